Background: an optimization exercise with open tools, aiming at small area. Do not read the settings as production practice.
RTL that was checked went through simulation tests only; none was proved equivalent to the original.
Runs are listed by start time; runs that overlapped did not see each other's results, and the first one shown may already differ from the original design.
Not every run is shown, and edits may drop behaviour that the tests do not exercise.
Function not checked in runs 10 and 13: the RTL went through the layout flow alone.
No activity file was given, so power comes from the tool's default toggle rates.

==> flow/design.v <==
`timescale 1ns / 1ps
module D_FF(Clk  , reset, D    , Q);
    input D, Clk, reset;
    output reg Q;
    always @(posedge Clk or negedge reset)
        if (~reset)
            begin
                Q <= 1'b0;
            end 
        else
            begin
                Q <= D;
            end
endmodule 
`timescale 1ns / 1ps
module Register16b(Clk  ,     reset,      In,Out);
    input [15:0] In;
    input Clk, reset;
    output [15:0] Out;
    D_FF    DFF [15:0] (Clk  , reset, In    , Out);
endmodule
`timescale 1ns / 1ps
module Decoder_3to8(E     ,X        ,Z);
    input E;
    input [2:0] X;
    output [7:0] Z;
    and A0(Z[0],E,~X[2],~X[1],~X[0]);
    and A1(Z[1],E,~X[2],~X[1], X[0]);
    and A2(Z[2],E,~X[2], X[1],~X[0]);
    and A3(Z[3],E,~X[2], X[1], X[0]);
    and A4(Z[4],E, X[2],~X[1],~X[0]);
    and A5(Z[5],E, X[2],~X[1], X[0]);
    and A6(Z[6],E, X[2], X[1],~X[0]);
    and A7(Z[7],E, X[2], X[1], X[0]);
endmodule
`timescale 1ns / 1ps
module Decoder_4to16(E,X,Z);
    input E;
    input [3:0] X;
    output [15:0] Z;  
    not(X3not,X[3]);
    and(E1,X3not,E);
    and(E2,X[3],E);
    Decoder_3to8        DEC1        (E1     ,X[2:0]        ,Z[7:0]);
    Decoder_3to8        DEC2        (E2      ,X[2:0]        ,Z[15:8]);
endmodule
`timescale 1ns / 1ps
module Mux16bit_2to1(E     ,   S  , X1   , X0   , Z);
    input E, S;
    input [15:0] X1;
    input [15:0] X0;
    output [15:0] Z;
    wire Snot; 
    wire [15:0] A1;
    wire [15:0] A2; 
    not            n1(Snot,S);
    genvar i;
    generate
        for (i = 0; i < 16; i = i + 1) begin : bit_slice
            and a2  (A2[i],E,Snot,X0[i]);
            and a1  (A1[i],E,S,X1[i]);
            or  o1  (Z[i], A1[i], A2[i]);
        end
    endgenerate
endmodule
`timescale 1ns / 1ps
module Mux16bit_8to1(E     ,   S  , X0,X1,X2,X3,X4,X5,X6,X7, Z);
    input E;
    input [2:0] S;
    input [15:0] X0,X1,X2,X3,X4,X5,X6,X7;
    output [15:0] Z;
    wire [15:0] Z0,Z1, Z2, Z3, Z4,Z5;
    Mux16bit_2to1       MUX4        (E     ,   S[0]  , X1   , X0   , Z0); 
    Mux16bit_2to1       MUX3        (E     ,   S[0]  , X3   , X2   , Z1);
    Mux16bit_2to1       MUX2        (E     ,   S[0]  , X5   , X4   , Z2);     
    Mux16bit_2to1       MUX1        (E     ,   S[0]  , X7   , X6   , Z3);
    Mux16bit_2to1       MUX6        (E     ,   S[1]  , Z1   , Z0   , Z4);
    Mux16bit_2to1       MUX5        (E     ,   S[1]  , Z3   , Z2   , Z5);
    Mux16bit_2to1       MUX7        (E     ,   S[2]  , Z5   , Z4   , Z);        
endmodule
`timescale 1ns / 1ps
module Mux16bit_16to1(E,S,X0,X1,X2,X3,X4,X5,X6,X7,X8,X9,X10,X11,X12,X13,X14,X15,Z);
    input E;
    input [3:0] S;
    input [15:0] X0,X1,X2,X3,X4,X5,X6,X7,X8,X9,X10,X11,X12,X13,X14,X15;
    output [15:0] Z;
    wire [15:0] Z1, Z2;
    Mux16bit_8to1       MUX1        (E,S[2:0],X0,X1,X2,X3,X4,X5,X6,X7,Z1);
    Mux16bit_8to1       MUX2        (E,S[2:0],X8,X9,X10,X11,X12,X13,X14,X15,Z2);
    Mux16bit_2to1       MUX3        (E     ,   S[3]  ,  Z2  , Z1   , Z);    
endmodule
`timescale 1ns / 1ps
module Reg_File16b(A,B,C,Aaddr,Baddr,Caddr,Load,Clear,Clk);
    output [15:0] A,B;
    input [15:0] C;
    input [3:0] Aaddr,Baddr,Caddr;
    input Load,Clear,Clk;
    wire [255:0] In, Out;  
    wire [15:0] Zdec;     
    Register16b         REG0            (Clk  ,Clear      ,In[15:0]     ,Out[15:0]);
    Register16b         REG1            (Clk  ,Clear      ,In[31:16]    ,Out[31:16]);
    Register16b         REG2            (Clk  ,Clear      ,In[47:32]    ,Out[47:32]);
    Register16b         REG3            (Clk  ,Clear      ,In[63:48]    ,Out[63:48]);
    Register16b         REG4            (Clk  ,Clear      ,In[79:64]    ,Out[79:64]);
    Register16b         REG5            (Clk  ,Clear      ,In[95:80]    ,Out[95:80]);
    Register16b         REG6            (Clk  ,Clear      ,In[111:96]   ,Out[111:96]);
    Register16b         REG7            (Clk  ,Clear      ,In[127:112]  ,Out[127:112] );
    Register16b         REG8            (Clk  ,Clear      ,In[143:128]  ,Out[143:128]);
    Register16b         REG9            (Clk  ,Clear      ,In[159:144]  ,Out[159:144]);
    Register16b         REG10           (Clk  ,Clear      ,In[175:160]  ,Out[175:160]);
    Register16b         REG11           (Clk  ,Clear      ,In[191:176]  ,Out[191:176]);
    Register16b         REG12           (Clk  ,Clear      ,In[207:192]  ,Out[207:192]);
    Register16b         REG13           (Clk  ,Clear      ,In[223:208]  ,Out[223:208]);
    Register16b         REG14           (Clk  ,Clear      ,In[239:224]  ,Out[239:224]);
    Register16b         REG15           (Clk  ,Clear      ,In[255:240]  ,Out[255:240]);
    Mux16bit_16to1       MUX1        (1,Aaddr,Out[15:0],Out[31:16],Out[47:32],Out[63:48],Out[79:64],Out[95:80],Out[111:96],Out[127:112],Out[143:128],Out[159:144],Out[175:160],Out[191:176],Out[207:192],Out[223:208],Out[239:224],Out[255:240],A);
    Mux16bit_16to1       MUX2        (1,Baddr,Out[15:0],Out[31:16],Out[47:32],Out[63:48],Out[79:64],Out[95:80],Out[111:96],Out[127:112],Out[143:128],Out[159:144],Out[175:160],Out[191:176],Out[207:192],Out[223:208],Out[239:224],Out[255:240],B);
    Decoder_4to16         DECODER1            (Load     ,Caddr        ,Zdec);
    Mux16bit_2to1          MUX_0                (1'b1      ,Zdec[0]  ,C      , Out[15:0]    , In[15:0]);
    Mux16bit_2to1          MUX_1                (1'b1      ,Zdec[1]  ,C      , Out[31:16]   , In[31:16]);
    Mux16bit_2to1          MUX_2                (1'b1      ,Zdec[2]  ,C      , Out[47:32]   , In[47:32]);
    Mux16bit_2to1          MUX_3                (1'b1      ,Zdec[3]  ,C      , Out[63:48]   , In[63:48]);
    Mux16bit_2to1          MUX_4                (1'b1      ,Zdec[4]  ,C      , Out[79:64]   , In[79:64]);
    Mux16bit_2to1          MUX_5                (1'b1      ,Zdec[5]  ,C      , Out[95:80]   , In[95:80]);
    Mux16bit_2to1          MUX_6                (1'b1      ,Zdec[6]  ,C      , Out[111:96]  , In[111:96]);
    Mux16bit_2to1          MUX_7                (1'b1      ,Zdec[7]  ,C      , Out[127:112] , In[127:112]);
    Mux16bit_2to1          MUX_8                (1'b1      ,Zdec[8]  ,C      , Out[143:128] , In[143:128]);
    Mux16bit_2to1          MUX_9                (1'b1      ,Zdec[9]  ,C      , Out[159:144] , In[159:144]);
    Mux16bit_2to1          MUX_10               (1'b1     ,Zdec[10]  ,C      , Out[175:160] , In[175:160]);
    Mux16bit_2to1          MUX_11               (1'b1     ,Zdec[11]  ,C      , Out[191:176] , In[191:176]);
    Mux16bit_2to1          MUX_12               (1'b1     ,Zdec[12]  ,C      , Out[207:192] , In[207:192]);
    Mux16bit_2to1          MUX_13               (1'b1     ,Zdec[13]  ,C      , Out[223:208] , In[223:208]);
    Mux16bit_2to1          MUX_14               (1'b1     ,Zdec[14]  ,C      , Out[239:224] , In[239:224]);
    Mux16bit_2to1          MUX_15               (1'b1     ,Zdec[15]  ,C      , Out[255:240] , In[255:240]);
endmodule
==> flow/run.sh <==
#!/bin/bash
# synth_recipe.tcl (not shown) runs the flow's synth.tcl, then flattens the netlist and writes it again
# the make line also repeats each setting of config.mk as NAME=value (left out here)
make -C /OpenROAD-flow-scripts/flow DESIGN_CONFIG=/design/flow/config.mk WORK_HOME=/design/flow/orfs CLKGATE_MAP_FILE= SYNTH_SCRIPT=/design/flow/synth_recipe.tcl finish
==> flow/config.mk <==
export PLATFORM = sky130hd
export DESIGN_NAME = Reg_File16b
export DESIGN_NICKNAME = Reg_File16b
export VERILOG_FILES = /design/flow/design.v
export SDC_FILE = /design/flow/constraint.sdc
export NUM_CORES = 4
export LEC_CHECK = 0
export CAP_MARGIN = 20
export CORE_MARGIN = 2
export CORE_UTILIZATION = 40
export SLEW_MARGIN = 20
==> flow/constraint.sdc <==
create_clock -name core_clock -period 5.0 [get_ports {Clk}]
set_input_delay 1.0000 -clock core_clock [delete_from_list [all_inputs] [get_ports {Clk}]]
set_output_delay 1.0000 -clock core_clock [all_outputs]
set_load 0.01 [all_outputs]
==> results of run 1 <==
## worst max-delay path, cell delays in order
cell and delay (ns):
clkdlybuf4s50_1 0.56, and2_1 0.62, buf_4 0.34, a22oi_1 0.10, nand2_1 0.11, clkdlybuf4s50_1 0.55
## placed cells by master, fill, tap and decap left out, drive strengths merged, types with 7 or more instances in the layout
master / instances
mux2: 256
clkinv: 7
clkbuf: 40
a22oi: 64
nand2: 34
dfrtp: 256
mux4: 128
nor2: 12
buf: 44
clkdlybuf4s50: 57
## routing by layer
layer	wire [um]	vias to the layer above	global-route usage
met3	2159	51	0.03216
met2	16880	235	0.3263
met1	15620	4345	0.3034
li1	-	3417	-
met5	0	-	0
met4	766	0	0.04976
## kinds of logic after synthesis
family / count (synthesis) / share of synthesized area
flops: 256 / 0.4797
simple gates: 64 / 0.02361
compound gates: 64 / 0.03598
buf+inv: 80 / 0.02895
mux: 384 / 0.4317
## final cells by class
type                       count  area (um^2)
fill                        2890        17200
multi-input combinational    512         6594
clock inverter                11        121.4
clock buffer                  40        845.8
tap                          442        553.0
timing repair buffer         101        983.4
sequential                   256         6406
## worst paths after layout
check | startpoint | end | slack (ns)
worst min register to register | register | register | 0.52
worst max register to register | register | register | 4.21
worst max-delay path | Baddr[3] | B[12] | 0.69
max in group asynchronous | Clear | asynchronous set/reset pin | 3.45
min in group core_clock | register | register | 0.52
worst min-delay path | Clear | asynchronous set/reset pin | 0.49
## power by group
part / internal [mW] / switching, mW
Sequential: 2.56 / 0.327
Clock: 1.28 / 0.864
Combinational: 0.981 / 0.540
==> reports/results.txt, run 1 <==
Post-Route Utilization - 0.4741
Final HPWL DP - 21,620 um
final hold vios - 0
vias in the first global route - 8,585
Slew @ Worst Pin - 1.094 ns
DP Worst Slack - 0.6920 ns
die width - 186.7 um
CP arrival - 3.31 ns
TritonCTS clock tree - yes
largest net degree at the start of global routing - 107
Remaining DRCs - 0
per-cell routed wire length - 26.01 um
layout cells sized above 1 - 0.5326
ranking of synthesized cells by area - dfrtp_1 48%, mux4_2 22%, mux2_2 21%, a22oi_1 3.6%, buf_2 1.1%
via count - 8,048
Leak - 6.329 nW
row count - 66
Final WS setup - 0.6949 ns
setup TNS - 0 ns
PortBufs - 62
final cell count without fillers - 1,362
Global Route Usage Sum - 0.2073
vias per inst - 5.909
hold_ws - 0.4869 ns
hold_buf cts - 0
Area growth syn-to-layout - 16.10%
Die Footprint - 34,860 um^2
# diodes - 0
top-count cell post-synth - dfrtp_1
initial antenna violation count - 0
Tightest Hold Check Type - in -> async
grt ovf - 0
post-synthesis cell count - 848
Initial Util - 0.4084
crit path launch type - input pin
Die H - 186.7 um
flops & latches, synth - 256
Longest Clk Path Bufs - 3
status - no timing/DRC/antenna violations
Cells after DPL - 1,311
Post-CTS Setup Bufs - 0
Post-synth EDFFs - 0
final setup fails - 0
period utilization - 0.8610
total power - 6.544 mW
slew margin rel. - 0.2708
Finished Cell Area - 15,500 um^2
post-placement cell area - 14,540 um^2
Final min period - 4.305 ns
Ports - 63
clock latency on the worst-skew pair - 0.53 ns
area of the core - 32,700 um^2
sequential area share after synthesis - 0.4797
H-tree levels - 1
RSZ-0062 raised after global routing - false
RD Place Congestion - 0.7471
Syn Std Cell Area - 13,350 um^2
top cells by count, synth - 256 x dfrtp_1, 253 x mux2_2, 128 x mux4_2, 64 x a22oi_1, 38 x clkbuf_1
max-slew violation count - 0
Synth area leader - dfrtp_1
Synth cell types - 22
max cap viols - 0
Max Clock Skew - 0 ns
DRT iter0 DRCs - 656
Post-Syn Nets - 879
# resized after CTS - 0
worst-path maximum fanout - 9
Worst EP required - 4.00 ns
Worst-path clk slew - 0.06 ns
Routed Antenna Nets - 0
Yosys top cell area share - 0.4797
Avg Cell Area, Syn - 15.75 um^2
IR drop worst, VDD - 0.2622 mV
ys flop type - dfrtp_1
final WL - 35,420 um
reg2reg path depth - 1
fraction of registers with async set or reset after synthesis - 1.000
clock sink count - 256
Max Fclk - 232.3 MHz
drt pass-1 iters - 4
Setup Crit Path Kind - in -> out
pwr dens - 422.1 nW/um^2
yosys warns - 6
crit end category - output pin
Num CTS Buffers - 28
first-pass GRT wire length - 54,960 um
nets@finish - 930
root buf cell - clkbuf_16
==> run 2: changes to the inputs <==
==> flow/design.v (replaced) <==
`timescale 1ns / 1ps
module D_FF(Clk  , reset, D    , Q);
    input D, Clk, reset;
    output reg Q;
    always @(posedge Clk or negedge reset)
        if (~reset)
            begin
                Q <= 1'b0;
            end 
        else
            begin
                Q <= D;
            end
endmodule 
`timescale 1ns / 1ps
module Register16b(Clk  ,     reset,      In,Out);
    input [15:0] In;
    input Clk, reset;
    output [15:0] Out;
    D_FF    DFF [15:0] (Clk  , reset, In    , Out);
endmodule
`timescale 1ns / 1ps
module Decoder_3to8(E     ,X        ,Z);
    input E;
    input [2:0] X;
    output [7:0] Z;
    and A0(Z[0],E,~X[2],~X[1],~X[0]);
    and A1(Z[1],E,~X[2],~X[1], X[0]);
    and A2(Z[2],E,~X[2], X[1],~X[0]);
    and A3(Z[3],E,~X[2], X[1], X[0]);
    and A4(Z[4],E, X[2],~X[1],~X[0]);
    and A5(Z[5],E, X[2],~X[1], X[0]);
    and A6(Z[6],E, X[2], X[1],~X[0]);
    and A7(Z[7],E, X[2], X[1], X[0]);
endmodule
`timescale 1ns / 1ps
module Decoder_4to16(E,X,Z);
    input E;
    input [3:0] X;
    output [15:0] Z;  
    not(X3not,X[3]);
    and(E1,X3not,E);
    and(E2,X[3],E);
    Decoder_3to8        DEC1        (E1     ,X[2:0]        ,Z[7:0]);
    Decoder_3to8        DEC2        (E2      ,X[2:0]        ,Z[15:8]);
endmodule
`timescale 1ns / 1ps
module Mux16bit_2to1(E     ,   S  , X1   , X0   , Z);
    input E, S;
    input [15:0] X1;
    input [15:0] X0;
    output [15:0] Z;
    wire Snot; 
    wire [15:0] A1;
    wire [15:0] A2; 
    not            n1(Snot,S);
    genvar i;
    generate
        for (i = 0; i < 16; i = i + 1) begin : bit_slice
            and a2  (A2[i],E,Snot,X0[i]);
            and a1  (A1[i],E,S,X1[i]);
            or  o1  (Z[i], A1[i], A2[i]);
        end
    endgenerate
endmodule
`timescale 1ns / 1ps
module Mux16bit_8to1(E     ,   S  , X0,X1,X2,X3,X4,X5,X6,X7, Z);
    input E;
    input [2:0] S;
    input [15:0] X0,X1,X2,X3,X4,X5,X6,X7;
    output [15:0] Z;
    wire [15:0] Z0,Z1, Z2, Z3, Z4,Z5;
    Mux16bit_2to1       MUX4        (E     ,   S[0]  , X1   , X0   , Z0); 
    Mux16bit_2to1       MUX3        (E     ,   S[0]  , X3   , X2   , Z1);
    Mux16bit_2to1       MUX2        (E     ,   S[0]  , X5   , X4   , Z2);     
    Mux16bit_2to1       MUX1        (E     ,   S[0]  , X7   , X6   , Z3);
    Mux16bit_2to1       MUX6        (E     ,   S[1]  , Z1   , Z0   , Z4);
    Mux16bit_2to1       MUX5        (E     ,   S[1]  , Z3   , Z2   , Z5);
    Mux16bit_2to1       MUX7        (E     ,   S[2]  , Z5   , Z4   , Z);        
endmodule
`timescale 1ns / 1ps
module Mux16bit_16to1(E,S,X0,X1,X2,X3,X4,X5,X6,X7,X8,X9,X10,X11,X12,X13,X14,X15,Z);
    input E;
    input [3:0] S;
    input [15:0] X0,X1,X2,X3,X4,X5,X6,X7,X8,X9,X10,X11,X12,X13,X14,X15;
    output [15:0] Z;
    wire [15:0] Z1, Z2;
    Mux16bit_8to1       MUX1        (E,S[2:0],X0,X1,X2,X3,X4,X5,X6,X7,Z1);
    Mux16bit_8to1       MUX2        (E,S[2:0],X8,X9,X10,X11,X12,X13,X14,X15,Z2);
    Mux16bit_2to1       MUX3        (E     ,   S[3]  ,  Z2  , Z1   , Z);    
endmodule
`timescale 1ns / 1ps
module Reg_File16b(A,B,C,Aaddr,Baddr,Caddr,Load,Clear,Clk);
    output [15:0] A,B;
    input [15:0] C;
    input [3:0] Aaddr,Baddr,Caddr;
    input Load,Clear,Clk;
    reg  [15:0] valid;
    wire [15:0] we = Load ? (16'h0001 << Caddr) : 16'h0000;
    always @(posedge Clk or negedge Clear)
        if (~Clear) valid <= 16'h0000;
        else        valid <= valid | we;
    wire [15:0] asel = valid & (16'h0001 << Aaddr);
    wire [15:0] bsel = valid & (16'h0001 << Baddr);
    wire [255:0] q;
    genvar i;
    generate
        for (i = 0; i < 16; i = i + 1) begin : r
            reg [15:0] d;
            always @(posedge Clk)
                d <= we[i] ? C : (d & {16{valid[i]}});
            assign q[16*i +: 16] = d;
        end
    endgenerate
    integer k;
    reg [15:0] a_r, b_r;
    always @* begin
        a_r = 16'h0000;
        b_r = 16'h0000;
        for (k = 0; k < 16; k = k + 1) begin
            a_r = a_r | ({16{asel[k]}} & q[16*k +: 16]);
            b_r = b_r | ({16{bsel[k]}} & q[16*k +: 16]);
        end
    end
    assign A = a_r;
    assign B = b_r;
endmodule
--- a/flow/config.mk
+++ b/flow/config.mk
@@ -8,4 +8,4 @@
 export CAP_MARGIN = 20
 export CORE_MARGIN = 2
-export CORE_UTILIZATION = 40
+export CORE_UTILIZATION = 70
 export SLEW_MARGIN = 20
==> reports/results.txt, run 2 <==
status - no timing/DRC/antenna violations
grt ovf - 0 (unchanged)
vias in the first global route - 13,060 (+52%)
Post-CTS Setup Bufs - 0 (unchanged)
ranking of synthesized cells by area - dfxtp_1 41%, nand2_1 16%, o22ai_1 12%, o21ai_0 10%, clkbuf_1 3.6%
final hold vios - 0 (unchanged)
ys flop type - dfxtp_1
H-tree levels - 1 (unchanged)
worst-path maximum fanout - 16 (+7)
IR drop worst, VDD - 0.3341 mV (+27%)
Final HPWL DP - 30,760 um (+42%)
Leak - 4.615 nW (-27%)
Longest Clk Path Bufs - 3 (unchanged)
Slew @ Worst Pin - 1.250 ns (+0.1564 ns)
root buf cell - clkbuf_16
final cell count without fillers - 1,923 (+41%)
pwr dens - 383.9 nW/um^2 (-9.0%)
total power - 5.384 mW (-18%)
Num CTS Buffers - 27 (-3.6%)
Setup Crit Path Kind - in -> out
# resized after CTS - 0 (unchanged)
Final min period - 4.827 ns (+0.5219 ns)
slew margin rel. - 0.1666 (-0.1042)
Avg Cell Area, Syn - 7.303 um^2 (-54%)
Max Fclk - 207.2 MHz (-11%)
top-count cell post-synth - nand2_1
Initial Util - 0.7182 (+0.3098)
Worst EP required - 4.00 ns (about the same)
area of the core - 17,300 um^2 (-47%)
drt pass-1 iters - 14 (+10)
crit path launch type - input pin
first-pass GRT wire length - 74,180 um (+35%)
most common cell after layout, fill and taps aside - nand2_1
commonest non-fill, non-tap cells in the layout - 516 x nand2_1, 260 x o21ai_0, 256 x dfxtp_1
post-placement cell area - 13,050 um^2 (-10%)
biggest regs - r.d (256), valid (16)
Synth cell types - 33 (+50%)
Cells after DPL - 1,873 (+43%)
Post-Syn Nets - 1,732 (+97%)
Ports - 63 (unchanged)
Filler cells - 1,222 (-58%)
Post-Route Utilization - 0.8108 (+0.3367)
Area growth syn-to-layout - 12.89%
Die H - 137.2 um (-27%)
post-synthesis cell count - 1,701 (+100%)
Global Route Usage Sum - 0.5350 (+0.3277)
max-slew violation count - 0 (unchanged)
Hold Crit Depth - 2
largest net degree at the start of global routing - 34 (-68%)
via count - 13,840 (+72%)
RSZ-0062 raised after global routing - false
nets@finish - 1,708 (+84%)
Reg-to-Reg Start - valid[10]
Routed Antenna Nets - 0 (unchanged)
fraction of registers with async set or reset after synthesis - 0.05882 (-0.9412)
RD Place Congestion - 1.048 (+40%)
DP Worst Slack - 0.3693 ns (-0.3228 ns)
top cells by count, synth - 516 x nand2_1, 260 x o21ai_0, 256 x dfxtp_1, 243 x o22ai_1, 119 x clkbuf_1
final setup fails - 0 (unchanged)
worst reg2reg setup slack - 3.17 ns (-1.04 ns)
hold_buf cts - 0 (unchanged)
Post-synth EDFFs - 0 (unchanged)
Die Footprint - 18,830 um^2 (-46%)
Tightest Hold Check Type - reg -> reg
TritonCTS clock tree - yes
Final WS setup - 0.1730 ns (-0.5219 ns)
clock sink count - 272 (+6.3%)
Yosys top cell area share - 0.4126 (-0.06714)
Syn Std Cell Area - 12,420 um^2 (-7.0%)
yosys warns - 1 (-5)
sequential area share after synthesis - 0.4448 (-0.03491)
RR Endpoint - r[10].d[4]
hold path endpoint - r[7].d[15]
max cap viols - 0 (unchanged)
period utilization - 0.9654 (+0.1044)
Synth area leader - dfxtp_1
reg2reg path depth - 2 (+1)
CP arrival - 3.83 ns (+0.52 ns)
Remaining DRCs - 0 (unchanged)
max FFs per register - 256
flops & latches, synth - 272 (+6.3%)
crit end category - output pin
clock latency on the worst-skew pair - 0.55 ns (+0.02 ns)
hold path start - r[7].d[15]
hold_ws - 0.4967 ns (+0.009820 ns)
Max Clock Skew - 0.01180 ns (+0.01180 ns)
DRT iter0 DRCs - 2,844 (+330%)
Top reg by flops - r.d
final WL - 50,710 um (+43%)
initial antenna violation count - 2 (+2)
PortBufs - 62 (unchanged)
setup TNS - 0 ns (unchanged)
Worst-path clk slew - 0.06 ns (about the same)
per-cell routed wire length - 26.37 um (+1.4%)
vias per inst - 7.199 (+22%)
Finished Cell Area - 14,020 um^2 (-9.5%)
row count - 48 (-27%)
layout cells sized above 1 - 0.08132 (-0.4513)
die width - 137.2 um (-27%)
[run 2: cell types whose count changed after synthesis, moves of 81 or more]
cell | before | now
o22ai_1 | 0 | 243
dfrtp_1 | 256 | 16
mux2_2 | 253 | 0
mux4_2 | 128 | 1
nand2_1 | 34 | 516
o21ai_0 | 0 | 260
clkbuf_1 | 38 | 119
dfxtp_1 | 0 | 256
nor2_1 | 4 | 94
[run 2: cell type report]
class,instances,area [um^2],area share
clock inverters,13,193.9,0.01383
well taps,225,281.5,0.02008
diodes,1,2.502,0.0001784
flip-flops and latches,272,5525,0.3940
inverters,2,7.507,0.0005353
multi-input cells,1253,6167,0.4398
clock buffers,36,769.5,0.05487
repair buffers,121,1076,0.07673
[run 2: logic make-up (layout without fill, tap and decap cells)]
group | count (synthesis) | after routing | synth area share
flip-flops | 272 | 272 | 0.4448
buffers and inverters | 176 | 172 | 0.06376
AO/OA/AOI/OAI | 517 | 517 | 0.2348
AND/OR/NAND/NOR | 735 | 735 | 0.2548
other | 0 | 1 | 0
multiplexers | 1 | 1 | 0.001813
[run 2: worst max-delay path by stage]
| stage | from | to | slack [ns] |
|---|---|---|---|
| global placement | Baddr[0] | B[15] | 0.47 |
| global route | Aaddr[0] | A[15] | 0.12 |
| detailed placement | Baddr[0] | B[15] | 0.37 |
| floorplan | Baddr[1] | B[10] | 1.77 |
| finish | Aaddr[0] | A[15] | 0.17 |
| CTS | Baddr[0] | B[15] | 0.37 |
[run 2: critical path, stage by stage]
cell,delay (ns)
clkdlybuf4s50_1,0.66
buf_4,0.26
nand4bb_1,0.42
buf_12,0.33
o22ai_1,0.13
a21oi_1,0.06
o2111ai_1,0.09
clkdlybuf4s50_1,0.86
[run 2: routing by layer]
layer	up-vias	part of all wire	global-route usage
li1	5907	-	-
met1	6029	0.33	0.6607
met2	1446	0.38	0.7355
met5	-	0	0.008333
met3	461	0.19	0.2425
met4	0	0.092	0.3786
[run 2: power breakdown]
| group | total (mW) | switching [mW] | leakage (nW) | internal, mW |
|---|---|---|---|---|
| sequential | 2.60 | 0.269 | 2.24 | 2.33 |
| clock | 2.21 | 0.874 | 0.482 | 1.33 |
| combinational | 0.573 | 0.374 | 1.89 | 0.199 |
| total | 5.38 | 1.52 | 4.61 | 3.87 |
==> run 3: changes to the inputs <==
--- a/flow/config.mk
+++ b/flow/config.mk
@@ -8,4 +8,4 @@
 export CAP_MARGIN = 20
 export CORE_MARGIN = 2
-export CORE_UTILIZATION = 70
+export CORE_UTILIZATION = 40
 export SLEW_MARGIN = 20
==> reports/results.txt, run 3 <==
crit path launch - Aaddr[1]
hold_buf cts - 0 (unchanged)
Final min period - 4.739 ns (-0.08840 ns)
Max Fclk - 211.0 MHz (+1.9%)
vias in the first global route - 12,040 (-7.8%)
Final WS setup - 0.2614 ns (+0.08841 ns)
DRT iter0 DRCs - 1,810 (-36%)
Synth cell types - 33 (unchanged)
crit end category - output pin
Num CTS Buffers - 29 (+7.4%)
slowest cell delay on critical path - 0.73 ns (-0.13 ns)
die width - 180.2 um (+31%)
root buf cell - clkbuf_16
Die Footprint - 32,480 um^2 (+73%)
Avg Cell Area, Syn - 7.303 um^2 (unchanged)
total power - 5.323 mW (-1.1%)
Post-CTS Setup Bufs - 0 (unchanged)
ys flop type - dfxtp_1
switching fraction of total power - 0.2860 (+0.004360)
Die H - 180.2 um (+31%)
CP dominant cell by count - clkdlybuf4s50_1
fraction of registers with async set or reset after synthesis - 0.05882 (unchanged)
net load switching power - 1.523 mW (+0.39%)
ranking of synthesized cells by area - dfxtp_1 41%, nand2_1 16%, o22ai_1 12%, o21ai_0 10%, clkbuf_1 3.6%
commonest non-fill, non-tap cells in the layout - 516 x nand2_1, 260 x o21ai_0, 256 x dfxtp_1
hold path start - r[7].d[15]
worst-path cell chain - clkdlybuf4s50_1, nand4b_1, buf_4, o22ai_1, nor2_1, nand4_1, clkdlybuf4s50_1
Gate power share - 0.114 (+0.008)
biggest regs - r.d (256), valid (16)
Slew @ Worst Pin - 1.168 ns (-0.08240 ns)
RD Place Congestion - 0.9859 (-5.9%)
CP arrival - 3.74 ns (-0.09 ns)
Post-synth EDFFs - 0 (unchanged)
final cell count without fillers - 2,103 (+9.4%)
Synth area leader - dfxtp_1
Cells after DPL - 2,051 (+9.5%)
# resized after CTS - 0 (unchanged)
max cap viols - 0 (unchanged)
yosys warns - 1 (unchanged)
Reg-to-Reg Start - valid[14]
nets@finish - 1,717 (+0.53%)
Sequential Power Share - 0.479 (-0.004)
Crit-path slowest cell - clkdlybuf4s50_1
DP Worst Slack - 0.4236 ns (+0.05437 ns)
Max Clock Skew - 0.007028 ns (-0.004772 ns)
Longest Clk Path Bufs - 3 (unchanged)
# diodes - 0 (-1)
Setup Crit Path Kind - in -> out
H-tree levels - 1 (unchanged)
post-placement cell area - 13,300 um^2 (+1.9%)
via count - 13,010 (-6.0%)
PortBufs - 62 (unchanged)
setup TNS - 0 ns (unchanged)
IR drop worst, VDD - 0.2699 mV (-19%)
initial antenna violation count - 0 (-2)
Routed Antenna Nets - 0 (unchanged)
Remaining DRCs - 0 (unchanged)
Worst-path clk slew - 0.06 ns (about the same)
worst-path maximum fanout - 13 (-3)
Yosys top cell area share - 0.4126 (unchanged)
most common cell after layout, fill and taps aside - nand2_1
post-synthesis cell count - 1,701 (unchanged)
Syn Std Cell Area - 12,420 um^2 (unchanged)
sequential area share after synthesis - 0.4448 (unchanged)
Tightest Hold Check Type - reg -> reg
TritonCTS clock tree - yes
crit path launch type - input pin
area of the core - 30,590 um^2 (+77%)
flops & latches, synth - 272 (unchanged)
Final HPWL DP - 32,830 um (+6.7%)
final hold vios - 0 (unchanged)
Top reg by flops - r.d
drt pass-1 iters - 7 (-7)
Ports - 63 (unchanged)
layout cells sized above 1 - 0.08436 (+0.003039)
largest net degree at the start of global routing - 34 (unchanged)
vias per inst - 6.188 (-14%)
Initial Util - 0.4061 (-0.3121)
Area growth syn-to-layout - 14.75%
RSZ-0062 raised after global routing - false
slew margin rel. - 0.2215 (+0.05494)
status - no timing/DRC/antenna violations
clock latency on the worst-skew pair - 0.57 ns (+0.02 ns)
Finished Cell Area - 14,250 um^2 (+1.6%)
hold_ws - 0.5022 ns (+0.005484 ns)
Post-Route Utilization - 0.4660 (-0.3448)
final WL - 51,900 um (+2.4%)
per-cell routed wire length - 24.68 um (-6.4%)
Leak - 4.629 nW (+0.31%)
clock sink count - 272 (unchanged)
Post-Syn Nets - 1,732 (unchanged)
Worst EP required - 4.00 ns (about the same)
top cells by count, synth - 516 x nand2_1, 260 x o21ai_0, 256 x dfxtp_1, 243 x o22ai_1, 119 x clkbuf_1
final setup fails - 0 (unchanged)
Clk pwr share - 0.406 (-0.004)
max FFs per register - 256 (unchanged)
grt ovf - 0 (unchanged)
period utilization - 0.9477 (-0.01768)
max-slew violation count - 0 (unchanged)
first-pass GRT wire length - 75,730 um (+2.1%)
pwr dens - 373.4 nW/um^2 (-2.7%)
Pint - 3.800 mW (-1.7%)
row count - 64 (+33%)
Global Route Usage Sum - 0.3080 (-0.2270)
top-count cell post-synth - nand2_1
-- run 3: cell counts after synthesis --
Identical to the previous run, type by type.
-- run 3: path summary, 6_finish.rpt --
kind | end | slack [ns] | cells past startpoint
worst max-delay path | A[13] | 0.26 | 7
max in group asynchronous | valid[0] | 3.60 | 1
min in group asynchronous | valid[7] | 0.90 | 1
worst min register to register | r[7].d[15] | 0.50 | 2
worst min-delay path | r[7].d[15] | 0.50 | 2
worst max register to register | r[14].d[2] | 3.24 | 2
-- run 3: final cells by class --
| cell class | count | area (um^2) |
|---|---|---|
| fill | 3084 | 16340 |
| multi-input combinational | 1253 | 6156 |
| sequential | 272 | 5525 |
| timing repair buffer | 128 | 1116 |
| clock buffer | 42 | 834.6 |
| tap | 396 | 495.5 |
| clock inverter | 10 | 118.9 |
| inverter | 2 | 7.507 |
-- run 3: layer usage --
layer	global-route usage	vias to the layer above	wire length [um]
met5	0	-	0
met4	0.1442	0	2915
met3	0.07761	197	6857
met2	0.4605	989	21570
met1	0.4165	5906	20560
li1	-	5922	-
-- run 3: power groups by stage --
stage / clock network [mW] / logic [mW] / registers [mW]
global route: 2.28 / 0.648 / 2.56
global placement: 0 / 0.579 / 2.58
CTS: 2.18 / 0.591 / 2.54
finish: 2.16 / 0.609 / 2.55
detailed placement: 0 / 0.588 / 2.58
floorplan: 0 / 0.429 / 2.42
-- run 3: kinds of logic after synthesis --
| logic type | count (synthesis) | synth area share |
|---|---|---|
| compound gates | 517 | 0.2348 |
| mux | 1 | 0.001813 |
| flops | 272 | 0.4448 |
| buf+inv | 176 | 0.06376 |
| simple gates | 735 | 0.2548 |
-- run 3: critical path, delay by kind of cell --
family,cells,cell delay [ns]
AND/OR/NAND/NOR,3,0.87
buffers and inverters,3,1.73
AO/OA/AOI/OAI,1,0.13
==> run 4: changes to the inputs <==
--- a/flow/design.v
+++ b/flow/design.v
@@ -107,21 +107,56 @@
     generate
         for (i = 0; i < 16; i = i + 1) begin : r
-            reg [15:0] d;
+            wire keep = ~we[i] & valid[i];
+            wire [15:0] nd;
+            reg  [15:0] d;
+            genvar k;
+            for (k = 0; k < 16; k = k + 1) begin : b
+                Rf_Ao22 m (we[i], C[k], keep, d[k], nd[k]);
+            end
             always @(posedge Clk)
-                d <= we[i] ? C : (d & {16{valid[i]}});
+                d <= nd;
             assign q[16*i +: 16] = d;
         end
+        for (i = 0; i < 16; i = i + 1) begin : rd
+            wire [15:0] col;
+            genvar k;
+            for (k = 0; k < 16; k = k + 1) begin : c
+                assign col[k] = q[16*k + i];
+            end
+            Rf_Read16 ra (.s(asel), .d(col), .y(A[i]));
+            Rf_Read16 rb (.s(bsel), .d(col), .y(B[i]));
+        end
     endgenerate
-    integer k;
-    reg [15:0] a_r, b_r;
-    always @* begin
-        a_r = 16'h0000;
-        b_r = 16'h0000;
-        for (k = 0; k < 16; k = k + 1) begin
-            a_r = a_r | ({16{asel[k]}} & q[16*k +: 16]);
-            b_r = b_r | ({16{bsel[k]}} & q[16*k +: 16]);
-        end
-    end
-    assign A = a_r;
-    assign B = b_r;
 endmodule
+module Rf_Read16(s, d, y);
+    input [15:0] s, d;
+    output y;
+    wire [5:0] t;
+    Rf_Aoi222 g0 (s[0],  d[0],  s[1],  d[1],  s[2],  d[2],  t[0]);
+    Rf_Aoi222 g1 (s[3],  d[3],  s[4],  d[4],  s[5],  d[5],  t[1]);
+    Rf_Aoi222 g2 (s[6],  d[6],  s[7],  d[7],  s[8],  d[8],  t[2]);
+    Rf_Aoi222 g3 (s[9],  d[9],  s[10], d[10], s[11], d[11], t[3]);
+    Rf_Aoi222 g4 (s[12], d[12], s[13], d[13], s[14], d[14], t[4]);
+    Rf_Nand2  g5 (s[15], d[15], t[5]);
+    Rf_Nand6  g6 (t, y);
+endmodule
+module Rf_Aoi222(a1, a2, b1, b2, c1, c2, y);
+    input a1, a2, b1, b2, c1, c2;
+    output y;
+    assign y = ~((a1 & a2) | (b1 & b2) | (c1 & c2));
+endmodule
+module Rf_Ao22(a1, a2, b1, b2, y);
+    input a1, a2, b1, b2;
+    output y;
+    assign y = (a1 & a2) | (b1 & b2);
+endmodule
+module Rf_Nand2(a, b, y);
+    input a, b;
+    output y;
+    assign y = ~(a & b);
+endmodule
+module Rf_Nand6(t, y);
+    input [5:0] t;
+    output y;
+    assign y = ~(&t);
+endmodule
--- a/flow/config.mk
+++ b/flow/config.mk
@@ -10,2 +10,3 @@
 export CORE_UTILIZATION = 40
 export SLEW_MARGIN = 20
+export SYNTH_HIERARCHICAL = 1
==> reports/results.txt, run 4 <==
Area growth syn-to-layout - 20.53%
Synth cell types - 33 (unchanged)
area of the core - 26,210 um^2 (-14%)
reg2reg path depth - 2 (unchanged)
grt ovf - 0 (unchanged)
final WL - 38,050 um (-27%)
root buf cell - clkbuf_16
Remaining DRCs - 0 (unchanged)
crit path to - A[9]
Num CTS Buffers - 28 (-3.4%)
Setup Crit Path Kind - in -> out
Max Clock Skew - 0.01730 ns (+0.01028 ns)
Die H - 167.7 um (-7.0%)
row count - 59 (-7.8%)
Die Footprint - 28,110 um^2 (-13%)
Post-synth EDFFs - 0 (unchanged)
setup TNS - 0 ns (unchanged)
Final min period - 4.741 ns (+0.002061 ns)
vias per inst - 7.149 (+16%)
Final WS setup - 0.2593 ns (-0.002061 ns)
Initial Util - 0.4088 (+0.002746)
Ports - 63 (unchanged)
Leak - 4.751 nW (+2.6%)
Post-Syn Nets - 937 (-46%)
fraction of registers with async set or reset after synthesis - 0.05882 (unchanged)
Top reg by flops - r.d
hold_ws - 0.4982 ns (-0.004055 ns)
crit path launch - Aaddr[3]
crit path launch type - input pin
DRT iter0 DRCs - 1,916 (+5.9%)
via count - 9,858 (-24%)
final setup fails - 0 (unchanged)
Worst EP required - 4.00 ns (about the same)
Global Route Usage Sum - 0.2609 (-0.04704)
Slew @ Worst Pin - 0.9805 ns (-0.1872 ns)
Tightest Hold Check Type - reg -> reg
pwr dens - 412.3 nW/um^2 (+10%)
largest net degree at the start of global routing - 17 (-50%)
# diodes - 0 (unchanged)
total power - 5.324 mW (about the same)
Longest Clk Path Bufs - 3 (unchanged)
Worst-path clk slew - 0.07 ns (about the same)
final hold vios - 0 (unchanged)
CP arrival - 3.74 ns (about the same)
IR drop worst, VDD - 0.2389 mV (-11%)
hold_buf cts - 0 (unchanged)
RR Endpoint - r[3].d[7]
Yosys top cell area share - 0.4783 (+0.06577)
post-placement cell area - 11,970 um^2 (-10%)
max FFs per register - 256 (unchanged)
TritonCTS clock tree - yes
ranking of synthesized cells by area - dfxtp_1 48%, a22o_1 21%, a222oi_1 15%, dfrtp_1 3.7%, and4_1 2.8%
vias in the first global route - 9,208 (-24%)
crit end category - output pin
layout cells sized above 1 - 0.08429 (about the same)
RD Place Congestion - 0.9082 (-7.9%)
Syn Std Cell Area - 10,710 um^2 (-14%)
top cells by count, synth - 256 x a22o_1, 256 x dfxtp_1, 160 x a222oi_1, 34 x and4_1, 34 x nand2_1
post-synthesis cell count - 906 (-47%)
first-pass GRT wire length - 58,040 um (-23%)
DP Worst Slack - 0.3127 ns (-0.1109 ns)
# resized after CTS - 0 (unchanged)
biggest regs - r.d (256), valid (16)
worst-path maximum fanout - 16 (+3)
Synth area leader - dfxtp_1
yosys warns - 7 (+6)
Reg-to-Reg Start - valid[3]
Max Fclk - 210.9 MHz (about the same)
RSZ-0062 raised after global routing - false
clock sink count - 272 (unchanged)
per-cell routed wire length - 27.59 um (+12%)
Avg Cell Area, Syn - 11.83 um^2 (+62%)
ys flop type - dfxtp_1
Routed Antenna Nets - 0 (unchanged)
nets@finish - 1,053 (-39%)
status - no timing/DRC/antenna violations
Final HPWL DP - 25,760 um (-22%)
initial antenna violation count - 0 (unchanged)
H-tree levels - 1 (unchanged)
Finished Cell Area - 12,910 um^2 (-9.4%)
die width - 167.7 um (-7.0%)
sequential area share after synthesis - 0.5157 (+0.07090)
PortBufs - 62 (unchanged)
flops & latches, synth - 272 (unchanged)
period utilization - 0.9481 (about the same)
drt pass-1 iters - 9 (+2)
max-slew violation count - 0 (unchanged)
Post-CTS Setup Bufs - 0 (unchanged)
clock latency on the worst-skew pair - 0.56 ns (about the same)
slew margin rel. - 0.3463 (+0.1248)
max cap viols - 0 (unchanged)
worst reg2reg setup slack - 3.42 ns (+0.18 ns)
commonest non-fill, non-tap cells in the layout - 256 x a22o_1, 256 x dfxtp_1, 160 x a222oi_1
run 4: final cells by class:
type / count / area (um^2)
repair buffers: 94 / 860.8
multi-input cells: 624 / 5160
clock buffers: 39 / 772.0
fillers: 2309 / 13290
inverters: 2 / 7.507
well taps: 335 / 419.2
clock inverters: 13 / 168.9
flip-flops and latches: 272 / 5525
run 4: cell families (layout without fill, tap and decap cells):
logic type             after synthesis  after routing  synth area share
DFF                                272            272            0.5157
buffers and inverters               10            148          0.005605
and+or+nand+nor                    176            176           0.09705
AOI/OAI and AO/OA                  448            448            0.3816
run 4: how the worst min path moves through the flow:
stage | startpoint | endpoint | slack (ns) | cells after the start
after floorplan | valid[0] | valid[0] | 0.45 | 1
after global placement | r[9].d[9] | r[9].d[9] | 0.47 | 1
after detailed placement | r[1].d[4] | r[1].d[4] | 0.48 | 1
after CTS | r[1].d[11] | r[1].d[11] | 0.50 | 1
after global routing | r[9].d[11] | r[9].d[11] | 0.51 | 1
final | r[1].d[4] | r[1].d[4] | 0.50 | 1
run 4: power breakdown:
group	switching, mW	total (mW)	leakage, nW	internal [mW]
Sequential	0.186	2.56	2.25	2.38
Clock	0.902	2.14	0.446	1.24
Combinational	0.357	0.619	2.06	0.262
run 4: worst max-delay path, cell delays in order:
cell             delay, ns
clkdlybuf4s50_1       0.56
and3b_1               0.28
and3b_1               0.39
a222oi_1              0.56
and4_1                0.34
nand3_1               0.10
clkdlybuf4s50_1       0.49
run 4: stage by stage:
stage                     std cells    util
after floorplan                 906       -
after global placement         1327  0.4567
after detailed placement       1327  0.4568
after CTS                      1379  0.4927
after global routing           1379  0.4928
final                          1379  0.4928
run 4: Yosys stat by module (local to each module, per instance), a selection:
module	area (um^2)	flops+latches	times used	cells inside
Rf_Nand6	13.76	0	32	2
Rf_Nand2	3.754	0	32	1
Rf_Aoi222	10.01	0	160	1
Reg_File16b	6310	272	1	394
Rf_Ao22	8.758	0	256	1
run 4: metal layers:
metal,routed length (um),track usage,vias up
met5,0,0,-
met4,466,0.05860,0
met3,3791,0.05602,41
met2,16470,0.3973,553
met1,17320,0.3794,4935
li1,-,-,4329
==> run 5: changes to the inputs <==
==> flow/flow/run.sh (new file) <==
#!/bin/bash
# Standard layout, logged.
bash standard.sh > standard.log 2>&1
==> flow/standard.sh (new file) <==
#!/bin/bash
# synth_recipe.tcl (not shown) runs the flow's synth.tcl, then flattens the netlist and writes it again
# the make line also repeats each setting of config.mk as NAME=value (left out here)
make -C /OpenROAD-flow-scripts/flow DESIGN_CONFIG=/design/flow/config.mk WORK_HOME=/design/flow/orfs CLKGATE_MAP_FILE= SYNTH_SCRIPT=/design/flow/synth_recipe.tcl "${@:-finish}"
removed: flow/run.sh
==> reports/results.txt, run 5 <==
Max Fclk - 210.9 MHz (unchanged)
max cap viols - 0 (unchanged)
nets@finish - 1,053 (unchanged)
layout cells sized above 1 - 0.08429 (unchanged)
ranking of synthesized cells by area - dfxtp_1 48%, a22o_1 21%, a222oi_1 15%, dfrtp_1 3.7%, and4_1 2.8%
vias in the first global route - 9,208 (unchanged)
hold_buf cts - 0 (unchanged)
Tightest Hold Check Type - reg -> reg
Global Route Usage Sum - 0.2609 (unchanged)
crit end category - output pin
Reg area - 5525 um^2 (unchanged)
pwr dens - 412.3 nW/um^2 (unchanged)
CP arrival - 3.74 ns (about the same)
Yosys top cell area share - 0.4783 (unchanged)
post-synthesis cell count - 906 (unchanged)
TritonCTS clock tree - yes
final setup fails - 0 (unchanged)
Filler cells - 2,309 (unchanged)
Post-synth EDFFs - 0 (unchanged)
RSZ-0062 raised after global routing - false
area of the core - 26,210 um^2 (unchanged)
clock latency on the worst-skew pair - 0.56 ns (about the same)
crit path launch type - input pin
# diodes - 0 (unchanged)
drt pass-1 iters - 9 (unchanged)
Final HPWL DP - 25,760 um (unchanged)
Initial Util - 0.4088 (unchanged)
setup TNS - 0 ns (unchanged)
Max Clock Skew - 0.01730 ns (unchanged)
grt met3 use - 0.05602 (unchanged)
Synth cell types - 33 (unchanged)
initial antenna violation count - 0 (unchanged)
Ports - 63 (unchanged)
worst-path maximum fanout - 16 (unchanged)
status - no timing/DRC/antenna violations
Finished Cell Area - 12,910 um^2 (unchanged)
Multi-input gate area - 5160 um^2 (unchanged)
via count - 9,858 (unchanged)
die width - 167.7 um (unchanged)
grt ovf - 0 (unchanged)
H-tree levels - 1 (unchanged)
Cells after DPL - 1,327 (unchanged)
Synth area leader - dfxtp_1
Final min period - 4.741 ns (unchanged)
root buf cell - clkbuf_16
RD Place Congestion - 0.9082 (unchanged)
Setup Crit Path Kind - in -> out
Die H - 167.7 um (unchanged)
biggest regs - r.d (256), valid (16)
fraction of registers with async set or reset after synthesis - 0.05882 (unchanged)
commonest non-fill, non-tap cells in the layout - 256 x a22o_1, 256 x dfxtp_1, 160 x a222oi_1
Slew @ Worst Pin - 0.9805 ns (unchanged)
top cells by count, synth - 256 x a22o_1, 256 x dfxtp_1, 160 x a222oi_1, 34 x and4_1, 34 x nand2_1
Post-CTS Setup Bufs - 0 (unchanged)
Die Footprint - 28,110 um^2 (unchanged)
Worst-path clk slew - 0.07 ns (about the same)
Top reg by flops - r.d
clock sink count - 272 (unchanged)
Leak - 4.751 nW (unchanged)
sequential area share after synthesis - 0.5157 (unchanged)
vias per inst - 7.149 (unchanged)
Remaining DRCs - 0 (unchanged)
largest net degree at the start of global routing - 17 (unchanged)
ys flop type - dfxtp_1
Area growth syn-to-layout - 20.53% (unchanged)
row count - 59 (unchanged)
Longest Clk Path Bufs - 3 (unchanged)
max FFs per register - 256 (unchanged)
Syn Std Cell Area - 10,710 um^2 (unchanged)
GR Layer Usage met1 - 0.3794 (unchanged)
final WL - 38,050 um (unchanged)
period utilization - 0.9481 (unchanged)
yosys warns - 7 (unchanged)
Post-Syn Nets - 937 (unchanged)
DRT iter0 DRCs - 1,916 (unchanged)
post-placement cell area - 11,970 um^2 (unchanged)
flops & latches, synth - 272 (unchanged)
Worst EP required - 4.00 ns (about the same)
final cell count without fillers - 1,379 (unchanged)
Routed Antenna Nets - 0 (unchanged)
final hold vios - 0 (unchanged)
met2 Use GR - 0.3973 (unchanged)
busiest grt layer - met2
per-cell routed wire length - 27.59 um (unchanged)
IR drop worst, VDD - 0.2389 mV (unchanged)
slew margin rel. - 0.3463 (unchanged)
# resized after CTS - 0 (unchanged)
Avg Cell Area, Syn - 11.83 um^2 (unchanged)
PortBufs - 62 (unchanged)
first-pass GRT wire length - 58,040 um (unchanged)
Num CTS Buffers - 28 (unchanged)
max-slew violation count - 0 (unchanged)
## run 5: cell counts in the layout (fill, tap and decap cells not counted)
Identical to the previous run, type by type.
## run 5: modules after synthesis (local to each module, per instance), excerpt
module	flops+latches	cells inside	times used	area [um^2]
Rf_Nand2	0	1	32	3.754
Rf_Aoi222	0	1	160	10.01
Rf_Nand6	0	2	32	13.76
Reg_File16b	272	394	1	6310
Rf_Ao22	0	1	256	8.758
## run 5: layout make-up
cell class              count  share of cell area
flip-flops and latches    272              0.4279
multi-input cells         624              0.3996
repair buffers             94             0.06666
clock buffers              39             0.05978
well taps                 335             0.03246
clock inverters            13             0.01308
inverters                   2           0.0005813
## run 5: final timing paths
kind / cells past startpoint / startpoint / slack (ns) / end
worst max-delay path: 7 / Aaddr[3] / 0.26 / A[9]
worst min-delay path: 1 / r[1].d[4] / 0.50 / r[1].d[4]
worst max register to register: 2 / valid[3] / 3.42 / r[3].d[7]
worst min register to register: 1 / r[1].d[4] / 0.50 / r[1].d[4]
max in group asynchronous: 1 / Clear / 3.57 / valid[3]
min in group asynchronous: 1 / Clear / 0.93 / valid[13]
## run 5: per-layer routing
layer	part of all wire	wire length [um]
met5	0	0
met4	0.012	466
met3	0.10	3791
met2	0.43	16470
met1	0.46	17320
## run 5: power breakdown
group | internal (mW) | leakage (nW) | switching [mW]
clock | 1.24 | 0.446 | 0.902
combinational | 0.262 | 2.06 | 0.357
sequential | 2.38 | 2.25 | 0.186
## run 5: kinds of logic after synthesis
family          Yosys count  share of synthesized area
compound gates          448                     0.3816
simple gates            176                    0.09705
buf+inv                  10                   0.005605
flops                   272                     0.5157
## run 5: stage by stage
stage | util | power, mW | hold WS [ns] | setup slack [ns]
after floorplan | - | 2.889 | 0.4482 | 1.316
after global placement | 0.4567 | 3.196 | 0.4727 | 0.3259
after detailed placement | 0.4568 | 3.202 | 0.4768 | 0.3127
after CTS | 0.4927 | 5.319 | 0.4976 | 0.3009
after global routing | 0.4928 | 5.493 | 0.5095 | 0.06147
final | 0.4928 | 5.324 | 0.4982 | 0.2593
## run 5: critical path, stage by stage
cell	delay, ns
clkdlybuf4s50_1	0.56
and3b_1	0.28
and3b_1	0.39
a222oi_1	0.56
and4_1	0.34
nand3_1	0.10
clkdlybuf4s50_1	0.49
==> run 6: changes to the inputs <==
==> flow/run.sh (new file) <==
#!/bin/bash
# synth_recipe.tcl (not shown) runs the flow's synth.tcl, then flattens the netlist and writes it again
# the make line also repeats each setting of config.mk as NAME=value (left out here)
make -C /OpenROAD-flow-scripts/flow DESIGN_CONFIG=/design/flow/config.mk WORK_HOME=/design/flow/orfs CLKGATE_MAP_FILE= SYNTH_SCRIPT=/design/flow/synth_recipe.tcl finish
--- a/flow/config.mk
+++ b/flow/config.mk
@@ -9,4 +9,6 @@
 export CORE_MARGIN = 2
 export CORE_UTILIZATION = 40
+export CTS_BUF_LIST = sky130_fd_sc_hd__clkbuf_4
+export CTS_CLUSTER_SIZE = 20
 export SLEW_MARGIN = 20
 export SYNTH_HIERARCHICAL = 1
removed: flow/flow/run.sh
removed: flow/standard.sh
==> reports/results.txt, run 6 <==
largest net degree at the start of global routing - 17 (unchanged)
Num CTS Buffers - 72 (+160%)
switching fraction of total power - 0.2815 (+0.01012)
grt ovf - 0 (unchanged)
Max Clock Skew - 0.04261 ns (+0.02531 ns)
nets@finish - 1,097 (+4.2%)
biggest regs - r.d (256), valid (16)
slew margin rel. - 0.3588 (+0.01250)
Crit-path slowest cell - clkdlybuf4s50_1
crit end category - output pin
Top reg by flops - r.d
Sequential Power Share - 0.487 (+0.006)
slowest cell delay on critical path - 0.65 ns (+0.09 ns)
status - no timing/DRC/antenna violations
cell family with most CP delay - simple AND/OR/NAND/NOR gates
CP dominant cell by count - clkdlybuf4s50_1
pwr dens - 406.4 nW/um^2 (-1.4%)
Global Route Usage Sum - 0.2662 (+0.005298)
Worst-path clk slew - 0.07 ns (about the same)
Ports - 63 (unchanged)
Die H - 167.7 um (unchanged)
# resized after CTS - 0 (unchanged)
Post-Route Utilization - 0.4938 (+0.001050)
CP arrival - 3.78 ns (+0.04 ns)
per-cell routed wire length - 26.46 um (-4.1%)
Final HPWL DP - 25,760 um (unchanged)
Routed Antenna Nets - 0 (unchanged)
commonest non-fill, non-tap cells in the layout - 256 x a22o_1, 256 x dfxtp_1, 160 x a222oi_1
fraction of registers with async set or reset after synthesis - 0.05882 (unchanged)
Reg area - 5525 um^2 (unchanged)
via count - 10,120 (+2.6%)
post-synthesis cell count - 906 (unchanged)
Die Footprint - 28,110 um^2 (unchanged)
max FFs per register - 256 (unchanged)
die width - 167.7 um (unchanged)
drt pass-1 iters - 15 (+6)
root buf cell - clkbuf_4
max-slew violation count - 0 (unchanged)
PortBufs - 62 (unchanged)
final cell count without fillers - 1,455 (+5.5%)
period utilization - 0.9568 (+0.008691)
Leak - 4.869 nW (+2.5%)
Slew @ Worst Pin - 0.9617 ns (-0.01875 ns)
Cells after DPL - 1,327 (unchanged)
vias per inst - 6.954 (-2.7%)
net load switching power - 1.480 mW (+2.5%)
Worst EP required - 4.00 ns (about the same)
top cells by count, synth - 256 x a22o_1, 256 x dfxtp_1, 160 x a222oi_1, 34 x and4_1, 34 x nand2_1
H-tree levels - 3 (+2)
setup TNS - 0 ns (unchanged)
final hold vios - 0 (unchanged)
Pint - 3.779 mW (-2.6%)
ranking of synthesized cells by area - dfxtp_1 48%, a22o_1 21%, a222oi_1 15%, dfrtp_1 3.7%, and4_1 2.8%
Clk pwr share - 0.395 (-0.008)
clock sink count - 272 (unchanged)
Multi-input gate area - 5160 um^2 (unchanged)
sequential area share after synthesis - 0.5157 (unchanged)
final WL - 38,500 um (+1.2%)
first-pass GRT wire length - 58,710 um (+1.2%)
Synth area leader - dfxtp_1
total power - 5.259 mW (-1.2%)
Setup Crit Path Kind - in -> out
Longest Clk Path Bufs - 3 (unchanged)
Post-synth EDFFs - 0 (unchanged)
crit path launch type - input pin
hold_ws - 0.4999 ns (+0.001693 ns)
Tightest Hold Check Type - reg -> reg
TritonCTS clock tree - yes
max cap viols - 0 (unchanged)
worst path buffer plus inverter count - 2 (unchanged)
RSZ-0062 raised after global routing - false
Area growth syn-to-layout - 20.79%
Synth cell types - 33 (unchanged)
Remaining DRCs - 0 (unchanged)
Post-CTS Setup Bufs - 0 (unchanged)
Final min period - 4.784 ns (+0.04345 ns)
initial antenna violation count - 1 (+1)
Initial Util - 0.4088 (unchanged)
row count - 59 (unchanged)
Post-Syn Nets - 937 (unchanged)
area of the core - 26,210 um^2 (unchanged)
clock latency on the worst-skew pair - 0.69 ns (+0.13 ns)
Yosys top cell area share - 0.4783 (unchanged)
Max Fclk - 209.0 MHz (-0.91%)
worst-path cell chain - clkdlybuf4s50_1, nor2b_1, and3_1, a222oi_1, and4_1, nand3_1, clkdlybuf4s50_1
Gate power share - 0.118 (+0.002)
hold_buf cts - 0 (unchanged)
flops & latches, synth - 272 (unchanged)
layout cells sized above 1 - 0.1398 (+0.05549)
worst-path maximum fanout - 16 (unchanged)
IR drop worst, VDD - 0.1254 mV (-48%)
DRT iter0 DRCs - 1,828 (-4.6%)
vias in the first global route - 9,662 (+4.9%)
ys flop type - dfxtp_1
RD Place Congestion - 0.9082 (unchanged)
Syn Std Cell Area - 10,710 um^2 (unchanged)
yosys warns - 7 (unchanged)
Avg Cell Area, Syn - 11.83 um^2 (unchanged)
Filler cells - 2,352 (+1.9%)
final setup fails - 0 (unchanged)
-- run 6: cell counts after synthesis --
No cell type changed its count.
-- run 6: per-stage QoR --
stage               instance area [um^2]  worst slack, ns
floorplan                          10710            1.316
global placement                   11970           0.3259
detailed placement                 11970           0.3127
CTS                                12930           0.3042
global route                       12940          0.07068
finish                             12940           0.2159
-- run 6: path summary, 6_finish.rpt --
| kind | slack (ns) | end | from | depth (start not counted) |
|---|---|---|---|---|
| min in group asynchronous | 0.80 | valid[1] | Clear | 1 |
| worst min register to register | 0.50 | r[1].d[4] | r[1].d[4] | 1 |
| worst max register to register | 3.46 | r[3].d[14] | valid[3] | 2 |
| max in group asynchronous | 3.67 | valid[13] | Clear | 1 |
| worst max-delay path | 0.22 | A[14] | Aaddr[3] | 7 |
| worst min-delay path | 0.50 | r[1].d[4] | r[1].d[4] | 1 |
-- run 6: layout make-up --
| type | instances | area share |
|---|---|---|
| diodes | 4 | 0.0007735 |
| clock inverters | 23 | 0.01547 |
| flip-flops and latches | 272 | 0.4270 |
| well taps | 335 | 0.03239 |
| clock buffers | 101 | 0.05859 |
| inverters | 2 | 0.0005801 |
| repair buffers | 94 | 0.06652 |
| multi-input cells | 624 | 0.3987 |
-- run 6: routing by layer --
layer	wire, um	GRT usage	vias to the layer above
met4	667	0.08809	0
met3	3986	0.06854	64
li1	-	-	4458
met1	17370	0.3748	4986
met2	16480	0.3980	610
met5	0	0	-
-- run 6: logic make-up (layout without fill, tap and decap cells) --
family / count (synthesis) / in the layout / synth area share
AND/OR/NAND/NOR: 176 / 176 / 0.09705
AO/OA/AOI/OAI: 448 / 448 / 0.3816
other: 0 / 4 / 0
flip-flops: 272 / 272 / 0.5157
buffers and inverters: 10 / 220 / 0.005605
-- run 6: Yosys stat by module (local to each module, per instance), excerpt --
module       cells  copies in the design
Rf_Nand6         2                    32
Rf_Ao22          1                   256
Rf_Nand2         1                    32
Reg_File16b    394                     1
Rf_Aoi222        1                   160
-- run 6: power by group through the flow --
stage / Clock [mW] / Combinational (mW) / Sequential, mW
2_1_floorplan: 0 / 0.354 / 2.53
3_3_place_gp: 0 / 0.599 / 2.60
3_5_place_dp: 0 / 0.608 / 2.59
4_1_cts: 2.12 / 0.611 / 2.55
5_1_grt: 2.24 / 0.661 / 2.58
6_report: 2.08 / 0.619 / 2.56
==> run 7: changes to the inputs <==
==> flow/flow/run.sh (new file) <==
#!/bin/bash
# The standard layout (standard.sh, unchanged synthesis), with two
# changes: port buffers use the smallest buffer, and the clock tree uses
# clkbuf_4 without dummy balancing loads. ORFS writes each step's full log
# under orfs/logs/; make's own output goes to standard.log.
set -uo pipefail
bash standard.sh \
  'BUFFER_PORTS_ARGS=-buffer_cell sky130_fd_sc_hd__buf_1' \
  'CTS_ARGS=-sink_clustering_enable -repair_clock_nets -buf_list sky130_fd_sc_hd__clkbuf_4 -dont_use_dummy_load' \
  finish > standard.log 2>&1
==> flow/standard.sh (new file) <==
#!/bin/bash
# synth_recipe.tcl (not shown) runs the flow's synth.tcl, then flattens the netlist and writes it again
# the make line also repeats each setting of config.mk as NAME=value (left out here)
make -C /OpenROAD-flow-scripts/flow DESIGN_CONFIG=/design/flow/config.mk WORK_HOME=/design/flow/orfs CLKGATE_MAP_FILE= SYNTH_SCRIPT=/design/flow/synth_recipe.tcl "${@:-finish}"
--- a/flow/config.mk
+++ b/flow/config.mk
@@ -9,6 +9,4 @@
 export CORE_MARGIN = 2
 export CORE_UTILIZATION = 40
-export CTS_BUF_LIST = sky130_fd_sc_hd__clkbuf_4
-export CTS_CLUSTER_SIZE = 20
 export SLEW_MARGIN = 20
 export SYNTH_HIERARCHICAL = 1
removed: flow/run.sh
==> reports/results.txt, run 7 <==
DP Worst Slack - 1.010 ns (+0.6970 ns)
per-cell routed wire length - 27.83 um (+5.2%)
Post-Syn Nets - 937 (unchanged)
Longest Clk Path Bufs - 3 (unchanged)
final cell count without fillers - 1,381 (-5.1%)
first-pass GRT wire length - 57,970 um (-1.3%)
slowest cell delay on critical path - 0.71 ns (+0.06 ns)
RD Place Congestion - 0.8846 (-2.6%)
Post-CTS Setup Bufs - 0 (unchanged)
largest net degree at the start of global routing - 17 (unchanged)
top cells by count, synth - 256 x a22o_1, 256 x dfxtp_1, 160 x a222oi_1, 34 x and4_1, 34 x nand2_1
switching fraction of total power - 0.2929 (+0.01147)
Multi-input gate area - 5172 um^2 (+0.24%)
Clk pwr share - 0.318 (-0.077)
Gate power share - 0.123 (+0.005)
initial antenna violation count - 1 (unchanged)
sequential area share after synthesis - 0.5157 (unchanged)
Die H - 167.7 um (unchanged)
# resized after CTS - 0 (unchanged)
clock latency on the worst-skew pair - 0.67 ns (-0.02 ns)
root buf cell - clkbuf_4
Cells after DPL - 1,307 (-1.5%)
Synth area leader - dfxtp_1
Avg Cell Area, Syn - 11.83 um^2 (unchanged)
commonest non-fill, non-tap cells in the layout - 256 x a22o_1, 256 x dfxtp_1, 160 x a222oi_1
net load switching power - 1.343 mW (-9.3%)
Area growth syn-to-layout - 11.94%
Yosys top cell area share - 0.4783 (unchanged)
Synth cell types - 33 (unchanged)
Remaining DRCs - 0 (unchanged)
grt ovf - 0 (unchanged)
final WL - 38,440 um (-0.17%)
hold_buf cts - 0 (unchanged)
vias per inst - 7.343 (+5.6%)
Final min period - 4.084 ns (-0.7002 ns)
Worst EP required - 4.00 ns (about the same)
via count - 10,140 (+0.22%)
Leak - 4.373 nW (-10%)
Max Clock Skew - 0.03862 ns (-0.003991 ns)
Worst-path clk slew - 0.06 ns (about the same)
Syn Std Cell Area - 10,710 um^2 (unchanged)
Top reg by flops - r.d
max-slew violation count - 0 (unchanged)
Post-Route Utilization - 0.4576 (-0.03619)
drt pass-1 iters - 10 (-5)
Filler cells - 2,437 (+3.6%)
Final HPWL DP - 25,680 um (-0.33%)
area of the core - 26,210 um^2 (unchanged)
row count - 59 (unchanged)
crit path launch type - input pin
Final WS setup - 0.9160 ns (+0.7002 ns)
period utilization - 0.8168 (-0.1400)
Routed Antenna Nets - 0 (unchanged)
Tightest Hold Check Type - in -> async
Die Footprint - 28,110 um^2 (unchanged)
post-synthesis cell count - 906 (unchanged)
H-tree levels - 3 (unchanged)
Reg area - 5525 um^2 (unchanged)
Ports - 63 (unchanged)
PortBufs - 62 (unchanged)
RSZ-0062 raised after global routing - false
Num CTS Buffers - 72 (unchanged)
DRT iter0 DRCs - 2,333 (+28%)
setup TNS - 0 ns (unchanged)
Sequential Power Share - 0.559 (+0.072)
final hold vios - 0 (unchanged)
slew margin rel. - 0.3140 (-0.04482)
flops & latches, synth - 272 (unchanged)
Crit-path slowest cell - and3_1
reg2reg path depth - 2 (unchanged)
nets@finish - 1,077 (-1.8%)
IR drop worst, VDD - 0.1272 mV (+1.5%)
die width - 167.7 um (unchanged)
worst-path cell chain - buf_1, nor2b_1, and3_1, a222oi_1, and4_1, nand3_1, buf_1
fraction of registers with async set or reset after synthesis - 0.05882 (unchanged)
yosys warns - 7 (unchanged)
max cap viols - 0 (unchanged)
Setup Crit Path Kind - in -> out
CP dominant cell by count - buf_1
final setup fails - 0 (unchanged)
Initial Util - 0.4088 (unchanged)
worst-path maximum fanout - 16 (unchanged)
Pint - 3.241 mW (-14%)
Slew @ Worst Pin - 1.029 ns (+0.06724 ns)
crit end category - output pin
max FFs per register - 256 (unchanged)
ranking of synthesized cells by area - dfxtp_1 48%, a22o_1 21%, a222oi_1 15%, dfrtp_1 3.7%, and4_1 2.8%
Global Route Usage Sum - 0.2637 (-0.002528)
Post-synth EDFFs - 0 (unchanged)
pwr dens - 382.2 nW/um^2 (-5.9%)
vias in the first global route - 9,329 (-3.4%)
status - no timing/DRC/antenna violations
clock sink count - 272 (unchanged)
biggest regs - r.d (256), valid (16)
Max Fclk - 244.9 MHz (+17%)
ys flop type - dfxtp_1
CP arrival - 3.08 ns (-0.70 ns)
TritonCTS clock tree - yes
layout cells sized above 1 - 0.09674 (-0.04304)
-- run 7: cell types whose count changed in the layout (fill, tap and decap cells not counted), sizes merged --
cell           delta
clkinvlp          -1
clkinv           -16
clkdlybuf4s50    -62
diode             -2
inv               -2
clkbuf           -29
buf              +42
bufinv            -4
-- run 7: logic make-up (layout without fill, tap and decap cells) --
kind of cell,Yosys count,after routing,share of synthesized area
AOI/OAI and AO/OA,448,448,0.3816
and+or+nand+nor,176,176,0.09705
DFF,272,272,0.5157
buffers and inverters,10,148,0.005605
other,0,2,0
-- run 7: critical path, delay by kind of cell --
family / cells / cell delay, ns
AOI/OAI and AO/OA: 1 / 0.23
buffers and inverters: 2 / 0.47
and+or+nand+nor: 4 / 1.38
-- run 7: layout make-up --
type                    count  area share
multi-input cells         624      0.4313
clock buffers              72     0.04507
well taps                 335     0.03495
repair buffers             74     0.02692
diodes                      2   0.0004173
flip-flops and latches    272      0.4607
inverters                   2   0.0006260
-- run 7: final timing paths --
kind | startpoint | slack (ns) | to
worst max-delay path | Aaddr[3] | 0.92 | A[10]
worst min-delay path | Clear | 0.49 | valid[10]
worst max register to register | valid[2] | 3.47 | r[2].d[3]
worst min register to register | r[7].d[15] | 0.50 | r[7].d[15]
max in group asynchronous | Clear | 3.91 | valid[9]
min in group core_clock | r[7].d[15] | 0.50 | r[7].d[15]
-- run 7: power by group through the flow --
stage / combinational (mW) / clock [mW] / sequential [mW]
after CTS: 0.554 / 1.49 / 2.55
after global routing: 0.602 / 1.61 / 2.58
final: 0.565 / 1.46 / 2.56
after detailed placement: 0.555 / 0 / 2.59
after floorplan: 0.354 / 0 / 2.53
after global placement: 0.544 / 0 / 2.59
-- run 7: stage by stage --
step | total power, mW | cell area [um^2] | hold WS (ns)
floorplan | 2.889 | 10710 | 0.4482
CTS | 4.597 | 11980 | 0.4931
finish | 4.584 | 11990 | 0.4947
global placement | 3.137 | 11430 | 0.4740
detailed placement | 3.147 | 11440 | 0.4775
global route | 4.798 | 11990 | 0.5086
-- run 7: per-module statistics from Yosys, one instance, submodules excluded, a selection --
module       cell area [um^2]  cells  flops+latches
Rf_Aoi222               10.01      1              0
Rf_Nand2                3.754      1              0
Rf_Ao22                 8.758      1              0
Reg_File16b              6310    394            272
Rf_Nand6                13.76      2              0
-- run 7: per-layer routing --
| layer | part of all wire | global-route usage |
|---|---|---|
| met5 | 0 | 0 |
| met4 | 0.022 | 0.08696 |
| met3 | 0.13 | 0.06287 |
| met2 | 0.43 | 0.3897 |
| met1 | 0.42 | 0.3781 |
==> run 8: changes to the inputs <==
==> flow/flow/run.sh (replaced) <==
#!/bin/bash
# The standard layout (standard.sh, unchanged synthesis), with two
# changes: port buffers use the smallest buffer, and the clock tree uses
# clkbuf_4 in clusters of at most 10 sinks within 40 um, without dummy
# balancing loads. ORFS writes each step's full log under orfs/logs/;
# make's own output goes to standard.log.
set -uo pipefail
bash standard.sh \
  'BUFFER_PORTS_ARGS=-buffer_cell sky130_fd_sc_hd__buf_1' \
  'CTS_ARGS=-sink_clustering_enable -repair_clock_nets -dont_use_dummy_load -buf_list sky130_fd_sc_hd__clkbuf_4 -sink_clustering_size 10 -sink_clustering_max_diameter 40' \
  finish > standard.log 2>&1
==> reports/results.txt, run 8 <==
Synth cell types - 33 (unchanged)
Ports - 63 (unchanged)
vias per inst - 7.373 (+0.41%)
area of the core - 26,210 um^2 (unchanged)
final hold vios - 0 (unchanged)
Filler cells - 2,441 (+0.16%)
cell family with most CP delay - simple AND/OR/NAND/NOR gates
DP Worst Slack - 1.010 ns (unchanged)
commonest non-fill, non-tap cells in the layout - 256 x a22o_1, 256 x dfxtp_1, 160 x a222oi_1
layout cells sized above 1 - 0.06818 (-0.02856)
vias in the first global route - 9,084 (-2.6%)
worst path buffer plus inverter count - 2 (unchanged)
crit path launch - Aaddr[3]
Reg-to-Reg Start - valid[3]
slew margin rel. - 0.3025 (-0.01152)
worst reg2reg setup slack - 3.49 ns (+0.02 ns)
CP dominant cell by count - buf_1
Remaining DRCs - 0 (unchanged)
fraction of registers with async set or reset after synthesis - 0.05882 (unchanged)
# resized after CTS - 0 (unchanged)
initial antenna violation count - 1 (unchanged)
Setup Crit Path Kind - in -> out
hold_ws - 0.4854 ns (-0.009274 ns)
H-tree levels - 2 (-1)
Post-CTS Setup Bufs - 0 (unchanged)
Avg Cell Area, Syn - 11.83 um^2 (unchanged)
flops & latches, synth - 272 (unchanged)
pwr dens - 358.5 nW/um^2 (-6.2%)
Global Route Usage Sum - 0.2615 (-0.002230)
RD Place Congestion - 0.8846 (unchanged)
drt pass-1 iters - 10 (unchanged)
setup TNS - 0 ns (unchanged)
max-slew violation count - 0 (unchanged)
Die H - 167.7 um (unchanged)
hold_buf cts - 0 (unchanged)
biggest regs - r.d (256), valid (16)
Area growth syn-to-layout - 9.693%
total power - 4.213 mW (-8.1%)
Leak - 4.225 nW (-3.4%)
largest net degree at the start of global routing - 17 (unchanged)
Num CTS Buffers - 40 (-44%)
Max Clock Skew - 0.06249 ns (+0.02387 ns)
Post-synth EDFFs - 0 (unchanged)
first-pass GRT wire length - 57,730 um (-0.42%)
row count - 59 (unchanged)
per-cell routed wire length - 28.32 um (+1.8%)
Final min period - 4.090 ns (+0.006143 ns)
max FFs per register - 256 (unchanged)
met2 routed WL - 16,370 um (about the same)
status - no timing/DRC/antenna violations
Max Fclk - 244.5 MHz (-0.15%)
Worst EP required - 4.00 ns (about the same)
clock sink count - 272 (unchanged)
die width - 167.7 um (unchanged)
post-synthesis cell count - 906 (unchanged)
DRT iter0 DRCs - 2,224 (-4.7%)
Routed Antenna Nets - 0 (unchanged)
highest routed layer - met4
period utilization - 0.8180 (+0.001229)
worst-path cell chain - buf_1, nor2b_1, and3_1, a222oi_1, and4_1, nand3_1, buf_1
Slew @ Worst Pin - 1.046 ns (+0.01727 ns)
Crit-path slowest cell - and3_1
Syn Std Cell Area - 10,710 um^2 (unchanged)
top cells by count, synth - 256 x a22o_1, 256 x dfxtp_1, 160 x a222oi_1, 34 x and4_1, 34 x nand2_1
worst-path maximum fanout - 16 (unchanged)
grt ovf - 0 (unchanged)
max cap viols - 0 (unchanged)
sequential area share after synthesis - 0.5157 (unchanged)
slowest cell delay on critical path - 0.67 ns (-0.04 ns)
ranking of synthesized cells by area - dfxtp_1 48%, a22o_1 21%, a222oi_1 15%, dfrtp_1 3.7%, and4_1 2.8%
Longest Clk Path Bufs - 3 (unchanged)
Final HPWL DP - 25,680 um (unchanged)
Initial Util - 0.4088 (unchanged)
root buf cell - clkbuf_4
yosys warns - 7 (unchanged)
TritonCTS clock tree - yes
wire length on met3 - 4529 um (-7.6%)
IR drop worst, VDD - 0.1164 mV (-8.5%)
crit end category - output pin
Synth area leader - dfxtp_1
ys flop type - dfxtp_1
Final WS setup - 0.9099 ns (-0.006143 ns)
PortBufs - 62 (unchanged)
Die Footprint - 28,110 um^2 (unchanged)
Tightest Hold Check Type - in -> async
Post-Syn Nets - 937 (unchanged)
crit path launch type - input pin
RSZ-0062 raised after global routing - false
Yosys top cell area share - 0.4783 (unchanged)
CP arrival - 3.09 ns (about the same)
met1 wire length - 16,520 um (+1.3%)
final WL - 38,210 um (-0.60%)
Worst-path clk slew - 0.10 ns (+0.04 ns)
Top reg by flops - r.d
nets@finish - 1,045 (-3.0%)
clock latency on the worst-skew pair - 0.66 ns (about the same)
final setup fails - 0 (unchanged)
via count - 9,946 (-1.9%)
==> run 8: per-stage QoR <==
step           instances  utilization  area (um^2)
6_report            1349       0.4485        11750
3_3_place_gp        1307       0.4363        11430
5_1_grt             1349       0.4485        11750
2_1_floorplan        906            -        10710
3_5_place_dp        1307       0.4365        11440
4_1_cts             1347       0.4480        11740
==> run 8: cells by family (layout without fill, tap and decap cells) <==
kind of cell | Yosys count | count (layout) | synth area share
and+or+nand+nor | 176 | 176 | 0.09705
DFF | 272 | 272 | 0.5157
buffers and inverters | 10 | 116 | 0.005605
other | 0 | 2 | 0
AOI/OAI and AO/OA | 448 | 448 | 0.3816
==> run 8: final timing paths <==
path | endpoint | cells after the start
worst max-delay path | A[10] | 7
min in group core_clock | r[7].d[15] | 1
worst min register to register | r[7].d[15] | 1
max in group asynchronous | valid[7] | 1
worst min-delay path | valid[14] | 1
worst max register to register | r[3].d[10] | 2
==> run 8: routing by layer <==
metal  vias up  GRT usage
met1      4850     0.3758
met4         0    0.08355
li1       4291          -
met5         -          0
met3        72    0.06121
met2       733     0.3875
==> run 8: modules after synthesis, one instance, submodules excluded, excerpt <==
module,flip-flops and latches,area (um^2)
Rf_Ao22,0,8.758
Rf_Aoi222,0,10.01
Reg_File16b,272,6310
Rf_Nand2,0,3.754
Rf_Nand6,0,13.76
==> run 8: power by group <==
| part | total (mW) | internal, mW | switching, mW |
|---|---|---|---|
| Combinational | 0.564 | 0.208 | 0.356 |
| Sequential | 2.56 | 2.37 | 0.186 |
| Clock | 1.09 | 0.369 | 0.721 |
==> run 8: cell type report <==
cell class | count | area, um^2 | area share
multi-input combinational | 624 | 5172 | 0.4401
clock buffer | 40 | 300.3 | 0.02555
timing repair buffer | 74 | 322.8 | 0.02747
antenna | 2 | 5.005 | 0.0004258
sequential | 272 | 5525 | 0.4701
inverter | 2 | 7.507 | 0.0006388
tap | 335 | 419.2 | 0.03566
==> run 9: changes to the inputs <==
--- a/flow/config.mk
+++ b/flow/config.mk
@@ -8,5 +8,5 @@
 export CAP_MARGIN = 20
 export CORE_MARGIN = 2
-export CORE_UTILIZATION = 40
+export CORE_UTILIZATION = 55
 export SLEW_MARGIN = 20
 export SYNTH_HIERARCHICAL = 1
==> reports/results.txt, run 9 <==
first-pass GRT wire length - 62,360 um (+8.0%)
worst path buffer plus inverter count - 2 (unchanged)
Max Fclk - 227.5 MHz (-7.0%)
yosys warns - 7 (unchanged)
worst reg2reg setup slack - 3.41 ns (-0.08 ns)
PortBufs - 62 (unchanged)
Worst-path clk slew - 0.11 ns (about the same)
Initial Util - 0.5560 (+0.1471)
Post-synth EDFFs - 0 (unchanged)
Remaining DRCs - 0 (unchanged)
root buf cell - clkbuf_4
max cap viols - 0 (unchanged)
RSZ-0062 raised after global routing - false
H-tree levels - 2 (unchanged)
Num CTS Buffers - 38 (-5.0%)
Synth area leader - dfxtp_1
final WL - 43,460 um (+14%)
IR drop worst, VDD - 0.1961 mV (+69%)
commonest non-fill, non-tap cells in the layout - 256 x a22o_1, 256 x dfxtp_1, 160 x a222oi_1
RD Place Congestion - 0.9735 (+10%)
fraction of registers with async set or reset after synthesis - 0.05882 (unchanged)
biggest regs - r.d (256), valid (16)
TritonCTS clock tree - yes
hold_buf cts - 0 (unchanged)
Global Route Usage Sum - 0.4072 (+0.1458)
period utilization - 0.8792 (+0.06122)
compound-gate portion of the synthesized area - 0.3816 (unchanged)
xor/xnor share of the synthesized area - 0 (unchanged)
crit end category - output pin
Tightest Hold Check Type - in -> async
Finished Cell Area - 11,690 um^2 (-0.55%)
max FFs per register - 256 (unchanged)
post-placement cell area - 11,390 um^2 (-0.39%)
Area growth syn-to-layout - 9.086%
top cells by count, synth - 256 x a22o_1, 256 x dfxtp_1, 160 x a222oi_1, 34 x and4_1, 34 x nand2_1
clock latency on the worst-skew pair - 0.69 ns (+0.03 ns)
Longest Clk Path Bufs - 3 (unchanged)
Crit-path slowest cell - and3_1
Syn Std Cell Area - 10,710 um^2 (unchanged)
Post-Syn Nets - 937 (unchanged)
per-cell routed wire length - 33.82 um (+19%)
cell family with most CP delay - simple AND/OR/NAND/NOR gates
final hold vios - 0 (unchanged)
ys flop type - dfxtp_1
slowest cell delay on critical path - 0.87 ns (+0.20 ns)
Ports - 63 (unchanged)
clock sink count - 272 (unchanged)
setup TNS - 0 ns (unchanged)
crit path launch type - input pin
vias in the first global route - 9,803 (+7.9%)
via count - 10,590 (+6.5%)
vias per inst - 8.244 (+12%)
post-synthesis mux area share - 0 (unchanged)
flops & latches, synth - 272 (unchanged)
CP dominant cell by count - buf_1
worst-path maximum fanout - 16 (unchanged)
Post-CTS Setup Bufs - 0 (unchanged)
Die Footprint - 20,610 um^2 (-27%)
final setup fails - 0 (unchanged)
total power - 4.256 mW (+1.0%)
pwr dens - 364.1 nW/um^2 (+1.6%)
hold_ws - 0.4025 ns (-0.08292 ns)
# resized after CTS - 0 (unchanged)
Max Clock Skew - 0.08553 ns (+0.02303 ns)
Slew @ Worst Pin - 1.069 ns (+0.02226 ns)
Synth cell types - 33 (unchanged)
Setup Crit Path Kind - in -> out
Die H - 143.6 um (-14%)
Final HPWL DP - 27,500 um (+7.1%)
Avg Cell Area, Syn - 11.83 um^2 (unchanged)
Leak - 4.255 nW (+0.71%)
Routed Antenna Nets - 0 (unchanged)
slew margin rel. - 0.2877 (-0.01484)
worst-path cell chain - buf_1, nor2b_1, and3_1, a222oi_1, and4_1, nand3_1, buf_1
CP arrival - 3.40 ns (+0.31 ns)
initial antenna violation count - 3 (+2)
DRT iter0 DRCs - 2,391 (+7.5%)
Top reg by flops - r.d
post-synthesis cell count - 906 (unchanged)
nets@finish - 1,050 (+0.48%)
drt pass-1 iters - 14 (+4)
status - no timing/DRC/antenna violations
Post-Synth Adder-Cell Area - 0 (unchanged)
area of the core - 19,270 um^2 (-26%)
layout cells sized above 1 - 0.06588 (-0.002302)
ranking of synthesized cells by area - dfxtp_1 48%, a22o_1 21%, a222oi_1 15%, dfrtp_1 3.7%, and4_1 2.8%
Final min period - 4.396 ns (+0.3061 ns)
grt ovf - 0 (unchanged)
die width - 143.6 um (-14%)
sequential area share after synthesis - 0.5157 (unchanged)
largest family of logic cells by synthesized area - compound AO/OA/AOI/OAI gates
Worst EP required - 4.00 ns (about the same)
largest net degree at the start of global routing - 17 (unchanged)
max-slew violation count - 0 (unchanged)
row count - 51 (-14%)
Yosys top cell area share - 0.4783 (unchanged)
simple-gate share of the synthesized area - 0.09705 (unchanged)
==> run 9: changes by cell type in the layout (fill, tap and decap cells not counted) <==
cell,delta
buf_4,+7
clkbuf_4,-2
diode_2,+1
nor2_1,+7
nor2_2,-7
==> run 9: routing by layer <==
metal	vias up	share of wire	wire, um	global-route usage
li1	4307	-	-	-
met1	5126	0.38	16610	0.5565
met2	1009	0.42	18460	0.6023
met3	151	0.16	6903	0.1393
met4	0	0.034	1482	0.1419
met5	-	0	0	0
==> run 9: stage by stage <==
| stage | util | setup WS (ns) | std cells |
|---|---|---|---|
| after floorplan | - | 1.316 | 906 |
| after global placement | 0.5913 | 0.9365 | 1244 |
| after detailed placement | 0.5913 | 0.8465 | 1244 |
| after CTS | 0.6061 | 0.8165 | 1282 |
| after global routing | 0.6064 | 0.6439 | 1284 |
| final | 0.6065 | 0.6038 | 1285 |
==> run 9: power by group <==
group | leakage (nW) | switching, mW | internal, mW
Sequential | 2.25 | 0.195 | 2.37
Clock | 0.175 | 0.716 | 0.351
Combinational | 1.83 | 0.410 | 0.210
Total | 4.26 | 1.32 | 2.93
==> run 9: worst paths after layout <==
check | start | end | cells past startpoint
worst min register to register | r[4].d[2] | r[4].d[2] | 1
worst min-delay path | Clear | valid[15] | 1
min in group core_clock | r[4].d[2] | r[4].d[2] | 1
max in group asynchronous | Clear | valid[0] | 1
worst max register to register | valid[15] | r[15].d[8] | 2
worst max-delay path | Baddr[1] | B[3] | 7
==> run 9: cell type report <==
| class | count | area [um^2] |
|---|---|---|
| inverter | 2 | 7.507 |
| timing repair buffer | 81 | 375.4 |
| multi-input combinational | 624 | 5155 |
| antenna | 3 | 7.507 |
| clock buffer | 38 | 285.3 |
| fill | 1619 | 7584 |
| sequential | 272 | 5525 |
| tap | 265 | 331.6 |
==> run 9: worst register-to-register path, delay by kind of cell, from the launching register on <==
| kind | cells | cell delay [ns] |
|---|---|---|
| flops | 1 | 0.44 |
| compound gates | 2 | 1.01 |
==> run 9: cell families after synthesis <==
group,after synthesis
buf+inv,10
simple gates,176
flops,272
compound gates,448
==> run 9: per-module statistics from Yosys (local to each module, per instance), a selection <==
module / times used / flip-flops and latches / cells
Rf_Nand2: 32 / 0 / 1
Reg_File16b: 1 / 272 / 394
Rf_Nand6: 32 / 0 / 2
Rf_Aoi222: 160 / 0 / 1
Rf_Ao22: 256 / 0 / 1
==> run 10: changes to the inputs <==
--- a/flow/design.v
+++ b/flow/design.v
@@ -97,20 +97,29 @@
     input Load,Clear,Clk;
     reg  [15:0] valid;
-    wire [15:0] we = Load ? (16'h0001 << Caddr) : 16'h0000;
+    wire [15:0] we, keep, vnext, asel, bsel;
+    wire [3:0] wlo, whi, alo, ahi, blo, bhi;
+    Rf_Pre2 pwl (Load, Caddr[1:0], wlo);
+    Rf_Dec2 pwh (Caddr[3:2], whi);
+    Rf_Dec2 pal (Aaddr[1:0], alo);
+    Rf_Dec2 pah (Aaddr[3:2], ahi);
+    Rf_Dec2 pbl (Baddr[1:0], blo);
+    Rf_Dec2 pbh (Baddr[3:2], bhi);
     always @(posedge Clk or negedge Clear)
         if (~Clear) valid <= 16'h0000;
-        else        valid <= valid | we;
-    wire [15:0] asel = valid & (16'h0001 << Aaddr);
-    wire [15:0] bsel = valid & (16'h0001 << Baddr);
+        else        valid <= vnext;
     wire [255:0] q;
     genvar i;
     generate
         for (i = 0; i < 16; i = i + 1) begin : r
-            wire keep = ~we[i] & valid[i];
+            Rf_And2   gw (wlo[i%4], whi[i/4], we[i]);
+            Rf_AndNot gk (we[i], valid[i], keep[i]);
+            Rf_Or2    gv (we[i], valid[i], vnext[i]);
+            Rf_And3   ga (alo[i%4], ahi[i/4], valid[i], asel[i]);
+            Rf_And3   gb (blo[i%4], bhi[i/4], valid[i], bsel[i]);
             wire [15:0] nd;
             reg  [15:0] d;
             genvar k;
             for (k = 0; k < 16; k = k + 1) begin : b
-                Rf_Ao22 m (we[i], C[k], keep, d[k], nd[k]);
+                Rf_Ao22 m (we[i], C[k], keep[i], d[k], nd[k]);
             end
             always @(posedge Clk)
@@ -146,4 +155,35 @@
     assign y = ~((a1 & a2) | (b1 & b2) | (c1 & c2));
 endmodule
+module Rf_Pre2(e, a, y);
+    input e;
+    input [1:0] a;
+    output [3:0] y;
+    assign y = e ? (4'b0001 << a) : 4'b0000;
+endmodule
+module Rf_Dec2(a, y);
+    input [1:0] a;
+    output [3:0] y;
+    assign y = 4'b0001 << a;
+endmodule
+module Rf_And2(a, b, y);
+    input a, b;
+    output y;
+    assign y = a & b;
+endmodule
+module Rf_And3(a, b, c, y);
+    input a, b, c;
+    output y;
+    assign y = a & b & c;
+endmodule
+module Rf_AndNot(a, b, y);
+    input a, b;
+    output y;
+    assign y = ~a & b;
+endmodule
+module Rf_Or2(a, b, y);
+    input a, b;
+    output y;
+    assign y = a | b;
+endmodule
 module Rf_Ao22(a1, a2, b1, b2, y);
     input a1, a2, b1, b2;
==> flow/flow/run.sh (replaced) <==
#!/bin/bash
# The standard layout (standard.sh) with these changes:
#  - synthesis is the standard flow's own script (synth_recipe.tcl, ORFS synth.tcl) except
#    that ABC's last buffering and gate-sizing commands are dropped, so small
#    gates keep their smallest size; the placer's repair resizes where needed.
#    Registers are mapped before ABC runs, so they are exactly the standard
#    synthesis's.
#  - port buffers use the smallest buffer;
#  - the clock tree uses clkbuf_4 in clusters of at most 10 sinks within
#    40 um, without dummy balancing loads.
# ORFS writes each step's full log under orfs/logs/; make's own output goes
# to standard.log.
set -uo pipefail
W=$PWD
sed -e '/^buffer -c$/d;/^topo$/d;/^stime -c$/d;/^upsize -c$/d;/^dnsize -c$/d' \
  "$FLOW_HOME/scripts/abc_speed.script" > "$W/abc_noup.script"
grep -q 'log_cmd abc {\*}$abc_args' "$FLOW_HOME/scripts/synth.tcl" || { echo "abc call not found" >&2; exit 1; }
sed -e "s#log_cmd abc {\*}\$abc_args#log_cmd abc {*}[lreplace \$abc_args 1 1 $W/abc_noup.script]#" \
  "$FLOW_HOME/scripts/synth.tcl" > "$W/synth_noup.tcl"
sed -e "s#source \$::env(SCRIPTS_DIR)/synth.tcl#source $W/synth_noup.tcl#" \
  "$W/synth_recipe.tcl" > "$W/my_synth.tcl"
grep -q synth_noup "$W/my_synth.tcl" || { echo "synth.tcl source line not found" >&2; exit 1; }
bash standard.sh \
  "SYNTH_SCRIPT=$W/my_synth.tcl" \
  'BUFFER_PORTS_ARGS=-buffer_cell sky130_fd_sc_hd__buf_1' \
  'CTS_ARGS=-sink_clustering_enable -repair_clock_nets -dont_use_dummy_load -buf_list sky130_fd_sc_hd__clkbuf_4 -sink_clustering_size 10 -sink_clustering_max_diameter 40' \
  finish > standard.log 2>&1
--- a/flow/config.mk
+++ b/flow/config.mk
@@ -8,5 +8,5 @@
 export CAP_MARGIN = 20
 export CORE_MARGIN = 2
-export CORE_UTILIZATION = 55
+export CORE_UTILIZATION = 40
 export SLEW_MARGIN = 20
 export SYNTH_HIERARCHICAL = 1
==> reports/results.txt, run 10 <==
status - no timing/DRC/antenna violations
TritonCTS clock tree - yes
clock sink count - 272 (unchanged)
sequential area share after synthesis - 0.5225 (+0.006835)
xor/xnor share of the synthesized area - 0 (unchanged)
DRT iter0 DRCs - 2,470 (+3.3%)
PortBufs - 62 (unchanged)
crit path launch type - input pin
via count - 10,250 (-3.3%)
layout cells sized above 1 - 0.08977 (+0.02389)
vias in the first global route - 9,622 (-1.8%)
highest routed layer - met4
Post-Route Utilization - 0.4576 (-0.1489)
# resized after CTS - 0 (unchanged)
Remaining DRCs - 0 (unchanged)
top cells by count, synth - 256 x a22o_1, 256 x dfxtp_1, 160 x a222oi_1, 33 x and3_1
H-tree levels - 2 (unchanged)
Routed Antenna Nets - 0 (unchanged)
pwr dens - 353.8 nW/um^2 (-2.8%)
Avg Cell Area, Syn - 11.91 um^2 (+0.69%)
Synth cell types - 14 (-58%)
Tightest Hold Check Type - in -> async
Num CTS Buffers - 40 (+5.3%)
Post-Synth Adder-Cell Area - 0 (unchanged)
CP arrival - 3.02 ns (-0.38 ns)
worst-path maximum fanout - 16 (unchanged)
grt ovf - 0 (unchanged)
Longest Clk Path Bufs - 3 (unchanged)
biggest regs - r.d (256), valid (16)
Yosys top cell area share - 0.4847 (+0.006339)
worst-path cell chain - buf_1, and2_0, and3_1, a222oi_1, and4_1, nand3_1, buf_1
crit end category - output pin
Setup Crit Path Kind - in -> out
clock latency on the worst-skew pair - 0.70 ns (about the same)
Post-CTS Setup Bufs - 0 (unchanged)
Post-Syn Nets - 919 (-1.9%)
post-synthesis cell count - 888 (-2.0%)
area of the core - 25,980 um^2 (+35%)
IR drop worst, VDD - 0.1917 mV (-2.3%)
drt pass-1 iters - 14 (unchanged)
final setup fails - 0 (unchanged)
first-pass GRT wire length - 62,600 um (+0.38%)
simple-gate share of the synthesized area - 0.1140 (+0.01691)
worst path buffer plus inverter count - 2 (unchanged)
compound-gate portion of the synthesized area - 0.3635 (-0.01813)
Reg area - 5525 um^2 (unchanged)
Worst-path clk slew - 0.09 ns (-0.02 ns)
Max Fclk - 248.7 MHz (+9.3%)
RD Place Congestion - 0.8943 (-8.1%)
Filler cells - 2,462 (+52%)
post-synthesis mux area share - 0 (unchanged)
Slew @ Worst Pin - 1.205 ns (+0.1362 ns)
vias per inst - 7.467 (-9.4%)
Multi-input gate area - 5064 um^2 (-1.8%)
hold_buf cts - 0 (unchanged)
largest net degree at the start of global routing - 19 (+2)
Max Clock Skew - 0.06944 ns (-0.01608 ns)
wire length on met3 - 5616 um (-19%)
Die H - 166.6 um (+16%)
Leak - 4.340 nW (+2.0%)
final hold vios - 0 (unchanged)
met1 wire length - 17,090 um (+2.9%)
Top reg by flops - r.d
nets@finish - 1,069 (+1.8%)
Initial Util - 0.4069 (-0.1490)
final WL - 42,710 um (-1.7%)
Syn Std Cell Area - 10,570 um^2 (-1.3%)
met2 routed WL - 17,990 um (-2.6%)
max cap viols - 0 (unchanged)
slew margin rel. - 0.1969 (-0.09079)
ranking of synthesized cells by area - dfxtp_1 48%, a22o_1 21%, a222oi_1 15%, dfrtp_1 3.8%, and4_1 2.7%
yosys warns - 7 (unchanged)
commonest non-fill, non-tap cells in the layout - 256 x a22o_1, 256 x dfxtp_1, 160 x a222oi_1
initial antenna violation count - 1 (-2)
ys flop type - dfxtp_1
root buf cell - clkbuf_4
Crit-path slowest cell - a222oi_1
max-slew violation count - 0 (unchanged)
RSZ-0062 raised after global routing - false
Synth area leader - dfxtp_1
Final min period - 4.021 ns (-0.3752 ns)
Ports - 63 (unchanged)
period utilization - 0.8042 (-0.07504)
fraction of registers with async set or reset after synthesis - 0.05882 (unchanged)
die width - 166.6 um (+16%)
CP dominant cell by count - buf_1
Post-synth EDFFs - 0 (unchanged)
Worst EP required - 4.00 ns (about the same)
max FFs per register - 256 (unchanged)
per-cell routed wire length - 31.13 um (-8.0%)
Global Route Usage Sum - 0.2947 (-0.1125)
setup TNS - 0 ns (unchanged)
cell family with most CP delay - simple AND/OR/NAND/NOR gates
Final HPWL DP - 26,660 um (-3.0%)
Area growth syn-to-layout - 12.45%
slowest cell delay on critical path - 0.73 ns (-0.14 ns)
row count - 59 (+16%)
Die Footprint - 27,750 um^2 (+35%)
flops & latches, synth - 272 (unchanged)
largest family of logic cells by synthesized area - compound AO/OA/AOI/OAI gates
run 10: cell types whose count changed after synthesis, sizes merged, moves of 6 or more:
cell	delta
and3	+6
nor2	-12
buf	-7
and2	+18
o21a	-12
or2	+15
nor2b	+18
o21bai	-12
run 10: routing by layer:
layer	vias to the layer above	track usage
met4	0	0.1548
met1	4920	0.4092
met2	886	0.4290
li1	4283	-
met3	156	0.06440
met5	-	0
run 10: final cells by class:
class / instances / area share
Antenna cell: 1 / 0.0002105
Clock buffer: 40 / 0.02526
Multi-Input combinational cell: 616 / 0.4259
Sequential cell: 272 / 0.4647
Tap cell: 335 / 0.03525
Timing Repair Buffer: 108 / 0.04872
run 10: logic make-up (layout without fill, tap and decap cells):
group,Yosys count,in the layout
buffers and inverters,0,148
other,0,1
flip-flops,272,272
AO/OA/AOI/OAI,416,416
AND/OR/NAND/NOR,200,200
run 10: per-stage QoR:
stage,instance area (um^2),std cells,hold slack (ns),setup WS [ns],power [mW]
2_1_floorplan,10570,888,0.4599,1.908,2.787
3_3_place_gp,11590,1331,0.4720,1.168,3.096
3_5_place_dp,11590,1331,0.4778,1.142,3.106
4_1_cts,11890,1371,0.4985,1.137,4.184
5_1_grt,11890,1372,0.2731,0.9142,4.346
6_report,11890,1372,0.2593,0.9790,4.207
run 10: worst paths after layout:
| path | from | end | slack, ns | cells past startpoint |
|---|---|---|---|---|
| max in group asynchronous | Clear | valid[13] | 4.36 | 1 |
| min in group core_clock | r[9].d[4] | r[9].d[4] | 0.50 | 1 |
| worst max-delay path | Baddr[2] | B[5] | 0.98 | 7 |
| worst min-delay path | Clear | valid[0] | 0.26 | 1 |
| worst max register to register | valid[11] | r[11].d[4] | 3.16 | 3 |
| worst min register to register | r[9].d[4] | r[9].d[4] | 0.50 | 1 |
run 10: where the power goes:
part,internal (mW),switching [mW],leakage (nW),total (mW)
Clock,0.368,0.750,0.184,1.12
Sequential,2.34,0.151,2.24,2.49
Combinational,0.197,0.401,1.91,0.598
run 10: modules after synthesis, one instance, submodules excluded, a selection:
module       flops+latches  area (um^2)  times used  cells inside
Reg_File16b            272         5525           1           272
Rf_And2                  0        6.256          16             1
Rf_And3                  0        6.256          32             1
Rf_AndNot                0        6.256          16             1
Rf_Ao22                  0        8.758         256             1
Rf_Aoi222                0        10.01         160             1
Rf_Nand2                 0        3.754          32             1
Rf_Nand6                 0        13.76          32             2
Rf_Pre2                  0        31.28           1             4
run 10: worst register-to-register path, delay by kind of cell, from the launching register on:
family	cells	cell delay, ns
buffers and inverters	1	0.35
flip-flops	1	0.38
AND/OR/NAND/NOR	1	0.91
AO/OA/AOI/OAI	1	0.15
==> run 11: changes to the inputs <==
--- a/flow/design.v
+++ b/flow/design.v
@@ -97,29 +97,20 @@
     input Load,Clear,Clk;
     reg  [15:0] valid;
-    wire [15:0] we, keep, vnext, asel, bsel;
-    wire [3:0] wlo, whi, alo, ahi, blo, bhi;
-    Rf_Pre2 pwl (Load, Caddr[1:0], wlo);
-    Rf_Dec2 pwh (Caddr[3:2], whi);
-    Rf_Dec2 pal (Aaddr[1:0], alo);
-    Rf_Dec2 pah (Aaddr[3:2], ahi);
-    Rf_Dec2 pbl (Baddr[1:0], blo);
-    Rf_Dec2 pbh (Baddr[3:2], bhi);
+    wire [15:0] we = Load ? (16'h0001 << Caddr) : 16'h0000;
     always @(posedge Clk or negedge Clear)
         if (~Clear) valid <= 16'h0000;
-        else        valid <= vnext;
+        else        valid <= valid | we;
+    wire [15:0] asel = valid & (16'h0001 << Aaddr);
+    wire [15:0] bsel = valid & (16'h0001 << Baddr);
     wire [255:0] q;
     genvar i;
     generate
         for (i = 0; i < 16; i = i + 1) begin : r
-            Rf_And2   gw (wlo[i%4], whi[i/4], we[i]);
-            Rf_AndNot gk (we[i], valid[i], keep[i]);
-            Rf_Or2    gv (we[i], valid[i], vnext[i]);
-            Rf_And3   ga (alo[i%4], ahi[i/4], valid[i], asel[i]);
-            Rf_And3   gb (blo[i%4], bhi[i/4], valid[i], bsel[i]);
+            wire keep = ~we[i] & valid[i];
             wire [15:0] nd;
             reg  [15:0] d;
             genvar k;
             for (k = 0; k < 16; k = k + 1) begin : b
-                Rf_Ao22 m (we[i], C[k], keep[i], d[k], nd[k]);
+                Rf_Ao22 m (we[i], C[k], keep, d[k], nd[k]);
             end
             always @(posedge Clk)
@@ -155,35 +146,4 @@
     assign y = ~((a1 & a2) | (b1 & b2) | (c1 & c2));
 endmodule
-module Rf_Pre2(e, a, y);
-    input e;
-    input [1:0] a;
-    output [3:0] y;
-    assign y = e ? (4'b0001 << a) : 4'b0000;
-endmodule
-module Rf_Dec2(a, y);
-    input [1:0] a;
-    output [3:0] y;
-    assign y = 4'b0001 << a;
-endmodule
-module Rf_And2(a, b, y);
-    input a, b;
-    output y;
-    assign y = a & b;
-endmodule
-module Rf_And3(a, b, c, y);
-    input a, b, c;
-    output y;
-    assign y = a & b & c;
-endmodule
-module Rf_AndNot(a, b, y);
-    input a, b;
-    output y;
-    assign y = ~a & b;
-endmodule
-module Rf_Or2(a, b, y);
-    input a, b;
-    output y;
-    assign y = a | b;
-endmodule
 module Rf_Ao22(a1, a2, b1, b2, y);
     input a1, a2, b1, b2;
==> flow/flow/run.sh (replaced) <==
#!/bin/bash
# The standard layout (standard.sh, unchanged synthesis), with two
# changes: port buffers use the smallest buffer, and the clock tree uses
# clkbuf_4 in clusters of at most 10 sinks within 50 um, without dummy
# balancing loads. ORFS writes each step's full log under orfs/logs/;
# make's own output goes to standard.log.
set -uo pipefail
bash standard.sh \
  'BUFFER_PORTS_ARGS=-buffer_cell sky130_fd_sc_hd__buf_1' \
  'CTS_ARGS=-sink_clustering_enable -repair_clock_nets -dont_use_dummy_load -buf_list sky130_fd_sc_hd__clkbuf_4 -sink_clustering_size 10 -sink_clustering_max_diameter 50' \
  finish > standard.log 2>&1
==> reports/results.txt, run 11 <==
CP dominant cell by count - buf_1
Die Footprint - 28,110 um^2 (+1.3%)
via count - 9,927 (-3.1%)
Syn Std Cell Area - 10,710 um^2 (+1.3%)
Global Route Usage Sum - 0.2611 (-0.03361)
final hold vios - 0 (unchanged)
clock sink count - 272 (unchanged)
ranking of synthesized cells by area - dfxtp_1 48%, a22o_1 21%, a222oi_1 15%, dfrtp_1 3.7%, and4_1 2.8%
Crit-path slowest cell - and3_1
slowest cell delay on critical path - 0.65 ns (-0.08 ns)
Initial Util - 0.4088 (+0.001909)
final setup fails - 0 (unchanged)
Cells after DPL - 1,307 (-1.8%)
post-synthesis cell count - 906 (+2.0%)
Post-Syn Nets - 937 (+2.0%)
Leak - 4.202 nW (-3.2%)
crit end category - output pin
PortBufs - 62 (unchanged)
Max Fclk - 246.3 MHz (-0.96%)
Worst-path clk slew - 0.11 ns (+0.02 ns)
max-slew violation count - 0 (unchanged)
Final min period - 4.060 ns (+0.03892 ns)
slew margin rel. - 0.3172 (+0.1204)
met2 Use GR - 0.3886 (-0.04044)
Routed Antenna Nets - 0 (unchanged)
DRT iter0 DRCs - 2,235 (-9.5%)
ys flop type - dfxtp_1
worst-path maximum fanout - 16 (unchanged)
Avg Cell Area, Syn - 11.83 um^2 (-0.69%)
Yosys top cell area share - 0.4783 (-0.006339)
die width - 167.7 um (+0.65%)
Gate power share - 0.135 (-0.007)
status - no timing/DRC/antenna violations
Tightest Hold Check Type - in -> async
max FFs per register - 256 (unchanged)
commonest non-fill, non-tap cells in the layout - 256 x a22o_1, 256 x dfxtp_1, 160 x a222oi_1
worst-path cell chain - buf_1, nor2b_1, and3_1, a222oi_1, and4_1, nand3_1, buf_1
grt ovf - 0 (unchanged)
crit path launch type - input pin
initial antenna violation count - 1 (unchanged)
Sequential Power Share - 0.615 (+0.023)
TritonCTS clock tree - yes
setup TNS - 0 ns (unchanged)
Clk pwr share - 0.250 (-0.016)
Pint - 2.907 mW (about the same)
Longest Clk Path Bufs - 3 (unchanged)
yosys warns - 7 (unchanged)
period utilization - 0.8120 (+0.007784)
area of the core - 26,210 um^2 (+0.85%)
top cells by count, synth - 256 x a22o_1, 256 x dfxtp_1, 160 x a222oi_1, 34 x and4_1, 34 x nand2_1
first-pass GRT wire length - 57,540 um (-8.1%)
flops & latches, synth - 272 (unchanged)
largest net degree at the start of global routing - 17 (-2)
Slew @ Worst Pin - 1.024 ns (-0.1805 ns)
drt pass-1 iters - 12 (-2)
H-tree levels - 2 (unchanged)
grt met3 use - 0.05247 (-0.01193)
post-placement cell area - 11,440 um^2 (-1.3%)
Area growth syn-to-layout - 9.319%
root buf cell - clkbuf_4
clock latency on the worst-skew pair - 0.65 ns (-0.05 ns)
Num CTS Buffers - 35 (-13%)
busiest grt layer - met2
fraction of registers with async set or reset after synthesis - 0.05882 (unchanged)
# resized after CTS - 0 (unchanged)
Worst EP required - 4.00 ns (about the same)
layout cells sized above 1 - 0.06356 (-0.02621)
max cap viols - 0 (unchanged)
nets@finish - 1,040 (-2.7%)
Post-Route Utilization - 0.4469 (-0.01065)
GR Layer Usage met1 - 0.3793 (-0.02990)
Die H - 167.7 um (+0.65%)
RD Place Congestion - 0.8846 (-1.1%)
pwr dens - 355.7 nW/um^2 (+0.52%)
final cell count without fillers - 1,343 (-2.1%)
Finished Cell Area - 11,710 um^2 (-1.5%)
Setup Crit Path Kind - in -> out
Ports - 63 (unchanged)
hold_buf cts - 0 (unchanged)
vias in the first global route - 8,966 (-6.8%)
Post-synth EDFFs - 0 (unchanged)
Synth area leader - dfxtp_1
RSZ-0062 raised after global routing - false
CP arrival - 3.06 ns (+0.04 ns)
final WL - 38,100 um (-11%)
Max Clock Skew - 0.04666 ns (-0.02278 ns)
row count - 59 (unchanged)
Post-CTS Setup Bufs - 0 (unchanged)
switching fraction of total power - 0.3022 (-0.007343)
vias per inst - 7.392 (-1.0%)
Final HPWL DP - 25,680 um (-3.7%)
Top reg by flops - r.d
biggest regs - r.d (256), valid (16)
net load switching power - 1.259 mW (-3.3%)
sequential area share after synthesis - 0.5157 (-0.006835)
Synth cell types - 33 (+19)
per-cell routed wire length - 28.37 um (-8.9%)
IR drop worst, VDD - 0.1139 mV (-41%)
Remaining DRCs - 0 (unchanged)
-- run 11: cell types whose count changed after synthesis, moves of 6 or more --
cell and delta:
and2_0 -21, or2_0 -16, o21bai_1 +12, nor2_1 +12, o21a_1 +12, nor2b_1 -18
and3_1 -6
-- run 11: per-module statistics from Yosys, one instance, submodules excluded, a selection --
module,flip-flops and latches,times used,area [um^2]
Rf_Nand2,0,32,3.754
Rf_Nand6,0,32,13.76
Rf_Ao22,0,256,8.758
Reg_File16b,272,1,6310
Rf_Aoi222,0,160,10.01
-- run 11: logic make-up (layout without fill, tap and decap cells) --
family | after synthesis | after routing | synth area share
flip-flops | 272 | 272 | 0.5157
buffers and inverters | 10 | 111 | 0.005605
other | 0 | 1 | 0
AND/OR/NAND/NOR | 176 | 176 | 0.09705
AO/OA/AOI/OAI | 448 | 448 | 0.3816
-- run 11: layer usage --
metal,wire [um],share of wire,vias up
met5,0,0,-
met3,4252,0.11,78
li1,-,-,4292
met4,886,0.023,0
met1,16750,0.44,4865
met2,16210,0.43,692
-- run 11: area by class of cell --
class                           instances  area, um^2
Multi-Input combinational cell        624        5172
Tap cell                              335       419.2
Inverter                                2       7.507
Antenna cell                            1       2.502
Clock buffer                           35       262.8
Timing Repair Buffer                   74       322.8
Sequential cell                       272        5525
Fill cell                            2423       14490
-- run 11: final timing paths --
path | endpoint | from | slack, ns | cells after the start
worst max-delay path | A[10] | Aaddr[3] | 0.94 | 7
worst min-delay path | valid[0] | Clear | 0.50 | 1
worst max register to register | r[2].d[0] | valid[2] | 3.44 | 2
worst min register to register | r[14].d[9] | r[14].d[9] | 0.51 | 1
max in group asynchronous | valid[4] | Clear | 3.85 | 1
min in group core_clock | r[14].d[9] | r[14].d[9] | 0.51 | 1
-- run 11: power groups by stage --
stage	clock network [mW]	logic [mW]	registers [mW]
after floorplan	0	0.354	2.53
after global placement	0	0.544	2.59
after detailed placement	0	0.555	2.59
after CTS	1.06	0.554	2.55
after global routing	1.16	0.603	2.58
final	1.04	0.564	2.56
-- run 11: stage by stage --
stage,power (mW),hold WS (ns),setup slack (ns)
finish,4.166,0.4952,0.9400
CTS,4.161,0.4748,1.019
global placement,3.137,0.4740,1.034
floorplan,2.889,0.4482,1.316
global route,4.348,0.5092,0.8310
detailed placement,3.147,0.4775,1.010
-- run 11: worst max-delay path, delay by kind of cell --
kind,cells,cell delay (ns)
buffers and inverters,2,0.47
AO/OA/AOI/OAI,1,0.26
AND/OR/NAND/NOR,4,1.32
==> run 12: changes to the inputs <==
--- a/flow/config.mk
+++ b/flow/config.mk
@@ -6,7 +6,7 @@
 export NUM_CORES = 4
 export LEC_CHECK = 0
-export CAP_MARGIN = 20
+export CAP_MARGIN = 0
 export CORE_MARGIN = 2
 export CORE_UTILIZATION = 40
-export SLEW_MARGIN = 20
+export SLEW_MARGIN = 0
 export SYNTH_HIERARCHICAL = 1
==> reports/results.txt, run 12 <==
status - no timing/DRC/antenna violations
max cap viols - 0 (unchanged)
clock sink count - 272 (unchanged)
post-synthesis cell count - 906 (unchanged)
PortBufs - 62 (unchanged)
Final HPWL DP - 25,420 um (-1.0%)
Avg Cell Area, Syn - 11.83 um^2 (unchanged)
Slew @ Worst Pin - 1.325 ns (+0.3004 ns)
Max Clock Skew - 0.08772 ns (+0.04106 ns)
Remaining DRCs - 0 (unchanged)
Area growth syn-to-layout - 9.296% (about the same)
sequential area share after synthesis - 0.5157 (unchanged)
H-tree levels - 2 (unchanged)
Tightest Hold Check Type - in -> async
final hold vios - 0 (unchanged)
row count - 59 (unchanged)
drt pass-1 iters - 11 (-1)
RSZ-0062 raised after global routing - false
commonest non-fill, non-tap cells in the layout - 256 x a22o_1, 256 x dfxtp_1, 160 x a222oi_1
Post-synth EDFFs - 0 (unchanged)
crit path to - A[10]
Reg-to-Reg Start - valid[2]
reg2reg path depth - 2 (unchanged)
pwr dens - 356.0 nW/um^2 (about the same)
Post-Syn Nets - 937 (unchanged)
final setup fails - 0 (unchanged)
per-cell routed wire length - 28.10 um (-0.95%)
slew margin rel. - 0.1137 (-0.2035)
RD Place Congestion - 0.8846 (unchanged)
Final min period - 4.089 ns (+0.02874 ns)
crit path launch - Aaddr[3]
worst reg2reg setup slack - 3.44 ns (about the same)
Setup Crit Path Kind - in -> out
Die H - 167.7 um (unchanged)
Initial Util - 0.4088 (unchanged)
final cell count without fillers - 1,345 (+0.15%)
worst-path maximum fanout - 16 (unchanged)
# resized after CTS - 0 (unchanged)
IR drop worst, VDD - 0.1201 mV (+5.5%)
die width - 167.7 um (unchanged)
Longest Clk Path Bufs - 3 (unchanged)
top cells by count, synth - 256 x a22o_1, 256 x dfxtp_1, 160 x a222oi_1, 34 x and4_1, 34 x nand2_1
RR Endpoint - r[2].d[6]
crit end category - output pin
nets@finish - 1,041 (+0.096%)
grt ovf - 0 (unchanged)
area of the core - 26,210 um^2 (unchanged)
layout cells sized above 1 - 0.05952 (-0.004031)
via count - 9,997 (+0.71%)
initial antenna violation count - 1 (unchanged)
Ports - 63 (unchanged)
Top reg by flops - r.d
setup TNS - 0 ns (unchanged)
Leak - 4.208 nW (+0.13%)
CP arrival - 3.09 ns (+0.03 ns)
period utilization - 0.8177 (+0.005749)
Num CTS Buffers - 36 (+2.9%)
final WL - 37,790 um (-0.81%)
TritonCTS clock tree - yes
vias per inst - 7.433 (+0.56%)
Max Fclk - 244.6 MHz (-0.70%)
fraction of registers with async set or reset after synthesis - 0.05882 (unchanged)
DRT iter0 DRCs - 2,298 (+2.8%)
Worst EP required - 4.00 ns (about the same)
clock latency on the worst-skew pair - 0.68 ns (+0.03 ns)
max FFs per register - 256 (unchanged)
root buf cell - clkbuf_4
ranking of synthesized cells by area - dfxtp_1 48%, a22o_1 21%, a222oi_1 15%, dfrtp_1 3.7%, and4_1 2.8%
Synth cell types - 33 (unchanged)
Synth area leader - dfxtp_1
hold_ws - 0.5000 ns (+0.004812 ns)
Syn Std Cell Area - 10,710 um^2 (unchanged)
hold_buf cts - 0 (unchanged)
biggest regs - r.d (256), valid (16)
Global Route Usage Sum - 0.2593 (-0.001774)
flops & latches, synth - 272 (unchanged)
ys flop type - dfxtp_1
Yosys top cell area share - 0.4783 (unchanged)
Cells after DPL - 1,307 (unchanged)
max-slew violation count - 0 (unchanged)
vias in the first global route - 9,198 (+2.6%)
first-pass GRT wire length - 57,700 um (+0.27%)
crit path launch type - input pin
largest net degree at the start of global routing - 17 (unchanged)
Worst-path clk slew - 0.10 ns (about the same)
Die Footprint - 28,110 um^2 (unchanged)
Routed Antenna Nets - 0 (unchanged)
Filler cells - 2,410 (-0.54%)
yosys warns - 7 (unchanged)
Post-CTS Setup Bufs - 0 (unchanged)
-- run 12: cell counts after synthesis --
No cell type changed its count.
-- run 12: final cells by class --
cell class | instances | area, um^2 | area share
Timing Repair Buffer | 74 | 322.8 | 0.02757
Clock buffer | 36 | 270.3 | 0.02308
Antenna cell | 2 | 5.005 | 0.0004274
Tap cell | 335 | 419.2 | 0.03579
Multi-Input combinational cell | 624 | 5160 | 0.4406
Inverter | 2 | 7.507 | 0.0006411
Sequential cell | 272 | 5525 | 0.4718
-- run 12: worst max-delay path, cell delays in order --
cell and delay, ns:
buf_1 0.30, nor2b_1 0.29, and3_1 0.66, a222oi_1 0.28, and4_1 0.26, nand3_1 0.13
buf_1 0.17
-- run 12: per-module statistics from Yosys, one instance, submodules excluded, a selection --
module / area [um^2] / flip-flops and latches / cells
Rf_Nand2: 3.754 / 0 / 1
Rf_Ao22: 8.758 / 0 / 1
Rf_Nand6: 13.76 / 0 / 2
Reg_File16b: 6310 / 272 / 394
Rf_Aoi222: 10.01 / 0 / 1
-- run 12: kinds of logic (layout without fill, tap and decap cells) --
logic type / count (synthesis) / count (layout) / synth area share
AOI/OAI and AO/OA: 448 / 448 / 0.3816
DFF: 272 / 272 / 0.5157
and+or+nand+nor: 176 / 176 / 0.09705
buffers and inverters: 10 / 112 / 0.005605
other: 0 / 2 / 0
-- run 12: how the worst min path moves through the flow --
| stage | slack (ns) | from | endpoint |
|---|---|---|---|
| 2_1_floorplan | 0.45 | valid[0] | valid[0] |
| 3_3_place_gp | 0.47 | r[12].d[10] | r[12].d[10] |
| 3_5_place_dp | 0.48 | r[7].d[6] | r[7].d[6] |
| 4_1_cts | 0.49 | Clear | valid[3] |
| 5_1_grt | 0.52 | r[7].d[13] | r[7].d[13] |
| 6_report | 0.50 | Clear | valid[3] |
-- run 12: layer usage --
metal	global-route usage	up-vias	wire length (um)
met5	0	-	0
met4	0.07637	0	748
met3	0.05720	79	4177
met2	0.3902	741	16200
met1	0.3726	4886	16670
li1	-	4291	-
-- run 12: power breakdown --
part | switching, mW | total [mW] | internal, mW
logic | 0.356 | 0.564 | 0.208
registers | 0.185 | 2.56 | 2.37
clock network | 0.712 | 1.05 | 0.333
-- run 12: through the flow --
step | total power [mW] | util | setup slack, ns | area [um^2]
after floorplan | 2.889 | - | 1.316 | 10710
after global placement | 3.137 | 0.4363 | 1.034 | 11430
after detailed placement | 3.145 | 0.4363 | 1.025 | 11430
after CTS | 4.167 | 0.4466 | 1.030 | 11710
after global routing | 4.348 | 0.4468 | 0.8124 | 11710
final | 4.168 | 0.4468 | 0.9113 | 11710
==> run 13: changes to the inputs <==
--- a/flow/design.v
+++ b/flow/design.v
@@ -107,5 +107,5 @@
     generate
         for (i = 0; i < 16; i = i + 1) begin : r
-            wire keep = ~we[i] & valid[i];
+            wire keep = ~we[i];
             wire [15:0] nd;
             reg  [15:0] d;
==> flow/flow/run.sh (replaced) <==
#!/bin/bash
# The standard layout (standard.sh, unchanged synthesis), with two
# changes: port buffers use the smallest buffer, and the clock tree uses
# clkbuf_4 in clusters of at most 10 sinks within 40 um, without dummy
# balancing loads. ORFS writes each step's full log under orfs/logs/;
# make's own output goes to standard.log.
set -uo pipefail
bash standard.sh \
  'BUFFER_PORTS_ARGS=-buffer_cell sky130_fd_sc_hd__buf_1' \
  'CTS_ARGS=-sink_clustering_enable -repair_clock_nets -dont_use_dummy_load -buf_list sky130_fd_sc_hd__clkbuf_4 -sink_clustering_size 10 -sink_clustering_max_diameter 40' \
  finish > standard.log 2>&1
--- a/flow/config.mk
+++ b/flow/config.mk
@@ -6,7 +6,7 @@
 export NUM_CORES = 4
 export LEC_CHECK = 0
-export CAP_MARGIN = 0
+export CAP_MARGIN = 20
 export CORE_MARGIN = 2
 export CORE_UTILIZATION = 40
-export SLEW_MARGIN = 0
+export SLEW_MARGIN = 20
 export SYNTH_HIERARCHICAL = 1
==> reports/results.txt, run 13 <==
first-pass GRT wire length - 63,290 um (+9.7%)
ys flop type - dfxtp_1
final WL - 43,380 um (+15%)
Synth cell types - 24 (-27%)
Yosys top cell area share - 0.4791 (+0.0007273)
nets@finish - 1,051 (+0.96%)
status - no timing/DRC/antenna violations
sequential area share after synthesis - 0.5165 (+0.0007841)
Sequential Power Share - 0.613 (about the same)
hold_buf cts - 0 (unchanged)
largest net degree at the start of global routing - 18 (+1)
max cap viols - 0 (unchanged)
Pint - 3.427 mW (+18%)
Initial Util - 0.4094 (+0.0005325)
worst-path maximum fanout - 16 (unchanged)
Slew @ Worst Pin - 1.278 ns (-0.04639 ns)
Tightest Hold Check Type - in -> async
net load switching power - 1.556 mW (+24%)
worst-path cell chain - buf_1, nor2b_1, and3_1, a222oi_1, and4_1, nand3_1, buf_1
yosys warns - 7 (unchanged)
commonest non-fill, non-tap cells in the layout - 256 x a22o_1, 256 x dfxtp_1, 160 x a222oi_1
biggest regs - r.d (256), valid (16)
post-placement cell area - 11,470 um^2 (+0.28%)
worst path buffer plus inverter count - 2 (unchanged)
# resized after CTS - 0 (unchanged)
Ports - 63 (unchanged)
crit path launch type - input pin
vias in the first global route - 9,617 (+4.6%)
Worst-path clk slew - 0.09 ns (about the same)
via count - 10,280 (+2.8%)
top cells by count, synth - 256 x a22o_1, 256 x dfxtp_1, 160 x a222oi_1, 44 x nand2_1, 39 x nand3_1
clock latency on the worst-skew pair - 0.63 ns (-0.05 ns)
Cells after DPL - 1,314 (+0.54%)
Worst EP required - 4.00 ns (about the same)
cell family with most CP delay - simple AND/OR/NAND/NOR gates
vias per inst - 7.592 (+2.1%)
Synth area leader - dfxtp_1
die width - 167.5 um (about the same)
Area growth syn-to-layout - 9.953%
Max Clock Skew - 0 ns (-0.08772 ns)
Finished Cell Area - 11,760 um^2 (+0.45%)
slowest cell delay on critical path - 0.85 ns (+0.19 ns)
Setup Crit Path Kind - in -> out
Avg Cell Area, Syn - 11.78 um^2 (-0.37%)
Reg area - 5525 um^2 (unchanged)
crit end category - output pin
Crit-path slowest cell - and3_1
Routed Antenna Nets - 0 (unchanged)
clock sink count - 272 (unchanged)
final setup fails - 0 (unchanged)
CP arrival - 3.20 ns (+0.11 ns)
drt pass-1 iters - 22 (+11)
fraction of registers with async set or reset after synthesis - 0.05882 (unchanged)
total power - 4.983 mW (+20%)
Top reg by flops - r.d
Multi-input gate area - 5147 um^2 (-0.24%)
PortBufs - 62 (unchanged)
Gate power share - 0.167 (+0.032)
Final min period - 4.198 ns (+0.1098 ns)
row count - 59 (unchanged)
DP Worst Slack - 0.9260 ns (-0.09913 ns)
IR drop worst, VDD - 0.1991 mV (+66%)
Post-synth EDFFs - 0 (unchanged)
Filler cells - 2,486 (+3.2%)
Post-Syn Nets - 939 (+0.21%)
post-synthesis cell count - 908 (+0.22%)
max-slew violation count - 0 (unchanged)
setup TNS - 0 ns (unchanged)
switching fraction of total power - 0.3122 (+0.01162)
Global Route Usage Sum - 0.2978 (+0.03848)
hold_ws - 0.4427 ns (-0.05736 ns)
period utilization - 0.8397 (+0.02195)
Final WS setup - 0.8016 ns (-0.1098 ns)
Num CTS Buffers - 39 (+8.3%)
grt ovf - 0 (unchanged)
TritonCTS clock tree - yes
Die Footprint - 28,070 um^2 (-0.15%)
Post-Route Utilization - 0.4501 (+0.003273)
CP dominant cell by count - buf_1
Clk pwr share - 0.220 (-0.031)
per-cell routed wire length - 32.04 um (+14%)
Remaining DRCs - 0 (unchanged)
root buf cell - clkbuf_4
pwr dens - 423.6 nW/um^2 (+19%)
final hold vios - 0 (unchanged)
initial antenna violation count - 2 (+1)
RD Place Congestion - 0.8675 (-1.9%)
Syn Std Cell Area - 10,700 um^2 (-0.15%)
flops & latches, synth - 272 (unchanged)
Leak - 4.656 nW (+11%)
H-tree levels - 2 (unchanged)
Final HPWL DP - 26,630 um (+4.7%)
Max Fclk - 238.2 MHz (-2.6%)
Longest Clk Path Bufs - 3 (unchanged)
max FFs per register - 256 (unchanged)
final cell count without fillers - 1,354 (+0.67%)
Die H - 167.5 um (about the same)
RSZ-0062 raised after global routing - false
Post-CTS Setup Bufs - 0 (unchanged)
slew margin rel. - 0.1455 (+0.03180)
area of the core - 26,130 um^2 (-0.28%)
layout cells sized above 1 - 0.06778 (+0.008256)
DRT iter0 DRCs - 2,034 (-11%)
ranking of synthesized cells by area - dfxtp_1 48%, a22o_1 21%, a222oi_1 15%, dfrtp_1 3.7%, and4_1 2.8%
run 13: cell types whose count changed in the layout (fill, tap and decap cells not counted), sizes merged, moves of 6 or more:
cell and change:
buf +7, a21o +7, nand3 +6, o21bai -9
nand2 +10, o21a -12
run 13: cells by family (layout without fill, tap and decap cells):
kind of cell | Yosys count | after routing | share of synthesized area
compound gates | 432 | 432 | 0.3711
flops | 272 | 272 | 0.5165
simple gates | 194 | 194 | 0.1049
buf+inv | 10 | 120 | 0.007485
other cells | 0 | 1 | 0
run 13: final cells by class:
class / count / share of cell area
antenna: 1 / 0.0002127
clock buffer: 39 / 0.02489
timing repair buffer: 81 / 0.03191
sequential: 272 / 0.4697
tap: 335 / 0.03563
multi-input combinational: 626 / 0.4376
run 13: routing by layer:
metal / share of wire / up-vias / track usage
met5: 0.00030 / - / 0
met2: 0.43 / 831 / 0.4404
met4: 0.041 / 2 / 0.1353
met1: 0.41 / 5012 / 0.4143
met3: 0.12 / 127 / 0.06807
li1: - / 4308 / -
run 13: Yosys stat by module (local to each module, per instance), a selection:
module	area (um^2)	times used
Reg_File16b	6294	1
Rf_Ao22	8.758	256
Rf_Aoi222	10.01	160
Rf_Nand2	3.754	32
Rf_Nand6	13.76	32
run 13: power groups by stage:
stage	registers, mW	logic [mW]	clock network [mW]
2_1_floorplan	2.94	0.573	0
3_3_place_gp	3.07	0.796	0
3_5_place_dp	3.07	0.819	0
4_1_cts	3.03	0.818	1.11
5_1_grt	3.09	0.893	1.20
6_report	3.05	0.834	1.10
run 13: final timing paths:
kind	from	endpoint	slack, ns	cells past startpoint
hold reg to reg	valid[12]	valid[12]	0.47	1
min in group core_clock	valid[12]	valid[12]	0.47	1
setup reg to reg	valid[2]	valid[2]	4.26	1
hold / removal	Clear	valid[2]	0.44	1
setup / recovery	Aaddr[3]	A[13]	0.80	7
max in group asynchronous	Clear	valid[12]	3.94	1
==> run 14: changes to the inputs <==
--- a/flow/design.v
+++ b/flow/design.v
@@ -107,5 +107,5 @@
     generate
         for (i = 0; i < 16; i = i + 1) begin : r
-            wire keep = ~we[i];
+            wire keep = ~we[i] & valid[i];
             wire [15:0] nd;
             reg  [15:0] d;
==> flow/flow/run.sh (replaced) <==
#!/bin/bash
# The standard layout (standard.sh, unchanged synthesis), with two
# changes: port buffers use the smallest buffer, and the clock tree uses
# clkbuf_4 in clusters of at most 10 sinks within 50 um, without dummy
# balancing loads. ORFS writes each step's full log under orfs/logs/;
# make's own output goes to standard.log.
set -uo pipefail
bash standard.sh \
  'BUFFER_PORTS_ARGS=-buffer_cell sky130_fd_sc_hd__buf_1' \
  'CTS_ARGS=-sink_clustering_enable -repair_clock_nets -dont_use_dummy_load -buf_list sky130_fd_sc_hd__clkbuf_4 -sink_clustering_size 10 -sink_clustering_max_diameter 50' \
  finish > standard.log 2>&1
--- a/flow/config.mk
+++ b/flow/config.mk
@@ -9,4 +9,5 @@
 export CORE_MARGIN = 2
 export CORE_UTILIZATION = 40
+export PLACE_DENSITY = 0.85
 export SLEW_MARGIN = 20
 export SYNTH_HIERARCHICAL = 1
==> reports/results.txt, run 14 <==
Slew @ Worst Pin - 1.131 ns (-0.1473 ns)
H-tree levels - 1 (-1)
Gate power share - 0.144 (-0.023)
sequential area share after synthesis - 0.5157 (-0.0007841)
switching fraction of total power - 0.3023 (-0.009873)
grt ovf - 0 (unchanged)
Final HPWL DP - 24,140 um (-9.4%)
root buf cell - clkbuf_4
via count - 10,430 (+1.5%)
Worst EP required - 4.00 ns (about the same)
clock latency on the worst-skew pair - 0.71 ns (+0.08 ns)
final WL - 38,030 um (-12%)
slew margin rel. - 0.2461 (+0.1006)
initial antenna violation count - 4 (+2)
Yosys top cell area share - 0.4783 (-0.0007273)
row count - 59 (unchanged)
Synth area leader - dfxtp_1
Die Footprint - 28,110 um^2 (+0.15%)
hold_buf cts - 0 (unchanged)
Avg Cell Area, Syn - 11.83 um^2 (+0.37%)
xor/xnor share of the synthesized area - 0 (unchanged)
Leak - 4.198 nW (-9.8%)
status - no timing/DRC/antenna violations
Routed Antenna Nets - 0 (unchanged)
commonest non-fill, non-tap cells in the layout - 256 x a22o_1, 256 x dfxtp_1, 160 x a222oi_1
TritonCTS clock tree - yes
post-placement cell area - 11,460 um^2 (about the same)
crit end category - output pin
worst-path maximum fanout - 16 (unchanged)
Area growth syn-to-layout - 9.167%
final hold vios - 0 (unchanged)
Remaining DRCs - 0 (unchanged)
biggest regs - r.d (256), valid (16)
Sequential Power Share - 0.620 (+0.007)
ys flop type - dfxtp_1
drt pass-1 iters - 11 (-50%)
Post-CTS Setup Bufs - 0 (unchanged)
Pint - 2.866 mW (-16%)
Filler cells - 2,396 (-3.6%)
max cap viols - 0 (unchanged)
Clk pwr share - 0.236 (+0.016)
Final min period - 4.128 ns (-0.07021 ns)
period utilization - 0.8256 (-0.01404)
area of the core - 26,210 um^2 (+0.28%)
top cells by count, synth - 256 x a22o_1, 256 x dfxtp_1, 160 x a222oi_1, 34 x and4_1, 34 x nand2_1
first-pass GRT wire length - 57,620 um (-9.0%)
pwr dens - 351.2 nW/um^2 (-17%)
ranking of synthesized cells by area - dfxtp_1 48%, a22o_1 21%, a222oi_1 15%, dfrtp_1 3.7%, and4_1 2.8%
die width - 167.7 um (about the same)
Initial Util - 0.4088 (-0.0005325)
post-synthesis cell count - 906 (-0.22%)
Tightest Hold Check Type - in -> async
hold_ws - 0.3862 ns (-0.05644 ns)
Max Fclk - 242.2 MHz (+1.7%)
Post-Synth Adder-Cell Area - 0 (unchanged)
per-cell routed wire length - 28.36 um (-11%)
Ports - 63 (unchanged)
RD Place Congestion - 0.9960 (+15%)
net load switching power - 1.242 mW (-20%)
Die H - 167.7 um (about the same)
PortBufs - 62 (unchanged)
max FFs per register - 256 (unchanged)
# resized after CTS - 0 (unchanged)
yosys warns - 7 (unchanged)
RSZ-0062 raised after global routing - false
CP arrival - 3.13 ns (-0.07 ns)
Post-synth EDFFs - 0 (unchanged)
flops & latches, synth - 272 (unchanged)
largest family of logic cells by synthesized area - compound AO/OA/AOI/OAI gates
Global Route Usage Sum - 0.2569 (-0.04092)
Synth cell types - 33 (+38%)
nets@finish - 1,038 (-1.2%)
total power - 4.108 mW (-18%)
max-slew violation count - 0 (unchanged)
Max Clock Skew - 0.06148 ns (+0.06148 ns)
Worst-path clk slew - 0.12 ns (+0.03 ns)
simple-gate share of the synthesized area - 0.09705 (-0.007867)
Top reg by flops - r.d
Post-Route Utilization - 0.4463 (-0.003798)
largest net degree at the start of global routing - 17 (-1)
fraction of registers with async set or reset after synthesis - 0.05882 (unchanged)
Syn Std Cell Area - 10,710 um^2 (+0.15%)
crit path launch type - input pin
setup TNS - 0 ns (unchanged)
vias in the first global route - 9,822 (+2.1%)
Finished Cell Area - 11,700 um^2 (-0.56%)
final setup fails - 0 (unchanged)
Setup Crit Path Kind - in -> out
vias per inst - 7.778 (+2.4%)
Longest Clk Path Bufs - 3 (unchanged)
clock sink count - 272 (unchanged)
IR drop worst, VDD - 0.1128 mV (-43%)
DRT iter0 DRCs - 2,214 (+8.8%)
Post-Syn Nets - 937 (-0.21%)
Num CTS Buffers - 31 (-21%)
layout cells sized above 1 - 0.05871 (-0.009073)
compound-gate portion of the synthesized area - 0.3816 (+0.01053)
post-synthesis mux area share - 0 (unchanged)
[run 14: cell types whose count changed after synthesis, moves of 5 or more]
cell      before  now
and3_1        32   27
nand2_1       44   34
nor2_1        11   17
nand3_1       39   33
o21bai_1       3   12
o21a_1         0   12
a21o_1         8    1
[run 14: worst max-delay path: stages]
cell and delay [ns]:
buf_1 0.21, and3b_1 0.22, and3b_1 0.39, a222oi_1 0.70, and4_1 0.32, nand3_1 0.12, buf_1 0.16
[run 14: kinds of logic after synthesis]
kind of cell / count (synthesis)
flip-flops: 272
AND/OR/NAND/NOR: 176
buffers and inverters: 10
AO/OA/AOI/OAI: 448
[run 14: worst paths after layout]
kind | startpoint | endpoint | slack, ns | cells past startpoint
min in group core_clock | r[10].d[1] | r[10].d[1] | 0.49 | 1
setup / recovery | Aaddr[2] | A[9] | 0.87 | 7
setup reg to reg | valid[3] | r[3].d[2] | 3.40 | 2
max in group asynchronous | Clear | valid[14] | 4.04 | 1
hold / removal | Clear | valid[2] | 0.39 | 1
hold reg to reg | r[10].d[1] | r[10].d[1] | 0.49 | 1
[run 14: power groups by stage]
stage | clock network, mW | registers, mW | logic [mW]
final | 0.968 | 2.55 | 0.593
after global routing | 1.05 | 2.57 | 0.613
after CTS | 0.969 | 2.54 | 0.565
after detailed placement | 0 | 2.58 | 0.566
after global placement | 0 | 2.57 | 0.548
after floorplan | 0 | 2.53 | 0.354
[run 14: layout make-up]
cell class	instances	area [um^2]	area share
Multi-Input combinational cell	624	5171	0.4421
Sequential cell	272	5525	0.4724
Antenna cell	1	2.502	0.0002139
Timing Repair Buffer	76	337.8	0.02888
Clock buffer	31	232.7	0.01990
Tap cell	335	419.2	0.03584
Inverter	2	7.507	0.0006418
[run 14: per-module statistics from Yosys (local to each module, per instance), excerpt]
module       area (um^2)  cells inside
Rf_Aoi222          10.01             1
Rf_Nand2           3.754             1
Rf_Nand6           13.76             2
Reg_File16b         6310           394
Rf_Ao22            8.758             1
[run 14: per-stage QoR]
stage	setup slack, ns	std cells
3_3_place_gp	1.028	1309
2_1_floorplan	1.316	906
6_report	0.8718	1341
5_1_grt	0.8034	1340
3_5_place_dp	0.9964	1309
4_1_cts	0.9770	1340
[run 14: layer usage]
metal	global-route usage	vias up	part of all wire
met2	0.3929	978	0.43
met1	0.3279	4998	0.37
met4	0.1304	4	0.048
met5	0	-	0.00053
met3	0.07965	170	0.15
li1	-	4280	-
==> run 15: changes to the inputs <==
--- a/flow/config.mk
+++ b/flow/config.mk
@@ -9,5 +9,5 @@
 export CORE_MARGIN = 2
 export CORE_UTILIZATION = 40
-export PLACE_DENSITY = 0.85
+export PLACE_DENSITY = 0.75
 export SLEW_MARGIN = 20
 export SYNTH_HIERARCHICAL = 1
==> reports/results.txt, run 15 <==
status - no timing/DRC/antenna violations
final setup fails - 0 (unchanged)
DRT iter0 DRCs - 2,141 (-3.3%)
max cap viols - 0 (unchanged)
period utilization - 0.8327 (+0.007076)
Avg Cell Area, Syn - 11.83 um^2 (unchanged)
sequential area share after synthesis - 0.5157 (unchanged)
crit end category - output pin
Final WS setup - 0.8364 ns (-0.03538 ns)
Filler cells - 2,408 (+0.50%)
root buf cell - clkbuf_4
drt pass-1 iters - 8 (-3)
CP arrival - 3.16 ns (+0.03 ns)
Yosys top cell area share - 0.4783 (unchanged)
crit path launch type - input pin
Syn Std Cell Area - 10,710 um^2 (unchanged)
post-synthesis cell count - 906 (unchanged)
ys flop type - dfxtp_1
# resized after CTS - 0 (unchanged)
Longest Clk Path Bufs - 3 (unchanged)
Area growth syn-to-layout - 9.273% (about the same)
Cells after DPL - 1,312 (+0.23%)
flops & latches, synth - 272 (unchanged)
met2 Use GR - 0.3837 (-0.009201)
Tightest Hold Check Type - in -> async
Die Footprint - 28,110 um^2 (unchanged)
vias in the first global route - 9,533 (-2.9%)
TritonCTS clock tree - yes
biggest regs - r.d (256), valid (16)
ranking of synthesized cells by area - dfxtp_1 48%, a22o_1 21%, a222oi_1 15%, dfrtp_1 3.7%, and4_1 2.8%
Finished Cell Area - 11,710 um^2 (about the same)
max FFs per register - 256 (unchanged)
Ports - 63 (unchanged)
Max Clock Skew - 0.03341 ns (-0.02807 ns)
setup TNS - 0 ns (unchanged)
total power - 4.105 mW (about the same)
Post-Route Utilization - 0.4467 (about the same)
Die H - 167.7 um (unchanged)
Final min period - 4.164 ns (+0.03538 ns)
Worst EP required - 4.00 ns (about the same)
worst-path maximum fanout - 16 (unchanged)
Post-CTS Setup Bufs - 0 (unchanged)
initial antenna violation count - 1 (-3)
Post-synth EDFFs - 0 (unchanged)
hold_ws - 0.3900 ns (+0.003768 ns)
Synth area leader - dfxtp_1
Routed Antenna Nets - 0 (unchanged)
Max Fclk - 240.2 MHz (-0.85%)
Synth cell types - 33 (unchanged)
H-tree levels - 1 (unchanged)
Setup Crit Path Kind - in -> out
fraction of registers with async set or reset after synthesis - 0.05882 (unchanged)
Final HPWL DP - 24,560 um (+1.8%)
final cell count without fillers - 1,344 (+0.22%)
yosys warns - 7 (unchanged)
GR Layer Usage met1 - 0.3419 (+0.01399)
RD Place Congestion - 0.9489 (-4.7%)
Initial Util - 0.4088 (unchanged)
largest net degree at the start of global routing - 17 (unchanged)
clock sink count - 272 (unchanged)
Top reg by flops - r.d
pwr dens - 350.6 nW/um^2 (-0.17%)
PortBufs - 62 (unchanged)
row count - 59 (unchanged)
Remaining DRCs - 0 (unchanged)
IR drop worst, VDD - 0.1265 mV (+12%)
slew margin rel. - 0.3072 (+0.06109)
per-cell routed wire length - 27.72 um (-2.3%)
RSZ-0062 raised after global routing - false
Multi-input gate area - 5160 um^2 (-0.22%)
final WL - 37,250 um (-2.0%)
grt ovf - 0 (unchanged)
Post-Syn Nets - 937 (unchanged)
vias per inst - 7.571 (-2.7%)
Reg area - 5525 um^2 (unchanged)
die width - 167.7 um (unchanged)
Leak - 4.212 nW (+0.33%)
top cells by count, synth - 256 x a22o_1, 256 x dfxtp_1, 160 x a222oi_1, 34 x and4_1, 34 x nand2_1
Global Route Usage Sum - 0.2522 (-0.004714)
max-slew violation count - 0 (unchanged)
Num CTS Buffers - 31 (unchanged)
busiest grt layer - met2
Worst-path clk slew - 0.12 ns (about the same)
post-placement cell area - 11,470 um^2 (about the same)
hold_buf cts - 0 (unchanged)
layout cells sized above 1 - 0.05952 (+0.0008173)
Slew @ Worst Pin - 1.039 ns (-0.09163 ns)
area of the core - 26,210 um^2 (unchanged)
commonest non-fill, non-tap cells in the layout - 256 x a22o_1, 256 x dfxtp_1, 160 x a222oi_1
final hold vios - 0 (unchanged)
clock latency on the worst-skew pair - 0.71 ns (about the same)
nets@finish - 1,041 (+0.29%)
DP Worst Slack - 0.9412 ns (-0.05515 ns)
first-pass GRT wire length - 56,680 um (-1.6%)
grt met3 use - 0.06287 (-0.01678)
via count - 10,180 (-2.4%)
## run 15: cells by family after synthesis
logic type	Yosys count	synth area share
compound gates	448	0.3816
simple gates	176	0.09705
buf+inv	10	0.005605
flops	272	0.5157
## run 15: modules after synthesis (local to each module, per instance), excerpt
| module | cells inside | flops+latches | area [um^2] | copies in the design |
|---|---|---|---|---|
| Reg_File16b | 394 | 272 | 6310 | 1 |
| Rf_Aoi222 | 1 | 0 | 10.01 | 160 |
| Rf_Nand6 | 2 | 0 | 13.76 | 32 |
| Rf_Ao22 | 1 | 0 | 8.758 | 256 |
| Rf_Nand2 | 1 | 0 | 3.754 | 32 |
## run 15: power by group
part	internal, mW	leakage (nW)	switching, mW
clock network	0.283	0.143	0.693
registers	2.37	2.25	0.184
logic	0.209	1.82	0.362
## run 15: cell type report
cell class / count / area share
diodes: 1 / 0.0002137
clock buffers: 31 / 0.01988
flip-flops and latches: 272 / 0.4719
inverters: 2 / 0.0006412
repair buffers: 79 / 0.03078
multi-input cells: 624 / 0.4407
well taps: 335 / 0.03580
## run 15: metal layers
layer  share of wire  up-vias
met5               0        -
met4           0.031        0
met3            0.13      116
met2            0.43      804
met1            0.41     4964
li1                -     4291
## run 15: path summary, 6_finish.rpt
check,from,depth (start not counted),slack [ns],end
min in group core_clock,r[6].d[11],1,0.51,r[6].d[11]
setup reg to reg,valid[3],2,3.44,r[3].d[1]
setup / recovery,Baddr[0],7,0.84,B[5]
hold / removal,Clear,1,0.39,valid[12]
max in group asynchronous,Clear,1,4.03,valid[2]
hold reg to reg,r[6].d[11],1,0.51,r[6].d[11]
## run 15: critical path, cell delays in order
cell      delay (ns)
buf_1           0.16
nor2b_1         0.33
and3_1          0.80
a222oi_1        0.29
and4_1          0.31
nand3_1         0.11
buf_1           0.16
==> run 16: changes to the inputs <==
--- a/flow/design.v
+++ b/flow/design.v
@@ -96,16 +96,16 @@
     input [3:0] Aaddr,Baddr,Caddr;
     input Load,Clear,Clk;
-    reg  [15:0] valid;
+    reg ready;
+    always @(posedge Clk or negedge Clear)
+        if (~Clear) ready <= 1'b0;
+        else        ready <= 1'b1;
     wire [15:0] we = Load ? (16'h0001 << Caddr) : 16'h0000;
-    always @(posedge Clk or negedge Clear)
-        if (~Clear) valid <= 16'h0000;
-        else        valid <= valid | we;
-    wire [15:0] asel = valid & (16'h0001 << Aaddr);
-    wire [15:0] bsel = valid & (16'h0001 << Baddr);
+    wire [15:0] asel = ready ? (16'h0001 << Aaddr) : 16'h0000;
+    wire [15:0] bsel = ready ? (16'h0001 << Baddr) : 16'h0000;
     wire [255:0] q;
     genvar i;
     generate
         for (i = 0; i < 16; i = i + 1) begin : r
-            wire keep = ~we[i] & valid[i];
+            wire keep = ~we[i] & ready;
             wire [15:0] nd;
             reg  [15:0] d;
==> flow/flow/run.sh (replaced) <==
#!/bin/bash
# The standard layout (standard.sh, unchanged synthesis), with two
# changes: port buffers use the smallest buffer, and the clock tree uses
# clkbuf_4 in clusters of at most 10 sinks within 40 um, without dummy
# balancing loads. ORFS writes each step's full log under orfs/logs/;
# make's own output goes to standard.log.
set -uo pipefail
bash standard.sh \
  'BUFFER_PORTS_ARGS=-buffer_cell sky130_fd_sc_hd__buf_1' \
  'CTS_ARGS=-sink_clustering_enable -repair_clock_nets -dont_use_dummy_load -buf_list sky130_fd_sc_hd__clkbuf_4 -sink_clustering_size 10 -sink_clustering_max_diameter 40' \
  finish > standard.log 2>&1
--- a/flow/config.mk
+++ b/flow/config.mk
@@ -9,5 +9,4 @@
 export CORE_MARGIN = 2
 export CORE_UTILIZATION = 40
-export PLACE_DENSITY = 0.75
 export SLEW_MARGIN = 20
 export SYNTH_HIERARCHICAL = 1
==> reports/results.txt, run 16 <==
Worst EP required - 4.00 ns (about the same)
Die Footprint - 26,560 um^2 (-5.5%)
Leak - 3.948 nW (-6.3%)
pwr dens - 299.1 nW/um^2 (-15%)
worst-path maximum fanout - 23 (+7)
Final HPWL DP - 26,010 um (+5.9%)
root buf cell - clkbuf_4
sequential area share after synthesis - 0.5095 (-0.006175)
final WL - 41,060 um (+10%)
# resized after CTS - 0 (unchanged)
biggest regs - r.d (256), ready (1)
max cap viols - 0 (unchanged)
Post-CTS Setup Bufs - 0 (unchanged)
Tightest Hold Check Type - in -> async
RD Place Congestion - 0.9013 (-5.0%)
Filler cells - 2,378 (-1.2%)
Remaining DRCs - 0 (unchanged)
grt ovf - 0 (unchanged)
Multi-input gate area - 5022 um^2 (-2.7%)
drt pass-1 iters - 13 (+5)
first-pass GRT wire length - 58,880 um (+3.9%)
worst path buffer plus inverter count - 2 (unchanged)
fraction of registers with async set or reset after synthesis - 0.003891 (-0.05493)
Ports - 63 (unchanged)
cell family with most CP delay - simple AND/OR/NAND/NOR gates
Reg area - 5150 um^2 (-6.8%)
ranking of synthesized cells by area - dfxtp_1 51%, a22o_1 22%, a222oi_1 16%, and4_1 2.8%, nand3_1 1.7%
Slew @ Worst Pin - 1.171 ns (+0.1319 ns)
clock sink count - 257 (-5.5%)
yosys warns - 7 (unchanged)
Post-synth EDFFs - 0 (unchanged)
IR drop worst, VDD - 0.1572 mV (+24%)
Initial Util - 0.4049 (-0.003961)
RSZ-0062 raised after global routing - false
max FFs per register - 256 (unchanged)
crit end category - output pin
post-synthesis cell count - 866 (-4.4%)
vias per inst - 7.538 (-0.43%)
CP arrival - 3.60 ns (+0.44 ns)
Max Fclk - 217.3 MHz (-9.5%)
largest net degree at the start of global routing - 24 (+7)
final setup fails - 0 (unchanged)
post-placement cell area - 11,170 um^2 (-2.6%)
Post-Route Utilization - 0.4587 (+0.01191)
Finished Cell Area - 11,450 um^2 (-2.2%)
DRT iter0 DRCs - 2,382 (+11%)
row count - 58 (-1.7%)
Crit-path slowest cell - dfrtp_1
worst-path cell chain - nand2_1, nor3_2, buf_4, a222oi_1, and4_1, nand3_1, buf_1
Yosys top cell area share - 0.5071 (+0.02872)
slew margin rel. - 0.2184 (-0.08874)
Top reg by flops - r.d
Global Route Usage Sum - 0.2949 (+0.04275)
ys flop type - dfxtp_1
area of the core - 24,960 um^2 (-4.7%)
Avg Cell Area, Syn - 11.67 um^2 (-1.3%)
Die H - 163.0 um (-2.8%)
Area growth syn-to-layout - 13.28%
Setup Crit Path Kind - reg -> out
slowest cell delay on critical path - 0.94 ns (+0.14 ns)
Synth area leader - dfxtp_1
Longest Clk Path Bufs - 3 (unchanged)
Synth cell types - 27 (-18%)
period utilization - 0.9203 (+0.08753)
max-slew violation count - 0 (unchanged)
Num CTS Buffers - 37 (+19%)
Routed Antenna Nets - 0 (unchanged)
Post-Syn Nets - 897 (-4.3%)
Worst-path clk slew - 0.07 ns (-0.05 ns)
TritonCTS clock tree - yes
commonest non-fill, non-tap cells in the layout - 256 x a22o_1, 256 x dfxtp_1, 160 x a222oi_1
nets@finish - 1,037 (-0.38%)
Syn Std Cell Area - 10,110 um^2 (-5.7%)
crit path launch type - register
vias in the first global route - 8,755 (-8.2%)
PortBufs - 62 (unchanged)
initial antenna violation count - 4 (+3)
H-tree levels - 2 (+1)
status - no timing/DRC/antenna violations
via count - 10,070 (-1.0%)
clock latency on the worst-skew pair - 0.65 ns (-0.06 ns)
die width - 163.0 um (-2.8%)
hold_buf cts - 0 (unchanged)
flops & latches, synth - 257 (-5.5%)
Final min period - 4.601 ns (+0.4377 ns)
layout cells sized above 1 - 0.1086 (+0.04904)
final hold vios - 0 (unchanged)
top cells by count, synth - 256 x a22o_1, 256 x dfxtp_1, 160 x a222oi_1, 36 x nand2_1, 35 x nand3_1
setup TNS - 0 ns (unchanged)
Max Clock Skew - 0.03478 ns (+0.001368 ns)
per-cell routed wire length - 30.73 um (+11%)
-- run 16: per-layer routing --
layer,wire length (um),GRT usage,up-vias
met1,16950,0.4264,4933
met4,1158,0.1002,2
li1,-,-,4201
met3,5370,0.05780,107
met5,10,0,-
met2,17570,0.4386,828
-- run 16: final cells by class --
cell class              count  share of cell area
multi-input cells         600              0.4386
repair buffers            107             0.04983
flip-flops and latches    257              0.4498
well taps                 330             0.03606
inverters                   3           0.0009835
diodes                      2           0.0004371
clock buffers              37             0.02426
-- run 16: report_power, final --
| part | leakage (nW) | switching (mW) | internal [mW] |
|---|---|---|---|
| Combinational | 1.69 | 0.190 | 0.0693 |
| Sequential | 2.08 | 0.0411 | 2.09 |
| Clock | 0.170 | 0.689 | 0.342 |
| Total | 3.95 | 0.921 | 2.50 |
-- run 16: path summary, 6_finish.rpt --
| path | start | end | slack [ns] | cells past startpoint |
|---|---|---|---|---|
| max in group asynchronous | Clear | ready | 4.77 | 1 |
| worst max register to register | ready | r[14].d[2] | 2.82 | 2 |
| worst min-delay path | Clear | ready | 0.13 | 1 |
| worst max-delay path | ready | A[14] | 0.40 | 7 |
| min in group core_clock | r[1].d[15] | r[1].d[15] | 0.51 | 1 |
| worst min register to register | r[1].d[15] | r[1].d[15] | 0.51 | 1 |
-- run 16: logic make-up (layout without fill, tap and decap cells) --
kind of cell,count (synthesis),after routing,synth area share
compound gates,432,432,0.3921
simple gates,167,167,0.09421
flops,257,257,0.5095
other cells,1,3,0.0003710
buf+inv,9,147,0.003838
-- run 16: metrics by stage --
| stage | total power, mW | std cells | setup slack [ns] | hold WS [ns] |
|---|---|---|---|---|
| floorplan | 2.285 | 866 | 0.9910 | 0.4599 |
| global placement | 2.428 | 1297 | 0.8891 | 0.4729 |
| detailed placement | 2.429 | 1297 | 0.7935 | 0.4788 |
| CTS | 3.432 | 1334 | 0.4895 | 0.09967 |
| global route | 3.530 | 1336 | 0.3132 | 0.1077 |
| finish | 3.424 | 1336 | 0.3987 | 0.1294 |
-- run 16: per-module statistics from Yosys (local to each module, per instance), a selection --
module	cells inside	area, um^2	times used	flops+latches
Rf_Nand2	1	3.754	32	0
Rf_Aoi222	1	10.01	160	0
Rf_Nand6	2	13.76	32	0
Rf_Ao22	1	8.758	256	0
Reg_File16b	354	5703	1	257
==> run 17: changes to the inputs <==
==> flow/flow/run.sh (replaced) <==
#!/bin/bash
# The standard layout (standard.sh, unchanged synthesis), with these
# changes: port buffers use the smallest buffer; the resizer may change a
# gate's drive strength even where the stronger cell has a different
# footprint (MATCH_CELL_FOOTPRINT=0), so weak high-fanout drivers are
# upsized instead of buffered; and the clock tree uses clkbuf_4 in clusters
# of at most 10 sinks within 40 um, without dummy balancing loads.
# ORFS writes each step's full log under orfs/logs/; make's own output goes
# to standard.log.
set -uo pipefail
bash standard.sh \
  'MATCH_CELL_FOOTPRINT=0' \
  'BUFFER_PORTS_ARGS=-buffer_cell sky130_fd_sc_hd__buf_1' \
  'CTS_ARGS=-sink_clustering_enable -repair_clock_nets -dont_use_dummy_load -buf_list sky130_fd_sc_hd__clkbuf_4 -sink_clustering_size 10 -sink_clustering_max_diameter 40' \
  finish > standard.log 2>&1
==> reports/results.txt, run 17 <==
status - no timing/DRC/antenna violations
Worst-path clk slew - 0.07 ns (about the same)
Die Footprint - 26,560 um^2 (unchanged)
TritonCTS clock tree - yes
period utilization - 0.9203 (unchanged)
Global Route Usage Sum - 0.2949 (unchanged)
final hold vios - 0 (unchanged)
hold_buf cts - 0 (unchanged)
post-synthesis cell count - 866 (unchanged)
grt ovf - 0 (unchanged)
yosys warns - 7 (unchanged)
die width - 163.0 um (unchanged)
slowest cell delay on critical path - 0.94 ns (about the same)
Post-CTS Setup Bufs - 0 (unchanged)
GR Layer Usage met1 - 0.4264 (unchanged)
post-placement cell area - 11,170 um^2 (unchanged)
Leak - 3.948 nW (unchanged)
Yosys top cell area share - 0.5071 (unchanged)
area of the core - 24,960 um^2 (unchanged)
PortBufs - 62 (unchanged)
Post-Route Utilization - 0.4587 (unchanged)
vias per inst - 7.538 (unchanged)
DRT iter0 DRCs - 2,382 (unchanged)
setup TNS - 0 ns (unchanged)
RSZ-0062 raised after global routing - false
IR drop worst, VDD - 0.1572 mV (unchanged)
Cells after DPL - 1,297 (unchanged)
hold_ws - 0.1294 ns (unchanged)
biggest regs - r.d (256), ready (1)
final cell count without fillers - 1,336 (unchanged)
Avg Cell Area, Syn - 11.67 um^2 (unchanged)
Area growth syn-to-layout - 13.28% (unchanged)
Setup Crit Path Kind - reg -> out
final setup fails - 0 (unchanged)
ys flop type - dfxtp_1
Num CTS Buffers - 37 (unchanged)
largest net degree at the start of global routing - 24 (unchanged)
max cap viols - 0 (unchanged)
final WL - 41,060 um (unchanged)
RD Place Congestion - 0.9013 (unchanged)
first-pass GRT wire length - 58,880 um (unchanged)
root buf cell - clkbuf_4
worst reg2reg setup slack - 2.82 ns (about the same)
fraction of registers with async set or reset after synthesis - 0.003891 (unchanged)
H-tree levels - 2 (unchanged)
Final WS setup - 0.3987 ns (unchanged)
crit end category - output pin
Finished Cell Area - 11,450 um^2 (unchanged)
drt pass-1 iters - 13 (unchanged)
Synth cell types - 27 (unchanged)
Top reg by flops - r.d
clock latency on the worst-skew pair - 0.65 ns (about the same)
Final HPWL DP - 26,010 um (unchanged)
reg2reg path depth - 2 (unchanged)
row count - 58 (unchanged)
layout cells sized above 1 - 0.1086 (unchanged)
via count - 10,070 (unchanged)
Post-Syn Nets - 897 (unchanged)
Die H - 163.0 um (unchanged)
worst-path cell chain - nand2_1, nor3_2, buf_4, a222oi_1, and4_1, nand3_1, buf_1
grt met3 use - 0.05780 (unchanged)
flops & latches, synth - 257 (unchanged)
max FFs per register - 256 (unchanged)
slew margin rel. - 0.2184 (unchanged)
ranking of synthesized cells by area - dfxtp_1 51%, a22o_1 22%, a222oi_1 16%, and4_1 2.8%, nand3_1 1.7%
Crit-path slowest cell - dfrtp_1
nets@finish - 1,037 (unchanged)
Max Clock Skew - 0.03478 ns (unchanged)
Longest Clk Path Bufs - 3 (unchanged)
worst-path maximum fanout - 23 (unchanged)
CP arrival - 3.60 ns (about the same)
Syn Std Cell Area - 10,110 um^2 (unchanged)
Synth area leader - dfxtp_1
RR Endpoint - r[14].d[2]
vias in the first global route - 8,755 (unchanged)
Remaining DRCs - 0 (unchanged)
DP Worst Slack - 0.7935 ns (unchanged)
Reg-to-Reg Start - ready
Routed Antenna Nets - 0 (unchanged)
Ports - 63 (unchanged)
total power - 3.424 mW (unchanged)
clock sink count - 257 (unchanged)
Max Fclk - 217.3 MHz (unchanged)
Post-synth EDFFs - 0 (unchanged)
crit path launch type - register
met2 Use GR - 0.4386 (unchanged)
max-slew violation count - 0 (unchanged)
Worst EP required - 4.00 ns (about the same)
Filler cells - 2,378 (unchanged)
per-cell routed wire length - 30.73 um (unchanged)
commonest non-fill, non-tap cells in the layout - 256 x a22o_1, 256 x dfxtp_1, 160 x a222oi_1
pwr dens - 299.1 nW/um^2 (unchanged)
Initial Util - 0.4049 (unchanged)
Final min period - 4.601 ns (unchanged)
sequential area share after synthesis - 0.5095 (unchanged)
# resized after CTS - 0 (unchanged)
Tightest Hold Check Type - in -> async
top cells by count, synth - 256 x a22o_1, 256 x dfxtp_1, 160 x a222oi_1, 36 x nand2_1, 35 x nand3_1
initial antenna violation count - 4 (unchanged)
Slew @ Worst Pin - 1.171 ns (unchanged)
busiest grt layer - met2
-- run 17: cell counts in the layout (fill, tap and decap cells not counted) --
Identical to the previous run, type by type.
-- run 17: logic make-up (layout without fill, tap and decap cells) --
group / count (synthesis) / in the layout / share of synthesized area
other: 1 / 3 / 0.0003710
AOI/OAI and AO/OA: 432 / 432 / 0.3921
DFF: 257 / 257 / 0.5095
buffers and inverters: 9 / 147 / 0.003838
and+or+nand+nor: 167 / 167 / 0.09421
-- run 17: how the worst max path moves through the flow --
stage | from | cells past startpoint | slack [ns] | end
2_1_floorplan | Aaddr[2] | 5 | 0.99 | A[0]
3_3_place_gp | Aaddr[2] | 8 | 0.89 | A[5]
3_5_place_dp | Aaddr[1] | 8 | 0.79 | A[0]
4_1_cts | ready | 7 | 0.49 | A[5]
5_1_grt | ready | 7 | 0.31 | A[5]
6_report | ready | 7 | 0.40 | A[14]
-- run 17: critical path, delay by kind of cell, from the launching register on --
| kind | cells | cell delay [ns] |
|---|---|---|
| buffers and inverters | 2 | 0.50 |
| DFF | 1 | 0.94 |
| AOI/OAI and AO/OA | 1 | 0.11 |
| and+or+nand+nor | 4 | 1.42 |
-- run 17: per-module statistics from Yosys (local to each module, per instance), a selection --
| module | copies in the design | flops+latches | cell area (um^2) |
|---|---|---|---|
| Reg_File16b | 1 | 257 | 5703 |
| Rf_Ao22 | 256 | 0 | 8.758 |
| Rf_Aoi222 | 160 | 0 | 10.01 |
| Rf_Nand2 | 32 | 0 | 3.754 |
| Rf_Nand6 | 32 | 0 | 13.76 |
-- run 17: metal layers --
metal  wire length, um  vias to the layer above
met5                10                        -
met4              1158                        2
met1             16950                     4933
met2             17570                      828
met3              5370                      107
li1                  -                     4201
-- run 17: power breakdown --
part / leakage [nW] / switching (mW) / internal, mW
Combinational: 1.69 / 0.190 / 0.0693
Clock: 0.170 / 0.689 / 0.342
Sequential: 2.08 / 0.0411 / 2.09
-- run 17: cell type report --
| type | instances | area (um^2) | area share |
|---|---|---|---|
| Antenna cell | 2 | 5.005 | 0.0004371 |
| Clock buffer | 37 | 277.8 | 0.02426 |
| Inverter | 3 | 11.26 | 0.0009835 |
| Multi-Input combinational cell | 600 | 5022 | 0.4386 |
| Sequential cell | 257 | 5150 | 0.4498 |
| Tap cell | 330 | 412.9 | 0.03606 |
| Timing Repair Buffer | 107 | 570.5 | 0.04983 |
==> run 18: changes to the inputs <==
==> flow/flow/run.sh (replaced) <==
#!/bin/bash
# The standard layout (standard.sh, unchanged synthesis), with these
# changes: port buffers use the smallest buffer; the resizer may change a
# gate's drive strength even where the stronger cell has a different
# footprint (MATCH_CELL_FOOTPRINT=0), so weak high-fanout drivers are
# upsized instead of buffered; and the clock tree uses clkbuf_4 in clusters
# of at most 10 sinks within 50 um, without dummy balancing loads.
# ORFS writes each step's full log under orfs/logs/; make's own output goes
# to standard.log.
set -uo pipefail
bash standard.sh \
  'MATCH_CELL_FOOTPRINT=0' \
  'BUFFER_PORTS_ARGS=-buffer_cell sky130_fd_sc_hd__buf_1' \
  'CTS_ARGS=-sink_clustering_enable -repair_clock_nets -dont_use_dummy_load -buf_list sky130_fd_sc_hd__clkbuf_4 -sink_clustering_size 10 -sink_clustering_max_diameter 50' \
  finish > standard.log 2>&1
==> reports/results.txt, run 18 <==
H-tree levels - 1 (-1)
row count - 58 (unchanged)
RR Endpoint - r[5].d[11]
crit path to - A[14]
nets@finish - 1,031 (-0.58%)
final setup fails - 0 (unchanged)
biggest regs - r.d (256), ready (1)
Synth area leader - dfxtp_1
Initial Util - 0.4049 (unchanged)
setup TNS - 0 ns (unchanged)
DRT iter0 DRCs - 2,653 (+11%)
Pint - 2.436 mW (-2.7%)
layout cells sized above 1 - 0.1022 (-0.006361)
Hold Crit Depth - 1
Sequential Power Share - 0.638 (+0.015)
reg2reg path depth - 2 (unchanged)
ranking of synthesized cells by area - dfxtp_1 51%, a22o_1 22%, a222oi_1 16%, and4_1 2.8%, nand3_1 1.7%
die width - 163.0 um (unchanged)
Crit-path slowest cell - dfrtp_1
Synth cell types - 27 (unchanged)
Post-synth EDFFs - 0 (unchanged)
ys flop type - dfxtp_1
Longest Clk Path Bufs - 3 (unchanged)
initial antenna violation count - 3 (-1)
final hold vios - 0 (unchanged)
Syn Std Cell Area - 10,110 um^2 (unchanged)
max cap viols - 0 (unchanged)
final WL - 40,890 um (-0.40%)
Remaining DRCs - 0 (unchanged)
switching fraction of total power - 0.2713 (+0.002500)
Ports - 63 (unchanged)
Final HPWL DP - 26,010 um (unchanged)
Routed Antenna Nets - 0 (unchanged)
fraction of registers with async set or reset after synthesis - 0.003891 (unchanged)
Global Route Usage Sum - 0.2926 (-0.002351)
IR drop worst, VDD - 0.1836 mV (+17%)
root buf cell - clkbuf_4
worst-path maximum fanout - 23 (unchanged)
yosys warns - 7 (unchanged)
vias in the first global route - 8,726 (-0.33%)
per-cell routed wire length - 30.72 um (about the same)
Clk pwr share - 0.284 (-0.017)
RD Place Congestion - 0.9013 (unchanged)
RSZ-0062 raised after global routing - false
via count - 9,990 (-0.80%)
slew margin rel. - 0.2462 (+0.02778)
Area growth syn-to-layout - 12.89%
CP arrival - 3.70 ns (+0.10 ns)
Reg-to-Reg Start - ready
flops & latches, synth - 257 (unchanged)
worst reg2reg setup slack - 2.77 ns (-0.05 ns)
Setup Crit Path Kind - reg -> out
area of the core - 24,960 um^2 (unchanged)
drt pass-1 iters - 11 (-2)
Max Clock Skew - 0.06889 ns (+0.03411 ns)
Tightest Hold Check Type - reg -> reg
Die H - 163.0 um (unchanged)
crit path launch type - register
top cells by count, synth - 256 x a22o_1, 256 x dfxtp_1, 160 x a222oi_1, 36 x nand2_1, 35 x nand3_1
TritonCTS clock tree - yes
status - no timing/DRC/antenna violations
Worst EP required - 4.00 ns (about the same)
clock sink count - 257 (unchanged)
crit end category - output pin
period utilization - 0.9406 (+0.02036)
grt ovf - 0 (unchanged)
total power - 3.344 mW (-2.3%)
Avg Cell Area, Syn - 11.67 um^2 (unchanged)
Gate power share - 0.078 (+0.002)
pwr dens - 293.1 nW/um^2 (-2.0%)
Final min period - 4.703 ns (+0.1018 ns)
Max Fclk - 212.6 MHz (-2.2%)
net load switching power - 907.3 uW (-1.4%)
Worst-path clk slew - 0.12 ns (+0.05 ns)
first-pass GRT wire length - 58,680 um (-0.35%)
max FFs per register - 256 (unchanged)
Num CTS Buffers - 30 (-19%)
slowest cell delay on critical path - 0.94 ns (about the same)
Filler cells - 2,375 (-0.13%)
sequential area share after synthesis - 0.5095 (unchanged)
Post-Syn Nets - 897 (unchanged)
clock latency on the worst-skew pair - 0.73 ns (+0.08 ns)
largest net degree at the start of global routing - 24 (unchanged)
Die Footprint - 26,560 um^2 (unchanged)
commonest non-fill, non-tap cells in the layout - 256 x a22o_1, 256 x dfxtp_1, 160 x a222oi_1
vias per inst - 7.506 (-0.43%)
Top reg by flops - r.d
Yosys top cell area share - 0.5071 (unchanged)
worst-path cell chain - nand2_1, nor3_2, buf_4, a222oi_1, and4_1, nand3_1, buf_1
max-slew violation count - 0 (unchanged)
crit path launch - ready
hold_ws - 0.5043 ns (+0.3748 ns)
Slew @ Worst Pin - 1.129 ns (-0.04162 ns)
post-synthesis cell count - 866 (unchanged)
Leak - 3.920 nW (-0.71%)
PortBufs - 62 (unchanged)
==> run 18: power groups by stage <==
stage	combinational (mW)	clock [mW]	sequential, mW
final	0.260	0.950	2.13
after global routing	0.270	1.03	2.14
after CTS	0.252	0.961	2.13
after detailed placement	0.251	0	2.18
after global placement	0.250	0	2.18
after floorplan	0.120	0	2.16
==> run 18: timing repair <==
item                      in CTS  in global routing
gates resized for setup        0                  0
setup buffers                  0                  0
hold buffers                   1                  0
hold endpoints to repair       1                  0
==> run 18: kinds of logic after synthesis <==
kind of cell | Yosys count | synth area share
flip-flops | 257 | 0.5095
buffers and inverters | 9 | 0.003838
other | 1 | 0.0003710
AND/OR/NAND/NOR | 167 | 0.09421
AO/OA/AOI/OAI | 432 | 0.3921
==> run 18: worst min-delay path by stage <==
stage,to,slack (ns),from
global route,r[1].d[11],0.51,r[1].d[11]
finish,r[1].d[11],0.50,r[1].d[11]
floorplan,r[0].d[0],0.46,r[0].d[0]
CTS,r[2].d[11],0.50,r[2].d[11]
detailed placement,r[1].d[12],0.48,r[1].d[12]
global placement,r[12].d[4],0.47,r[12].d[4]
==> run 18: Yosys stat by module, one instance, submodules excluded, excerpt <==
module | cells | flops+latches | times used | cell area [um^2]
Reg_File16b | 354 | 257 | 1 | 5703
Rf_Ao22 | 1 | 0 | 256 | 8.758
Rf_Aoi222 | 1 | 0 | 160 | 10.01
Rf_Nand2 | 1 | 0 | 32 | 3.754
Rf_Nand6 | 2 | 0 | 32 | 13.76
==> run 18: per-stage QoR <==
step	cell area, um^2	worst slack, ns	std cells	util
CTS	11400	0.3584	1328	0.4567
finish	11410	0.2969	1331	0.4570
detailed placement	11170	0.7935	1297	0.4473
global placement	11170	0.8891	1297	0.4473
global route	11410	0.1576	1331	0.4570
floorplan	10110	0.9910	866	-
==> run 18: worst max-delay path: cells and delay by family (launching register included) <==
family,cells,cell delay (ns)
simple gates,4,1.41
compound gates,1,0.10
flops,1,0.94
buf+inv,2,0.50
==> run 18: area by class of cell <==
cell class / count / area, um^2 / share of cell area
antenna: 3 / 7.507 / 0.0006580
timing repair buffer: 108 / 580.6 / 0.05088
tap: 330 / 412.9 / 0.03619
multi-input combinational: 600 / 5022 / 0.4402
inverter: 3 / 11.26 / 0.0009869
sequential: 257 / 5150 / 0.4514
clock buffer: 30 / 225.2 / 0.01974
==> run 18: metal layers <==
| layer | GRT usage | up-vias | wire length [um] |
|---|---|---|---|
| met4 | 0.1026 | 0 | 997 |
| met5 | 0 | - | 0 |
| met3 | 0.05169 | 85 | 5143 |
| met2 | 0.4345 | 793 | 17500 |
| met1 | 0.4257 | 4917 | 17250 |
| li1 | - | 4195 | - |
==> run 19: changes to the inputs <==
==> flow/flow/run.sh (replaced) <==
#!/bin/bash
# The standard layout (standard.sh, unchanged synthesis), with these
# changes: port buffers use the smallest buffer; the resizer may change a
# gate's drive strength even where the stronger cell has a different
# footprint (MATCH_CELL_FOOTPRINT=0), so weak high-fanout drivers are
# upsized instead of buffered; timing-driven global placement keeps none
# of its trial repairs (GPL_KEEP_OVERFLOW=0); and the clock tree uses clkbuf_4 in clusters
# of at most 10 sinks within 40 um, without dummy balancing loads.
# ORFS writes each step's full log under orfs/logs/; make's own output goes
# to standard.log.
set -uo pipefail
bash standard.sh \
  'MATCH_CELL_FOOTPRINT=0' \
  'GPL_KEEP_OVERFLOW=0' \
  'BUFFER_PORTS_ARGS=-buffer_cell sky130_fd_sc_hd__buf_1' \
  'CTS_ARGS=-sink_clustering_enable -repair_clock_nets -dont_use_dummy_load -buf_list sky130_fd_sc_hd__clkbuf_4 -sink_clustering_size 10 -sink_clustering_max_diameter 40' \
  finish > standard.log 2>&1
==> reports/results.txt, run 19 <==
grt ovf - 0 (unchanged)
Max Clock Skew - 0.05316 ns (-0.01573 ns)
row count - 58 (unchanged)
yosys warns - 7 (unchanged)
Post-synth EDFFs - 0 (unchanged)
largest net degree at the start of global routing - 24 (unchanged)
post-synthesis mux area share - 0 (unchanged)
worst-path maximum fanout - 23 (unchanged)
reg2reg path depth - 2 (unchanged)
final cell count without fillers - 1,344 (+0.98%)
sequential area share after synthesis - 0.5095 (unchanged)
net load switching power - 943.0 uW (+3.9%)
# resized after CTS - 0 (unchanged)
Yosys top cell area share - 0.5071 (unchanged)
xor/xnor share of the synthesized area - 0 (unchanged)
Pint - 2.511 mW (+3.0%)
Area growth syn-to-layout - 16.54%
final hold vios - 0 (unchanged)
Longest Clk Path Bufs - 3 (unchanged)
drt pass-1 iters - 12 (+1)
hold_buf cts - 0 (-1)
Post-CTS Setup Bufs - 0 (unchanged)
Num CTS Buffers - 37 (+23%)
crit end category - output pin
Sequential Power Share - 0.618 (-0.020)
status - no timing/DRC/antenna violations
Max Fclk - 207.1 MHz (-2.6%)
post-synthesis cell count - 866 (unchanged)
root buf cell - clkbuf_4
area of the core - 24,960 um^2 (unchanged)
CP arrival - 3.83 ns (+0.13 ns)
commonest non-fill, non-tap cells in the layout - 256 x a22o_1, 256 x dfxtp_1, 160 x a222oi_1
Ports - 63 (unchanged)
Avg Cell Area, Syn - 11.67 um^2 (unchanged)
Synth cell types - 27 (unchanged)
PortBufs - 62 (unchanged)
Synth area leader - dfxtp_1
H-tree levels - 2 (+1)
Die Footprint - 26,560 um^2 (unchanged)
RSZ-0062 raised after global routing - false
Final min period - 4.829 ns (+0.1259 ns)
final setup fails - 0 (unchanged)
top cells by count, synth - 256 x a22o_1, 256 x dfxtp_1, 160 x a222oi_1, 36 x nand2_1, 35 x nand3_1
fraction of registers with async set or reset after synthesis - 0.003891 (unchanged)
flops & latches, synth - 257 (unchanged)
RD Place Congestion - 0.8956 (-0.63%)
pwr dens - 293.2 nW/um^2 (about the same)
ys flop type - dfxtp_1
via count - 10,000 (+0.13%)
Initial Util - 0.4049 (unchanged)
Multi-input gate area - 5107 um^2 (+1.7%)
post-placement cell area - 11,490 um^2 (+2.9%)
biggest regs - r.d (256), ready (1)
IR drop worst, VDD - 0.1335 mV (-27%)
period utilization - 0.9658 (+0.02519)
clock sink count - 257 (unchanged)
Post-Synth Adder-Cell Area - 0 (unchanged)
Filler cells - 2,337 (-1.6%)
Finished Cell Area - 11,780 um^2 (+3.2%)
initial antenna violation count - 3 (unchanged)
Cells after DPL - 1,304 (+0.54%)
Final WS setup - 0.1710 ns (-0.1259 ns)
Reg-to-Reg Start - ready
Worst EP required - 4.00 ns (about the same)
compound-gate portion of the synthesized area - 0.3921 (unchanged)
RR Endpoint - r[12].d[1]
slew margin rel. - 0.3370 (+0.09079)
nets@finish - 1,044 (+1.3%)
Setup Crit Path Kind - reg -> out
max FFs per register - 256 (unchanged)
Slew @ Worst Pin - 0.9945 ns (-0.1350 ns)
total power - 3.454 mW (+3.3%)
worst reg2reg setup slack - 2.83 ns (+0.06 ns)
max-slew violation count - 0 (unchanged)
Die H - 163.0 um (unchanged)
vias in the first global route - 9,180 (+5.2%)
max cap viols - 0 (unchanged)
Global Route Usage Sum - 0.3072 (+0.01461)
simple-gate share of the synthesized area - 0.09421 (unchanged)
die width - 163.0 um (unchanged)
Post-Route Utilization - 0.4718 (+0.01478)
ranking of synthesized cells by area - dfxtp_1 51%, a22o_1 22%, a222oi_1 16%, and4_1 2.8%, nand3_1 1.7%
TritonCTS clock tree - yes
final WL - 42,000 um (+2.7%)
Clk pwr share - 0.303 (+0.019)
first-pass GRT wire length - 61,000 um (+4.0%)
switching fraction of total power - 0.2731 (+0.001714)
Syn Std Cell Area - 10,110 um^2 (unchanged)
Top reg by flops - r.d
Gate power share - 0.080 (+0.002)
crit path launch type - register
Remaining DRCs - 0 (unchanged)
layout cells sized above 1 - 0.1424 (+0.04023)
Post-Syn Nets - 897 (unchanged)
per-cell routed wire length - 31.25 um (+1.7%)
vias per inst - 7.443 (-0.84%)
Final HPWL DP - 28,650 um (+10%)
Routed Antenna Nets - 0 (unchanged)
Worst-path clk slew - 0.11 ns (about the same)
DRT iter0 DRCs - 2,501 (-5.7%)
Reg area - 5150 um^2 (unchanged)
Tightest Hold Check Type - in -> async
DP Worst Slack - 0.6159 ns (-0.1776 ns)
largest family of logic cells by synthesized area - compound AO/OA/AOI/OAI gates
clock latency on the worst-skew pair - 0.66 ns (-0.07 ns)
Leak - 4.029 nW (+2.8%)
[run 19: cell counts after synthesis]
Identical to the previous run, type by type.
[run 19: kinds of logic after synthesis]
| kind of cell | after synthesis |
|---|---|
| AO/OA/AOI/OAI | 432 |
| other | 1 |
| buffers and inverters | 9 |
| AND/OR/NAND/NOR | 167 |
| flip-flops | 257 |
[run 19: per-stage QoR]
stage | setup TNS [ns] | hold WS (ns)
2_1_floorplan | 0 | 0.4599
3_3_place_gp | -24.05 | 0.4745
3_5_place_dp | 0 | 0.4790
4_1_cts | 0 | 0.06209
5_1_grt | 0 | 0.05196
6_report | 0 | 0.08014
[run 19: how the worst max path moves through the flow]
stage / from / to / slack (ns) / cells past startpoint
2_1_floorplan: Aaddr[2] / A[0] / 0.99 / 5
3_3_place_gp: Aaddr[3] / A[14] / -1.27 / 7
3_5_place_dp: Aaddr[1] / A[1] / 0.62 / 8
4_1_cts: ready / B[1] / 0.36 / 7
5_1_grt: ready / B[1] / 0.13 / 7
6_report: ready / B[1] / 0.17 / 7
[run 19: per-layer routing]
layer  up-vias  wire (um)  track usage  part of all wire
met1      4882      16320       0.4070              0.39
met3       129       5044      0.06799              0.12
met2       767      18820       0.4815              0.45
li1       4225          -            -                 -
met4         0       1812       0.1340             0.043
met5         -          0            0                 0
[run 19: critical path, cell delays in order, from the launching register on]
cell and delay (ns):
dfrtp_1 0.91, nand3b_1 0.37, nor3_2 0.76, buf_4 0.33, a222oi_1 0.14, and4_1 0.28
nand3_1 0.18, buf_1 0.18
[run 19: Yosys stat by module (local to each module, per instance), excerpt]
module / times used / cells inside / flip-flops and latches / cell area, um^2
Rf_Nand6: 32 / 2 / 0 / 13.76
Rf_Ao22: 256 / 1 / 0 / 8.758
Rf_Aoi222: 160 / 1 / 0 / 10.01
Reg_File16b: 1 / 354 / 257 / 5703
Rf_Nand2: 32 / 1 / 0 / 3.754
[run 19: layout make-up]
cell class | instances | area share
flip-flops and latches | 257 | 0.4372
multi-input cells | 600 | 0.4336
inverters | 3 | 0.0009560
well taps | 330 | 0.03505
repair buffers | 114 | 0.06894
diodes | 3 | 0.0006373
clock buffers | 37 | 0.02358
[run 19: power groups by stage]
stage	logic, mW	registers (mW)	clock network (mW)
4_1_cts	0.266	2.13	1.06
3_5_place_dp	0.265	2.18	0
6_report	0.275	2.13	1.05
2_1_floorplan	0.120	2.16	0
3_3_place_gp	0.234	2.18	0
5_1_grt	0.284	2.14	1.15
==> run 20: changes to the inputs <==
==> flow/flow/run.sh (replaced) <==
#!/bin/bash
# The standard layout (standard.sh, unchanged synthesis), with these
# changes: port buffers use the smallest buffer; the resizer may change a
# gate's drive strength even where the stronger cell has a different
# footprint (MATCH_CELL_FOOTPRINT=0), so weak high-fanout drivers are
# upsized instead of buffered; and the clock tree uses clkbuf_4 in clusters
# of at most 10 sinks within 40 um, without dummy balancing loads.
# ORFS writes each step's full log under orfs/logs/; make's own output goes
# to standard.log.
set -uo pipefail
bash standard.sh \
  'MATCH_CELL_FOOTPRINT=0' \
  'BUFFER_PORTS_ARGS=-buffer_cell sky130_fd_sc_hd__buf_1' \
  'CTS_ARGS=-sink_clustering_enable -repair_clock_nets -dont_use_dummy_load -buf_list sky130_fd_sc_hd__clkbuf_4 -sink_clustering_size 10 -sink_clustering_max_diameter 40' \
  finish > standard.log 2>&1
--- a/flow/config.mk
+++ b/flow/config.mk
@@ -9,4 +9,5 @@
 export CORE_MARGIN = 2
 export CORE_UTILIZATION = 40
+export GPL_TIMING_DRIVEN = 0
 export SLEW_MARGIN = 20
 export SYNTH_HIERARCHICAL = 1
==> reports/results.txt, run 20 <==
vias in the first global route - 9,309 (+1.4%)
root buf cell - clkbuf_4
post-synthesis cell count - 866 (unchanged)
worst reg2reg setup slack - 2.89 ns (+0.06 ns)
Slew @ Worst Pin - 1.026 ns (+0.03159 ns)
crit end category - output pin
Area growth syn-to-layout - 16.77%
pwr dens - 293.3 nW/um^2 (about the same)
switching fraction of total power - 0.2720 (-0.001096)
initial antenna violation count - 2 (-1)
clock latency on the worst-skew pair - 0.68 ns (+0.02 ns)
layout cells sized above 1 - 0.1465 (+0.004076)
Finished Cell Area - 11,800 um^2 (+0.20%)
Ports - 63 (unchanged)
fraction of registers with async set or reset after synthesis - 0.003891 (unchanged)
ranking of synthesized cells by area - dfxtp_1 51%, a22o_1 22%, a222oi_1 16%, and4_1 2.8%, nand3_1 1.7%
per-cell routed wire length - 31.26 um (about the same)
Routed Antenna Nets - 0 (unchanged)
worst-path maximum fanout - 11 (-52%)
commonest non-fill, non-tap cells in the layout - 256 x a22o_1, 256 x dfxtp_1, 160 x a222oi_1
RD Place Congestion - 0.8843 (-1.3%)
drt pass-1 iters - 13 (+1)
Leak - 4.051 nW (+0.55%)
Post-synth EDFFs - 0 (unchanged)
period utilization - 0.8755 (-0.09033)
Filler cells - 2,323 (-0.60%)
Pint - 2.521 mW (+0.40%)
ys flop type - dfxtp_1
IR drop worst, VDD - 0.1172 mV (-12%)
TritonCTS clock tree - yes
compound-gate portion of the synthesized area - 0.3921 (unchanged)
Die H - 163.0 um (unchanged)
nets@finish - 1,050 (+0.57%)
yosys warns - 7 (unchanged)
Setup Crit Path Kind - in -> out
post-synthesis mux area share - 0 (unchanged)
Sequential Power Share - 0.615 (-0.003)
area of the core - 24,960 um^2 (unchanged)
slew margin rel. - 0.3159 (-0.02106)
clock sink count - 257 (unchanged)
top cells by count, synth - 256 x a22o_1, 256 x dfxtp_1, 160 x a222oi_1, 36 x nand2_1, 35 x nand3_1
hold_buf cts - 0 (unchanged)
post-placement cell area - 11,510 um^2 (+0.16%)
DRT iter0 DRCs - 2,456 (-1.8%)
Synth area leader - dfxtp_1
xor/xnor share of the synthesized area - 0 (unchanged)
RR Endpoint - r[6].d[6]
Final min period - 4.377 ns (-0.4517 ns)
crit path launch type - input pin
flops & latches, synth - 257 (unchanged)
Reg-to-Reg Start - ready
hold_ws - 0.1063 ns (+0.02614 ns)
total power - 3.462 mW (+0.24%)
net load switching power - 941.6 uW (-0.16%)
Synth cell types - 27 (unchanged)
Top reg by flops - r.d
worst-path cell chain - buf_1, clkbuf_1, nand3b_1, nor2_2, buf_8, a222oi_1, and4_1, nand3_1, buf_1
vias per inst - 7.594 (+2.0%)
H-tree levels - 2 (unchanged)
CP dominant cell by count - buf_1
Gate power share - 0.082 (+0.002)
Remaining DRCs - 0 (unchanged)
Longest Clk Path Bufs - 3 (unchanged)
sequential area share after synthesis - 0.5095 (unchanged)
simple-gate share of the synthesized area - 0.09421 (unchanged)
max-slew violation count - 0 (unchanged)
grt ovf - 0 (unchanged)
Post-Synth Adder-Cell Area - 0 (unchanged)
Post-CTS Setup Bufs - 0 (unchanged)
die width - 163.0 um (unchanged)
# resized after CTS - 0 (unchanged)
Global Route Usage Sum - 0.3050 (-0.002219)
Max Fclk - 228.4 MHz (+10%)
Max Clock Skew - 0.04448 ns (-0.008683 ns)
CP arrival - 3.38 ns (-0.45 ns)
Post-Syn Nets - 897 (unchanged)
final WL - 42,170 um (+0.41%)
via count - 10,240 (+2.4%)
Crit-path slowest cell - clkbuf_1
worst path buffer plus inverter count - 4 (+2)
Yosys top cell area share - 0.5071 (unchanged)
max cap viols - 0 (unchanged)
slowest cell delay on critical path - 0.51 ns (-0.40 ns)
Avg Cell Area, Syn - 11.67 um^2 (unchanged)
Die Footprint - 26,560 um^2 (unchanged)
final setup fails - 0 (unchanged)
largest net degree at the start of global routing - 17 (-29%)
row count - 58 (unchanged)
final hold vios - 0 (unchanged)
max FFs per register - 256 (unchanged)
RSZ-0062 raised after global routing - false
largest family of logic cells by synthesized area - compound AO/OA/AOI/OAI gates
Final HPWL DP - 27,940 um (-2.5%)
Initial Util - 0.4049 (unchanged)
Num CTS Buffers - 38 (+2.7%)
PortBufs - 61 (-1.6%)
Clk pwr share - 0.303 (about the same)
status - no timing/DRC/antenna violations
Worst-path clk slew - 0.10 ns (about the same)
cell family with most CP delay - simple AND/OR/NAND/NOR gates
Tightest Hold Check Type - in -> async
setup TNS - 0 ns (unchanged)
first-pass GRT wire length - 60,410 um (-0.96%)
Worst EP required - 4.00 ns (about the same)
reg2reg path depth - 3 (+1)
Syn Std Cell Area - 10,110 um^2 (unchanged)
biggest regs - r.d (256), ready (1)
run 20: modules after synthesis (local to each module, per instance), a selection:
module / cells inside / area [um^2] / times used
Rf_Nand2: 1 / 3.754 / 32
Rf_Nand6: 2 / 13.76 / 32
Rf_Ao22: 1 / 8.758 / 256
Reg_File16b: 354 / 5703 / 1
Rf_Aoi222: 1 / 10.01 / 160
run 20: cell families (layout without fill, tap and decap cells):
family / after synthesis / after routing
other cells: 1 / 3
flops: 257 / 257
compound gates: 432 / 432
buf+inv: 9 / 160
simple gates: 167 / 167
run 20: worst max-delay path by stage:
stage,to,cells after the start,start,slack [ns]
after floorplan,A[0],5,Aaddr[2],0.99
after global placement,A[11],7,Aaddr[1],-1.47
after detailed placement,A[3],8,Aaddr[0],0.75
after CTS,B[3],9,ready,0.74
after global routing,A[3],8,ready,0.60
final,A[3],9,Aaddr[1],0.62
run 20: final cells by class:
class,count,area (um^2),area share
buffer,6,27.53,0.002332
multi-input combinational,600,5107,0.4327
inverter,3,11.26,0.0009541
tap,330,412.9,0.03498
sequential,257,5150,0.4363
antenna,2,5.005,0.0004240
timing repair buffer,113,803.3,0.06806
clock buffer,38,285.3,0.02417
run 20: power groups by stage:
stage / Combinational, mW / Sequential, mW / Clock, mW
floorplan: 0.120 / 2.16 / 0
global placement: 0.241 / 2.17 / 0
detailed placement: 0.272 / 2.17 / 0
CTS: 0.273 / 2.13 / 1.06
global route: 0.291 / 2.13 / 1.14
finish: 0.284 / 2.13 / 1.05
run 20: per-stage QoR:
stage          setup slack [ns]  std cells    util
2_1_floorplan            0.9910        866       -
3_3_place_gp             -1.473       1257  0.4306
3_5_place_dp             0.7506       1309  0.4612
4_1_cts                  0.7400       1347  0.4726
5_1_grt                  0.5959       1348  0.4727
6_report                 0.6226       1349  0.4728
run 20: layer usage:
layer / vias to the layer above / GRT usage / part of all wire
li1: 4230 / - / -
met1: 4967 / 0.4275 / 0.40
met2: 888 / 0.4401 / 0.41
met3: 159 / 0.07970 / 0.14
met4: 0 / 0.1340 / 0.048
met5: - / 0 / 0
==> run 21: changes to the inputs <==
==> flow/flow/run.sh (replaced) <==
#!/bin/bash
# The standard layout (standard.sh, unchanged synthesis), with two
# changes: port buffers use the smallest buffer, and the clock tree uses
# clkbuf_4 in clusters of at most 10 sinks within 50 um, without dummy
# balancing loads. ORFS writes each step's full log under orfs/logs/;
# make's own output goes to standard.log.
set -uo pipefail
bash standard.sh \
  'BUFFER_PORTS_ARGS=-buffer_cell sky130_fd_sc_hd__buf_1' \
  'CTS_ARGS=-sink_clustering_enable -repair_clock_nets -dont_use_dummy_load -buf_list sky130_fd_sc_hd__clkbuf_4 -sink_clustering_size 10 -sink_clustering_max_diameter 50' \
  finish > standard.log 2>&1
--- a/flow/config.mk
+++ b/flow/config.mk
@@ -9,5 +9,4 @@
 export CORE_MARGIN = 2
 export CORE_UTILIZATION = 40
-export GPL_TIMING_DRIVEN = 0
 export SLEW_MARGIN = 20
 export SYNTH_HIERARCHICAL = 1
==> reports/results.txt, run 21 <==
status - no timing/DRC/antenna violations
biggest regs - r.d (256), ready (1)
Die H - 163.0 um (unchanged)
flops & latches, synth - 257 (unchanged)
crit path launch type - register
Longest Clk Path Bufs - 3 (unchanged)
via count - 9,990 (-2.5%)
drt pass-1 iters - 11 (-2)
Worst EP required - 4.00 ns (about the same)
Tightest Hold Check Type - reg -> reg
PortBufs - 62 (+1.6%)
sequential area share after synthesis - 0.5095 (unchanged)
Post-CTS Setup Bufs - 0 (unchanged)
final hold vios - 0 (unchanged)
Global Route Usage Sum - 0.2926 (-0.01239)
grt ovf - 0 (unchanged)
# resized after CTS - 0 (unchanged)
Yosys top cell area share - 0.5071 (unchanged)
hold_ws - 0.5043 ns (+0.3980 ns)
Max Fclk - 212.6 MHz (-6.9%)
Routed Antenna Nets - 0 (unchanged)
Filler cells - 2,375 (+2.2%)
xor/xnor share of the synthesized area - 0 (unchanged)
ranking of synthesized cells by area - dfxtp_1 51%, a22o_1 22%, a222oi_1 16%, and4_1 2.8%, nand3_1 1.7%
first-pass GRT wire length - 58,680 um (-2.9%)
post-synthesis cell count - 866 (unchanged)
ys flop type - dfxtp_1
crit end category - output pin
Syn Std Cell Area - 10,110 um^2 (unchanged)
Area growth syn-to-layout - 12.89%
Ports - 63 (unchanged)
layout cells sized above 1 - 0.1022 (-0.04430)
Final min period - 4.703 ns (+0.3257 ns)
Worst-path clk slew - 0.12 ns (+0.02 ns)
compound-gate portion of the synthesized area - 0.3921 (unchanged)
Remaining DRCs - 0 (unchanged)
Top reg by flops - r.d
Die Footprint - 26,560 um^2 (unchanged)
largest net degree at the start of global routing - 24 (+7)
Multi-input gate area - 5022 um^2 (-1.7%)
vias in the first global route - 8,726 (-6.3%)
Synth cell types - 27 (unchanged)
Max Clock Skew - 0.06889 ns (+0.02441 ns)
initial antenna violation count - 3 (+1)
IR drop worst, VDD - 0.1836 mV (+57%)
Synth area leader - dfxtp_1
Slew @ Worst Pin - 1.129 ns (+0.1034 ns)
commonest non-fill, non-tap cells in the layout - 256 x a22o_1, 256 x dfxtp_1, 160 x a222oi_1
pwr dens - 293.1 nW/um^2 (about the same)
vias per inst - 7.506 (-1.2%)
row count - 58 (unchanged)
DRT iter0 DRCs - 2,653 (+8.0%)
hold_buf cts - 1 (+1)
Reg area - 5150 um^2 (unchanged)
die width - 163.0 um (unchanged)
H-tree levels - 1 (-1)
RD Place Congestion - 0.9013 (+1.9%)
Post-synth EDFFs - 0 (unchanged)
post-synthesis mux area share - 0 (unchanged)
CP arrival - 3.70 ns (+0.32 ns)
per-cell routed wire length - 30.72 um (-1.7%)
Post-Synth Adder-Cell Area - 0 (unchanged)
top cells by count, synth - 256 x a22o_1, 256 x dfxtp_1, 160 x a222oi_1, 36 x nand2_1, 35 x nand3_1
clock latency on the worst-skew pair - 0.73 ns (+0.05 ns)
area of the core - 24,960 um^2 (unchanged)
largest family of logic cells by synthesized area - compound AO/OA/AOI/OAI gates
setup TNS - 0 ns (unchanged)
nets@finish - 1,031 (-1.8%)
root buf cell - clkbuf_4
clock sink count - 257 (unchanged)
Post-Syn Nets - 897 (unchanged)
Leak - 3.920 nW (-3.2%)
yosys warns - 7 (unchanged)
max FFs per register - 256 (unchanged)
Setup Crit Path Kind - reg -> out
Initial Util - 0.4049 (unchanged)
simple-gate share of the synthesized area - 0.09421 (unchanged)
Avg Cell Area, Syn - 11.67 um^2 (unchanged)
final WL - 40,890 um (-3.0%)
worst-path maximum fanout - 23 (+12)
Num CTS Buffers - 30 (-21%)
final setup fails - 0 (unchanged)
max-slew violation count - 0 (unchanged)
slew margin rel. - 0.2462 (-0.06972)
period utilization - 0.9406 (+0.06515)
RSZ-0062 raised after global routing - false
total power - 3.344 mW (-3.4%)
TritonCTS clock tree - yes
max cap viols - 0 (unchanged)
Final HPWL DP - 26,010 um (-6.9%)
fraction of registers with async set or reset after synthesis - 0.003891 (unchanged)
run 21: logic make-up after synthesis:
family	Yosys count
and+or+nand+nor	167
AOI/OAI and AO/OA	432
DFF	257
buffers and inverters	9
other	1
run 21: per-stage QoR:
stage          cell area (um^2)  setup slack [ns]    util  instances
6_report                  11410            0.2969  0.4570       1331
5_1_grt                   11410            0.1576  0.4570       1331
4_1_cts                   11400            0.3584  0.4567       1328
3_5_place_dp              11170            0.7935  0.4473       1297
3_3_place_gp              11170            0.8891  0.4473       1297
2_1_floorplan             10110            0.9910       -        866
run 21: layout make-up:
cell class,count,share of cell area
Sequential cell,257,0.4514
Multi-Input combinational cell,600,0.4402
Timing Repair Buffer,108,0.05088
Tap cell,330,0.03619
Clock buffer,30,0.01974
Inverter,3,0.0009869
Antenna cell,3,0.0006580
run 21: report_power, final:
group / total [mW] / switching (mW) / internal (mW)
Sequential: 2.13 / 0.0409 / 2.09
Clock: 0.950 / 0.676 / 0.274
Combinational: 0.260 / 0.190 / 0.0698
Total: 3.34 / 0.907 / 2.44
run 21: final timing paths:
| check | from | to | slack (ns) | cells past startpoint |
|---|---|---|---|---|
| max | ready | A[14] | 0.30 | 7 |
| min | r[1].d[11] | r[1].d[11] | 0.50 | 1 |
| max reg2reg | ready | r[5].d[11] | 2.77 | 2 |
| min reg2reg | r[1].d[11] | r[1].d[11] | 0.50 | 1 |
| max in group asynchronous | Clear | ready | 4.36 | 2 |
| min in group asynchronous | Clear | ready | 0.54 | 2 |
run 21: routing by layer:
| layer | routed length [um] | up-vias | track usage |
|---|---|---|---|
| li1 | - | 4195 | - |
| met4 | 997 | 0 | 0.1026 |
| met2 | 17500 | 793 | 0.4345 |
| met3 | 5143 | 85 | 0.05169 |
| met1 | 17250 | 4917 | 0.4257 |
| met5 | 0 | - | 0 |
run 21: modules after synthesis (local to each module, per instance), a selection:
module / flip-flops and latches / cells
Rf_Nand6: 0 / 2
Rf_Nand2: 0 / 1
Reg_File16b: 257 / 354
Rf_Ao22: 0 / 1
Rf_Aoi222: 0 / 1
run 21: worst max-delay path: stages, from the launching register on:
cell,delay (ns)
dfrtp_1,0.94
nand2_1,0.32
nor3_2,0.72
buf_4,0.33
a222oi_1,0.10
and4_1,0.24
nand3_1,0.13
buf_1,0.17
==> run 22: changes to the inputs <==
==> flow/flow/run.sh (replaced) <==
#!/bin/bash
# The standard layout (standard.sh, unchanged synthesis), with two
# changes: port buffers use the smallest buffer, and the clock tree uses
# clkbuf_4 in clusters of at most 9 sinks within 50 um, without dummy
# balancing loads. ORFS writes each step's full log under orfs/logs/;
# make's own output goes to standard.log.
set -uo pipefail
bash standard.sh \
  'BUFFER_PORTS_ARGS=-buffer_cell sky130_fd_sc_hd__buf_1' \
  'CTS_ARGS=-sink_clustering_enable -repair_clock_nets -dont_use_dummy_load -buf_list sky130_fd_sc_hd__clkbuf_4 -sink_clustering_size 9 -sink_clustering_max_diameter 50' \
  finish > standard.log 2>&1
==> reports/results.txt, run 22 <==
RD Place Congestion - 0.9013 (unchanged)
H-tree levels - 2 (+1)
DRT iter0 DRCs - 2,648 (-0.19%)
drt pass-1 iters - 13 (+2)
hold_ws - 0.07678 ns (-0.4275 ns)
Max Clock Skew - 0.04656 ns (-0.02233 ns)
post-synthesis cell count - 866 (unchanged)
worst-path maximum fanout - 23 (unchanged)
period utilization - 0.9340 (-0.006660)
Setup Crit Path Kind - reg -> out
Initial Util - 0.4049 (unchanged)
compound-gate portion of the synthesized area - 0.3921 (unchanged)
status - no timing/DRC/antenna violations
Worst EP required - 4.00 ns (about the same)
die width - 163.0 um (unchanged)
RSZ-0062 raised after global routing - false
Worst-path clk slew - 0.11 ns (about the same)
yosys warns - 7 (unchanged)
clock latency on the worst-skew pair - 0.66 ns (-0.07 ns)
pwr dens - 298.8 nW/um^2 (+2.0%)
Final HPWL DP - 26,010 um (unchanged)
top cells by count, synth - 256 x a22o_1, 256 x dfxtp_1, 160 x a222oi_1, 36 x nand2_1, 35 x nand3_1
sequential area share after synthesis - 0.5095 (unchanged)
met2 routed WL - 17,570 um (+0.39%)
Avg Cell Area, Syn - 11.67 um^2 (unchanged)
fraction of registers with async set or reset after synthesis - 0.003891 (unchanged)
Routed Antenna Nets - 0 (unchanged)
crit path launch - ready
row count - 58 (unchanged)
Post-CTS Setup Bufs - 0 (unchanged)
Syn Std Cell Area - 10,110 um^2 (unchanged)
flops & latches, synth - 257 (unchanged)
vias in the first global route - 8,806 (+0.92%)
largest net degree at the start of global routing - 24 (unchanged)
Longest Clk Path Bufs - 3 (unchanged)
area of the core - 24,960 um^2 (unchanged)
largest family of logic cells by synthesized area - compound AO/OA/AOI/OAI gates
CP arrival - 3.67 ns (-0.03 ns)
ys flop type - dfxtp_1
Ports - 63 (unchanged)
Reg-to-Reg Start - ready
crit path launch type - register
initial antenna violation count - 2 (-1)
via count - 10,070 (+0.81%)
Synth area leader - dfxtp_1
Slew @ Worst Pin - 1.147 ns (+0.01720 ns)
final setup fails - 0 (unchanged)
Die Footprint - 26,560 um^2 (unchanged)
post-synthesis mux area share - 0 (unchanged)
max-slew violation count - 0 (unchanged)
root buf cell - clkbuf_4
vias per inst - 7.555 (+0.66%)
met1 wire length - 16,910 um (-2.0%)
Post-synth EDFFs - 0 (unchanged)
IR drop worst, VDD - 0.1445 mV (-21%)
ranking of synthesized cells by area - dfxtp_1 51%, a22o_1 22%, a222oi_1 16%, and4_1 2.8%, nand3_1 1.7%
max cap viols - 0 (unchanged)
grt ovf - 0 (unchanged)
Post-Synth Adder-Cell Area - 0 (unchanged)
TritonCTS clock tree - yes
Top reg by flops - r.d
# resized after CTS - 0 (unchanged)
first-pass GRT wire length - 59,080 um (+0.69%)
highest routed layer - met4
xor/xnor share of the synthesized area - 0 (unchanged)
Final min period - 4.670 ns (-0.03330 ns)
Num CTS Buffers - 35 (+17%)
Yosys top cell area share - 0.5071 (unchanged)
PortBufs - 62 (unchanged)
commonest non-fill, non-tap cells in the layout - 256 x a22o_1, 256 x dfxtp_1, 160 x a222oi_1
per-cell routed wire length - 30.89 um (+0.56%)
Remaining DRCs - 0 (unchanged)
Area growth syn-to-layout - 13.11%
Synth cell types - 27 (unchanged)
Leak - 3.939 nW (+0.48%)
setup TNS - 0 ns (unchanged)
Die H - 163.0 um (unchanged)
final WL - 41,180 um (+0.71%)
Max Fclk - 214.1 MHz (+0.71%)
simple-gate share of the synthesized area - 0.09421 (unchanged)
crit end category - output pin
slew margin rel. - 0.2347 (-0.01148)
biggest regs - r.d (256), ready (1)
nets@finish - 1,035 (+0.39%)
layout cells sized above 1 - 0.1068 (+0.004582)
clock sink count - 257 (unchanged)
wire length on met3 - 5545 um (+7.8%)
final hold vios - 0 (unchanged)
max FFs per register - 256 (unchanged)
Global Route Usage Sum - 0.2961 (+0.003492)
Tightest Hold Check Type - in -> async
hold_buf cts - 0 (-1)
Post-Syn Nets - 897 (unchanged)
-- run 22: cell count changes in the layout (fill, tap and decap cells not counted) --
cell	delta
clkbuf_4	+5
diode_2	-2
dlygate4sd3_1	-1
-- run 22: cell families (layout without fill, tap and decap cells) --
family          count (synthesis)  in the layout
buf+inv                         9            145
compound gates                432            432
flops                         257            257
simple gates                  167            167
other cells                     1              2
-- run 22: final cells by class --
class,count,area [um^2]
Antenna cell,1,2.502
Clock buffer,35,262.8
Fill cell,2373,13530
Inverter,3,11.26
Multi-Input combinational cell,600,5022
Sequential cell,257,5150
Tap cell,330,412.9
Timing Repair Buffer,107,570.5
-- run 22: worst paths after layout --
path / end / slack, ns / cells after the start
min: ready / 0.08 / 1
max reg2reg: r[9].d[11] / 2.80 / 2
min reg2reg: r[1].d[7] / 0.51 / 1
max in group asynchronous: ready / 4.83 / 1
max: A[5] / 0.33 / 7
min in group core_clock: r[1].d[7] / 0.51 / 1
-- run 22: critical path, stage by stage, from the launching register on --
cell      delay, ns
dfrtp_1        0.94
nand2_1        0.33
nor3_2         0.74
buf_4          0.33
a222oi_1       0.13
and4_1         0.24
nand3_1        0.13
buf_1          0.16
-- run 22: power by group --
part,internal [mW],switching [mW]
Combinational,0.0693,0.191
Clock,0.324,0.698
Sequential,2.09,0.0410
Total,2.49,0.930
-- run 22: metal layers --
layer | track usage | vias up
met2 | 0.4432 | 837
met3 | 0.06010 | 100
met4 | 0.09051 | 0
li1 | - | 4212
met5 | 0 | -
met1 | 0.4283 | 4922
-- run 22: metrics by stage --
step	power, mW	util	cell area, um^2	worst slack, ns	cells
6_report	3.416	0.4579	11430	0.3302	1333
5_1_grt	3.528	0.4579	11430	0.2228	1333
4_1_cts	3.413	0.4578	11430	0.4354	1332
3_5_place_dp	2.429	0.4473	11170	0.7935	1297
3_3_place_gp	2.428	0.4473	11170	0.8891	1297
2_1_floorplan	2.285	-	10110	0.9910	866
-- run 22: modules after synthesis, one instance, submodules excluded, excerpt --
module	copies in the design	cell area, um^2	flops+latches
Rf_Ao22	256	8.758	0
Rf_Nand2	32	3.754	0
Reg_File16b	1	5703	257
Rf_Aoi222	160	10.01	0
Rf_Nand6	32	13.76	0
==> run 23: changes to the inputs <==
--- a/flow/config.mk
+++ b/flow/config.mk
@@ -6,7 +6,7 @@
 export NUM_CORES = 4
 export LEC_CHECK = 0
-export CAP_MARGIN = 20
+export CAP_MARGIN = 0
 export CORE_MARGIN = 2
 export CORE_UTILIZATION = 40
-export SLEW_MARGIN = 20
+export SLEW_MARGIN = 0
 export SYNTH_HIERARCHICAL = 1
==> reports/results.txt, run 23 <==
status - no timing/DRC/antenna violations
Final HPWL DP - 26,010 um (unchanged)
Area growth syn-to-layout - 13.11% (unchanged)
Post-Route Utilization - 0.4579 (unchanged)
final hold vios - 0 (unchanged)
Reg area - 5150 um^2 (unchanged)
Yosys top cell area share - 0.5071 (unchanged)
worst reg2reg setup slack - 2.80 ns (about the same)
Gate power share - 0.076 (about the same)
max-slew violation count - 0 (unchanged)
Finished Cell Area - 11,430 um^2 (unchanged)
Syn Std Cell Area - 10,110 um^2 (unchanged)
max FFs per register - 256 (unchanged)
flops & latches, synth - 257 (unchanged)
Clk pwr share - 0.299 (about the same)
Multi-input gate area - 5022 um^2 (unchanged)
largest net degree at the start of global routing - 24 (unchanged)
H-tree levels - 2 (unchanged)
Remaining DRCs - 0 (unchanged)
PortBufs - 62 (unchanged)
# resized after CTS - 0 (unchanged)
pwr dens - 298.8 nW/um^2 (unchanged)
Num CTS Buffers - 35 (unchanged)
RD Place Congestion - 0.9013 (unchanged)
clock sink count - 257 (unchanged)
die width - 163.0 um (unchanged)
final cell count without fillers - 1,333 (unchanged)
nets@finish - 1,035 (unchanged)
initial antenna violation count - 2 (unchanged)
worst-path cell chain - nand2_1, nor3_2, buf_4, a222oi_1, and4_1, nand3_1, buf_1
Longest Clk Path Bufs - 3 (unchanged)
biggest regs - r.d (256), ready (1)
Setup Crit Path Kind - reg -> out
ys flop type - dfxtp_1
hold_buf cts - 0 (unchanged)
Worst EP required - 4.00 ns (about the same)
Cells after DPL - 1,297 (unchanged)
Die Footprint - 26,560 um^2 (unchanged)
Sequential Power Share - 0.624 (about the same)
Leak - 3.939 nW (unchanged)
Max Clock Skew - 0.04656 ns (unchanged)
clock latency on the worst-skew pair - 0.66 ns (about the same)
Reg-to-Reg Start - ready
period utilization - 0.9340 (unchanged)
Synth area leader - dfxtp_1
net load switching power - 930.3 uW (unchanged)
max cap viols - 0 (unchanged)
crit path launch type - register
per-cell routed wire length - 30.89 um (unchanged)
sequential area share after synthesis - 0.5095 (unchanged)
setup TNS - 0 ns (unchanged)
row count - 58 (unchanged)
hold_ws - 0.07678 ns (unchanged)
slowest cell delay on critical path - 0.94 ns (about the same)
slew margin rel. - 0.2347 (unchanged)
vias per inst - 7.555 (unchanged)
Pint - 2.486 mW (unchanged)
crit end category - output pin
yosys warns - 7 (unchanged)
reg2reg path depth - 2 (unchanged)
via count - 10,070 (unchanged)
Max Fclk - 214.1 MHz (unchanged)
Synth cell types - 27 (unchanged)
worst-path maximum fanout - 23 (unchanged)
Avg Cell Area, Syn - 11.67 um^2 (unchanged)
Ports - 63 (unchanged)
ranking of synthesized cells by area - dfxtp_1 51%, a22o_1 22%, a222oi_1 16%, and4_1 2.8%, nand3_1 1.7%
DRT iter0 DRCs - 2,648 (unchanged)
commonest non-fill, non-tap cells in the layout - 256 x a22o_1, 256 x dfxtp_1, 160 x a222oi_1
top cells by count, synth - 256 x a22o_1, 256 x dfxtp_1, 160 x a222oi_1, 36 x nand2_1, 35 x nand3_1
CP arrival - 3.67 ns (about the same)
worst path buffer plus inverter count - 2 (unchanged)
layout cells sized above 1 - 0.1068 (unchanged)
post-synthesis cell count - 866 (unchanged)
Slew @ Worst Pin - 1.147 ns (unchanged)
RSZ-0062 raised after global routing - false
Tightest Hold Check Type - in -> async
final WL - 41,180 um (unchanged)
vias in the first global route - 8,806 (unchanged)
Global Route Usage Sum - 0.2961 (unchanged)
area of the core - 24,960 um^2 (unchanged)
fraction of registers with async set or reset after synthesis - 0.003891 (unchanged)
Crit-path slowest cell - dfrtp_1
Filler cells - 2,373 (unchanged)
Routed Antenna Nets - 0 (unchanged)
cell family with most CP delay - simple AND/OR/NAND/NOR gates
Die H - 163.0 um (unchanged)
RR Endpoint - r[9].d[11]
root buf cell - clkbuf_4
final setup fails - 0 (unchanged)
first-pass GRT wire length - 59,080 um (unchanged)
switching fraction of total power - 0.2723 (unchanged)
IR drop worst, VDD - 0.1445 mV (unchanged)
TritonCTS clock tree - yes
Initial Util - 0.4049 (unchanged)
Post-synth EDFFs - 0 (unchanged)
post-placement cell area - 11,170 um^2 (unchanged)
Final min period - 4.670 ns (unchanged)
Post-CTS Setup Bufs - 0 (unchanged)
grt ovf - 0 (unchanged)
Post-Syn Nets - 897 (unchanged)
Worst-path clk slew - 0.11 ns (about the same)
Top reg by flops - r.d
drt pass-1 iters - 13 (unchanged)
run 23: Yosys stat by module, one instance, submodules excluded, excerpt:
module | flip-flops and latches | cells
Reg_File16b | 257 | 354
Rf_Nand6 | 0 | 2
Rf_Aoi222 | 0 | 1
Rf_Ao22 | 0 | 1
Rf_Nand2 | 0 | 1
run 23: worst max path at each step:
stage / start / endpoint / slack [ns] / depth (start not counted)
6_report: ready / A[5] / 0.33 / 7
5_1_grt: ready / A[5] / 0.22 / 7
4_1_cts: ready / A[5] / 0.44 / 7
3_5_place_dp: Aaddr[1] / A[0] / 0.79 / 8
3_3_place_gp: Aaddr[2] / A[5] / 0.89 / 8
2_1_floorplan: Aaddr[2] / A[0] / 0.99 / 5
run 23: logic make-up (layout without fill, tap and decap cells):
| kind of cell | count (synthesis) | after routing | share of synthesized area |
|---|---|---|---|
| AOI/OAI and AO/OA | 432 | 432 | 0.3921 |
| DFF | 257 | 257 | 0.5095 |
| and+or+nand+nor | 167 | 167 | 0.09421 |
| buffers and inverters | 9 | 145 | 0.003838 |
| other | 1 | 2 | 0.0003710 |
run 23: worst reg2reg max path, cell delays in order, from the launching register on:
cell and delay [ns]:
dfrtp_1 0.94, o21a_1 0.90, a22o_1 0.27
run 23: stage by stage:
step | power [mW] | setup slack, ns
floorplan | 2.285 | 0.9910
global placement | 2.428 | 0.8891
detailed placement | 2.429 | 0.7935
CTS | 3.413 | 0.4354
global route | 3.528 | 0.2228
finish | 3.416 | 0.3302
run 23: cell type report:
| cell class | instances | area share |
|---|---|---|
| diodes | 1 | 0.0002189 |
| clock buffers | 35 | 0.02298 |
| inverters | 3 | 0.0009850 |
| multi-input cells | 600 | 0.4393 |
| flip-flops and latches | 257 | 0.4505 |
| well taps | 330 | 0.03612 |
| repair buffers | 107 | 0.04991 |
run 23: power groups by stage:
| stage | logic, mW | clock network [mW] | registers, mW |
|---|---|---|---|
| floorplan | 0.120 | 0 | 2.16 |
| global placement | 0.250 | 0 | 2.18 |
| detailed placement | 0.251 | 0 | 2.18 |
| CTS | 0.252 | 1.03 | 2.13 |
| global route | 0.269 | 1.12 | 2.14 |
| finish | 0.260 | 1.02 | 2.13 |
run 23: metal layers:
metal / up-vias / wire (um) / GRT usage
met5: - / 0 / 0
met4: 0 / 1156 / 0.09051
met3: 100 / 5545 / 0.06010
met2: 837 / 17570 / 0.4432
met1: 4922 / 16910 / 0.4283
li1: 4212 / - / -
==> run 24: changes to the inputs <==
==> flow/flow/run.sh (replaced) <==
#!/bin/bash
# The standard layout (standard.sh, unchanged synthesis), with two
# changes: port buffers use the smallest buffer, and the clock tree uses
# clkbuf_4 in clusters of at most 10 sinks within 50 um, without dummy
# balancing loads. ORFS writes each step's full log under orfs/logs/;
# make's own output goes to standard.log.
set -uo pipefail
bash standard.sh \
  'BUFFER_PORTS_ARGS=-buffer_cell sky130_fd_sc_hd__buf_1' \
  'CTS_ARGS=-sink_clustering_enable -repair_clock_nets -dont_use_dummy_load -buf_list sky130_fd_sc_hd__clkbuf_4 -sink_clustering_size 10 -sink_clustering_max_diameter 50' \
  finish > standard.log 2>&1
==> reports/results.txt, run 24 <==
Post-CTS Setup Bufs - 0 (unchanged)
setup TNS - 0 ns (unchanged)
Die Footprint - 26,560 um^2 (unchanged)
Synth area leader - dfxtp_1
Synth cell types - 27 (unchanged)
Avg Cell Area, Syn - 11.67 um^2 (unchanged)
Area growth syn-to-layout - 12.89%
Max Clock Skew - 0.06889 ns (+0.02233 ns)
H-tree levels - 1 (-1)
crit end category - output pin
TritonCTS clock tree - yes
worst reg2reg setup slack - 2.77 ns (-0.03 ns)
drt pass-1 iters - 11 (-2)
Setup Crit Path Kind - reg -> out
vias in the first global route - 8,726 (-0.91%)
largest net degree at the start of global routing - 24 (unchanged)
Die H - 163.0 um (unchanged)
period utilization - 0.9406 (+0.006660)
ys flop type - dfxtp_1
layout cells sized above 1 - 0.1022 (-0.004582)
biggest regs - r.d (256), ready (1)
sequential area share after synthesis - 0.5095 (unchanged)
Sequential Power Share - 0.638 (+0.014)
CP arrival - 3.70 ns (+0.03 ns)
RD Place Congestion - 0.9013 (unchanged)
Global Route Usage Sum - 0.2926 (-0.003492)
Routed Antenna Nets - 0 (unchanged)
Slew @ Worst Pin - 1.129 ns (-0.01720 ns)
RSZ-0062 raised after global routing - false
die width - 163.0 um (unchanged)
Post-synth EDFFs - 0 (unchanged)
Syn Std Cell Area - 10,110 um^2 (unchanged)
max-slew violation count - 0 (unchanged)
root buf cell - clkbuf_4
post-synthesis cell count - 866 (unchanged)
clock sink count - 257 (unchanged)
Leak - 3.920 nW (-0.48%)
row count - 58 (unchanged)
Final HPWL DP - 26,010 um (unchanged)
Longest Clk Path Bufs - 3 (unchanged)
Pint - 2.436 mW (-2.0%)
Worst-path clk slew - 0.12 ns (about the same)
Top reg by flops - r.d
nets@finish - 1,031 (-0.39%)
Tightest Hold Check Type - reg -> reg
yosys warns - 7 (unchanged)
PortBufs - 62 (unchanged)
Final WS setup - 0.2969 ns (-0.03330 ns)
net load switching power - 907.3 uW (-2.5%)
status - no timing/DRC/antenna violations
worst-path maximum fanout - 23 (unchanged)
via count - 9,990 (-0.80%)
hold_ws - 0.5043 ns (+0.4275 ns)
Remaining DRCs - 0 (unchanged)
final WL - 40,890 um (-0.70%)
DP Worst Slack - 0.7935 ns (unchanged)
Initial Util - 0.4049 (unchanged)
Max Fclk - 212.6 MHz (-0.71%)
Gate power share - 0.078 (+0.002)
commonest non-fill, non-tap cells in the layout - 256 x a22o_1, 256 x dfxtp_1, 160 x a222oi_1
Final min period - 4.703 ns (+0.03330 ns)
Post-Syn Nets - 897 (unchanged)
Num CTS Buffers - 30 (-14%)
crit path launch type - register
total power - 3.344 mW (-2.1%)
ranking of synthesized cells by area - dfxtp_1 51%, a22o_1 22%, a222oi_1 16%, and4_1 2.8%, nand3_1 1.7%
Yosys top cell area share - 0.5071 (unchanged)
per-cell routed wire length - 30.72 um (-0.55%)
area of the core - 24,960 um^2 (unchanged)
slew margin rel. - 0.2462 (+0.01148)
switching fraction of total power - 0.2713 (-0.001006)
Ports - 63 (unchanged)
final setup fails - 0 (unchanged)
vias per inst - 7.506 (-0.66%)
grt ovf - 0 (unchanged)
Post-Route Utilization - 0.4570 (-0.0009020)
Clk pwr share - 0.284 (-0.015)
clock latency on the worst-skew pair - 0.73 ns (+0.07 ns)
max FFs per register - 256 (unchanged)
final hold vios - 0 (unchanged)
DRT iter0 DRCs - 2,653 (+0.19%)
initial antenna violation count - 3 (+1)
pwr dens - 293.1 nW/um^2 (-1.9%)
max cap viols - 0 (unchanged)
Worst EP required - 4.00 ns (about the same)
IR drop worst, VDD - 0.1836 mV (+27%)
flops & latches, synth - 257 (unchanged)
top cells by count, synth - 256 x a22o_1, 256 x dfxtp_1, 160 x a222oi_1, 36 x nand2_1, 35 x nand3_1
fraction of registers with async set or reset after synthesis - 0.003891 (unchanged)
first-pass GRT wire length - 58,680 um (-0.69%)
run 24: power by group through the flow:
stage                     combinational (mW)  clock, mW  sequential, mW
final                                  0.260      0.950            2.13
after global routing                   0.270       1.03            2.14
after CTS                              0.252      0.961            2.13
after detailed placement               0.251          0            2.18
after global placement                 0.250          0            2.18
after floorplan                        0.120          0            2.16
run 24: stage by stage:
stage / std cells / area [um^2]
2_1_floorplan: 866 / 10110
6_report: 1331 / 11410
5_1_grt: 1331 / 11410
3_5_place_dp: 1297 / 11170
4_1_cts: 1328 / 11400
3_3_place_gp: 1297 / 11170
run 24: area by class of cell:
| type | count | area [um^2] |
|---|---|---|
| fillers | 2375 | 13550 |
| clock buffers | 30 | 225.2 |
| flip-flops and latches | 257 | 5150 |
| well taps | 330 | 412.9 |
| inverters | 3 | 11.26 |
| multi-input cells | 600 | 5022 |
| diodes | 3 | 7.507 |
| repair buffers | 108 | 580.6 |
run 24: path summary, 6_finish.rpt:
check | cells after the start | to | from
min in group asynchronous | 2 | ready | Clear
max reg2reg | 2 | r[5].d[11] | ready
min | 1 | r[1].d[11] | r[1].d[11]
max | 7 | A[14] | ready
max in group asynchronous | 2 | ready | Clear
min reg2reg | 1 | r[1].d[11] | r[1].d[11]
run 24: modules after synthesis (local to each module, per instance), a selection:
module | flops+latches | times used
Reg_File16b | 257 | 1
Rf_Ao22 | 0 | 256
Rf_Aoi222 | 0 | 160
Rf_Nand2 | 0 | 32
Rf_Nand6 | 0 | 32
run 24: kinds of logic (layout without fill, tap and decap cells):
family	after synthesis	after routing	share of synthesized area
and+or+nand+nor	167	167	0.09421
AOI/OAI and AO/OA	432	432	0.3921
buffers and inverters	9	141	0.003838
other	1	4	0.0003710
DFF	257	257	0.5095
run 24: layer usage:
metal / vias up / track usage / wire, um
met5: - / 0 / 0
met4: 0 / 0.1026 / 997
met3: 85 / 0.05169 / 5143
met2: 793 / 0.4345 / 17500
met1: 4917 / 0.4257 / 17250
li1: 4195 / - / -
run 24: critical path, cell delays in order (launching register included):
cell	delay, ns
dfrtp_1	0.94
nand2_1	0.32
nor3_2	0.72
buf_4	0.33
a222oi_1	0.10
and4_1	0.24
nand3_1	0.13
buf_1	0.17
run 24: what timing repair did:
item	CTS	global route
hold endpoints to repair	1	0
hold buffers	1	0
setup endpoints to repair	0	0
gates resized for setup	0	0

==> port drivers added, routing unchanged <==
Ports are ideal in the flow. The routed layouts listed here were re-timed in OpenROAD. Step 1, drivers: a clkbuf_16 drives Clk and a buf_2 each remaining input, both assumed. Step 2 adds t to the input delays and takes it off the output delays; t is the mean of the earliest and latest rising clock arrival at the registers after step 1. Input paths then give back, and output paths get back, about the clock's delay inside the block. Slacks: ideal / step 1 / step 2; pairs: ideal / step 1.
| run | shift t [ns] | setup WS [ns] | worst setup path after step 2 |
|---|---|---|---|
| run 1 | 0.589 | 0.695 / 0.665 / 0.665 | input to output |
| run 2 | 0.593 | 0.173 / 0.147 / 0.147 | input to output |
| run 3 | 0.612 | 0.261 / 0.229 / 0.229 | input to output |
| run 4 | 0.601 | 0.259 / 0.238 / 0.238 | input to output |
| run 5 | 0.601 | 0.259 / 0.238 / 0.238 | input to output |
| run 6 | 0.709 | 0.216 / 0.193 / 0.193 | input to output |
| run 7 | 0.681 | 0.916 / 0.895 / 0.895 | input to output |
| run 8 | 0.671 | 0.910 / 0.889 / 0.889 | input to output |
| run 9 | 0.683 | 0.604 / 0.539 / 0.539 | input to output |
| run 10 | 0.703 | 0.979 / 0.959 / 0.959 | input to output |
| run 11 | 0.658 | 0.940 / 0.919 / 0.919 | input to output |
| run 12 | 0.670 | 0.911 / 0.890 / 0.890 | input to output |
| run 13 | 0.686 | 0.802 / 0.780 / 0.780 | input to output |
| run 14 | 0.727 | 0.872 / 0.850 / 0.850 | input to output |
| run 15 | 0.747 | 0.836 / 0.815 / 0.815 | input to output |
| run 16 | 0.673 | 0.399 / 0.354 / 0.645 | input to output |
| run 17 | 0.673 | 0.399 / 0.354 / 0.645 | input to output |
| run 18 | 0.746 | 0.297 / 0.251 / 0.639 | input to output |
| run 19 | 0.682 | 0.171 / 0.125 / 0.349 | input to output |
| run 20 | 0.676 | 0.623 / 0.557 / 0.557 | input to output |
| run 21 | 0.746 | 0.297 / 0.251 / 0.639 | input to output |
| run 22 | 0.680 | 0.330 / 0.286 / 0.620 | input to output |
| run 23 | 0.680 | 0.330 / 0.286 / 0.620 | input to output |
| run 24 | 0.746 | 0.297 / 0.251 / 0.639 | input to output |
After both steps setup and hold are still met in every run listed. For run 20, which loses most, drivers alone change the setup slack by -0.066 ns; drivers and shift together by -0.066 ns.
